Background: an optimization exercise with open tools, aiming at small area. Do not read the settings as production practice. The RTL was checked by simulation tests, not by an equivalence proof against the original design. Runs are listed by start time; runs that overlapped did not see each other's results, and the first one shown may already differ from the original design. Some runs may be left out. An edit can pass the tests and still lose a function that they never use.

$ cat design/flow/run.sh
#!/bin/bash
# synth_recipe.tcl (not shown) runs the flow's synth.tcl, then flattens the netlist and writes it again
# the make line also repeats each setting of config.mk as NAME=value (left out here)
make -C /OpenROAD-flow-scripts/flow DESIGN_CONFIG=/design/flow/config.mk WORK_HOME=/design/flow/orfs CLKGATE_MAP_FILE= SYNTH_SCRIPT=/design/flow/synth_recipe.tcl finish
$ cat design/flow/constraint.sdc
create_clock -name core_clock -period 11.0 [get_ports {clk_i}]
set_input_delay 2.2000 -clock core_clock [delete_from_list [all_inputs] [get_ports {clk_i}]]
set_output_delay 2.2000 -clock core_clock [all_outputs]
set_load 0.01 [all_outputs]
$ cat design/flow/design.v
module fifo_sync #(
    parameter integer FIFO_DEPTH = 16,
    parameter integer DATA_RESET = 0,
    parameter integer DATA_WIDTH = 32
) (
    input  logic                    clk_i,
    input  logic                    rst_ni,
    input  logic                    clr_i,
    input  logic                    we_i,
    input  logic [DATA_WIDTH-1:0]   wdata_i,
    output logic                    full_o,
    input  logic                    re_i,
    output logic [DATA_WIDTH-1:0]   rdata_o,
    output logic                    empty_o
);
    localparam integer ADDR_WIDTH = $clog2(FIFO_DEPTH);
    logic [DATA_WIDTH-1:0] fifo_data_q [0:FIFO_DEPTH-1];
    logic [ADDR_WIDTH:0]   ri_q;
    logic [ADDR_WIDTH-1:0] ri;
    logic [ADDR_WIDTH:0]   wi_q;
    logic [ADDR_WIDTH-1:0] wi;
    assign ri = ri_q[ADDR_WIDTH-1:0];
    assign wi = wi_q[ADDR_WIDTH-1:0];
    always_ff @(posedge clk_i or negedge rst_ni) begin
        if(rst_ni == 1'b0) ri_q <= {ADDR_WIDTH+1{1'b0}};
        else begin
            if(clr_i == 1'b1) ri_q <= {ADDR_WIDTH+1{1'b0}};
            else if(re_i == 1'b1) ri_q <= ri_q + {{ADDR_WIDTH{1'b0}}, 1'b1};
        end
    end
    always_ff @(posedge clk_i or negedge rst_ni) begin
        if(rst_ni == 1'b0) wi_q <= {ADDR_WIDTH+1{1'b0}};
        else begin
            if(clr_i == 1'b1) wi_q <= {ADDR_WIDTH+1{1'b0}};
            else if(we_i == 1'b1) wi_q <= wi_q + {{ADDR_WIDTH{1'b0}}, 1'b1};
        end
    end
    genvar g;
    for(g = 0; g < FIFO_DEPTH; g = g + 1) begin : fifo_data_genblk
        if(DATA_RESET != 0) begin : rst_genblk
            always_ff @(posedge clk_i or negedge rst_ni) begin
                if(rst_ni == 1'b0) fifo_data_q[g] <= {DATA_WIDTH{1'b0}};
                else if(clr_i == 1'b1) fifo_data_q[g] <= {DATA_WIDTH{1'b0}};
                else if(we_i == 1'b1 && wi == g) fifo_data_q[g] <= wdata_i;
            end
        end
        else begin : nrst_genblk
            always_ff @(posedge clk_i) begin
                if(clr_i == 1'b1) fifo_data_q[g] <= {DATA_WIDTH{1'b0}};
                else if(we_i == 1'b1 && wi == g) fifo_data_q[g] <= wdata_i;
            end
        end
    end
    assign rdata_o = fifo_data_q[ri];
    assign full_o = (ri_q[ADDR_WIDTH] != wi_q[ADDR_WIDTH]) &&
                    (ri_q[ADDR_WIDTH-1:0] == wi_q[ADDR_WIDTH-1:0]);
    assign empty_o = ri_q == wi_q;
endmodule
module rv0_sbuf (
    input  logic            clk_i,
    input  logic            rst_ni,
    input  logic            flush_i,
    input  logic [31:0]     addr_i,
    input  logic [31:0]     insn_i,
    input  logic [31:0]     idata1_i,
    input  logic [31:0]     idata2_i,
    input  logic [31:0]     tags_i,
    input  logic            rdy_i,
    output logic            ack_o,
    output logic [31:0]     insn_o,
    output logic [31:0]     addr_o,
    output logic [31:0]     idata1_o,
    output logic [31:0]     idata2_o,
    output logic [31:0]     tags_o,
    output logic            rdy_o,
    input  logic            ack_i
);
    always_ff @(posedge clk_i or negedge rst_ni) begin
        if(rst_ni == 1'b0) begin
            insn_o   <= 32'h13;
            addr_o   <= 32'h0;
            idata1_o <= 32'h0;
            idata2_o <= 32'h0;
            tags_o   <= 32'h0;
            rdy_o    <= 1'b0;
        end
        else begin
            if(rdy_i == 1'b1 && ack_i == 1'b1) begin
                addr_o   <= addr_i;
                insn_o   <= insn_i;
                idata1_o <= idata1_i;
                idata2_o <= idata2_i;
                tags_o   <= tags_i;
            end
            rdy_o <= rdy_i || (rdy_o && !ack_i);
            if(flush_i == 1'b1) begin
                rdy_o <= 1'b0;
            end
        end
    end
    assign ack_o = ack_i;
endmodule
module rv0_ifu #(
    parameter logic [31:0] PC_RST_VAL = 32'h0010_0000
) (
    input  logic            clk_i,
    input  logic            rst_ni,
    input  logic            ifu_flush_i,
    input  logic [31:0]     ct_target_i,
    input  logic            ct_trans_i,
    output logic [31:0]     sbuf_insn_o,
    output logic [31:0]     sbuf_addr_o,
    output logic            sbuf_rdy_o,
    input  logic            sbuf_ack_i,
    output logic [31:0]     imem_haddr_o,
    output logic [1:0]      imem_htrans_o,
    input  logic [31:0]     imem_hrdata_i,
    input  logic            imem_hreadyout_i
);
    localparam logic [1:0] HTRANS_IDLE   = 2'd0;
    localparam logic [1:0] HTRANS_NONSEQ = 2'd2;
    localparam logic [1:0] HTRANS_SEQ    = 2'd3;
    localparam logic [5:0] S_IDLE       = 6'b000001;
    localparam logic [5:0] S_REQ_NONSEQ = 6'b000010;
    localparam logic [5:0] S_REQ_SEQ    = 6'b000100;
    localparam logic [5:0] S_PEND_RSP   = 6'b010000;
    localparam logic [5:0] S_PEND_ACK   = 6'b100000;
    logic [31:0]    pc_q;
    logic [31:0]    pc_d;
    logic [31:0]    sbuf_insn;
    logic [31:0]    sbuf_addr;
    logic           sbuf_rdy;
    logic           sbuf_ack;
    logic [31:0]    pend_addr_q;
    logic [31:0]    pend_addr_d;
    logic [5:0]     imem_fsm_state_q;
    logic [5:0]     imem_fsm_state_d;
    always_comb begin
        imem_fsm_state_d = imem_fsm_state_q;
        case(imem_fsm_state_q)
            S_IDLE: begin
                if(sbuf_ack == 1'b1) begin
                    imem_fsm_state_d = S_REQ_NONSEQ;
                end
            end
            S_REQ_NONSEQ: begin
                if(imem_hreadyout_i == 1'b1) begin
                    imem_fsm_state_d = S_REQ_SEQ;
                end
                else begin
                    imem_fsm_state_d = S_PEND_RSP;
                end
            end
            S_REQ_SEQ: begin
                if(sbuf_ack == 1'b0) begin
                    imem_fsm_state_d = S_PEND_ACK;
                end
                if(imem_hreadyout_i == 1'b0) begin
                    imem_fsm_state_d = S_PEND_RSP;
                end
            end
            S_PEND_RSP: begin
                if(imem_hreadyout_i == 1'b1) begin
                    imem_fsm_state_d = S_REQ_SEQ;
                end
            end
            S_PEND_ACK: begin
                if(sbuf_ack == 1'b1) begin
                    imem_fsm_state_d = S_IDLE;
                end
            end
            default: ;
        endcase
        if(ct_trans_i == 1'b1) imem_fsm_state_d = S_IDLE;
    end
    always_ff @(posedge clk_i or negedge rst_ni) begin
        if(rst_ni == 1'b0) imem_fsm_state_q <= S_IDLE;
        else imem_fsm_state_q <= imem_fsm_state_d;
    end
    always_comb begin
        pc_d = pc_q;
        case(imem_fsm_state_q)
            S_REQ_NONSEQ: pc_d = pc_q + 32'h4;
            S_REQ_SEQ:    pc_d = pc_q + 32'h4;
            default: ;
        endcase
        case(imem_fsm_state_d)
            S_PEND_ACK:   pc_d = pc_q;
            S_PEND_RSP:   pc_d = pc_q;
            default: ;
        endcase
        if(ct_trans_i == 1'b1) begin
            pc_d = ct_target_i;
        end
    end
    always_ff @(posedge clk_i or negedge rst_ni) begin
        if(rst_ni == 1'b0) pc_q <= PC_RST_VAL;
        else pc_q <= pc_d;
    end
    assign imem_haddr_o = pc_q;
    always_comb begin
        case(imem_fsm_state_q)
            S_REQ_NONSEQ: imem_htrans_o = HTRANS_NONSEQ;
            S_REQ_SEQ:    imem_htrans_o = HTRANS_SEQ;
            default:      imem_htrans_o = HTRANS_IDLE;
        endcase
        if(sbuf_ack == 1'b0) imem_htrans_o = HTRANS_IDLE;
    end
    always_comb begin
        pend_addr_d = pend_addr_q;
        case(imem_fsm_state_q)
            S_REQ_NONSEQ: pend_addr_d = pc_q;
            S_REQ_SEQ:    pend_addr_d = pc_q;
            default: ;
        endcase
        if(imem_fsm_state_d == S_PEND_ACK) begin
            pend_addr_d = pend_addr_q;
        end
        if(imem_fsm_state_d == S_PEND_RSP) begin
            pend_addr_d = pend_addr_q;
        end
    end
    always_ff @(posedge clk_i or negedge rst_ni) begin
        if(rst_ni == 1'b0) pend_addr_q <= PC_RST_VAL;
        else pend_addr_q <= pend_addr_d;
    end
    always_comb begin
        sbuf_rdy = 1'b0;
        case(imem_fsm_state_q)
            S_REQ_SEQ:     sbuf_rdy = 1'b1;
            S_PEND_ACK:    sbuf_rdy = 1'b1;
            default: ;
        endcase
        if(imem_hreadyout_i == 1'b0) begin
            sbuf_rdy = 1'b0;
        end
    end
    assign sbuf_insn = imem_hrdata_i;
    assign sbuf_addr = pend_addr_q;
    rv0_sbuf
    u_ifu_sbuf (
        .clk_i      (clk_i          ),
        .rst_ni     (rst_ni         ),
        .flush_i    (ifu_flush_i    ),
        .addr_i     (sbuf_addr      ),
        .insn_i     (sbuf_insn      ),
        .idata1_i   (32'h0          ),
        .idata2_i   (32'h0          ),
        .tags_i     (32'h0          ),
        .rdy_i      (sbuf_rdy       ),
        .ack_o      (sbuf_ack       ),
        .insn_o     (sbuf_insn_o    ),
        .addr_o     (sbuf_addr_o    ),
        .idata1_o   (               ),
        .idata2_o   (               ),
        .tags_o     (               ),
        .rdy_o      (sbuf_rdy_o     ),
        .ack_i      (sbuf_ack_i     )
    );
endmodule
module rv0_rf_i (
    input  logic            clk_i,
    input  logic            rst_ni,
    input  logic [4:0]      raddr1_i,
    output logic [31:0]     rdata1_o,
    input  logic [4:0]      raddr2_i,
    output logic [31:0]     rdata2_o,
    input  logic [4:0]      waddr_i,
    input  logic [31:0]     wdata_i,
    input  logic            we_i
);
    logic [31:0] reg_out [0:31];
    assign reg_out[0] = 32'h0;
    genvar i;
    for(i = 1; i < 32; i = i + 1) begin : rf_i_genblk
        logic [31:0] reg_q;
        always_ff @(posedge clk_i or negedge rst_ni) begin
            if(rst_ni == 1'b0) reg_q <= 32'h0;
            else if(we_i == 1'b1 && waddr_i == i) reg_q <= wdata_i;
        end
        assign reg_out[i] = reg_q;
    end  
    assign rdata1_o = reg_out[raddr1_i];
    assign rdata2_o = reg_out[raddr2_i];
endmodule
module rv0_idu (
    input  logic            clk_i,
    input  logic            rst_ni,
    input  logic            idu_flush_i,
    input  logic [4:0]      rfi_waddr_i,
    input  logic [31:0]     rfi_wdata_i,
    input  logic            rfi_we_i,
    input  logic [31:0]     ipu_insn_i,
    input  logic [31:0]     ipu_addr_i,
    input  logic            ipu_rdy_i,
    output logic            ipu_ack_o,
    output logic [31:0]     idu0_insn_o,
    output logic [31:0]     idu0_addr_o,
    output logic [31:0]     idu0_idata1_o,
    output logic [31:0]     idu0_idata2_o,
    output logic            idu0_rdy_o,
    input  logic            idu0_ack_i,
    output logic [31:0]     idu1_insn_o,
    output logic [31:0]     idu1_addr_o,
    output logic [31:0]     idu1_idata1_o,
    output logic [31:0]     idu1_idata2_o,
    output logic            idu1_rdy_o,
    input  logic            idu1_ack_i
);
    localparam logic [6:0] LUI       = 7'b0110111;
    localparam logic [6:0] AUIPC     = 7'b0010111;
    localparam logic [6:0] JAL       = 7'b1101111;
    localparam logic [6:0] JALR      = 7'b1100111;
    localparam logic [6:0] BRANCH    = 7'b1100011;
    localparam logic [6:0] LOAD      = 7'b0000011;
    localparam logic [6:0] STORE     = 7'b0100011;
    localparam logic [6:0] OP_IMM    = 7'b0010011;
    localparam logic [6:0] OP        = 7'b0110011;
    localparam logic [6:0] OP_IMM_32 = 7'b0011011;
    localparam logic [6:0] OP_32     = 7'b0111011;
    logic [6:0] opcode;
    logic [4:0] rd;
    logic [4:0] rs1;
    logic [4:0] rs2;
    assign opcode = ipu_insn_i[6:0];
    assign rd     = ipu_insn_i[11:7];
    assign rs1    = ipu_insn_i[19:15];
    assign rs2    = ipu_insn_i[24:20];
    logic r_lsu;
    assign r_lsu = opcode == LOAD || opcode == STORE;
    logic [2:0] r_reg;
    always_comb begin
        case(opcode)
            LUI:        r_reg = 3'b001;
            AUIPC:      r_reg = 3'b001;
            JAL:        r_reg = 3'b001;
            JALR:       r_reg = 3'b011;
            BRANCH:     r_reg = 3'b110;
            LOAD:       r_reg = 3'b011;
            STORE:      r_reg = 3'b110;
            OP_IMM:     r_reg = 3'b011;
            OP:         r_reg = 3'b111;
            OP_IMM_32:  r_reg = 3'b011;
            OP_32:      r_reg = 3'b111;
            default:    r_reg = 3'b000;
        endcase
    end
    logic [7:0] ireg_res_cnt_q [0:31];
    logic [7:0] ireg_res_cnt_d [0:31];
    assign ireg_res_cnt_q[0] = 8'h0;
    assign ireg_res_cnt_d[0] = 8'h0;
    genvar i;
    for(i = 1; i < 32; i = i + 1) begin : res_cnt_genblk
        always_comb begin
            ireg_res_cnt_d[i] = ireg_res_cnt_q[i];
            if(r_reg[0] == 1'b1 && rd == i && ipu_rdy_i == 1'b1 && ipu_ack_o == 1'b1) begin
                ireg_res_cnt_d[i] = ireg_res_cnt_d[i] + 8'h1;
            end
            if(rfi_waddr_i == i && rfi_we_i == 1'b1) begin
                ireg_res_cnt_d[i] = ireg_res_cnt_d[i] - 8'h1;
            end
            if(idu_flush_i == 1'b1) begin
                ireg_res_cnt_d[i] = 8'h0;
            end
        end
        always_ff @(posedge clk_i or negedge rst_ni) begin
            if(rst_ni == 1'b0) ireg_res_cnt_q[i] <= 8'h0;
            else ireg_res_cnt_q[i] <= ireg_res_cnt_d[i];
        end
    end  
    logic [31:0] rfi_rdata1;
    logic [31:0] rfi_rdata2;
    rv0_rf_i
    u_rfi (
        .clk_i              (clk_i              ),
        .rst_ni             (rst_ni             ),
        .raddr1_i           (rs1                ),
        .rdata1_o           (rfi_rdata1         ),
        .raddr2_i           (rs2                ),
        .rdata2_o           (rfi_rdata2         ),
        .waddr_i            (rfi_waddr_i        ),
        .wdata_i            (rfi_wdata_i        ),
        .we_i               (rfi_we_i           )
    );
    logic [31:0] imm;
    always_comb begin
        case(opcode)
            LUI:     imm = {ipu_insn_i[31:12], 12'h0};
            AUIPC:   imm = {ipu_insn_i[31:12], 12'h0};
            OP_IMM:  imm = {{20{ipu_insn_i[31]}}, ipu_insn_i[31:20]};
            default: imm = 32'h0;
        endcase
    end
    logic [31:0] irdata1;
    logic [31:0] irdata2;
    assign irdata1 = r_reg[1] ? rfi_rdata1 : 32'h0;
    assign irdata2 = r_reg[2] ? rfi_rdata2 : imm;
    logic stall;
    logic iss;
    logic idx;
    assign stall = (ireg_res_cnt_q[rs1] != 8'h0 && r_reg[1] == 1'b1) ||
                   (ireg_res_cnt_q[rs2] != 8'h0 && r_reg[2] == 1'b1);
    assign iss   = !stall;
    assign idx   = r_lsu;
    logic idu_sbuf_rdy0;
    logic idu_sbuf_rdy1;
    logic idu_sbuf_ack0;
    logic idu_sbuf_ack1;
    assign idu_sbuf_rdy0 = ipu_rdy_i && iss && idx == 1'b0;
    assign idu_sbuf_rdy1 = ipu_rdy_i && iss && idx == 1'b1;
    always_comb begin
        ipu_ack_o = idx ? idu_sbuf_ack1 : idu_sbuf_ack0;
        if(iss == 1'b0) begin
            ipu_ack_o = 1'b0;
        end
        if(ipu_rdy_i == 1'b0) begin
            ipu_ack_o = 1'b1;
        end
    end
    rv0_sbuf
    u_idu_sbuf0 (
        .clk_i      (clk_i              ),
        .rst_ni     (rst_ni             ),
        .flush_i    (idu_flush_i        ),
        .addr_i     (ipu_addr_i         ),
        .insn_i     (ipu_insn_i         ),
        .idata1_i   (irdata1            ),
        .idata2_i   (irdata2            ),
        .tags_i     (32'h0              ),
        .rdy_i      (idu_sbuf_rdy0      ),
        .ack_o      (idu_sbuf_ack0      ),
        .insn_o     (idu0_insn_o        ),
        .addr_o     (idu0_addr_o        ),
        .idata1_o   (idu0_idata1_o      ),
        .idata2_o   (idu0_idata2_o      ),
        .tags_o     (                   ),
        .rdy_o      (idu0_rdy_o         ),
        .ack_i      (idu0_ack_i         )
    );
    rv0_sbuf
    u_idu_sbuf1 (
        .clk_i      (clk_i              ),
        .rst_ni     (rst_ni             ),
        .flush_i    (idu_flush_i        ),
        .addr_i     (ipu_addr_i         ),
        .insn_i     (ipu_insn_i         ),
        .idata1_i   (irdata1            ),
        .idata2_i   (irdata2            ),
        .tags_i     (32'h0              ),
        .rdy_i      (idu_sbuf_rdy1      ),
        .ack_o      (idu_sbuf_ack1      ),
        .insn_o     (idu1_insn_o        ),
        .addr_o     (idu1_addr_o        ),
        .idata1_o   (idu1_idata1_o      ),
        .idata2_o   (idu1_idata2_o      ),
        .tags_o     (                   ),
        .rdy_o      (idu1_rdy_o         ),
        .ack_i      (idu1_ack_i         )
    );
endmodule
module rv0_alu_i (
    input  logic [31:0]     alu_insn_i,
    input  logic [31:0]     alu_addr_i,
    input  logic [31:0]     alu_rdata1_i,
    input  logic [31:0]     alu_rdata2_i,
    output logic [31:0]     alu_wdata_o
);
    localparam logic [6:0] LUI    = 7'b0110111;
    localparam logic [6:0] AUIPC  = 7'b0010111;
    localparam logic [6:0] OP_IMM = 7'b0010011;
    localparam logic [6:0] OP     = 7'b0110011;
    localparam logic [2:0] ADD  = 3'b000;
    localparam logic [2:0] SLL  = 3'b001;
    localparam logic [2:0] SLT  = 3'b010;
    localparam logic [2:0] SLTU = 3'b011;
    localparam logic [2:0] XOR  = 3'b100;
    localparam logic [2:0] SRL  = 3'b101;
    localparam logic [2:0] OR   = 3'b110;
    localparam logic [2:0] AND  = 3'b111;
    logic [6:0]         opcode;
    logic [2:0]         funct3;
    logic [4:0]         shamt;
    logic               mod;
    logic [31:0]        alu_res;
    assign opcode = alu_insn_i[6:0];
    assign funct3 = alu_insn_i[14:12];
    assign mod    = alu_insn_i[30];
    logic        [31:0] rdata1;
    logic        [31:0] rdata2;
    logic signed [31:0] srdata1;
    logic signed [31:0] srdata2;
    assign rdata1  = alu_rdata1_i;
    assign rdata2  = alu_rdata2_i;
    assign srdata1 = alu_rdata1_i;
    assign srdata2 = alu_rdata2_i;
    assign shamt = rdata2[4:0];
    always_comb begin
        alu_res = 32'h0;
        case(opcode)
            LUI:   alu_res = {alu_insn_i[31:12], 12'h0};
            AUIPC: alu_res = {alu_insn_i[31:12], 12'h0} + alu_addr_i;
            OP_IMM: begin
                case(funct3)
                    ADD:  alu_res = rdata1 + rdata2;
                    SLL:  alu_res = rdata1 << shamt;
                    SLT:  alu_res = {31'h0, srdata1 < srdata2};
                    SLTU: alu_res = {31'h0, rdata1 < rdata2};
                    XOR:  alu_res = rdata1 ^ rdata2;
                    SRL: begin
                        if(mod == 1'b1) alu_res = srdata1 >>> shamt;
                        else alu_res = rdata1 >> shamt;
                    end
                    OR:   alu_res = rdata1 | rdata2;
                    AND:  alu_res = rdata1 & rdata2;
                endcase
            end
            OP: begin
                case(funct3)
                    ADD:  alu_res = mod ? rdata1 - rdata2 : rdata1 + rdata2;
                    SLL:  alu_res = rdata1 << shamt;
                    SLT:  alu_res = {31'h0, srdata1 < srdata2};
                    SLTU: alu_res = {31'h0, rdata1 < rdata2};
                    XOR:  alu_res = rdata1 ^ rdata2;
                    SRL: begin
                        if(mod) alu_res = srdata1 >>> shamt;
                        else alu_res = rdata1 >> shamt;
                    end
                    OR:   alu_res = rdata1 | rdata2;
                    AND:  alu_res = rdata1 & rdata2;
                endcase
            end
            default: alu_res = rdata1 + rdata2;
        endcase
    end
    assign alu_wdata_o = alu_res;
endmodule
module rv0_alu_b (
    input  logic [31:0]     alu_insn_i,
    input  logic [31:0]     alu_addr_i,
    input  logic [31:0]     alu_rdata1_i,
    input  logic [31:0]     alu_rdata2_i,
    output logic [31:0]     alu_ct_wdata_o,
    output logic [31:0]     alu_ct_target_o,
    output logic            alu_ct_trans_o
);
    localparam logic [6:0] JAL    = 7'b1101111;
    localparam logic [6:0] JALR   = 7'b1100111;
    localparam logic [6:0] BRANCH = 7'b1100011;
    localparam logic [2:0] BEQ  = 3'b000;
    localparam logic [2:0] BNE  = 3'b001;
    localparam logic [2:0] BLT  = 3'b100;
    localparam logic [2:0] BGE  = 3'b101;
    localparam logic [2:0] BLTU = 3'b110;
    localparam logic [2:0] BGEU = 3'b111;
    logic [6:0]     opcode;
    logic [2:0]     funct3;
    assign opcode = alu_insn_i[6:0];
    assign funct3 = alu_insn_i[14:12];
    logic        [31:0] rdata1;
    logic        [31:0] rdata2;
    logic signed [31:0] srdata1;
    logic signed [31:0] srdata2;
    assign rdata1  = alu_rdata1_i;
    assign rdata2  = alu_rdata2_i;
    assign srdata1 = alu_rdata1_i;
    assign srdata2 = alu_rdata2_i;
    logic [31:0] jal_ct_target_offs;
    logic [31:0] jalr_ct_target_offs;
    logic [31:0] branch_ct_target_offs;
    assign jal_ct_target_offs = {
        {11{alu_insn_i[31]}},
        alu_insn_i[31],
        alu_insn_i[19:12],
        alu_insn_i[20],
        alu_insn_i[30:21],
        1'b0
    };
    assign jalr_ct_target_offs = {
        {20{alu_insn_i[31]}},
        alu_insn_i[31:20]
    };
    assign branch_ct_target_offs = {
        {19{alu_insn_i[31]}},
        alu_insn_i[31],
        alu_insn_i[7],
        alu_insn_i[30:25],
        alu_insn_i[11:8],
        1'b0
    };
    always_comb begin
        alu_ct_wdata_o  = 32'h0;
        alu_ct_target_o = 32'h0;
        alu_ct_trans_o  = 1'b0;
        case(opcode)
            JAL: begin
                alu_ct_wdata_o  = alu_addr_i + 32'h4;
                alu_ct_target_o = alu_addr_i + jal_ct_target_offs;
                alu_ct_trans_o  = 1'b1;
            end
            JALR: begin
                alu_ct_wdata_o  = alu_addr_i + 32'h4;
                alu_ct_target_o = (rdata1 + jalr_ct_target_offs) & 32'hffff_fffe;
                alu_ct_trans_o  = 1'b1;
            end
            BRANCH: begin
                alu_ct_target_o = alu_addr_i + branch_ct_target_offs;
                case(funct3)
                    BEQ:  alu_ct_trans_o = rdata1 == rdata2;
                    BNE:  alu_ct_trans_o = rdata1 != rdata2;
                    BLT:  alu_ct_trans_o = srdata1 <  srdata2;
                    BGE:  alu_ct_trans_o = srdata1 >= srdata2;
                    BLTU: alu_ct_trans_o = rdata1 <  rdata2;
                    BGEU: alu_ct_trans_o = rdata1 >= rdata2;
                    default: ;
                endcase
            end
            default: ;
        endcase
    end
endmodule
module rv0_exu_ib (
    input  logic            clk_i,
    input  logic            rst_ni,
    input  logic            exu_flush_i,
    input  logic [31:0]     idu_insn_i,
    input  logic [31:0]     idu_addr_i,
    input  logic [31:0]     idu_idata1_i,
    input  logic [31:0]     idu_idata2_i,
    input  logic            idu_rdy_i,
    output logic            idu_ack_o,
    output logic [31:0]     exu_insn_o,
    output logic [31:0]     exu_addr_o,
    output logic [31:0]     exu_idata1_o,
    output logic [31:0]     exu_idata2_o,
    output logic [31:0]     exu_tags_o,
    output logic            exu_rdy_o,
    input  logic            exu_ack_i
);
    localparam logic [6:0] JAL  = 7'b1101111;
    localparam logic [6:0] JALR = 7'b1100111;
    localparam integer EXU_BUF_WIDTH = 3*32 + 32;
    logic                       exu_buf_we;
    logic [EXU_BUF_WIDTH-1:0]   exu_buf_wdata;
    logic                       exu_buf_full;
    logic                       exu_buf_re;
    logic [EXU_BUF_WIDTH-1:0]   exu_buf_rdata;
    logic                       exu_buf_empty;
    logic [31:0]                exu_buf_insn;
    logic [31:0]                exu_buf_addr;
    logic [31:0]                exu_buf_idata1;
    logic [31:0]                exu_buf_idata2;
    logic [6:0]                 exu_sbuf_opcode;
    logic [31:0]                exu_sbuf_insn;
    logic [31:0]                exu_sbuf_addr;
    logic [31:0]                exu_sbuf_idata1;
    logic [31:0]                exu_sbuf_idata2;
    logic [31:0]                exu_sbuf_tags;
    logic                       exu_sbuf_rdy;
    logic                       exu_sbuf_ack;
    logic [31:0]                alu_wdata;
    logic [31:0]                alu_ct_wdata;
    logic [31:0]                alu_ct_target;
    logic                       alu_ct_trans;
    assign exu_buf_we = idu_rdy_i == 1'b1 && idu_ack_o == 1'b1 && exu_buf_full == 1'b0;
    assign exu_buf_re = exu_sbuf_rdy == 1'b1 && exu_sbuf_ack == 1'b1 && exu_buf_empty == 1'b0;
    assign exu_buf_wdata = {
        idu_insn_i,
        idu_addr_i,
        idu_idata1_i,
        idu_idata2_i
    };
    assign idu_ack_o = exu_buf_full == 1'b0;
    assign {
        exu_buf_insn,
        exu_buf_addr,
        exu_buf_idata1,
        exu_buf_idata2
    } = exu_buf_rdata;
    assign exu_sbuf_opcode = exu_buf_insn[6:0];
    assign exu_sbuf_insn   = exu_buf_insn;
    assign exu_sbuf_addr   = exu_buf_addr;
    assign exu_sbuf_idata2 = alu_ct_target;
    assign exu_sbuf_tags   = {
        30'b0,
        alu_ct_trans,
        1'b0
    };
    assign exu_sbuf_rdy    = exu_buf_empty == 1'b0;
    always_comb begin
        case(exu_sbuf_opcode)
            JAL:     exu_sbuf_idata1 = alu_ct_wdata;
            JALR:    exu_sbuf_idata1 = alu_ct_wdata;
            default: exu_sbuf_idata1 = alu_wdata;
        endcase
    end
    fifo_sync #(.DATA_WIDTH(EXU_BUF_WIDTH))
    u_exu_buf (
        .clk_i              (clk_i              ),
        .rst_ni             (rst_ni             ),
        .clr_i              (exu_flush_i        ),
        .we_i               (exu_buf_we         ),
        .wdata_i            (exu_buf_wdata      ),
        .full_o             (exu_buf_full       ),
        .re_i               (exu_buf_re         ),
        .rdata_o            (exu_buf_rdata      ),
        .empty_o            (exu_buf_empty      )
    );
    rv0_alu_i
    u_alu_i (
        .alu_insn_i         (exu_buf_insn       ),
        .alu_addr_i         (exu_buf_addr       ),
        .alu_rdata1_i       (exu_buf_idata1     ),
        .alu_rdata2_i       (exu_buf_idata2     ),
        .alu_wdata_o        (alu_wdata          )
    );
    rv0_alu_b
    u_alu_b (
        .alu_insn_i         (exu_buf_insn       ),
        .alu_addr_i         (exu_buf_addr       ),
        .alu_rdata1_i       (exu_buf_idata1     ),
        .alu_rdata2_i       (exu_buf_idata2     ),
        .alu_ct_wdata_o     (alu_ct_wdata       ),
        .alu_ct_target_o    (alu_ct_target      ),
        .alu_ct_trans_o     (alu_ct_trans       )
    );
    rv0_sbuf
    u_exu_sbuf (
        .clk_i              (clk_i              ),
        .rst_ni             (rst_ni             ),
        .flush_i            (exu_flush_i        ),
        .addr_i             (exu_sbuf_addr      ),
        .insn_i             (exu_sbuf_insn      ),
        .idata1_i           (exu_sbuf_idata1    ),
        .idata2_i           (exu_sbuf_idata2    ),
        .tags_i             (exu_sbuf_tags      ),
        .rdy_i              (exu_sbuf_rdy       ),
        .ack_o              (exu_sbuf_ack       ),
        .insn_o             (exu_insn_o         ),
        .addr_o             (exu_addr_o         ),
        .idata1_o           (exu_idata1_o       ),
        .idata2_o           (exu_idata2_o       ),
        .tags_o             (exu_tags_o         ),
        .rdy_o              (exu_rdy_o          ),
        .ack_i              (exu_ack_i          )
    );
endmodule
module rv0_lsu (
    input  logic            clk_i,
    input  logic            rst_ni,
    input  logic            exu_flush_i,
    input  logic [31:0]     idu_insn_i,
    input  logic [31:0]     idu_addr_i,
    input  logic [31:0]     idu_idata1_i,
    input  logic [31:0]     idu_idata2_i,
    input  logic            idu_rdy_i,
    output logic            idu_ack_o,
    output logic [31:0]     exu_insn_o,
    output logic [31:0]     exu_addr_o,
    output logic [31:0]     exu_idata1_o,
    output logic [31:0]     exu_idata2_o,
    output logic [31:0]     exu_tags_o,
    output logic            exu_rdy_o,
    input  logic            exu_ack_i,
    output logic [31:0]     dmem_haddr_o,
    output logic [2:0]      dmem_hsize_o,
    output logic [1:0]      dmem_htrans_o,
    output logic [31:0]     dmem_hwdata_o,
    output logic [3:0]      dmem_hwstrb_o,
    output logic            dmem_hwrite_o,
    input  logic [31:0]     dmem_hrdata_i,
    input  logic            dmem_hreadyout_i
);
    localparam logic [6:0] STORE = 7'b0100011;
    localparam logic [1:0] HTRANS_IDLE   = 2'd0;
    localparam logic [1:0] HTRANS_NONSEQ = 2'd2;
    localparam logic [2:0] LB  = 3'b000;
    localparam logic [2:0] LH  = 3'b001;
    localparam logic [2:0] LW  = 3'b010;
    localparam logic [2:0] LBU = 3'b100;
    localparam logic [2:0] LHU = 3'b101;
    localparam logic [2:0] SB = 3'b000;
    localparam logic [2:0] SH = 3'b001;
    localparam logic [2:0] SW = 3'b010;
    localparam logic [2:0] SD = 3'b011;
    localparam logic [2:0] S_IDLE    = 3'b001;
    localparam logic [2:0] S_LD_NSEQ = 3'b010;
    localparam logic [2:0] S_ST_NSEQ = 3'b100;
    logic [2:0] dmem_fsm_state_q;
    logic [2:0] dmem_fsm_state_d;
    localparam integer DMEM_BUF_WIDTH = 3*32 + 32;
    logic                       exu_buf_we;
    logic [DMEM_BUF_WIDTH-1:0]  exu_buf_wdata;
    logic                       exu_buf_full;
    logic                       exu_buf_re;
    logic [DMEM_BUF_WIDTH-1:0]  exu_buf_rdata;
    logic                       exu_buf_empty;
    logic [31:0]                exu_insn_q;
    logic [31:0]                exu_insn_d;
    logic [31:0]                exu_addr_q;
    logic [31:0]                exu_addr_d;
    logic [31:0]                exu_idata1;
    logic [31:0]                exu_idata2;
    logic [31:0]                exu_sbuf_insn;
    logic [31:0]                exu_sbuf_addr;
    logic [31:0]                exu_sbuf_idata;
    logic                       exu_sbuf_rdy;
    logic                       exu_sbuf_ack;
    fifo_sync #(.DATA_WIDTH(DMEM_BUF_WIDTH), .DATA_RESET(1))
    u_exu_buf (
        .clk_i      (clk_i              ),
        .rst_ni     (rst_ni             ),
        .clr_i      (exu_flush_i        ),
        .we_i       (exu_buf_we         ),
        .wdata_i    (exu_buf_wdata      ),
        .full_o     (exu_buf_full       ),
        .re_i       (exu_buf_re         ),
        .rdata_o    (exu_buf_rdata      ),
        .empty_o    (exu_buf_empty      )
    );
    assign exu_buf_we = idu_rdy_i == 1'b1 && idu_ack_o == 1'b1;
    assign exu_buf_wdata = {
        idu_insn_i,
        idu_addr_i,
        idu_idata1_i,
        idu_idata2_i
    };
    always_comb begin
        exu_buf_re = 1'b0;
        case(dmem_fsm_state_d)
            S_LD_NSEQ: exu_buf_re = dmem_hreadyout_i;
            S_ST_NSEQ: exu_buf_re = dmem_hreadyout_i;
            default: ;
        endcase
        if(exu_sbuf_ack == 1'b0) exu_buf_re = 1'b0;
    end
    assign {
        exu_insn_d,
        exu_addr_d,
        exu_idata1,
        exu_idata2
    } = exu_buf_rdata;
    always_ff @(posedge clk_i) begin
        if(dmem_hreadyout_i == 1'b1 && exu_sbuf_ack == 1'b1) begin
            exu_insn_q <= exu_insn_d;
            exu_addr_q <= exu_addr_d;
        end
    end
    logic buf_st;
    assign buf_st = exu_insn_d[6:0] == STORE;
    always_comb begin
        dmem_fsm_state_d = dmem_fsm_state_q;
        case(dmem_fsm_state_q)
            S_IDLE: begin
                if(exu_buf_empty == 1'b0 && buf_st == 1'b1) begin
                    dmem_fsm_state_d = S_ST_NSEQ;
                end
                if(exu_buf_empty == 1'b0 && buf_st == 1'b0) begin
                    dmem_fsm_state_d = S_LD_NSEQ;
                end
            end
            S_LD_NSEQ: begin
                if(exu_buf_empty == 1'b1) begin
                    dmem_fsm_state_d = S_IDLE;
                end
                else if(buf_st == 1'b1) begin
                    dmem_fsm_state_d = S_ST_NSEQ;
                end
                if(dmem_hreadyout_i == 1'b0) begin
                    dmem_fsm_state_d = S_LD_NSEQ;
                end
                if(exu_sbuf_ack == 1'b0) begin
                    dmem_fsm_state_d = S_IDLE;
                end
            end
            S_ST_NSEQ: begin
                if(exu_buf_empty == 1'b1) begin
                    dmem_fsm_state_d = S_IDLE;
                end
                else if(buf_st == 1'b0) begin
                    dmem_fsm_state_d = S_LD_NSEQ;
                end
                if(dmem_hreadyout_i == 1'b0) begin
                    dmem_fsm_state_d = S_LD_NSEQ;
                end
                if(exu_sbuf_ack == 1'b0) begin
                    dmem_fsm_state_d = S_IDLE;
                end
            end
            default: ;
        endcase
    end
    always_ff @(posedge clk_i or negedge rst_ni) begin
        if(rst_ni == 1'b0) dmem_fsm_state_q <= S_IDLE;
        else dmem_fsm_state_q <= dmem_fsm_state_d;
    end
    always_comb begin
        dmem_haddr_o = 32'h0;
        case(dmem_fsm_state_d)
            S_LD_NSEQ: dmem_haddr_o = exu_idata1;
            S_ST_NSEQ: dmem_haddr_o = exu_idata1;
            default: ;
        endcase
    end
    always_comb begin
        dmem_hsize_o = 3'h0;
        case(dmem_fsm_state_d)
            S_LD_NSEQ: dmem_hsize_o = {1'b0, exu_insn_d[13:12]};
            S_ST_NSEQ: dmem_hsize_o = {1'b0, exu_insn_d[13:12]};
            default: ;
        endcase
    end
    always_comb begin
        dmem_htrans_o = HTRANS_IDLE;
        case(dmem_fsm_state_d)
            S_LD_NSEQ: dmem_htrans_o = HTRANS_NONSEQ;
            S_ST_NSEQ: dmem_htrans_o = HTRANS_NONSEQ;
            default: ;
        endcase
    end
    always_ff @(posedge clk_i or negedge rst_ni) begin
        if(rst_ni == 1'b0) dmem_hwdata_o <= 32'h0;
        else if(dmem_fsm_state_d == S_ST_NSEQ) begin
            dmem_hwdata_o <= exu_idata2;
        end
    end
    always_comb begin
        dmem_hwstrb_o = 4'h0;
        if(dmem_fsm_state_d == S_ST_NSEQ) begin
            case(exu_insn_d[14:12])
                SB: dmem_hwstrb_o = 4'b0001;
                SH: dmem_hwstrb_o = 4'b0011;
                SW: dmem_hwstrb_o = 4'b1111;
                SD: dmem_hwstrb_o = 4'b1111;
                default: ;
            endcase
        end
    end
    assign dmem_hwrite_o = dmem_fsm_state_d == S_ST_NSEQ;
    always_comb begin
        idu_ack_o = 1'b1;
        if(exu_buf_full == 1'b1) begin
            idu_ack_o = 1'b0;
        end
        if(idu_rdy_i == 1'b0) begin
            idu_ack_o = 1'b1;
        end
    end
    always_comb begin
        exu_sbuf_idata = 32'h0;
        case(exu_sbuf_insn[14:12])
            LB:  exu_sbuf_idata = {{24{dmem_hrdata_i[7]}},  dmem_hrdata_i[7:0]};
            LH:  exu_sbuf_idata = {{16{dmem_hrdata_i[15]}}, dmem_hrdata_i[15:0]};
            LW:  exu_sbuf_idata = dmem_hrdata_i;
            LBU: exu_sbuf_idata = {24'h0, dmem_hrdata_i[7:0]};
            LHU: exu_sbuf_idata = {16'h0, dmem_hrdata_i[15:0]};
            default: ;
        endcase
    end
    logic rsp_pend_q;
    logic rsp_pend_d;
    logic ack_pend_q;
    logic ack_pend_d;
    always_comb begin
        rsp_pend_d = rsp_pend_q;
        if(dmem_htrans_o != HTRANS_IDLE && dmem_hreadyout_i == 1'b1) rsp_pend_d = 1'b1;
        if(dmem_htrans_o == HTRANS_IDLE && dmem_hreadyout_i == 1'b1) rsp_pend_d = 1'b0;
    end
    always_ff @(posedge clk_i or negedge rst_ni) begin
        if(rst_ni == 1'b0) rsp_pend_q <= 1'b0;
        else rsp_pend_q <= rsp_pend_d;
    end
    always_comb begin
        ack_pend_d = ack_pend_q;
        if(exu_sbuf_rdy == 1'b1 && exu_sbuf_ack == 1'b0) begin
            ack_pend_d = 1'b1;
        end
        if(exu_sbuf_ack == 1'b1) begin
            ack_pend_d = 1'b0;
        end
    end
    always_ff @(posedge clk_i or negedge rst_ni) begin
        if(rst_ni == 1'b0) ack_pend_q <= 1'b0;
        else ack_pend_q <= ack_pend_d;
    end
    assign exu_sbuf_insn = exu_insn_q;
    assign exu_sbuf_addr = exu_addr_q;
    always_comb begin
        exu_sbuf_rdy = 1'b0;
        case(dmem_fsm_state_q)
            S_IDLE: begin
                exu_sbuf_rdy = rsp_pend_q && dmem_hreadyout_i == 1'b1;
            end
            S_LD_NSEQ: begin
                exu_sbuf_rdy = dmem_hreadyout_i;
            end
            S_ST_NSEQ: begin
                exu_sbuf_rdy = dmem_hreadyout_i;
            end
            default: ;
        endcase
        if(ack_pend_q == 1'b1) begin
            exu_sbuf_rdy = 1'b1;
        end
    end
    rv0_sbuf
    u_exu_sbuf (
        .clk_i      (clk_i              ),
        .rst_ni     (rst_ni             ),
        .flush_i    (exu_flush_i        ),
        .addr_i     (exu_sbuf_addr      ),
        .insn_i     (exu_sbuf_insn      ),
        .idata1_i   (exu_sbuf_idata     ),
        .idata2_i   (32'h0              ),
        .tags_i     (32'h0              ),
        .rdy_i      (exu_sbuf_rdy       ),
        .ack_o      (exu_sbuf_ack       ),
        .insn_o     (exu_insn_o         ),
        .addr_o     (exu_addr_o         ),
        .idata1_o   (exu_idata1_o       ),
        .idata2_o   (exu_idata2_o       ),
        .tags_o     (exu_tags_o         ),
        .rdy_o      (exu_rdy_o          ),
        .ack_i      (exu_ack_i          )
    );
endmodule
module rv0_wbu (
    input  logic            clk_i,
    input  logic            rst_ni,
    output logic [31:0]     ct_target_o,
    output logic            ct_trans_o,
    input  logic [31:0]     exu0_insn_i,
    input  logic [31:0]     exu0_idata1_i,
    input  logic [31:0]     exu0_idata2_i,
    input  logic [31:0]     exu0_tags_i,
    input  logic            exu0_rdy_i,
    output logic            exu0_ack_o,
    input  logic [31:0]     exu1_insn_i,
    input  logic [31:0]     exu1_idata1_i,
    input  logic [31:0]     exu1_idata2_i,
    input  logic [31:0]     exu1_tags_i,
    input  logic            exu1_rdy_i,
    output logic            exu1_ack_o,
    output logic [4:0]      rfi_waddr_o,
    output logic [31:0]     rfi_wdata_o,
    output logic            rfi_we_o
);
    localparam logic [6:0] LUI       = 7'b0110111;
    localparam logic [6:0] AUIPC     = 7'b0010111;
    localparam logic [6:0] JAL       = 7'b1101111;
    localparam logic [6:0] JALR      = 7'b1100111;
    localparam logic [6:0] BRANCH    = 7'b1100011;
    localparam logic [6:0] LOAD      = 7'b0000011;
    localparam logic [6:0] OP_IMM    = 7'b0010011;
    localparam logic [6:0] OP        = 7'b0110011;
    localparam logic [6:0] OP_IMM_32 = 7'b0011011;
    localparam logic [6:0] OP_32     = 7'b0111011;
    logic exu_idx_q;
    logic exu_idx_d;
    always_comb begin
        exu_idx_d = exu_idx_q;
        if(exu_idx_q == 1'b0) begin
            if(exu0_rdy_i == 1'b1) exu_idx_d = 1'b0;
            if(exu1_rdy_i == 1'b1) exu_idx_d = 1'b1;
        end
        else begin
            if(exu1_rdy_i == 1'b1) exu_idx_d = 1'b1;
            if(exu0_rdy_i == 1'b1) exu_idx_d = 1'b0;
        end
    end
    always_ff @(posedge clk_i or negedge rst_ni) begin
        if(rst_ni == 1'b0) exu_idx_q <= 1'b0;
        else exu_idx_q <= exu_idx_d;
    end
    assign exu0_ack_o = exu0_rdy_i == 1'b0 || exu_idx_q == 1'b0;
    assign exu1_ack_o = exu1_rdy_i == 1'b0 || exu_idx_q == 1'b1;
    logic [31:0] wbu_insn;
    logic [31:0] wbu_idata1;
    logic [31:0] wbu_idata2;
    logic [31:0] wbu_tags;
    logic        wbu_rdy;
    logic [6:0]  wbu_opcode;
    assign wbu_insn   = exu_idx_q ? exu1_insn_i   : exu0_insn_i;
    assign wbu_idata1 = exu_idx_q ? exu1_idata1_i : exu0_idata1_i;
    assign wbu_idata2 = exu_idx_q ? exu1_idata2_i : exu0_idata2_i;
    assign wbu_tags   = exu_idx_q ? exu1_tags_i   : exu0_tags_i;
    assign wbu_rdy    = exu_idx_q ? exu1_rdy_i    : exu0_rdy_i;
    assign wbu_opcode = wbu_insn[6:0];
    always_comb begin
        case(wbu_opcode)
            LUI:        rfi_we_o = 1'b1;
            AUIPC:      rfi_we_o = 1'b1;
            JAL:        rfi_we_o = 1'b1;
            JALR:       rfi_we_o = 1'b1;
            LOAD:       rfi_we_o = 1'b1;
            OP_IMM:     rfi_we_o = 1'b1;
            OP:         rfi_we_o = 1'b1;
            OP_IMM_32:  rfi_we_o = 1'b1;
            OP_32:      rfi_we_o = 1'b1;
            default:    rfi_we_o = 1'b0;
        endcase
        if(wbu_rdy == 1'b0) rfi_we_o = 1'b0;
    end
    assign rfi_waddr_o = wbu_insn[11:7];
    assign rfi_wdata_o = wbu_idata1;
    always_comb begin
        ct_trans_o = 1'b0;
        case(wbu_opcode)
            JAL:    ct_trans_o = 1'b1;
            JALR:   ct_trans_o = 1'b1;
            BRANCH: ct_trans_o = ^wbu_tags[1:0];
            default: ;
        endcase
        if(wbu_rdy == 1'b0) ct_trans_o = 1'b0;
    end
    assign ct_target_o = wbu_idata2;
endmodule
module rv0_core (
    input  logic            clk_i,
    input  logic            rst_ni,
    output logic [31:0]     imem_haddr_o,
    output logic [1:0]      imem_htrans_o,
    input  logic [31:0]     imem_hrdata_i,
    input  logic            imem_hreadyout_i,
    output logic [31:0]     dmem_haddr_o,
    output logic [2:0]      dmem_hsize_o,
    output logic [1:0]      dmem_htrans_o,
    output logic [31:0]     dmem_hwdata_o,
    output logic [3:0]      dmem_hwstrb_o,
    output logic            dmem_hwrite_o,
    input  logic [31:0]     dmem_hrdata_i,
    input  logic            dmem_hreadyout_i
);
    logic [31:0]    ifu_insn;
    logic [31:0]    ifu_addr;
    logic           ifu_rdy;
    logic           ifu_ack;
    logic [31:0]    idu0_insn,   idu1_insn;
    logic [31:0]    idu0_addr,   idu1_addr;
    logic [31:0]    idu0_idata1, idu1_idata1;
    logic [31:0]    idu0_idata2, idu1_idata2;
    logic           idu0_rdy,    idu1_rdy;
    logic           idu0_ack,    idu1_ack;
    logic [31:0]    exu0_insn,   exu1_insn;
    logic [31:0]    exu0_idata1, exu1_idata1;
    logic [31:0]    exu0_idata2, exu1_idata2;
    logic [31:0]    exu0_tags,   exu1_tags;
    logic           exu0_rdy,    exu1_rdy;
    logic           exu0_ack,    exu1_ack;
    logic [4:0]     rfi_waddr;
    logic [31:0]    rfi_wdata;
    logic           rfi_we;
    logic [31:0]    ct_target;
    logic           ct_trans;
    logic           flush;
    assign flush = ct_trans == 1'b1;
    rv0_ifu
    u_ifu (
        .clk_i              (clk_i              ),
        .rst_ni             (rst_ni             ),
        .ifu_flush_i        (flush              ),
        .ct_target_i        (ct_target          ),
        .ct_trans_i         (ct_trans           ),
        .sbuf_insn_o        (ifu_insn           ),
        .sbuf_addr_o        (ifu_addr           ),
        .sbuf_rdy_o         (ifu_rdy            ),
        .sbuf_ack_i         (ifu_ack            ),
        .imem_haddr_o       (imem_haddr_o       ),
        .imem_htrans_o      (imem_htrans_o      ),
        .imem_hrdata_i      (imem_hrdata_i      ),
        .imem_hreadyout_i   (imem_hreadyout_i   )
    );
    rv0_idu
    u_idu (
        .clk_i              (clk_i              ),
        .rst_ni             (rst_ni             ),
        .idu_flush_i        (flush              ),
        .rfi_waddr_i        (rfi_waddr          ),
        .rfi_wdata_i        (rfi_wdata          ),
        .rfi_we_i           (rfi_we             ),
        .ipu_insn_i         (ifu_insn           ),
        .ipu_addr_i         (ifu_addr           ),
        .ipu_rdy_i          (ifu_rdy            ),
        .ipu_ack_o          (ifu_ack            ),
        .idu0_insn_o        (idu0_insn          ),
        .idu0_addr_o        (idu0_addr          ),
        .idu0_idata1_o      (idu0_idata1        ),
        .idu0_idata2_o      (idu0_idata2        ),
        .idu0_rdy_o         (idu0_rdy           ),
        .idu0_ack_i         (idu0_ack           ),
        .idu1_insn_o        (idu1_insn          ),
        .idu1_addr_o        (idu1_addr          ),
        .idu1_idata1_o      (idu1_idata1        ),
        .idu1_idata2_o      (idu1_idata2        ),
        .idu1_rdy_o         (idu1_rdy           ),
        .idu1_ack_i         (idu1_ack           )
    );
    rv0_exu_ib
    u_exu_ib (
        .clk_i              (clk_i              ),
        .rst_ni             (rst_ni             ),
        .exu_flush_i        (flush              ),
        .idu_insn_i         (idu0_insn          ),
        .idu_addr_i         (idu0_addr          ),
        .idu_idata1_i       (idu0_idata1        ),
        .idu_idata2_i       (idu0_idata2        ),
        .idu_rdy_i          (idu0_rdy           ),
        .idu_ack_o          (idu0_ack           ),
        .exu_insn_o         (exu0_insn          ),
        .exu_addr_o         (                   ),
        .exu_idata1_o       (exu0_idata1        ),
        .exu_idata2_o       (exu0_idata2        ),
        .exu_tags_o         (exu0_tags          ),
        .exu_rdy_o          (exu0_rdy           ),
        .exu_ack_i          (exu0_ack           )
    );
    rv0_lsu
    u_lsu (
        .clk_i              (clk_i              ),
        .rst_ni             (rst_ni             ),
        .exu_flush_i        (flush              ),
        .idu_insn_i         (idu1_insn          ),
        .idu_addr_i         (idu1_addr          ),
        .idu_idata1_i       (idu1_idata1        ),
        .idu_idata2_i       (idu1_idata2        ),
        .idu_rdy_i          (idu1_rdy           ),
        .idu_ack_o          (idu1_ack           ),
        .exu_insn_o         (exu1_insn          ),
        .exu_addr_o         (                   ),
        .exu_idata1_o       (exu1_idata1        ),
        .exu_idata2_o       (exu1_idata2        ),
        .exu_tags_o         (exu1_tags          ),
        .exu_rdy_o          (exu1_rdy           ),
        .exu_ack_i          (exu1_ack           ),
        .dmem_haddr_o       (dmem_haddr_o       ),
        .dmem_hsize_o       (dmem_hsize_o       ),
        .dmem_htrans_o      (dmem_htrans_o      ),
        .dmem_hwdata_o      (dmem_hwdata_o      ),
        .dmem_hwstrb_o      (dmem_hwstrb_o      ),
        .dmem_hwrite_o      (dmem_hwrite_o      ),
        .dmem_hrdata_i      (dmem_hrdata_i      ),
        .dmem_hreadyout_i   (dmem_hreadyout_i   )
    );
    rv0_wbu
    u_wbu (
        .clk_i              (clk_i              ),
        .rst_ni             (rst_ni             ),
        .ct_target_o        (ct_target          ),
        .ct_trans_o         (ct_trans           ),
        .exu0_insn_i        (exu0_insn          ),
        .exu0_idata1_i      (exu0_idata1        ),
        .exu0_idata2_i      (exu0_idata2        ),
        .exu0_tags_i        (exu0_tags          ),
        .exu0_rdy_i         (exu0_rdy           ),
        .exu0_ack_o         (exu0_ack           ),
        .exu1_insn_i        (exu1_insn          ),
        .exu1_idata1_i      (exu1_idata1        ),
        .exu1_idata2_i      (exu1_idata2        ),
        .exu1_tags_i        (exu1_tags          ),
        .exu1_rdy_i         (exu1_rdy           ),
        .exu1_ack_o         (exu1_ack           ),
        .rfi_waddr_o        (rfi_waddr          ),
        .rfi_wdata_o        (rfi_wdata          ),
        .rfi_we_o           (rfi_we             )
    );
endmodule
$ cat design/flow/config.mk
export PLATFORM = sky130hd
export DESIGN_NAME = rv0_core
export DESIGN_NICKNAME = rv0_core
export VERILOG_FILES = /design/flow/design.v
export SDC_FILE = /design/flow/constraint.sdc
export NUM_CORES = 8
export LEC_CHECK = 0
export CAP_MARGIN = 20
export CORE_MARGIN = 2
export CORE_UTILIZATION = 35
export PLACE_DENSITY = 0.5
export SLEW_MARGIN = 20
==> flow_summary.json, run 1 <==
{
  "status": "finished clean",
  "core_sq_mm": 0.7071,
  "worst_pin_slew_ns": 1.336,
  "slew_headroom_pct": 10.93,
  "post_cts_resized": 0,
  "port_buffers": 173,
  "yosysMostFrequentCell": "nand2_1",
  "cts.sinks": 5092,
  "yosys-top-cells-count": "7868 x nand2_1, 4778 x a21oi_1, 3010 x dfrtp_1, 2413 x clkbuf_1, 2048 x dfxtp_1",
  "dpl.hpwl_microns": 796100,
  "max-cap-violations": 0,
  "critPathBufInv": 2,
  "clkTransAtPathRegs_ns": 0.07,
  "fin_tns_setup_ns": 0,
  "dieArea_sq_mm": 0.7156,
  "worstHoldPathType": "flop to flop",
  "layout-drive-gt1-share_pct": 8.348,
  "slowest_delay_ns": 0.97,
  "post-route-period-util_pct": 85.42,
  "startpoint_type": "flop",
  "placed_cells": 37481,
  "synth_top_area_cell": "dfrtp_1",
  "period_needed_ns": 9.396,
  "row_count": 309,
  "wl_per_cell_microns": 34.28,
  "viasPerCell": 6.255,
  "synth-edff-count": 15,
  "endpoint_kind": "primary output",
  "initialDrtViolationCount": 36532,
  "slowest_stage": "nand2_1",
  "syn2layout_area_growth_pct": 12.31,
  "grt_max_degree": 229,
  "die_h_microns": 846.0,
  "yosys_warnings": 16,
  "cts_buffer_depth": 4,
  "io_pins": 176,
  "skew_ns": 0.09551,
  "path_max_fanout": 18,
  "grt_pass1_vias": 222712,
  "synth_flop_cell": "dfrtp_1",
  "die_w_microns": 846.0,
  "hold_slack_ns": 0.4497,
  "hold_buffers": 0,
  "wirelength_microns": 1325000,
  "post_cts_buffers": 0,
  "synth_async_sr_flop_share_pct": 59.49,
  "worstPathRequired_ns": 8.80,
  "antenna_found_initial": 109,
  "clock_latency_ns": 1.22,
  "cts_tree": "done",
  "report.final.slew_viol_count": 0,
  "cp_data_arrival_time_ns": 7.20,
  "layout.cells.non_filler": 38636,
  "clockRootBuffer": "clkbuf_16",
  "hold_violations": 0,
  "drc": 0,
  "synth-seq-cells": 5092,
  "syn_area_sq_mm": 0.2481,
  "grt_pass1_wl_microns": 1822000,
  "cp_cell_sequence": "nand2_1 > nor2_4 > buf_4 > o21a_1 > a2111oi_0 > nand4_1 > o31ai_4 > nand3_1 > o21ai_2 > and2_1 > clkdlybuf4s50_1",
  "htreeDepth": 6,
  "cts_buffers": 595,
  "path_delay_family": "compound AO/OA/AOI/OAI gates",
  "fmax_mhz": 106.4,
  "fin_nets": 29081,
  "synth_area_leaders": "dfrtp_1 30%, dfxtp_1 17%, nand2_1 12%",
  "grt_overflow": 0,
  "setup_violations": 0,
  "start_util_pct": 35.09,
  "num_vias": 241677,
  "globalplace.congestion": 0.9804,
  "syn_area_per_cell_sq_um": 8.205,
  "seq_area_frac_synth_pct": 47.27,
  "synth_top_area_share_pct": 30.36,
  "ant_nets": 0,
  "ys_types": 108,
  "gr-usage-all-layers_pct": 35.34,
  "criticalPathCategory": "flop to primary output",
  "syn_inst": 30238,
  "rsz0062_at_grt": "false",
  "dr.pass1.iters": 9
}
[cell families (layout without fill, tap and decap cells)]
| logic type | Yosys count | in the layout | synth area share [%] |
|---|---|---|---|
| mux | 642 | 642 | 2.798 |
| fa+ha+maj | 262 | 262 | 1.335 |
| buf+inv | 3209 | 2199 | 5.177 |
| other cells | 1 | 79 | 0.001511 |
| flops | 5092 | 5092 | 47.27 |
| compound gates | 8808 | 8808 | 21.87 |
| simple gates | 11554 | 11554 | 19.18 |
| xor+xnor | 670 | 670 | 2.371 |
[flip-flops by register name, summed over array words and instances (netlist names), 248 cells and up]
name and cells:
u_exu_ib.u_exu_buf.fifo_data_q 2048, u_idu.ireg_res_cnt_q 248, u_idu.u_rfi.rf_i_genblk.reg_q 992, u_lsu.u_exu_buf.fifo_data_q 1264
[cell type report]
cell class | count | area (sq um)
Inverter | 218 | 822.0
Antenna cell | 77 | 192.7
Timing Repair Buffer | 907 | 8154
Multi-Input combinational cell | 21938 | 120500
Sequential cell | 5092 | 117300
Fill cell | 70901 | 428500
Tap cell | 9330 | 11670
Clock inverter | 174 | 2218
Clock buffer | 900 | 17860
[layer usage]
metal / GRT usage, % / routed length [microns] / vias up / part of all wire [%]
li1: - / - / 101966 / -
met5: 0 / 510 / - / 0.039
met1: 47.84 / 536200 / 120736 / 40
met3: 9.603 / 151400 / 3586 / 11
met2: 51.77 / 555500 / 15315 / 42
met4: 17.89 / 80910 / 74 / 6.1
[path summary, 6_finish.rpt]
| kind | from | to | slack (ns) | cells past startpoint |
|---|---|---|---|---|
| min in group asynchronous | rst_ni | u_lsu.u_exu_buf.fifo_data_q[12][25] | 0.95 | 1 |
| worst max-delay path | u_ifu.u_ifu_sbuf.insn_o[24] | imem_htrans_o[1] | 1.60 | 11 |
| worst min-delay path | u_exu_ib.u_exu_buf.fifo_data_q[0][72] | u_exu_ib.u_exu_buf.fifo_data_q[0][72] | 0.45 | 2 |
| worst max register to register | u_exu_ib.u_exu_buf.ri_q[0] | u_exu_ib.u_exu_sbuf.idata2_o[29] | 1.72 | 26 |
| worst min register to register | u_exu_ib.u_exu_buf.fifo_data_q[0][72] | u_exu_ib.u_exu_buf.fifo_data_q[0][72] | 0.45 | 2 |
| max in group asynchronous | rst_ni | u_lsu.u_exu_sbuf.idata1_o[30] | 7.45 | 3 |
[worst register-to-register path, stage by stage (launching register included)]
cell	delay, ns
dfrtp_1	0.50
inv_1	0.25
ha_4	0.63
or3_1	0.41
or2_4	0.78
o221ai_1	0.39
o32ai_1	0.54
nand2_1	0.20
nor3_1	1.05
buf_4	0.31
nand3_1	0.08
buf_4	0.26
mux2_2	0.31
ha_1	0.24
fa_1	0.47
a21o_1	0.20
a21oi_1	0.21
o21bai_1	0.14
a31o_2	0.27
a21oi_1	0.39
o31a_1	0.28
o31ai_1	0.15
a21o_1	0.21
a21oi_1	0.25
o21ai_0	0.16
xnor2_1	0.15
a221o_1	0.31
[through the flow]
stage	utilization, %	area (sq um)	setup WS (ns)
6_report	39.41	278700	1.604
5_1_grt	39.39	278500	1.538
4_1_cts	39.36	278300	1.716
3_5_place_dp	36.52	258300	2.058
3_3_place_gp	36.50	258100	1.916
2_1_floorplan	-	248100	3.698
[cell usage in the layout (no fill, tap or decap), drive strengths merged, types with 64 or more instances in the layout]
master            n
nand2          7868
inv             230
diode            77
nor4             89
nand3           421
and2            113
a21o             75
nor3            291
o22ai           147
a222oi          156
a31oi           107
xor2            194
clkdlybuf4s50   172
dfxtp          2048
xnor2           475
dfrtp          3010
clkbuf          900
nand4           305
or3              64
nor2           1856
a21oi          4778
a211oi          103
mux2i           337
a22oi          1522
a221oi          338
o21ai           617
ha              256
mux2            293
a22o            280
buf             735
o211ai           79
and3            169
clkinv          127
Power of run 1 is not shown: the default activity estimate is doubtful for this run.
==> inputs of run 2 (changes only) <==
==> design/flow/design.v (replaced) <==
module fifo_sync #(
    parameter integer FIFO_DEPTH = 16,
    parameter integer DATA_WIDTH = 32,
    parameter integer CLR_WIDTH  = 0     
) (
    input  logic                    clk_i,
    input  logic                    rst_ni,
    input  logic                    clr_i,
    input  logic                    we_i,
    input  logic [DATA_WIDTH-1:0]   wdata_i,
    output logic                    full_o,
    input  logic                    re_i,
    output logic [DATA_WIDTH-1:0]   rdata_o,
    output logic                    empty_o,
    output logic [$clog2(FIFO_DEPTH)-1:0] wi_o,
    output logic [$clog2(FIFO_DEPTH)-1:0] ri_o
);
    localparam integer ADDR_WIDTH = $clog2(FIFO_DEPTH);
    logic [DATA_WIDTH-1:0] fifo_data_q [0:FIFO_DEPTH-1];
    logic [ADDR_WIDTH:0]   ri_q;
    logic [ADDR_WIDTH:0]   wi_q;
    logic [ADDR_WIDTH-1:0] ri;
    logic [ADDR_WIDTH-1:0] wi;
    assign ri = ri_q[ADDR_WIDTH-1:0];
    assign wi = wi_q[ADDR_WIDTH-1:0];
    assign ri_o = ri;
    assign wi_o = wi;
    always_ff @(posedge clk_i or negedge rst_ni) begin
        if(rst_ni == 1'b0) ri_q <= {ADDR_WIDTH+1{1'b0}};
        else begin
            if(clr_i == 1'b1) ri_q <= {ADDR_WIDTH+1{1'b0}};
            else if(re_i == 1'b1) ri_q <= ri_q + {{ADDR_WIDTH{1'b0}}, 1'b1};
        end
    end
    always_ff @(posedge clk_i or negedge rst_ni) begin
        if(rst_ni == 1'b0) wi_q <= {ADDR_WIDTH+1{1'b0}};
        else begin
            if(clr_i == 1'b1) wi_q <= {ADDR_WIDTH+1{1'b0}};
            else if(we_i == 1'b1) wi_q <= wi_q + {{ADDR_WIDTH{1'b0}}, 1'b1};
        end
    end
    genvar g;
    for(g = 0; g < FIFO_DEPTH; g = g + 1) begin : fifo_data_genblk
        always_ff @(posedge clk_i) begin
            if(we_i == 1'b1 && wi == g) fifo_data_q[g][DATA_WIDTH-CLR_WIDTH-1:0] <= wdata_i[DATA_WIDTH-CLR_WIDTH-1:0];
        end
        if(CLR_WIDTH > 0) begin : clr_genblk
            always_ff @(posedge clk_i or negedge rst_ni) begin
                if(rst_ni == 1'b0) fifo_data_q[g][DATA_WIDTH-1:DATA_WIDTH-CLR_WIDTH] <= {CLR_WIDTH{1'b0}};
                else if(clr_i == 1'b1) fifo_data_q[g][DATA_WIDTH-1:DATA_WIDTH-CLR_WIDTH] <= {CLR_WIDTH{1'b0}};
                else if(we_i == 1'b1 && wi == g) fifo_data_q[g][DATA_WIDTH-1:DATA_WIDTH-CLR_WIDTH] <= wdata_i[DATA_WIDTH-1:DATA_WIDTH-CLR_WIDTH];
            end
        end
    end
    assign rdata_o = fifo_data_q[ri];
    assign full_o = (ri_q[ADDR_WIDTH] != wi_q[ADDR_WIDTH]) &&
                    (ri_q[ADDR_WIDTH-1:0] == wi_q[ADDR_WIDTH-1:0]);
    assign empty_o = ri_q == wi_q;
endmodule
module rv0_sbuf #(
    parameter integer WIDTH = 32
) (
    input  logic                clk_i,
    input  logic                rst_ni,
    input  logic                flush_i,
    input  logic [WIDTH-1:0]    data_i,
    input  logic                rdy_i,
    output logic [WIDTH-1:0]    data_o,
    output logic                rdy_o,
    input  logic                ack_i
);
    always_ff @(posedge clk_i) begin
        if(rdy_i == 1'b1 && ack_i == 1'b1) data_o <= data_i;
    end
    always_ff @(posedge clk_i or negedge rst_ni) begin
        if(rst_ni == 1'b0) rdy_o <= 1'b0;
        else rdy_o <= (rdy_i || (rdy_o && !ack_i)) && !flush_i;
    end
endmodule
module rv0_ifu #(
    parameter logic [31:0] PC_RST_VAL = 32'h0010_0000
) (
    input  logic            clk_i,
    input  logic            rst_ni,
    input  logic            ifu_flush_i,
    input  logic [31:1]     ct_target_i,
    input  logic            ct_trans_i,
    output logic [31:0]     sbuf_insn_o,
    output logic [31:1]     sbuf_addr_o,
    output logic            sbuf_rdy_o,
    input  logic            sbuf_ack_i,
    output logic [31:0]     imem_haddr_o,
    output logic [1:0]      imem_htrans_o,
    input  logic [31:0]     imem_hrdata_i,
    input  logic            imem_hreadyout_i
);
    localparam logic [1:0] HTRANS_IDLE   = 2'd0;
    localparam logic [1:0] HTRANS_NONSEQ = 2'd2;
    localparam logic [1:0] HTRANS_SEQ    = 2'd3;
    localparam logic [2:0] S_IDLE       = 3'd0;
    localparam logic [2:0] S_REQ_NONSEQ = 3'd1;
    localparam logic [2:0] S_REQ_SEQ    = 3'd2;
    localparam logic [2:0] S_PEND_RSP   = 3'd3;
    localparam logic [2:0] S_PEND_ACK   = 3'd4;
    logic [31:1]    pc_q;
    logic [31:1]    pc_d;
    logic [31:1]    pend_addr_q;
    logic [2:0]     state_q;
    logic [2:0]     state_d;
    logic           sbuf_rdy;
    logic           req;
    logic           hold;
    always_comb begin
        state_d = state_q;
        case(state_q)
            S_IDLE:       if(sbuf_ack_i) state_d = S_REQ_NONSEQ;
            S_REQ_NONSEQ: state_d = imem_hreadyout_i ? S_REQ_SEQ : S_PEND_RSP;
            S_REQ_SEQ: begin
                if(!sbuf_ack_i) state_d = S_PEND_ACK;
                if(!imem_hreadyout_i) state_d = S_PEND_RSP;
            end
            S_PEND_RSP:   if(imem_hreadyout_i) state_d = S_REQ_SEQ;
            S_PEND_ACK:   if(sbuf_ack_i) state_d = S_IDLE;
            default: ;
        endcase
        if(ct_trans_i) state_d = S_IDLE;
    end
    always_ff @(posedge clk_i or negedge rst_ni) begin
        if(rst_ni == 1'b0) state_q <= S_IDLE;
        else state_q <= state_d;
    end
    assign req  = state_q == S_REQ_NONSEQ || state_q == S_REQ_SEQ;
    assign hold = state_d == S_PEND_ACK || state_d == S_PEND_RSP;
    always_comb begin
        pc_d = pc_q;
        if(req && !hold) pc_d = pc_q + 31'h2;
        if(ct_trans_i) pc_d = ct_target_i;
    end
    always_ff @(posedge clk_i or negedge rst_ni) begin
        if(rst_ni == 1'b0) pc_q <= PC_RST_VAL[31:1];
        else pc_q <= pc_d;
    end
    always_ff @(posedge clk_i or negedge rst_ni) begin
        if(rst_ni == 1'b0) pend_addr_q <= PC_RST_VAL[31:1];
        else if(req && !hold) pend_addr_q <= pc_q;
    end
    assign imem_haddr_o = {pc_q, 1'b0};
    always_comb begin
        case(state_q)
            S_REQ_NONSEQ: imem_htrans_o = HTRANS_NONSEQ;
            S_REQ_SEQ:    imem_htrans_o = HTRANS_SEQ;
            default:      imem_htrans_o = HTRANS_IDLE;
        endcase
        if(!sbuf_ack_i) imem_htrans_o = HTRANS_IDLE;
    end
    assign sbuf_rdy = (state_q == S_REQ_SEQ || state_q == S_PEND_ACK) && imem_hreadyout_i;
    rv0_sbuf #(.WIDTH(63))
    u_ifu_sbuf (
        .clk_i      (clk_i                          ),
        .rst_ni     (rst_ni                         ),
        .flush_i    (ifu_flush_i                    ),
        .data_i     ({imem_hrdata_i, pend_addr_q}   ),
        .rdy_i      (sbuf_rdy                       ),
        .data_o     ({sbuf_insn_o, sbuf_addr_o}     ),
        .rdy_o      (sbuf_rdy_o                     ),
        .ack_i      (sbuf_ack_i                     )
    );
endmodule
module rv0_rf_i (
    input  logic            clk_i,
    input  logic            rst_ni,
    input  logic [4:0]      raddr1_i,
    output logic [31:0]     rdata1_o,
    input  logic [4:0]      raddr2_i,
    output logic [31:0]     rdata2_o,
    input  logic [4:0]      waddr_i,
    input  logic [31:0]     wdata_i,
    input  logic            we_i
);
    logic [31:0] reg_out [0:31];
    logic [31:0] vld;
    assign reg_out[0] = 32'h0;
    assign vld[0]     = 1'b0;
    genvar i;
    for(i = 1; i < 32; i = i + 1) begin : rf_i_genblk
        logic [31:0] reg_q;
        always_ff @(posedge clk_i) begin
            if(we_i == 1'b1 && waddr_i == i) reg_q <= wdata_i;
        end
        always_ff @(posedge clk_i or negedge rst_ni) begin
            if(rst_ni == 1'b0) vld[i] <= 1'b0;
            else if(we_i == 1'b1 && waddr_i == i) vld[i] <= 1'b1;
        end
        assign reg_out[i] = reg_q;
    end  
    assign rdata1_o = vld[raddr1_i] ? reg_out[raddr1_i] : 32'h0;
    assign rdata2_o = vld[raddr2_i] ? reg_out[raddr2_i] : 32'h0;
endmodule
module rv0_idu (
    input  logic            clk_i,
    input  logic            rst_ni,
    input  logic            idu_flush_i,
    input  logic [4:0]      rfi_waddr_i,
    input  logic [31:0]     rfi_wdata_i,
    input  logic            rfi_we_i,
    input  logic [31:0]     ipu_insn_i,
    input  logic [31:1]     ipu_addr_i,
    input  logic            ipu_rdy_i,
    output logic            ipu_ack_o,
    output logic [37:0]     idu0_data_o,
    output logic            idu0_rdy_o,
    input  logic            idu0_ack_i,
    output logic [67:0]     idu1_data_o,
    output logic            idu1_rdy_o,
    input  logic            idu1_ack_i,
    output logic [31:1]     ct_target_o
);
    localparam logic [6:0] LUI       = 7'b0110111;
    localparam logic [6:0] AUIPC     = 7'b0010111;
    localparam logic [6:0] JAL       = 7'b1101111;
    localparam logic [6:0] JALR      = 7'b1100111;
    localparam logic [6:0] BRANCH    = 7'b1100011;
    localparam logic [6:0] LOAD      = 7'b0000011;
    localparam logic [6:0] STORE     = 7'b0100011;
    localparam logic [6:0] OP_IMM    = 7'b0010011;
    localparam logic [6:0] OP        = 7'b0110011;
    localparam logic [6:0] OP_IMM_32 = 7'b0011011;
    localparam logic [6:0] OP_32     = 7'b0111011;
    logic [6:0] opcode;
    logic [4:0] rd;
    logic [4:0] rs1;
    logic [4:0] rs2;
    logic [2:0] funct3;
    assign opcode = ipu_insn_i[6:0];
    assign rd     = ipu_insn_i[11:7];
    assign rs1    = ipu_insn_i[19:15];
    assign rs2    = ipu_insn_i[24:20];
    assign funct3 = ipu_insn_i[14:12];
    logic r_lsu;
    assign r_lsu = opcode == LOAD || opcode == STORE;
    logic [2:0] r_reg;
    always_comb begin
        case(opcode)
            LUI:        r_reg = 3'b001;
            AUIPC:      r_reg = 3'b001;
            JAL:        r_reg = 3'b001;
            JALR:       r_reg = 3'b011;
            BRANCH:     r_reg = 3'b110;
            LOAD:       r_reg = 3'b011;
            STORE:      r_reg = 3'b110;
            OP_IMM:     r_reg = 3'b011;
            OP:         r_reg = 3'b111;
            OP_IMM_32:  r_reg = 3'b011;
            OP_32:      r_reg = 3'b111;
            default:    r_reg = 3'b000;
        endcase
    end
    logic [7:0] ireg_res_cnt_q [0:31];
    logic [7:0] ireg_res_cnt_d [0:31];
    assign ireg_res_cnt_q[0] = 8'h0;
    assign ireg_res_cnt_d[0] = 8'h0;
    genvar i;
    for(i = 1; i < 32; i = i + 1) begin : res_cnt_genblk
        logic       up, dn;
        logic [7:0] c_up, c_dn;
        assign up = r_reg[0] == 1'b1 && rd == i && ipu_rdy_i == 1'b1 && ipu_ack_o == 1'b1;
        assign dn = rfi_waddr_i == i && rfi_we_i == 1'b1;
        always_comb begin
            c_up[0] = up && !dn;
            c_dn[0] = dn && !up;
            for(int k = 1; k < 8; k++) begin
                c_up[k] = c_up[k-1] &&  ireg_res_cnt_q[i][k-1];
                c_dn[k] = c_dn[k-1] && !ireg_res_cnt_q[i][k-1];
            end
            ireg_res_cnt_d[i] = (ireg_res_cnt_q[i] ^ (c_up | c_dn)) & {8{!idu_flush_i}};
        end
        always_ff @(posedge clk_i or negedge rst_ni) begin
            if(rst_ni == 1'b0) ireg_res_cnt_q[i] <= 8'h0;
            else ireg_res_cnt_q[i] <= ireg_res_cnt_d[i];
        end
    end  
    logic [31:0] rfi_rdata1;
    logic [31:0] rfi_rdata2;
    rv0_rf_i
    u_rfi (
        .clk_i              (clk_i              ),
        .rst_ni             (rst_ni             ),
        .raddr1_i           (rs1                ),
        .rdata1_o           (rfi_rdata1         ),
        .raddr2_i           (rs2                ),
        .rdata2_o           (rfi_rdata2         ),
        .waddr_i            (rfi_waddr_i        ),
        .wdata_i            (rfi_wdata_i        ),
        .we_i               (rfi_we_i           )
    );
    logic [31:0] imm;
    always_comb begin
        case(opcode)
            LUI:     imm = {ipu_insn_i[31:12], 12'h0};
            AUIPC:   imm = {ipu_insn_i[31:12], 12'h0};
            OP_IMM:  imm = {{20{ipu_insn_i[31]}}, ipu_insn_i[31:20]};
            default: imm = 32'h0;
        endcase
    end
    logic [31:0] irdata1;
    logic [31:0] irdata2;
    assign irdata1 = r_reg[1] ? rfi_rdata1 : 32'h0;
    assign irdata2 = r_reg[2] ? rfi_rdata2 : imm;
    logic        is_jump;
    logic        is_op;
    logic        sub;
    logic [31:0] alu_a;
    logic [31:0] alu_b;
    logic [31:0] alu_res;
    logic        alu_eq;
    logic        alu_lt;
    logic        alu_ltu;
    logic [31:1] ct_target;
    logic        ct_trans;
    logic        wb;
    assign is_jump = opcode == JAL || opcode == JALR;
    assign is_op   = opcode == OP || opcode == OP_IMM;
    assign sub = (opcode == OP && funct3 == 3'b000 && ipu_insn_i[30]) ||
                 (is_op && funct3[2:1] == 2'b01) ||
                 opcode == BRANCH;
    assign alu_a = (is_jump || opcode == AUIPC) ? {ipu_addr_i, 1'b0} : irdata1;
    assign alu_b = is_jump ? 32'h4 : irdata2;
    rv0_alu_i
    u_alu_i (
        .insn_i     (ipu_insn_i ),
        .a_i        (alu_a      ),
        .b_i        (alu_b      ),
        .sub_i      (sub        ),
        .op_i       (is_op      ),
        .res_o      (alu_res    ),
        .eq_o       (alu_eq     ),
        .lt_o       (alu_lt     ),
        .ltu_o      (alu_ltu    )
    );
    rv0_alu_b
    u_alu_b (
        .insn_i         (ipu_insn_i ),
        .addr_i         (ipu_addr_i ),
        .rdata1_i       (irdata1    ),
        .eq_i           (alu_eq     ),
        .lt_i           (alu_lt     ),
        .ltu_i          (alu_ltu    ),
        .ct_target_o    (ct_target  ),
        .ct_trans_o     (ct_trans   )
    );
    always_comb begin
        case(opcode)
            LUI, AUIPC, JAL, JALR, OP_IMM, OP, OP_IMM_32, OP_32: wb = 1'b1;
            default: wb = 1'b0;
        endcase
    end
    logic stall;
    logic iss;
    logic idx;
    assign stall = (ireg_res_cnt_q[rs1] != 8'h0 && r_reg[1] == 1'b1) ||
                   (ireg_res_cnt_q[rs2] != 8'h0 && r_reg[2] == 1'b1);
    assign iss   = !stall;
    assign idx   = r_lsu;
    logic idu_sbuf_rdy0;
    logic idu_sbuf_rdy1;
    assign idu_sbuf_rdy0 = ipu_rdy_i && iss && idx == 1'b0;
    assign idu_sbuf_rdy1 = ipu_rdy_i && iss && idx == 1'b1;
    always_comb begin
        ipu_ack_o = idx ? idu1_ack_i : idu0_ack_i;
        if(iss == 1'b0) begin
            ipu_ack_o = 1'b0;
        end
        if(ipu_rdy_i == 1'b0) begin
            ipu_ack_o = 1'b1;
        end
    end
    logic ct_pend_q;
    always_ff @(posedge clk_i or negedge rst_ni) begin
        if(rst_ni == 1'b0) ct_pend_q <= 1'b0;
        else if(idu_flush_i) ct_pend_q <= 1'b0;
        else if(idu_sbuf_rdy0 && idu0_ack_i && ct_trans) ct_pend_q <= 1'b1;
    end
    always_ff @(posedge clk_i) begin
        if(!ct_pend_q && idu_sbuf_rdy0 && idu0_ack_i) ct_target_o <= ct_target;
    end
    logic        ld;
    logic [31:0] lsu_f;
    assign ld    = opcode == LOAD;
    assign lsu_f = {irdata2[31:5], ld ? rd : irdata2[4:0]};
    rv0_sbuf #(.WIDTH(38))
    u_idu_sbuf0 (
        .clk_i      (clk_i                                  ),
        .rst_ni     (rst_ni                                 ),
        .flush_i    (idu_flush_i                            ),
        .data_i     ({alu_res, wb ? rd : 5'h0, ct_trans}    ),
        .rdy_i      (idu_sbuf_rdy0                          ),
        .data_o     (idu0_data_o                            ),
        .rdy_o      (idu0_rdy_o                             ),
        .ack_i      (idu0_ack_i                             )
    );
    rv0_sbuf #(.WIDTH(68))
    u_idu_sbuf1 (
        .clk_i      (clk_i                                  ),
        .rst_ni     (rst_ni                                 ),
        .flush_i    (idu_flush_i                            ),
        .data_i     ({ld, funct3, irdata1, lsu_f}           ),
        .rdy_i      (idu_sbuf_rdy1                          ),
        .data_o     (idu1_data_o                            ),
        .rdy_o      (idu1_rdy_o                             ),
        .ack_i      (idu1_ack_i                             )
    );
endmodule
module rv0_alu_i (
    input  logic [31:0]     insn_i,
    input  logic [31:0]     a_i,
    input  logic [31:0]     b_i,
    input  logic            sub_i,       
    input  logic            op_i,        
    output logic [31:0]     res_o,
    output logic            eq_o,        
    output logic            lt_o,        
    output logic            ltu_o        
);
    localparam logic [2:0] ADD  = 3'b000;
    localparam logic [2:0] SLL  = 3'b001;
    localparam logic [2:0] SLT  = 3'b010;
    localparam logic [2:0] SLTU = 3'b011;
    localparam logic [2:0] XOR  = 3'b100;
    localparam logic [2:0] SRL  = 3'b101;
    localparam logic [2:0] OR   = 3'b110;
    localparam logic [2:0] AND  = 3'b111;
    logic [2:0]  funct3;
    logic [4:0]  shamt;
    logic [32:0] sum;
    logic [31:0] shl;
    logic [31:0] shr;
    assign funct3 = insn_i[14:12];
    assign shamt  = b_i[4:0];
    assign sum   = {1'b0, a_i} + {1'b0, sub_i ? ~b_i : b_i} + {32'h0, sub_i};
    assign eq_o  = sum[31:0] == 32'h0;
    assign ltu_o = !sum[32];
    assign lt_o  = (a_i[31] != b_i[31]) ? a_i[31] : sum[31];
    logic [31:0] sh_in;
    logic [31:0] sh_out;
    logic        sh_left;
    assign sh_left = funct3 == SLL;
    always_comb begin
        for(int k = 0; k < 32; k++) sh_in[k] = sh_left ? a_i[31-k] : a_i[k];
    end
    logic        sh_fill;
    logic [31:0] sh_s [0:5];
    assign sh_fill = insn_i[30] && a_i[31] && !sh_left;
    assign sh_s[0] = sh_in;
    genvar s;
    for(s = 0; s < 5; s = s + 1) begin : sh_genblk
        assign sh_s[s+1] = shamt[s] ? {{(1<<s){sh_fill}}, sh_s[s][31:(1<<s)]} : sh_s[s];
    end
    assign sh_out = sh_s[5];
    always_comb begin
        for(int k = 0; k < 32; k++) shl[k] = sh_out[31-k];
    end
    assign shr = sh_out;
    always_comb begin
        res_o = sum[31:0];
        if(op_i) begin
            case(funct3)
                SLL:  res_o = shl;
                SLT:  res_o = {31'h0, lt_o};
                SLTU: res_o = {31'h0, ltu_o};
                XOR:  res_o = a_i ^ b_i;
                SRL:  res_o = shr;
                OR:   res_o = a_i | b_i;
                AND:  res_o = a_i & b_i;
                default: ;
            endcase
        end
    end
endmodule
module rv0_alu_b (
    input  logic [31:0]     insn_i,
    input  logic [31:1]     addr_i,
    input  logic [31:0]     rdata1_i,
    input  logic            eq_i,
    input  logic            lt_i,
    input  logic            ltu_i,
    output logic [31:1]     ct_target_o,
    output logic            ct_trans_o
);
    localparam logic [6:0] JAL    = 7'b1101111;
    localparam logic [6:0] JALR   = 7'b1100111;
    localparam logic [6:0] BRANCH = 7'b1100011;
    localparam logic [2:0] BEQ  = 3'b000;
    localparam logic [2:0] BNE  = 3'b001;
    localparam logic [2:0] BLT  = 3'b100;
    localparam logic [2:0] BGE  = 3'b101;
    localparam logic [2:0] BLTU = 3'b110;
    localparam logic [2:0] BGEU = 3'b111;
    logic [6:0]  opcode;
    logic [2:0]  funct3;
    logic [31:0] base;
    logic [31:0] offs;
    logic [31:0] target;
    assign opcode = insn_i[6:0];
    assign funct3 = insn_i[14:12];
    always_comb begin
        base = {addr_i, 1'b0};
        case(opcode)
            JAL:  offs = {{12{insn_i[31]}}, insn_i[19:12], insn_i[20], insn_i[30:21], 1'b0};
            JALR: begin
                offs = {{20{insn_i[31]}}, insn_i[31:20]};
                base = rdata1_i;
            end
            default: offs = {{20{insn_i[31]}}, insn_i[7], insn_i[30:25], insn_i[11:8], 1'b0};
        endcase
    end
    assign target      = base + offs;
    assign ct_target_o = target[31:1];
    always_comb begin
        ct_trans_o = 1'b0;
        case(opcode)
            JAL:  ct_trans_o = 1'b1;
            JALR: ct_trans_o = 1'b1;
            BRANCH: begin
                case(funct3)
                    BEQ:  ct_trans_o = eq_i;
                    BNE:  ct_trans_o = !eq_i;
                    BLT:  ct_trans_o = lt_i;
                    BGE:  ct_trans_o = !lt_i;
                    BLTU: ct_trans_o = ltu_i;
                    BGEU: ct_trans_o = !ltu_i;
                    default: ;
                endcase
            end
            default: ;
        endcase
    end
endmodule
module rv0_exu_ib (
    input  logic            clk_i,
    input  logic            rst_ni,
    input  logic            exu_flush_i,
    input  logic [37:0]     idu_data_i,
    input  logic            idu_rdy_i,
    output logic            idu_ack_o,
    output logic [37:0]     exu_data_o,
    output logic            exu_rdy_o,
    input  logic            exu_ack_i
);
    logic           exu_buf_we;
    logic           exu_buf_full;
    logic           exu_buf_re;
    logic [37:0]    exu_buf_rdata;
    logic           exu_buf_empty;
    assign idu_ack_o  = exu_buf_full == 1'b0;
    assign exu_buf_we = idu_rdy_i == 1'b1 && exu_buf_full == 1'b0;
    assign exu_buf_re = exu_buf_empty == 1'b0 && exu_ack_i == 1'b1;
    fifo_sync #(.DATA_WIDTH(38))
    u_exu_buf (
        .clk_i              (clk_i              ),
        .rst_ni             (rst_ni             ),
        .clr_i              (exu_flush_i        ),
        .we_i               (exu_buf_we         ),
        .wdata_i            (idu_data_i         ),
        .full_o             (exu_buf_full       ),
        .re_i               (exu_buf_re         ),
        .rdata_o            (exu_buf_rdata      ),
        .empty_o            (exu_buf_empty      ),
        .wi_o               (                   ),
        .ri_o               (                   )
    );
    rv0_sbuf #(.WIDTH(38))
    u_exu_sbuf (
        .clk_i              (clk_i              ),
        .rst_ni             (rst_ni             ),
        .flush_i            (exu_flush_i        ),
        .data_i             (exu_buf_rdata      ),
        .rdy_i              (!exu_buf_empty     ),
        .data_o             (exu_data_o         ),
        .rdy_o              (exu_rdy_o          ),
        .ack_i              (exu_ack_i          )
    );
endmodule
module rv0_lsu (
    input  logic            clk_i,
    input  logic            rst_ni,
    input  logic            exu_flush_i,
    input  logic [67:0]     idu_data_i,
    input  logic            idu_rdy_i,
    output logic            idu_ack_o,
    output logic [36:0]     exu_data_o,
    output logic            exu_rdy_o,
    input  logic            exu_ack_i,
    output logic [31:0]     dmem_haddr_o,
    output logic [2:0]      dmem_hsize_o,
    output logic [1:0]      dmem_htrans_o,
    output logic [31:0]     dmem_hwdata_o,
    output logic [3:0]      dmem_hwstrb_o,
    output logic            dmem_hwrite_o,
    input  logic [31:0]     dmem_hrdata_i,
    input  logic            dmem_hreadyout_i
);
    localparam logic [1:0] HTRANS_IDLE   = 2'd0;
    localparam logic [1:0] HTRANS_NONSEQ = 2'd2;
    localparam logic [2:0] LB  = 3'b000;
    localparam logic [2:0] LH  = 3'b001;
    localparam logic [2:0] LW  = 3'b010;
    localparam logic [2:0] LBU = 3'b100;
    localparam logic [2:0] LHU = 3'b101;
    localparam logic [2:0] SB = 3'b000;
    localparam logic [2:0] SH = 3'b001;
    localparam logic [2:0] SW = 3'b010;
    localparam logic [2:0] SD = 3'b011;
    localparam logic [1:0] S_IDLE    = 2'd0;
    localparam logic [1:0] S_LD_NSEQ = 2'd1;
    localparam logic [1:0] S_ST_NSEQ = 2'd2;
    logic [1:0]     state_q;
    logic [1:0]     state_d;
    logic           exu_buf_full;
    logic           exu_buf_re;
    logic [67:0]    exu_buf_rdata;
    logic           exu_buf_empty;
    logic           buf_ld;
    logic [2:0]     buf_funct3;
    logic [31:0]    buf_addr;
    logic [31:0]    buf_f;
    logic           hready;
    logic           sbuf_ack;
    logic           sbuf_rdy;
    logic [4:0]     rd_q;
    logic [2:0]     funct3_q;
    logic [31:0]    ld_data;
    assign hready   = dmem_hreadyout_i;
    assign sbuf_ack = exu_ack_i;
    assign idu_ack_o = !exu_buf_full || !idu_rdy_i;
    fifo_sync #(.DATA_WIDTH(68), .CLR_WIDTH(1))
    u_exu_buf (
        .clk_i      (clk_i                      ),
        .rst_ni     (rst_ni                     ),
        .clr_i      (exu_flush_i                ),
        .we_i       (idu_rdy_i && !exu_buf_full ),
        .wdata_i    (idu_data_i                 ),
        .full_o     (exu_buf_full               ),
        .re_i       (exu_buf_re                 ),
        .rdata_o    (exu_buf_rdata              ),
        .empty_o    (exu_buf_empty              ),
        .wi_o       (                           ),
        .ri_o       (                           )
    );
    assign {buf_ld, buf_funct3, buf_addr, buf_f} = exu_buf_rdata;
    always_comb begin
        state_d = state_q;
        case(state_q)
            S_IDLE: begin
                if(!exu_buf_empty) state_d = buf_ld ? S_LD_NSEQ : S_ST_NSEQ;
            end
            S_LD_NSEQ: begin
                if(exu_buf_empty) state_d = S_IDLE;
                else if(!buf_ld) state_d = S_ST_NSEQ;
                if(!hready) state_d = S_LD_NSEQ;
                if(!sbuf_ack) state_d = S_IDLE;
            end
            S_ST_NSEQ: begin
                if(exu_buf_empty) state_d = S_IDLE;
                else if(buf_ld) state_d = S_LD_NSEQ;
                if(!hready) state_d = S_LD_NSEQ;
                if(!sbuf_ack) state_d = S_IDLE;
            end
            default: ;
        endcase
    end
    always_ff @(posedge clk_i or negedge rst_ni) begin
        if(rst_ni == 1'b0) state_q <= S_IDLE;
        else state_q <= state_d;
    end
    assign exu_buf_re = state_d != S_IDLE && hready && sbuf_ack;
    always_ff @(posedge clk_i) begin
        if(hready && sbuf_ack) begin
            rd_q     <= buf_ld ? buf_f[4:0] : 5'h0;
            funct3_q <= buf_funct3;
        end
    end
    assign dmem_haddr_o  = buf_addr;
    assign dmem_hsize_o  = {1'b0, buf_funct3[1:0]};
    assign dmem_htrans_o = state_d != S_IDLE ? HTRANS_NONSEQ : HTRANS_IDLE;
    assign dmem_hwrite_o = state_d == S_ST_NSEQ;
    always_comb begin
        case(buf_funct3)
            SB: dmem_hwstrb_o = 4'b0001;
            SH: dmem_hwstrb_o = 4'b0011;
            SW: dmem_hwstrb_o = 4'b1111;
            SD: dmem_hwstrb_o = 4'b1111;
            default: dmem_hwstrb_o = 4'b0000;
        endcase
    end
    always_ff @(posedge clk_i) begin
        if(state_d == S_ST_NSEQ) dmem_hwdata_o <= buf_f;
    end
    always_comb begin
        ld_data = 32'h0;
        case(funct3_q)
            LB:  ld_data = {{24{dmem_hrdata_i[7]}},  dmem_hrdata_i[7:0]};
            LH:  ld_data = {{16{dmem_hrdata_i[15]}}, dmem_hrdata_i[15:0]};
            LW:  ld_data = dmem_hrdata_i;
            LBU: ld_data = {24'h0, dmem_hrdata_i[7:0]};
            LHU: ld_data = {16'h0, dmem_hrdata_i[15:0]};
            default: ;
        endcase
    end
    logic rsp_pend_q;
    logic ack_pend_q;
    always_ff @(posedge clk_i or negedge rst_ni) begin
        if(rst_ni == 1'b0) rsp_pend_q <= 1'b0;
        else if(hready) rsp_pend_q <= state_d != S_IDLE;
    end
    always_ff @(posedge clk_i or negedge rst_ni) begin
        if(rst_ni == 1'b0) ack_pend_q <= 1'b0;
        else if(sbuf_ack) ack_pend_q <= 1'b0;
        else if(sbuf_rdy) ack_pend_q <= 1'b1;
    end
    always_comb begin
        case(state_q)
            S_IDLE:  sbuf_rdy = rsp_pend_q && hready;
            default: sbuf_rdy = hready;
        endcase
        if(ack_pend_q) sbuf_rdy = 1'b1;
    end
    rv0_sbuf #(.WIDTH(37))
    u_exu_sbuf (
        .clk_i      (clk_i              ),
        .rst_ni     (rst_ni             ),
        .flush_i    (exu_flush_i        ),
        .data_i     ({rd_q, ld_data}    ),
        .rdy_i      (sbuf_rdy           ),
        .data_o     (exu_data_o         ),
        .rdy_o      (exu_rdy_o          ),
        .ack_i      (exu_ack_i          )
    );
endmodule
module rv0_wbu (
    input  logic            clk_i,
    input  logic            rst_ni,
    output logic            ct_trans_o,
    input  logic [37:0]     exu0_data_i,
    input  logic            exu0_rdy_i,
    output logic            exu0_ack_o,
    input  logic [36:0]     exu1_data_i,
    input  logic            exu1_rdy_i,
    output logic            exu1_ack_o,
    output logic [4:0]      rfi_waddr_o,
    output logic [31:0]     rfi_wdata_o,
    output logic            rfi_we_o
);
    logic exu_idx_q;
    logic exu_idx_d;
    always_comb begin
        exu_idx_d = exu_idx_q;
        if(exu_idx_q == 1'b0) begin
            if(exu0_rdy_i == 1'b1) exu_idx_d = 1'b0;
            if(exu1_rdy_i == 1'b1) exu_idx_d = 1'b1;
        end
        else begin
            if(exu1_rdy_i == 1'b1) exu_idx_d = 1'b1;
            if(exu0_rdy_i == 1'b1) exu_idx_d = 1'b0;
        end
    end
    always_ff @(posedge clk_i or negedge rst_ni) begin
        if(rst_ni == 1'b0) exu_idx_q <= 1'b0;
        else exu_idx_q <= exu_idx_d;
    end
    assign exu0_ack_o = exu0_rdy_i == 1'b0 || exu_idx_q == 1'b0;
    assign exu1_ack_o = exu1_rdy_i == 1'b0 || exu_idx_q == 1'b1;
    assign rfi_we_o    = exu_idx_q ? exu1_rdy_i : exu0_rdy_i;
    assign rfi_waddr_o = exu_idx_q ? exu1_data_i[36:32] : exu0_data_i[5:1];
    assign rfi_wdata_o = exu_idx_q ? exu1_data_i[31:0] : exu0_data_i[37:6];
    assign ct_trans_o  = !exu_idx_q && exu0_rdy_i && exu0_data_i[0];
endmodule
module rv0_core (
    input  logic            clk_i,
    input  logic            rst_ni,
    output logic [31:0]     imem_haddr_o,
    output logic [1:0]      imem_htrans_o,
    input  logic [31:0]     imem_hrdata_i,
    input  logic            imem_hreadyout_i,
    output logic [31:0]     dmem_haddr_o,
    output logic [2:0]      dmem_hsize_o,
    output logic [1:0]      dmem_htrans_o,
    output logic [31:0]     dmem_hwdata_o,
    output logic [3:0]      dmem_hwstrb_o,
    output logic            dmem_hwrite_o,
    input  logic [31:0]     dmem_hrdata_i,
    input  logic            dmem_hreadyout_i
);
    logic [31:0]    ifu_insn;
    logic [31:1]    ifu_addr;
    logic           ifu_rdy;
    logic           ifu_ack;
    logic [37:0]    idu0_data;
    logic [67:0]    idu1_data;
    logic           idu0_rdy,    idu1_rdy;
    logic           idu0_ack,    idu1_ack;
    logic [37:0]    exu0_data;
    logic [36:0]    exu1_data;
    logic           exu0_rdy,    exu1_rdy;
    logic           exu0_ack,    exu1_ack;
    logic [4:0]     rfi_waddr;
    logic [31:0]    rfi_wdata;
    logic           rfi_we;
    logic [31:1]    ct_target;
    logic           ct_trans;
    logic           flush;
    assign flush = ct_trans;
    rv0_ifu
    u_ifu (
        .clk_i              (clk_i              ),
        .rst_ni             (rst_ni             ),
        .ifu_flush_i        (flush              ),
        .ct_target_i        (ct_target          ),
        .ct_trans_i         (ct_trans           ),
        .sbuf_insn_o        (ifu_insn           ),
        .sbuf_addr_o        (ifu_addr           ),
        .sbuf_rdy_o         (ifu_rdy            ),
        .sbuf_ack_i         (ifu_ack            ),
        .imem_haddr_o       (imem_haddr_o       ),
        .imem_htrans_o      (imem_htrans_o      ),
        .imem_hrdata_i      (imem_hrdata_i      ),
        .imem_hreadyout_i   (imem_hreadyout_i   )
    );
    rv0_idu
    u_idu (
        .clk_i              (clk_i              ),
        .rst_ni             (rst_ni             ),
        .idu_flush_i        (flush              ),
        .rfi_waddr_i        (rfi_waddr          ),
        .rfi_wdata_i        (rfi_wdata          ),
        .rfi_we_i           (rfi_we             ),
        .ipu_insn_i         (ifu_insn           ),
        .ipu_addr_i         (ifu_addr           ),
        .ipu_rdy_i          (ifu_rdy            ),
        .ipu_ack_o          (ifu_ack            ),
        .idu0_data_o        (idu0_data          ),
        .idu0_rdy_o         (idu0_rdy           ),
        .idu0_ack_i         (idu0_ack           ),
        .idu1_data_o        (idu1_data          ),
        .idu1_rdy_o         (idu1_rdy           ),
        .idu1_ack_i         (idu1_ack           ),
        .ct_target_o        (ct_target          )
    );
    rv0_exu_ib
    u_exu_ib (
        .clk_i              (clk_i              ),
        .rst_ni             (rst_ni             ),
        .exu_flush_i        (flush              ),
        .idu_data_i         (idu0_data          ),
        .idu_rdy_i          (idu0_rdy           ),
        .idu_ack_o          (idu0_ack           ),
        .exu_data_o         (exu0_data          ),
        .exu_rdy_o          (exu0_rdy           ),
        .exu_ack_i          (exu0_ack           )
    );
    rv0_lsu
    u_lsu (
        .clk_i              (clk_i              ),
        .rst_ni             (rst_ni             ),
        .exu_flush_i        (flush              ),
        .idu_data_i         (idu1_data          ),
        .idu_rdy_i          (idu1_rdy           ),
        .idu_ack_o          (idu1_ack           ),
        .exu_data_o         (exu1_data          ),
        .exu_rdy_o          (exu1_rdy           ),
        .exu_ack_i          (exu1_ack           ),
        .dmem_haddr_o       (dmem_haddr_o       ),
        .dmem_hsize_o       (dmem_hsize_o       ),
        .dmem_htrans_o      (dmem_htrans_o      ),
        .dmem_hwdata_o      (dmem_hwdata_o      ),
        .dmem_hwstrb_o      (dmem_hwstrb_o      ),
        .dmem_hwrite_o      (dmem_hwrite_o      ),
        .dmem_hrdata_i      (dmem_hrdata_i      ),
        .dmem_hreadyout_i   (dmem_hreadyout_i   )
    );
    rv0_wbu
    u_wbu (
        .clk_i              (clk_i              ),
        .rst_ni             (rst_ni             ),
        .ct_trans_o         (ct_trans           ),
        .exu0_data_i        (exu0_data          ),
        .exu0_rdy_i         (exu0_rdy           ),
        .exu0_ack_o         (exu0_ack           ),
        .exu1_data_i        (exu1_data          ),
        .exu1_rdy_i         (exu1_rdy           ),
        .exu1_ack_o         (exu1_ack           ),
        .rfi_waddr_o        (rfi_waddr          ),
        .rfi_wdata_o        (rfi_wdata          ),
        .rfi_we_o           (rfi_we             )
    );
endmodule
==> flow_summary.json, run 2 <==
{
  "status": "finished clean",
  "layout-drive-gt1-share_pct": 11.58,
  "gr-usage-all-layers_pct": 31.14,
  "top_register": "u_lsu.u_exu_buf.fifo_data_q",
  "final_common_cell": "edfxtp_1",
  "syn_area_per_cell_sq_um": 13.70,
  "ys_types": 105,
  "io_pins": 176,
  "hold_buffers": 0,
  "port_buffers": 172,
  "post-route-period-util_pct": 87.18,
  "post_cts_buffers": 0,
  "worst_slack_ns": 1.410,
  "cts.sinks": 3378,
  "synth_fa_ha_area_share_pct": 1.770,
  "r2r_end": "u_idu.u_idu_sbuf0.data_o[0]",
  "multiInputGateArea_sq_mm": 0.04424,
  "rsz0062_at_grt": "false",
  "cts_buffers": 368,
  "htreeDepth": 5,
  "syn_inst": 10697,
  "globalplace.congestion": 1.025,
  "min_path_cells": 0,
  "synth_xor_area_share_pct": 2.320,
  "seq_area_frac_synth_pct": 67.90,
  "worst_pin_slew_ns": 1.289,
  "core_sq_mm": 0.4166,
  "placed_cells": 16060,
  "criticalPathCategory": "flop to primary output",
  "place_area_sq_mm": 0.1562,
  "yosys-top-cells-count": "2987 x edfxtp_1, 1146 x a22oi_1, 758 x nor2_1, 532 x nand2_1, 465 x nand3_1",
  "cts_buffer_depth": 4,
  "hold_violations": 0,
  "min_to": "u_ifu.u_ifu_sbuf.data_o[7]",
  "ant_nets": 0,
  "skew_ns": 0.08254,
  "setup_violations": 0,
  "clockRootBuffer": "clkbuf_16",
  "yosys_warnings": 19,
  "period_needed_ns": 9.590,
  "top_regs": "u_lsu.u_exu_buf.fifo_data_q: 1088 flops, u_idu.u_rfi.rf_i_genblk.reg_q: 992 flops, u_exu_ib.u_exu_buf.fifo_data_q: 608 flops",
  "cp_data_arrival_time_ns": 7.39,
  "grt_max_degree": 137,
  "synth_top_area_cell": "edfxtp_1",
  "fillers": 38351,
  "fin_tns_setup_ns": 0,
  "synth_top_area_share_pct": 61.22,
  "initialDrtViolationCount": 17909,
  "grt_overflow": 0,
  "viasPerCell": 6.442,
  "synth-seq-cells": 3378,
  "regArea_sq_mm": 0.09948,
  "start_util_pct": 35.16,
  "die_w_microns": 651.0,
  "reg2reg_depth": 23,
  "critPathBufInv": 1,
  "synth-edff-count": 2987,
  "r2r_slack_ns": 1.65,
  "wl_per_cell_microns": 40.68,
  "antenna_found_initial": 59,
  "grt_pass1_wl_microns": 906300,
  "syn_area_sq_mm": 0.1465,
  "synth_top_family_by_area": "compound AO/OA/AOI/OAI gates",
  "row_count": 237,
  "clock_latency_ns": 1.02,
  "max-cap-violations": 0,
  "syn2layout_area_growth_pct": 14.95,
  "fmax_mhz": 104.3,
  "dr.pass1.iters": 10,
  "synth_flop_cell": "edfxtp_1",
  "reg2reg_from": "u_ifu.u_ifu_sbuf.data_o[55]",
  "cts_tree": "done",
  "clkTransAtPathRegs_ns": 0.06,
  "endpoint_kind": "primary output",
  "synth_area_leaders": "edfxtp_1 61%, dfrtp_1 6.6%, a22oi_1 5.9%",
  "wirelength_microns": 682700,
  "die_h_microns": 651.0,
  "synth-simple-area-share_pct": 9.896,
  "fin_nets": 11208,
  "dieArea_sq_mm": 0.4238,
  "path_delay_family": "simple AND/OR/NAND/NOR gates",
  "synth_mux_area_share_pct": 2.473,
  "report.final.slew_viol_count": 0,
  "slowest_delay_ns": 1.06,
  "largest_register_ffs": 1088,
  "path_max_fanout": 25,
  "worstHoldPathType": "flop to flop",
  "cp_cell_sequence": "nand2b_1 > nor2_4 > a22o_1 > a2111oi_0 > nand4_1 > nor4_1 > a221oi_1 > o31a_1 > or2_2 > nor3b_1 > clkdlybuf4s50_1",
  "synth_compound_area_share_pct": 13.14,
  "num_vias": 108136,
  "stdcell_area_sq_mm": 0.1684,
  "grt_pass1_vias": 101855,
  "yosysMostFrequentCell": "edfxtp_1",
  "layout.cells.non_filler": 16785,
  "dpl.hpwl_microns": 429200,
  "dp_slack_ns": 2.034,
  "final_cell_mix": "2987 x edfxtp_1, 1144 x a22oi_1, 690 x nor2_1",
  "slowest_stage": "nand2b_1",
  "synth_async_sr_flop_share_pct": 11.57,
  "startpoint_type": "flop",
  "post_cts_resized": 0,
  "drc": 0,
  "hp-start": "u_ifu.pend_addr_q[8]",
  "worstPathRequired_ns": 8.80,
  "slew_headroom_pct": 14.04
}
run 2: cell types whose count changed after synthesis, sizes merged, moves of 137 or more:
cell and delta:
nand2 -7333, buf -328, nor2 -1089, edfxtp +2972, dfxtp -2048, clkbuf -1980, o21ai -382, a22oi -375
xnor2 -290, a21oi -4507, dfrtp -2621, mux2 -174, a221oi -203, mux2i -137
run 2: layout make-up:
cell class / count / area share [%]
sequential: 3378 / 59.07
tap: 5497 / 4.084
multi-input combinational: 6424 / 26.27
antenna: 52 / 0.07727
clock inverter: 197 / 1.256
timing repair buffer: 548 / 2.853
clock buffer: 475 / 5.904
inverter: 214 / 0.4785
run 2: how the worst max path moves through the flow:
stage / startpoint / depth (start not counted) / to
detailed placement: u_ifu.u_ifu_sbuf.data_o[55] / 22 / u_idu.u_idu_sbuf0.data_o[0]
finish: u_ifu.u_ifu_sbuf.data_o[55] / 11 / imem_htrans_o[0]
floorplan: u_ifu.u_ifu_sbuf.data_o[46] / 11 / u_ifu.u_ifu_sbuf.data_o[0]
global placement: u_ifu.u_ifu_sbuf.data_o[55] / 22 / u_idu.u_idu_sbuf0.data_o[0]
global route: u_ifu.u_ifu_sbuf.data_o[55] / 11 / imem_htrans_o[0]
CTS: u_ifu.u_ifu_sbuf.data_o[55] / 11 / imem_htrans_o[0]
run 2: per-stage QoR:
step                util, %  hold slack, ns
detailed placement    37.49          0.4289
floorplan                 -          0.4003
finish                40.42          0.4166
global placement      37.48          0.4265
global route          40.39          0.4059
CTS                   40.38          0.3967
run 2: cell families (layout without fill, tap and decap cells):
| logic type | Yosys count | count (layout) |
|---|---|---|
| DFF | 3378 | 3378 |
| and+or+nand+nor | 2906 | 2906 |
| AOI/OAI and AO/OA | 2590 | 2590 |
| buffers and inverters | 897 | 1434 |
| xor gates and xnor gates | 388 | 388 |
| muxes | 331 | 331 |
| adders and majority gates | 206 | 206 |
| other | 1 | 55 |
run 2: worst register-to-register path, cell delays in order (launching register included):
cell and delay (ns):
edfxtp_1 1.16, nand2b_1 0.93, nor2_4 1.07, buf_4 0.54, a22oi_1 0.17, nand4_1 0.14
nor3_1 0.06, a21oi_1 0.44, a221oi_1 0.33, xnor2_1 0.28, ha_1 0.31, a21oi_1 0.28
o22ai_1 0.14, o21ai_0 0.26, nor4b_1 0.38, a21oi_1 0.26, o21a_1 0.23, o31ai_1 0.39
or4b_1 0.54, a2111oi_2 0.24, and4_1 0.25, nand4_1 0.12, mux2i_1 0.19, or3_1 0.36
run 2: routing by layer:
metal  up-vias  track usage, %  share of wire, %
li1      42702               -                 -
met1     55560           39.93                38
met2      7900           49.08                46
met3      1960           7.320                10
met4        14           16.25               6.2
met5         -               0             0.015
Power of run 2 is not shown: the default activity estimate is doubtful for this run.
==> inputs of run 3 (changes only) <==
--- a/design/flow/design.v
+++ b/design/flow/design.v
@@ -26,17 +26,11 @@
     assign ri_o = ri;
     assign wi_o = wi;
-    always_ff @(posedge clk_i or negedge rst_ni) begin
-        if(rst_ni == 1'b0) ri_q <= {ADDR_WIDTH+1{1'b0}};
-        else begin
-            if(clr_i == 1'b1) ri_q <= {ADDR_WIDTH+1{1'b0}};
-            else if(re_i == 1'b1) ri_q <= ri_q + {{ADDR_WIDTH{1'b0}}, 1'b1};
-        end
+    always_ff @(posedge clk_i) begin
+        if(!rst_ni || clr_i) ri_q <= {ADDR_WIDTH+1{1'b0}};
+        else if(re_i == 1'b1) ri_q <= ri_q + {{ADDR_WIDTH{1'b0}}, 1'b1};
     end
-    always_ff @(posedge clk_i or negedge rst_ni) begin
-        if(rst_ni == 1'b0) wi_q <= {ADDR_WIDTH+1{1'b0}};
-        else begin
-            if(clr_i == 1'b1) wi_q <= {ADDR_WIDTH+1{1'b0}};
-            else if(we_i == 1'b1) wi_q <= wi_q + {{ADDR_WIDTH{1'b0}}, 1'b1};
-        end
+    always_ff @(posedge clk_i) begin
+        if(!rst_ni || clr_i) wi_q <= {ADDR_WIDTH+1{1'b0}};
+        else if(we_i == 1'b1) wi_q <= wi_q + {{ADDR_WIDTH{1'b0}}, 1'b1};
     end
     genvar g;
@@ -46,7 +40,6 @@
         end
         if(CLR_WIDTH > 0) begin : clr_genblk
-            always_ff @(posedge clk_i or negedge rst_ni) begin
-                if(rst_ni == 1'b0) fifo_data_q[g][DATA_WIDTH-1:DATA_WIDTH-CLR_WIDTH] <= {CLR_WIDTH{1'b0}};
-                else if(clr_i == 1'b1) fifo_data_q[g][DATA_WIDTH-1:DATA_WIDTH-CLR_WIDTH] <= {CLR_WIDTH{1'b0}};
+            always_ff @(posedge clk_i) begin
+                if(!rst_ni || clr_i) fifo_data_q[g][DATA_WIDTH-1:DATA_WIDTH-CLR_WIDTH] <= {CLR_WIDTH{1'b0}};
                 else if(we_i == 1'b1 && wi == g) fifo_data_q[g][DATA_WIDTH-1:DATA_WIDTH-CLR_WIDTH] <= wdata_i[DATA_WIDTH-1:DATA_WIDTH-CLR_WIDTH];
             end
@@ -73,7 +66,6 @@
         if(rdy_i == 1'b1 && ack_i == 1'b1) data_o <= data_i;
     end
-    always_ff @(posedge clk_i or negedge rst_ni) begin
-        if(rst_ni == 1'b0) rdy_o <= 1'b0;
-        else rdy_o <= (rdy_i || (rdy_o && !ack_i)) && !flush_i;
+    always_ff @(posedge clk_i) begin
+        rdy_o <= (rdy_i || (rdy_o && !ack_i)) && !flush_i && rst_ni;
     end
 endmodule
@@ -273,9 +265,8 @@
                 c_dn[k] = c_dn[k-1] && !ireg_res_cnt_q[i][k-1];
             end
-            ireg_res_cnt_d[i] = (ireg_res_cnt_q[i] ^ (c_up | c_dn)) & {8{!idu_flush_i}};
+            ireg_res_cnt_d[i] = (ireg_res_cnt_q[i] ^ (c_up | c_dn)) & {8{!idu_flush_i && rst_ni}};
         end
-        always_ff @(posedge clk_i or negedge rst_ni) begin
-            if(rst_ni == 1'b0) ireg_res_cnt_q[i] <= 8'h0;
-            else ireg_res_cnt_q[i] <= ireg_res_cnt_d[i];
+        always_ff @(posedge clk_i) begin
+            ireg_res_cnt_q[i] <= ireg_res_cnt_d[i];
         end
     end  
@@ -376,11 +367,12 @@
     end
     logic ct_pend_q;
-    always_ff @(posedge clk_i or negedge rst_ni) begin
-        if(rst_ni == 1'b0) ct_pend_q <= 1'b0;
-        else if(idu_flush_i) ct_pend_q <= 1'b0;
-        else if(idu_sbuf_rdy0 && idu0_ack_i && ct_trans) ct_pend_q <= 1'b1;
+    logic sbuf0_ct;
+    assign sbuf0_ct = idu0_rdy_o && idu0_data_o[0];
+    always_ff @(posedge clk_i) begin
+        if(!rst_ni || idu_flush_i) ct_pend_q <= 1'b0;
+        else if(sbuf0_ct && idu0_ack_i) ct_pend_q <= 1'b1;
     end
     always_ff @(posedge clk_i) begin
-        if(!ct_pend_q && idu_sbuf_rdy0 && idu0_ack_i) ct_target_o <= ct_target;
+        if(!ct_pend_q && !sbuf0_ct && idu_sbuf_rdy0 && idu0_ack_i) ct_target_o <= ct_target;
     end
     logic        ld;
@@ -438,5 +430,5 @@
     assign shamt  = b_i[4:0];
     assign sum   = {1'b0, a_i} + {1'b0, sub_i ? ~b_i : b_i} + {32'h0, sub_i};
-    assign eq_o  = sum[31:0] == 32'h0;
+    assign eq_o  = a_i == b_i;
     assign ltu_o = !sum[32];
     assign lt_o  = (a_i[31] != b_i[31]) ? a_i[31] : sum[31];
--- a/design/flow/config.mk
+++ b/design/flow/config.mk
@@ -8,5 +8,7 @@
 export CAP_MARGIN = 20
 export CORE_MARGIN = 2
-export CORE_UTILIZATION = 35
-export PLACE_DENSITY = 0.5
+export CORE_UTILIZATION = 60
+export CTS_CLUSTER_DIAMETER = 60
+export CTS_CLUSTER_SIZE = 26
+export PLACE_DENSITY = 0.75
 export SLEW_MARGIN = 20
==> flow_summary.json, run 3 <==
{
  "synth_top_area_share_pct": 61.61,
  "yosys-top-cells-count": "2987 x edfxtp_1, 1200 x a22oi_1, 743 x nor2_1, 576 x nand2_1, 497 x nand3_1",
  "initialDrtViolationCount": 22734,
  "die_h_microns": 496.6,
  "rsz0062_at_grt": "false",
  "worstPathRequired_ns": 8.80,
  "startpoint_type": "flop",
  "grt_overflow": 0,
  "start_util_pct": 60.42,
  "fmax_mhz": 106.9,
  "clockRootBuffer": "clkbuf_16",
  "synth_top_area_cell": "edfxtp_1",
  "post-route-period-util_pct": 85.02,
  "dieArea_sq_mm": 0.2466,
  "grt_pass1_vias": 100284,
  "final_common_cell": "edfxtp_1",
  "dpl.hpwl_microns": 377700,
  "max-cap-violations": 0,
  "gr-usage-all-layers_pct": 47.48,
  "drt-met1-wl_microns": 199700,
  "dr_wl_met3_microns": 92270,
  "core_sq_mm": 0.2410,
  "grt_max_degree": 102,
  "setup_violations": 0,
  "hold_violations": 0,
  "top_register": "u_lsu.u_exu_buf.fifo_data_q",
  "synth_async_sr_flop_share_pct": 2.990,
  "syn_area_per_cell_sq_um": 13.51,
  "clock_latency_ns": 0.95,
  "yosys_warnings": 19,
  "largest_register_ffs": 1088,
  "synth-edff-count": 2987,
  "synth-seq-cells": 3378,
  "yosysMostFrequentCell": "edfxtp_1",
  "fillers": 16817,
  "cp_common_cell": "buf_4",
  "cp_data_arrival_time_ns": 7.15,
  "seq_area_frac_synth_pct": 67.33,
  "drc": 0,
  "htreeDepth": 4,
  "port_buffers": 172,
  "synth_area_leaders": "edfxtp_1 62%, a22oi_1 6.2%, dfxtp_1 4.0%",
  "globalplace.congestion": 1.067,
  "slowest_delay_ns": 0.99,
  "ant_nets": 0,
  "top_regs": "u_lsu.u_exu_buf.fifo_data_q: 1088 flops, u_idu.u_rfi.rf_i_genblk.reg_q: 992 flops, u_exu_ib.u_exu_buf.fifo_data_q: 608 flops",
  "criticalPathCategory": "flop to primary output",
  "hold_buffers": 0,
  "fin_nets": 11027,
  "hold_slack_ns": 0.4469,
  "viasPerCell": 7.739,
  "slowest_stage": "o31ai_4",
  "r2r_slack_ns": 2.14,
  "worst_pin_slew_ns": 1.341,
  "report.final.slew_viol_count": 0,
  "dr.max_layer_used": "met5",
  "synth_flop_cell": "edfxtp_1",
  "ys_types": 110,
  "cts_buffers": 190,
  "dr_wl_met2_microns": 253900,
  "fin_tns_setup_ns": 0,
  "io_pins": 176,
  "cts_tree": "done",
  "die_w_microns": 496.6,
  "final_cell_mix": "2987 x edfxtp_1, 1199 x a22oi_1, 675 x nor2_1",
  "syn2layout_area_growth_pct": 8.720,
  "syn_inst": 10778,
  "post_cts_resized": 0,
  "skew_ns": 0.06358,
  "row_count": 180,
  "worstHoldPathType": "flop to flop",
  "wl_per_cell_microns": 42.30,
  "path_max_fanout": 15,
  "layout-drive-gt1-share_pct": 9.811,
  "cp_cell_sequence": "buf_4 > nand2b_1 > nor2_4 > buf_4 > a22oi_1 > nand4_1 > a2111oi_0 > and4_1 > a31oi_1 > o31ai_4 > inv_1 > nor3_1 > clkdlybuf4s50_1",
  "slew_headroom_pct": 10.42,
  "endpoint_kind": "primary output",
  "status": "finished clean",
  "num_vias": 109355,
  "clkTransAtPathRegs_ns": 0.09,
  "post_cts_buffers": 0,
  "wirelength_microns": 597700,
  "grt_pass1_wl_microns": 805900,
  "antenna_found_initial": 52,
  "cts.sinks": 3378,
  "dr.pass1.iters": 17,
  "cts_buffer_depth": 3,
  "period_needed_ns": 9.352,
  "syn_area_sq_mm": 0.1456
}
==> run 3: cell types whose count changed after synthesis, moves of 31 or more <==
cell       previous run  this run
a2111oi_0            38        70
dfxtp_1               0       290
and4_1               78        47
dfrtp_1             389        99
and3_1              199       309
a22o_1              222       132
nor3_1              210       175
nand2_1             532       576
mux2i_1             197       137
clkbuf_1            434       483
nand3_1             465       497
a22oi_1            1146      1200
==> run 3: kinds of logic (layout without fill, tap and decap cells) <==
logic type      count (synthesis)  after routing  synth area share [%]
compound gates               2548           2548                 12.96
buf+inv                       909           1035                 2.606
xor+xnor                      388            388                 2.334
mux                           318            318                 2.581
other cells                     1             42              0.002576
simple gates                 3029           3029                 10.40
flops                        3378           3378                 67.33
fa+ha+maj                     207            207                 1.787
==> run 3: final timing paths <==
kind                                        startpoint                     endpoint  cells past startpoint
max in group asynchronous                       rst_ni              u_wbu.exu_idx_q                      2
setup reg to reg           u_ifu.u_ifu_sbuf.data_o[52]  u_idu.u_idu_sbuf0.data_o[0]                     21
hold / removal                           u_lsu.rd_q[4]  u_lsu.u_exu_sbuf.data_o[36]                      0
min in group asynchronous                       rst_ni        u_ifu.pend_addr_q[28]                      1
hold reg to reg                          u_lsu.rd_q[4]  u_lsu.u_exu_sbuf.data_o[36]                      0
setup / recovery           u_ifu.u_ifu_sbuf.data_o[46]             imem_htrans_o[1]                     13
==> run 3: worst max-delay path: cells and delay by family (launching register included) <==
kind                   cells  cell delay [ns]
AOI/OAI and AO/OA          4             2.55
and+or+nand+nor            5             1.52
buffers and inverters      4             1.47
DFF                        1             0.65
==> run 3: area by class of cell <==
class	count	area, sq um	area share (%)
Sequential cell	3378	98030	61.93
Multi-Input combinational cell	6493	44610	28.18
Clock buffer	234	5024	3.174
Timing Repair Buffer	494	4215	2.663
Tap cell	3185	3985	2.518
Clock inverter	111	1553	0.9809
Inverter	196	774.5	0.4893
Antenna cell	39	97.59	0.06165
==> run 3: layer usage <==
layer,GRT usage [%],vias up
met4,30.06,28
met2,69.63,10976
met3,16.71,2891
li1,-,42275
met1,60.36,53185
met5,0.4826,-
==> run 3: through the flow <==
stage / instance area [sq um] / setup WS, ns / instances / util, %
final: 158300 / 1.648 / 14130 / 65.69
after global routing: 158200 / 1.651 / 14094 / 65.65
after CTS: 158100 / 1.852 / 14088 / 65.62
after detailed placement: 151600 / 2.638 / 13743 / 62.89
after global placement: 151600 / 2.725 / 13743 / 62.89
after floorplan: 145600 / 2.609 / 10780 / -
Power of run 3 is not shown: the default activity estimate is doubtful for this run.
==> inputs of run 4 (changes only) <==
==> design/flow/flow/run.sh (new file) <==
#!/bin/bash
# Layout flow: the standard layout (standard.sh), with changes that only reduce cell area:
#  - synthesis maps the combinational logic with an area-oriented ABC script
#    (flow/abc_area.script); the registers are the standard synthesis's, which ABC does not touch;
#  - input and output ports are buffered with buf_1;
#  - clock tree synthesis inserts no dummy loads and clusters up to 26 sinks within 60 um.
# Each tool's output goes to a log of its own: synth.log, layout.log, and ORFS's per-step logs
# under orfs/logs.
set -euo pipefail
W=$(pwd)

# the standard synthesis script, with ABC's script swapped for the area one
{
  echo 'proc abc {args} {'
  echo '  set i [lsearch -exact $args -script]'
  echo "  if {\$i >= 0} { lset args [expr {\$i + 1}] {$W/flow/abc_area.script} }"
  echo '  yosys abc {*}$args'
  echo '}'
  cat "$W/synth_recipe.tcl"
} > "$W/own_synth.tcl"

CTS="-sink_clustering_enable -repair_clock_nets -dont_use_dummy_load"
CTS="$CTS -sink_clustering_size 26 -sink_clustering_max_diameter 60"

bash "$W/standard.sh" "SYNTH_SCRIPT=$W/own_synth.tcl" synth > "$W/synth.log" 2>&1
bash "$W/standard.sh" "SYNTH_SCRIPT=$W/own_synth.tcl" \
  "BUFFER_PORTS_ARGS=-buffer_cell sky130_fd_sc_hd__buf_1" \
  "CTS_ARGS=$CTS" finish > "$W/layout.log" 2>&1
==> design/flow/flow/abc_area.script (new file) <==
strash
&get -n
&fraig -x
&put
dc2
strash
&get -n
&dch -f
&nf -R 40
&put
==> design/flow/standard.sh (new file) <==
#!/bin/bash
# synth_recipe.tcl (not shown) runs the flow's synth.tcl, then flattens the netlist and writes it again
# the make line also repeats each setting of config.mk as NAME=value (left out here)
make -C /OpenROAD-flow-scripts/flow DESIGN_CONFIG=/design/flow/config.mk WORK_HOME=/design/flow/orfs CLKGATE_MAP_FILE= SYNTH_SCRIPT=/design/flow/synth_recipe.tcl "${@:-finish}"
--- a/design/flow/config.mk
+++ b/design/flow/config.mk
@@ -9,6 +9,4 @@
 export CORE_MARGIN = 2
 export CORE_UTILIZATION = 60
-export CTS_CLUSTER_DIAMETER = 60
-export CTS_CLUSTER_SIZE = 26
 export PLACE_DENSITY = 0.75
 export SLEW_MARGIN = 20
removed: design/flow/run.sh
==> flow_summary.json, run 4 <==
{
  "initialDrtViolationCount": 26966,
  "dr_wl_met2_microns": 238400,
  "skew_ns": 0.1390,
  "htreeDepth": 4,
  "period_needed_ns": 10.01,
  "fillers": 15537,
  "seq_area_frac_synth_pct": 71.68,
  "placed_cells": 12629,
  "post-route-period-util_pct": 90.97,
  "setup_violations": 0,
  "status": "finished clean",
  "worstHoldPathType": "flop to flop",
  "cp_data_arrival_time_ns": 10.57,
  "drc": 0,
  "antenna_found_initial": 27,
  "final_common_cell": "edfxtp_1",
  "dpl.hpwl_microns": 349600,
  "place_area_sq_mm": 0.1452,
  "cts.sinks": 3378,
  "startpoint_type": "flop",
  "grt_overflow": 0,
  "hold_buffers": 0,
  "syn_area_per_cell_sq_um": 15.11,
  "clockRootBuffer": "clkbuf_16",
  "fin_tns_setup_ns": 0,
  "criticalPathCategory": "flop to flop",
  "clkTransAtPathRegs_ns": 0.09,
  "top_regs": "u_lsu.u_exu_buf.fifo_data_q: 1088 flops, u_idu.u_rfi.rf_i_genblk.reg_q: 992 flops, u_exu_ib.u_exu_buf.fifo_data_q: 608 flops",
  "fmax_mhz": 99.93,
  "worst_pin_slew_ns": 1.337,
  "synth_async_sr_flop_share_pct": 2.990,
  "endpoint_kind": "flop",
  "hold_violations": 0,
  "report.final.slew_viol_count": 0,
  "ys_types": 57,
  "io_pins": 176,
  "wirelength_microns": 560800,
  "fin_nets": 10086,
  "synth-edff-count": 2987,
  "cp_common_cell": "o21ai_0",
  "port_buffers": 172,
  "synth_top_area_share_pct": 65.59,
  "cts_tree": "done",
  "worstPathRequired_ns": 11.56,
  "die_w_microns": 481.4,
  "clock_latency_ns": 0.95,
  "start_util_pct": 60.23,
  "path_max_fanout": 7,
  "dr_wl_met3_microns": 93330,
  "yosys_warnings": 19,
  "synth-seq-cells": 3378,
  "largest_register_ffs": 1088,
  "grt_pass1_vias": 96030,
  "dieArea_sq_mm": 0.2318,
  "yosysMostFrequentCell": "edfxtp_1",
  "gr-usage-all-layers_pct": 47.43,
  "syn_area_sq_mm": 0.1368,
  "grt_pass1_wl_microns": 761200,
  "rsz0062_at_grt": "false",
  "dr.max_layer_used": "met5",
  "globalplace.congestion": 1.081,
  "row_count": 175,
  "yosys-top-cells-count": "2987 x edfxtp_1, 729 x a222oi_1, 556 x a21oi_1, 542 x a22oi_1, 539 x nand2_1",
  "cts_buffers": 188,
  "wl_per_cell_microns": 43.69,
  "slew_headroom_pct": 10.16,
  "cts_buffer_depth": 3,
  "syn2layout_area_growth_pct": 9.691,
  "viasPerCell": 8.047,
  "layout.cells.non_filler": 12837,
  "core_sq_mm": 0.2271,
  "stdcell_area_sq_mm": 0.1500,
  "synth_top_area_cell": "edfxtp_1",
  "drt-met1-wl_microns": 183700,
  "die_h_microns": 481.4,
  "max-cap-violations": 0,
  "final_cell_mix": "2987 x edfxtp_1, 729 x a222oi_1, 553 x a21oi_1",
  "grt_max_degree": 102,
  "syn_inst": 9052,
  "top_register": "u_lsu.u_exu_buf.fifo_data_q",
  "slowest_delay_ns": 0.61,
  "ant_nets": 0,
  "num_vias": 103305,
  "dr.pass1.iters": 19,
  "layout-drive-gt1-share_pct": 8.186,
  "post_cts_buffers": 0,
  "synth_area_leaders": "edfxtp_1 66%, a222oi_1 5.3%, dfxtp_1 4.2%",
  "post_cts_resized": 0,
  "slowest_stage": "a2111oi_0",
  "synth_flop_cell": "edfxtp_1"
}
==> run 4: cell count changes after synthesis, sizes merged, moves of 279 or more <==
cell | previous run | this run
a21oi | 257 | 556
a222oi | 129 | 729
a22oi | 1200 | 542
clkbuf | 483 | 0
nand3 | 497 | 218
nor2 | 746 | 358
==> run 4: kinds of logic after synthesis <==
kind of cell / share of synthesized area (%)
AOI/OAI and AO/OA: 15.95
xor gates and xnor gates: 0.9479
adders and majority gates: 1.896
buffers and inverters: 0.5654
DFF: 71.68
muxes: 1.672
other: 0.002742
and+or+nand+nor: 7.287
==> run 4: layer usage <==
metal,track usage (%),vias to the layer above
met4,28.66,20
met2,69.14,10869
met5,0,-
met3,16.52,2520
met1,61.48,50162
li1,-,39734
==> run 4: cell type report <==
| class | instances | area [sq um] | area share [%] |
|---|---|---|---|
| Tap cell | 3009 | 3765 | 2.510 |
| Inverter | 194 | 750.7 | 0.5005 |
| Multi-Input combinational cell | 5476 | 38950 | 25.97 |
| Antenna cell | 18 | 45.04 | 0.03003 |
| Clock buffer | 188 | 4705 | 3.136 |
| Sequential cell | 3378 | 98030 | 65.35 |
| Timing Repair Buffer | 574 | 3755 | 2.503 |
==> run 4: per-stage QoR <==
step / setup WS [ns] / util (%) / hold WS, ns
after floorplan: 0.4643 / - / 0.4003
after global placement: 1.080 / 63.93 / 0.4220
after detailed placement: 1.163 / 63.93 / 0.4130
after CTS: 1.141 / 66.01 / 0.3845
after global routing: 0.2521 / 66.05 / 0.4049
final: 0.9934 / 66.06 / 0.3847
==> run 4: path summary, 6_finish.rpt <==
check | start | to | slack (ns) | cells past startpoint
hold / removal | u_idu.ct_target_o[1] | u_ifu.pc_q[1] | 0.38 | 2
max in group asynchronous | rst_ni | u_ifu.pc_q[13] | 8.48 | 2
setup reg to reg | u_ifu.u_ifu_sbuf.data_o[48] | u_idu.u_idu_sbuf0.data_o[0] | 0.99 | 45
min in group asynchronous | rst_ni | u_idu.u_rfi.vld[8] | 1.45 | 1
setup / recovery | u_ifu.u_ifu_sbuf.data_o[48] | u_idu.u_idu_sbuf0.data_o[0] | 0.99 | 45
hold reg to reg | u_idu.ct_target_o[1] | u_ifu.pc_q[1] | 0.38 | 2
==> run 4: worst max-delay path: cells and delay by family, from the launching register on <==
family / cells / cell delay (ns)
AO/OA/AOI/OAI: 23 / 5.03
multiplexers: 1 / 0.28
buffers and inverters: 2 / 0.39
adder cells (fa/ha/maj): 1 / 0.36
AND/OR/NAND/NOR: 18 / 3.19
flip-flops: 1 / 0.48
Power of run 4 is not shown: the default activity estimate is doubtful for this run.
==> inputs of run 5 (changes only) <==
--- a/design/flow/design.v
+++ b/design/flow/design.v
@@ -118,5 +118,5 @@
         if(ct_trans_i) state_d = S_IDLE;
     end
-    always_ff @(posedge clk_i or negedge rst_ni) begin
+    always_ff @(posedge clk_i) begin
         if(rst_ni == 1'b0) state_q <= S_IDLE;
         else state_q <= state_d;
@@ -129,9 +129,9 @@
         if(ct_trans_i) pc_d = ct_target_i;
     end
-    always_ff @(posedge clk_i or negedge rst_ni) begin
+    always_ff @(posedge clk_i) begin
         if(rst_ni == 1'b0) pc_q <= PC_RST_VAL[31:1];
         else pc_q <= pc_d;
     end
-    always_ff @(posedge clk_i or negedge rst_ni) begin
+    always_ff @(posedge clk_i) begin
         if(rst_ni == 1'b0) pend_addr_q <= PC_RST_VAL[31:1];
         else if(req && !hold) pend_addr_q <= pc_q;
@@ -180,5 +180,5 @@
             if(we_i == 1'b1 && waddr_i == i) reg_q <= wdata_i;
         end
-        always_ff @(posedge clk_i or negedge rst_ni) begin
+        always_ff @(posedge clk_i) begin
             if(rst_ni == 1'b0) vld[i] <= 1'b0;
             else if(we_i == 1'b1 && waddr_i == i) vld[i] <= 1'b1;
@@ -661,5 +661,5 @@
         endcase
     end
-    always_ff @(posedge clk_i or negedge rst_ni) begin
+    always_ff @(posedge clk_i) begin
         if(rst_ni == 1'b0) state_q <= S_IDLE;
         else state_q <= state_d;
@@ -701,9 +701,9 @@
     logic rsp_pend_q;
     logic ack_pend_q;
-    always_ff @(posedge clk_i or negedge rst_ni) begin
+    always_ff @(posedge clk_i) begin
         if(rst_ni == 1'b0) rsp_pend_q <= 1'b0;
         else if(hready) rsp_pend_q <= state_d != S_IDLE;
     end
-    always_ff @(posedge clk_i or negedge rst_ni) begin
+    always_ff @(posedge clk_i) begin
         if(rst_ni == 1'b0) ack_pend_q <= 1'b0;
         else if(sbuf_ack) ack_pend_q <= 1'b0;
@@ -756,5 +756,5 @@
         end
     end
-    always_ff @(posedge clk_i or negedge rst_ni) begin
+    always_ff @(posedge clk_i) begin
         if(rst_ni == 1'b0) exu_idx_q <= 1'b0;
         else exu_idx_q <= exu_idx_d;
--- a/design/flow/flow/run.sh
+++ b/design/flow/flow/run.sh
@@ -4,5 +4,6 @@
 #    (flow/abc_area.script); the registers are the standard synthesis's, which ABC does not touch;
 #  - input and output ports are buffered with buf_1;
-#  - clock tree synthesis inserts no dummy loads and clusters up to 26 sinks within 60 um.
+#  - clock tree synthesis inserts no dummy loads, clusters up to 26 sinks within 60 um and
+#    drives the clusters through a tree of clkbuf_4.
 # Each tool's output goes to a log of its own: synth.log, layout.log, and ORFS's per-step logs
 # under orfs/logs.
@@ -22,4 +23,5 @@
 CTS="-sink_clustering_enable -repair_clock_nets -dont_use_dummy_load"
 CTS="$CTS -sink_clustering_size 26 -sink_clustering_max_diameter 60"
+CTS="$CTS -tree_buf sky130_fd_sc_hd__clkbuf_4 -sink_clustering_buffer sky130_fd_sc_hd__clkbuf_16"
 
 bash "$W/standard.sh" "SYNTH_SCRIPT=$W/own_synth.tcl" synth > "$W/synth.log" 2>&1
==> flow_summary.json, run 5 <==
{
  "ys_types": 59,
  "post-route-period-util_pct": 98.70,
  "grt_pass1_vias": 97913,
  "io_pins": 176,
  "cts_buffer_depth": 3,
  "start_util_pct": 60.48,
  "synth-seq-cells": 3378,
  "htreeDepth": 4,
  "hp-start": "u_lsu.rd_q[0]",
  "yosys-top-cells-count": "2987 x edfxtp_1, 738 x a222oi_1, 567 x a22oi_1, 555 x a21oi_1, 505 x nand2_1",
  "globalplace.congestion": 1.021,
  "core_sq_mm": 0.2253,
  "cp_cell_sequence": "nand2b_1 > nor2_4 > buf_4 > buf_4 > a22o_1 > a221oi_1 > nand4_1 > or4_1 > a2111oi_0 > nand4_1 > nor3_2 > a21oi_1 > a21oi_1 > and2_0 > clkinv_1 > a211oi_1 > buf_1",
  "syn_area_sq_mm": 0.1363,
  "dieArea_sq_mm": 0.2310,
  "synth_top_area_cell": "edfxtp_1",
  "grt_overflow": 0,
  "ant_nets": 0,
  "wirelength_microns": 562300,
  "clkTransAtPathRegs_ns": 0.10,
  "max-cap-violations": 0,
  "port_buffers": 172,
  "syn2layout_area_growth_pct": 9.412,
  "largest_register_ffs": 1088,
  "status": "finished clean",
  "rsz0062_at_grt": "false",
  "final_cell_mix": "2987 x edfxtp_1, 738 x a222oi_1, 563 x a22oi_1",
  "post_cts_buffers": 0,
  "slowest_stage": "nor3_2",
  "period_needed_ns": 10.86,
  "synth-edff-count": 2987,
  "antenna_found_initial": 47,
  "wl_per_cell_microns": 43.77,
  "slew_headroom_pct": 10.61,
  "critPathBufInv": 4,
  "top_regs": "u_lsu.u_exu_buf.fifo_data_q: 1088 flops, u_idu.u_rfi.rf_i_genblk.reg_q: 992 flops, u_exu_ib.u_exu_buf.fifo_data_q: 608 flops",
  "report.final.slew_viol_count": 0,
  "synth_flop_cell": "edfxtp_1",
  "die_h_microns": 480.6,
  "die_w_microns": 480.6,
  "drc": 0,
  "startpoint_type": "flop",
  "dpl.hpwl_microns": 343000,
  "fin_tns_setup_ns": 0,
  "worst_pin_slew_ns": 1.335,
  "slowest_delay_ns": 0.71,
  "grt_pass1_wl_microns": 760200,
  "viasPerCell": 8.053,
  "syn_inst": 9081,
  "fillers": 15512,
  "syn_area_per_cell_sq_um": 15.01,
  "reg2reg_from": "u_ifu.u_ifu_sbuf.data_o[46]",
  "r2r_slack_ns": 0.85,
  "cts_buffers": 189,
  "fin_nets": 10095,
  "r2r_end": "u_idu.u_idu_sbuf0.data_o[0]",
  "synth_top_area_share_pct": 65.81,
  "final_common_cell": "edfxtp_1",
  "endpoint_kind": "primary output",
  "fmax_mhz": 92.11,
  "gr-usage-all-layers_pct": 47.61,
  "top_register": "u_lsu.u_exu_buf.fifo_data_q",
  "seq_area_frac_synth_pct": 71.56,
  "dr.pass1.iters": 15,
  "cts.sinks": 3378,
  "setup_violations": 0,
  "cts_tree": "done",
  "yosys_warnings": 19,
  "hold_violations": 0,
  "yosysMostFrequentCell": "edfxtp_1",
  "min_to": "u_lsu.u_exu_sbuf.data_o[32]",
  "synth_area_leaders": "edfxtp_1 66%, dfxtp_1 5.7%, a222oi_1 5.4%",
  "clock_latency_ns": 1.21,
  "row_count": 174,
  "min_path_cells": 0,
  "grt_max_degree": 109,
  "hold_buffers": 0,
  "criticalPathCategory": "flop to primary output",
  "clockRootBuffer": "clkbuf_16",
  "worstPathRequired_ns": 8.80,
  "layout-drive-gt1-share_pct": 8.005,
  "path_max_fanout": 19,
  "post_cts_resized": 0,
  "path_delay_family": "simple AND/OR/NAND/NOR gates",
  "reg2reg_depth": 41,
  "num_vias": 103446,
  "worstHoldPathType": "flop to flop",
  "skew_ns": 0.2715,
  "initialDrtViolationCount": 25792,
  "cp_data_arrival_time_ns": 8.66,
  "synth_async_sr_flop_share_pct": 0
}
run 5: cell count changes after synthesis, sizes merged, moves of 49 or more:
cell / change
nor3: +49
a221o: +60
and4: -52
dfxtp: +101
nand2b: -59
dfrtp: -99
mux2i: +49
a22o: -63
o21ai: +67
run 5: worst max-delay path by stage:
| stage | start | endpoint | slack, ns | cells after the start |
|---|---|---|---|---|
| 2_1_floorplan | u_lsu.u_exu_buf.ri_q[0] | dmem_hwrite_o | 0.09 | 8 |
| 3_3_place_gp | u_ifu.u_ifu_sbuf.data_o[55] | u_idu.u_idu_sbuf0.data_o[0] | 1.14 | 44 |
| 3_5_place_dp | u_ifu.u_ifu_sbuf.data_o[46] | u_idu.u_idu_sbuf0.data_o[0] | 1.04 | 41 |
| 4_1_cts | u_ifu.u_ifu_sbuf.data_o[51] | imem_htrans_o[0] | 0.71 | 17 |
| 5_1_grt | u_ifu.u_ifu_sbuf.data_o[46] | u_idu.u_idu_sbuf0.data_o[0] | 0.09 | 41 |
| 6_report | u_ifu.u_ifu_sbuf.data_o[51] | imem_htrans_o[0] | 0.14 | 17 |
run 5: metal layers:
metal	vias up	wire [microns]	track usage [%]
met4	44	50360	32.01
met5	-	362	0.1864
met2	10563	239800	69.91
met1	50289	181000	59.17
li1	39855	-	-
met3	2695	90780	17.54
run 5: area by class of cell:
class	instances	area [sq um]	area share, %
antenna	34	85.08	0.05706
multi-input combinational	5457	38840	26.05
tap	2992	3744	2.511
inverter	242	914.6	0.6134
sequential	3378	97520	65.40
timing repair buffer	553	3552	2.382
clock buffer	189	4449	2.984
run 5: cell families after synthesis:
| kind of cell | after synthesis | share of synthesized area, % |
|---|---|---|
| AOI/OAI and AO/OA | 2938 | 16.08 |
| xor gates and xnor gates | 135 | 0.8676 |
| adders and majority gates | 206 | 1.902 |
| buffers and inverters | 248 | 0.6996 |
| DFF | 3378 | 71.56 |
| muxes | 258 | 2.004 |
| other | 1 | 0.002752 |
| and+or+nand+nor | 1917 | 6.891 |
run 5: stage by stage:
| step | utilization, % | setup WS (ns) | std cells | hold WS [ns] | area, sq um |
|---|---|---|---|---|---|
| finish | 66.18 | 0.1430 | 12845 | 0.3859 | 149100 |
| global route | 66.15 | 0.08844 | 12822 | 0.3790 | 149100 |
| CTS | 66.11 | 0.7137 | 12809 | 0.3557 | 149000 |
| detailed placement | 64.14 | 1.041 | 12620 | 0.4155 | 144500 |
| global placement | 64.12 | 1.138 | 12619 | 0.4142 | 144500 |
| floorplan | - | 0.09355 | 9083 | 0.4003 | 136300 |
Power of run 5 is not shown: the default activity estimate is doubtful for this run.
==> inputs of run 6 (changes only) <==
==> design/flow/flow/abc_area.script (replaced) <==
strash
&get -n
&fraig -x
&put
dc2
strash
&get -n
&deepsyn -T 300
&dch -f
&nf
&put
==> flow_summary.json, run 6 <==
{
  "top_register": "u_lsu.u_exu_buf.fifo_data_q",
  "drc": 0,
  "fillers": 15319,
  "fin_tns_setup_ns": 0,
  "endpoint_kind": "flop",
  "slew_headroom_pct": 14.85,
  "synth_top_family_by_area": "compound AO/OA/AOI/OAI gates",
  "clkTransAtPathRegs_ns": 0.10,
  "synth-simple-area-share_pct": 7.377,
  "post-route-period-util_pct": 92.30,
  "cts_buffers": 183,
  "layout-drive-gt1-share_pct": 8.040,
  "final_common_cell": "edfxtp_1",
  "core_sq_mm": 0.2242,
  "worstHoldPathType": "flop to flop",
  "dieArea_sq_mm": 0.2289,
  "synth_top_area_share_pct": 66.42,
  "status": "finished clean",
  "syn_area_sq_mm": 0.1350,
  "gr-usage-all-layers_pct": 47.53,
  "criticalPathCategory": "flop to flop",
  "clockRootBuffer": "clkbuf_16",
  "worst_pin_slew_ns": 1.277,
  "cts_buffer_depth": 3,
  "cp_common_cell": "o21ai_0",
  "period_needed_ns": 10.15,
  "worst_slack_ns": 0.8468,
  "hp-start": "u_idu.ct_target_o[8]",
  "synth-seq-cells": 3378,
  "synth_flop_cell": "edfxtp_1",
  "rsz0062_at_grt": "false",
  "largest_register_ffs": 1088,
  "dpl.hpwl_microns": 342800,
  "start_util_pct": 60.22,
  "synth_mux_area_share_pct": 1.356,
  "cts.sinks": 3378,
  "slowest_stage": "a22oi_1",
  "fmax_mhz": 98.49,
  "yosys_warnings": 19,
  "die_h_microns": 478.4,
  "die_w_microns": 478.4,
  "globalplace.congestion": 1.061,
  "grt_pass1_vias": 93488,
  "path_max_fanout": 12,
  "synth-edff-count": 2987,
  "grt_max_degree": 135,
  "slowest_delay_ns": 0.53,
  "hold_buffers": 0,
  "yosys-top-cells-count": "2987 x edfxtp_1, 629 x a22oi_1, 595 x a222oi_1, 570 x nand2_1, 468 x nor2_1",
  "dp_slack_ns": 0.6401,
  "seq_area_frac_synth_pct": 72.22,
  "ys_types": 57,
  "worstPathRequired_ns": 11.71,
  "skew_ns": 0.1958,
  "syn2layout_area_growth_pct": 9.513,
  "num_vias": 100596,
  "max-cap-violations": 0,
  "row_count": 174,
  "grt_overflow": 0,
  "setup_violations": 0,
  "htreeDepth": 4,
  "initialDrtViolationCount": 23745,
  "synth_top_area_cell": "edfxtp_1",
  "hold_slack_ns": 0.3698,
  "r2r_end": "u_idu.u_idu_sbuf0.data_o[0]",
  "min_path_cells": 2,
  "reg2reg_depth": 51,
  "dr.pass1.iters": 22,
  "final_cell_mix": "2987 x edfxtp_1, 625 x a22oi_1, 595 x a222oi_1",
  "startpoint_type": "flop",
  "yosysMostFrequentCell": "edfxtp_1",
  "antenna_found_initial": 35,
  "hold_violations": 0,
  "wirelength_microns": 554900,
  "synth_fa_ha_area_share_pct": 1.920,
  "min_to": "u_ifu.pc_q[8]",
  "report.final.slew_viol_count": 0,
  "synth_xor_area_share_pct": 0.9924,
  "wl_per_cell_microns": 43.31,
  "syn_inst": 9029,
  "reg2reg_from": "u_ifu.u_ifu_sbuf.data_o[54]",
  "clock_latency_ns": 1.13,
  "ant_nets": 0,
  "synth_area_leaders": "edfxtp_1 66%, dfxtp_1 5.8%, a222oi_1 4.4%",
  "synth_async_sr_flop_share_pct": 0,
  "io_pins": 176,
  "fin_nets": 10052,
  "top_regs": "u_lsu.u_exu_buf.fifo_data_q: 1088 flops, u_idu.u_rfi.rf_i_genblk.reg_q: 992 flops, u_exu_ib.u_exu_buf.fifo_data_q: 608 flops",
  "port_buffers": 172,
  "viasPerCell": 7.852,
  "r2r_slack_ns": 0.85,
  "grt_pass1_wl_microns": 748600,
  "syn_area_per_cell_sq_um": 14.96,
  "cp_data_arrival_time_ns": 10.86,
  "cts_tree": "done",
  "synth_compound_area_share_pct": 15.34
}
==> run 6: changes by cell type in the layout (fill, tap and decap cells not counted), moves of 58 or more <==
cell	previous run	this run
nand4_1	227	150
o21ai_0	436	370
nor3_2	70	12
o21a_1	6	65
a22oi_1	563	625
nand3_1	184	274
a221o_1	69	2
a21oi_1	551	458
a222oi_1	738	595
and2_0	28	86
nand2_1	503	568
==> run 6: final cells by class <==
| class | instances | area [sq um] | area share [%] |
|---|---|---|---|
| Timing Repair Buffer | 568 | 3727 | 2.520 |
| Inverter | 272 | 1033 | 0.6989 |
| Tap cell | 2992 | 3744 | 2.531 |
| Antenna cell | 43 | 107.6 | 0.07276 |
| Sequential cell | 3378 | 97520 | 65.95 |
| Multi-Input combinational cell | 5375 | 37450 | 25.32 |
| Clock buffer | 183 | 4299 | 2.907 |
==> run 6: per-stage QoR <==
stage               area (sq um)  cells  util, %
floorplan                 135000   9031        -
global placement          143200  12560    63.84
detailed placement        143200  12563    63.87
CTS                       147500  12746    65.78
global route              147800  12779    65.91
finish                    147900  12811    65.95
==> run 6: how the worst max path moves through the flow <==
stage	cells past startpoint	endpoint	slack, ns	from
6_report	51	u_idu.u_idu_sbuf0.data_o[0]	0.85	u_ifu.u_ifu_sbuf.data_o[54]
5_1_grt	51	u_idu.u_idu_sbuf0.data_o[0]	0.002	u_ifu.u_ifu_sbuf.data_o[54]
4_1_cts	45	u_idu.u_idu_sbuf0.data_o[0]	0.56	u_ifu.u_ifu_sbuf.data_o[48]
3_5_place_dp	45	u_idu.u_idu_sbuf0.data_o[0]	0.64	u_ifu.u_ifu_sbuf.data_o[48]
3_3_place_gp	45	u_idu.u_idu_sbuf0.data_o[0]	0.60	u_ifu.u_ifu_sbuf.data_o[48]
2_1_floorplan	45	u_idu.u_idu_sbuf0.data_o[0]	0.34	u_ifu.u_ifu_sbuf.data_o[36]
==> run 6: kinds of logic after synthesis <==
logic type | count (synthesis)
DFF | 3378
AOI/OAI and AO/OA | 2774
and+or+nand+nor | 2065
buffers and inverters | 278
adders and majority gates | 206
muxes | 174
xor gates and xnor gates | 153
other | 1
==> run 6: worst max-delay path: cells and delay by family (launching register included) <==
family	cells	cell delay, ns
AOI/OAI and AO/OA	27	5.14
xor gates and xnor gates	1	0.17
DFF	1	0.46
buffers and inverters	3	0.69
and+or+nand+nor	19	3.02
adders and majority gates	1	0.38
==> run 6: what timing repair did <==
item | in CTS | in global routing
hold endpoints to repair | 0 | 0
setup buffers | 0 | 22
endpoints found under the setup margin | 0 | 2
resized for setup | 0 | 22
==> run 6: per-layer routing <==
| metal | routed length [microns] | vias up | GRT usage [%] | share of wire [%] |
|---|---|---|---|---|
| met5 | 176 | - | 0 | 0.032 |
| met4 | 49430 | 26 | 32.94 | 8.9 |
| met3 | 85380 | 2583 | 15.76 | 15 |
| met2 | 242000 | 10069 | 71.09 | 44 |
| met1 | 177900 | 49039 | 58.70 | 32 |
| li1 | - | 38879 | - | - |
Power of run 6 is not shown: the default activity estimate is doubtful for this run.

-- port drivers added, routing unchanged --
How much do the figures lean on ideal ports? The routed layouts below were timed once more, with nothing changed but the port constraints. Step 1, drivers: a clkbuf_16 drives clk_i and a buf_2 each remaining input, both assumed. Step 2 also shifts input and output timing later by t, the mid clock arrival at the registers, as if the neighbouring blocks saw the same clock. Three values: ideal, step 1, step 2; two values: the first two.
| run | shift t [ns] | slack for setup (ns) | worst hold slack (ns) | worst data-port slew with drivers (ns) |
|---|---|---|---|---|
| run 1 | 1.322 | 1.604 / 1.444 / 1.715 | 0.450 / 0.450 / 0.450 | 0.13 |
| run 2 | 1.096 | 1.410 / 1.301 / 1.654 | 0.417 / 0.417 / 0.417 | 0.15 |
| run 3 | 1.032 | 1.648 / 1.539 / 2.136 | 0.447 / 0.447 / 0.447 | 0.16 |
| run 4 | 0.968 | 0.993 / 0.993 / 0.993 | 0.385 / 0.385 / 0.385 | 0.21 |
| run 5 | 1.181 | 0.143 / 0.036 / 0.854 | 0.386 / 0.386 / 0.386 | 0.16 |
| run 6 | 1.139 | 0.847 / 0.847 / 0.847 | 0.370 / 0.370 / 0.370 | 0.16 |
After both steps setup and hold are still met in every run listed.
